This design comes from an exercise in tuning for small area on the open sky130 flow, not from production work.
Where RTL was checked, it was by simulation tests only, not by an equivalence proof against the original.
Order is by start time. A run may have started before the one above it ended, and the first run may already hold edits.
Some runs may be left out. An edit can pass the tests and still lose a function that they never use.
No functional check of the RTL was part of run 9.

[flow/config.mk]
export PLATFORM = sky130hd
export DESIGN_NAME = Mitm
export DESIGN_NICKNAME = Mitm
export VERILOG_FILES = /design/flow/design.v
export SDC_FILE = /design/flow/constraint.sdc
export NUM_CORES = 4
export LEC_CHECK = 0
export CAP_MARGIN = 20
export CORE_MARGIN = 2
export CORE_UTILIZATION = 40
export SLEW_MARGIN = 20
[flow/constraint.sdc]
create_clock -name core_clock -period 10.0 [get_ports {CLK}]
set_input_delay 2.0000 -clock core_clock [delete_from_list [all_inputs] [get_ports {CLK}]]
set_output_delay 2.0000 -clock core_clock [all_outputs]
set_load 0.01 [all_outputs]
[flow/design.v]
`timescale 1ns / 1ps
module Receiver(
	input wire clk,
	input wire rst,
	input wire din,
	output reg [7:0] data,
	output wire valid
	);
localparam [8:0] C0 = 9'd440;
reg [3:0] ph;
reg [8:0] cnt;
wire idle  = (ph[3:1] == 3'b000);
wire start = (ph == 4'd2);
wire stop  = (ph == 4'd3);
wire e139  = ((cnt & 9'b001111101) == (9'd346 & 9'b001111101));
wire e278  = ((cnt & 9'b110111001) == (9'd70  & 9'b110111001));
wire e140  = ((cnt & 9'b101001010) == (9'd180 & 9'b101001010));
assign valid = (ph == 4'd1);
always @(posedge clk) begin
	cnt <= (idle | e278) ? C0 : {cnt[7:0], cnt[8] ^ cnt[1]};
	if (ph[3] && e139)
		data[ph[2:0]] <= din;
	if (rst)
		ph <= 4'd0;
	else if (idle)
		ph <= din ? 4'd0 : 4'd2;
	else if (start) begin
		if (e139 && din) ph <= 4'd0;
		else if (e278) ph <= 4'd8;
	end else if (stop) begin
		if (e139 && !din) ph <= 4'd0;
		else if (e140) ph <= 4'd1;
	end else if (e278)
		ph <= (ph == 4'd15) ? 4'd3 : ph + 4'd1;
end
endmodule
`timescale 1ns / 1ps
module Transmitter(
	input wire clk,
	input wire rst,
	input wire en,
	output wire [2:0] idx,
	input wire bit_in,
	output reg dout
	);
localparam [8:0] C0 = 9'd171;
reg [3:0] ph;
reg [8:0] cnt;
wire ready = (ph[3:1] == 3'b000);
wire start = (ph == 4'd2);
wire e0    = ((cnt & 9'b101110100) == (9'd171 & 9'b101110100));
wire e278  = ((cnt & 9'b110100111) == (9'd280 & 9'b110100111));
assign idx = ph[2:0];
always @(posedge clk) begin
	cnt <= (ready | e278) ? C0 : {cnt[7:0], cnt[8] ^ cnt[1]};
	if (rst | ~ph[3] & ~start)
		dout <= 1'b1;
	else if (start)
		dout <= 1'b0;
	else if (e0)
		dout <= bit_in;
	if (rst)
		ph <= 4'd0;
	else if (ready)
		ph <= en ? 4'd2 : 4'd0;
	else if (e278)
		ph <= start ? 4'd8 : (ph == 4'd15) ? 4'd3 : ph[3] ? ph + 4'd1 : 4'd0;
end
endmodule
`timescale 1ns / 1ps
module Mitm(
	input wire CLK,
	input wire rst,  
	input wire RX,
	output wire TX,
	output wire C4,  
	output wire C5,  
	input wire C6,  
	input wire C7,  
	output reg LED1
);
reg [1:0] state;
wire green  = ~state[1];
wire normal = ~state[0];
reg grn, fwd_bs, fwd_bg;
reg bs_en, bg_en;
wire [7:0] data, bs_data_rx, bg_data_rx;
wire usb_valid, bs_valid, bg_valid;
wire [2:0] usb_idx, bs_idx, bg_idx;
Receiver r_usb(.clk(CLK), .rst(rst), .din(RX), .data(data), .valid(usb_valid));
Receiver r_bs (.clk(CLK), .rst(rst), .din(C6), .data(bs_data_rx), .valid(bs_valid));
Receiver r_bg (.clk(CLK), .rst(rst), .din(C7), .data(bg_data_rx), .valid(bg_valid));
wire [7:0] G = 8'd71;
Transmitter t_usb(.clk(CLK), .rst(rst), .en(usb_valid), .idx(usb_idx),
	.bit_in(data[usb_idx]), .dout(TX));
Transmitter t_bs(.clk(CLK), .rst(rst), .en(bs_en), .idx(bs_idx),
	.bit_in(fwd_bs ? bg_data_rx[bs_idx] : grn & G[bs_idx]), .dout(C4));
Transmitter t_bg(.clk(CLK), .rst(rst), .en(bg_en), .idx(bg_idx),
	.bit_in(fwd_bg ? bs_data_rx[bg_idx] : grn & G[bg_idx]), .dout(C5));
wire cmd = usb_valid & (data[7:4] == 4'b0100) & data[2] & data[1] & (data[3] | data[0]);
always @(posedge CLK) begin
	if (rst) begin
		state <= 2'b11;
		LED1 <= 1'b0;
		grn <= 1'b0;
		fwd_bs <= 1'b0;
		fwd_bg <= 1'b0;
		bs_en <= 1'b0;
		bg_en <= 1'b0;
	end else begin
		if (cmd) begin
			LED1 <= ~LED1;
			state <= {data[3], data[0]};
		end
		if (normal) begin
			bg_en <= bs_valid;
			bs_en <= bg_valid & ~bs_valid;
			if (bs_valid) fwd_bg <= 1'b1;
			else if (bg_valid) fwd_bs <= 1'b1;
		end else begin
			bg_en <= green;
			bs_en <= green;
			grn <= green;
			fwd_bs <= 1'b0;
			fwd_bg <= 1'b0;
		end
	end
end
endmodule
[flow/run.sh]
#!/bin/bash
# synth_recipe.tcl (not shown) runs the flow's synth.tcl, then flattens the netlist and writes it again
# the make line also repeats each setting of config.mk as NAME=value (left out here)
make -C /OpenROAD-flow-scripts/flow DESIGN_CONFIG=/design/flow/config.mk WORK_HOME=/design/flow/orfs CLKGATE_MAP_FILE= SYNTH_SCRIPT=/design/flow/synth_recipe.tcl finish
==> flow_summary_export.csv, run 1 <==
group,metric,value,unit
outcome,run_status,"timing/DRC/antenna clean",
sta,worst_slack,6300,ps
global_route,grt_max_degree,33,
clock_tree,clock_latency,420,ps
detailed_routing,drtAntennaViolNets,0,
global_route,antenna_found_initial,0,
detailed_routing,routed_via_density,5.33,
logic_synthesis,syn_area_per_cell,9.71,um2
logic_synthesis,synth_top_area_share,32.4,%
floorplanning,initial_utilization,41.2,%
worst_setup_path,end_kind,"flop",
placement,post-place-ws,5890,ps
floorplanning,die_h,121,um
worst_setup_path,crit_fanout,10,
worst_setup_path,path_delay_family,"simple AND/OR/NAND/NOR gates",
logic_synthesis,synth_area_leader_cell,"dfxtp_1",
floorplanning,die_w,121,um
logic_synthesis,synth_fa_ha_area_share,4.78,%
floorplanning,ios,9,
clock_tree,post_cts_buffers,0,
global_route,grt_overflow,0,
clock_tree,cts-htree-levels,4,
detailed_routing,drt_pass1_iterations,4,
placement,dp_hpwl,7020,um
sta,setup_tns,0,ps
sta,finalCritPeriodShare,37.0,%
clock_tree,ctsResizeCount,0,
hold_path,hold_path_class,"reg -> reg",
floorplanning,rows,42,
placement,gp_congestion,0.829,
logic_synthesis,synthSimpleGateAreaFrac,25.2,%
detailed_routing,vias,4051,
detailed_routing,wl,10400,um
logic_synthesis,synth_top_family_by_area,"simple AND/OR/NAND/NOR gates",
cells_and_area,nets,598,
placement,numPlacedInstances,729,
clock_tree,cts.sinks,113,
logic_synthesis,synth-seq-area-share,45.5,%
cells_and_area,fill_cells,1274,
logic_synthesis,synthTopCellsByArea,"dfxtp_1 32%, edfxtp_1 13%, ha_1 4.8%, nand2_1 3.3%, o21ai_0 2.8%",
sta,tightest_slew,929,ps
logic_synthesis,syn-instance-count,566,
logic_synthesis,yosysWarnings,3,
global_route,grt_use_total,15.1,%
cells_and_area,fin_util,46.9,%
cells_and_area,antenna_cells,0,
clock_tree,clock-root-buffer,"clkbuf_16",
cells_and_area,final_cell_count_no_fill,760,
logic_synthesis,synth_compound_area_share,11.0,%
clock_tree,cts_buffers,17,
sta,setup_viol,0,
run,cap_violations,0,
clock_tree,clk_pin_slew,60,ps
detailed_routing,drc,0,
logic_synthesis,postSynthNetCount,592,
placement,io_buffers,8,
worst_setup_path,crit_arrival,4040,ps
detailed_routing,wl_per_cell,13.6,um
worst_setup_path,cp_slowest_cell,"clkdlybuf4s50_1",
clock_tree,cts.path.max_buffers,2,
sta,relSlewSlack,37.6,%
logic_synthesis,muxShareOfSynthArea,7.29,%
global_route,grt_pass1_wl,17600,um
worst_setup_path,crit_chain,"clkdlybuf4s50_1 > nand4bb_1 > nor4_1 > o32ai_2 > or4_1 > a21oi_1",
logic_synthesis,synth_ff_type,"dfxtp_1",
worst_setup_path,crit_type,"in -> reg",
worst_setup_path,cp.required,10340,ps
sta,hold_violations,0,
floorplanning,die_area,14700,um2
logic_synthesis,ys_seq_elements,113,
clock_tree,cts_tree,"done",
cells_and_area,area_growth,13.8,%
global_route,grt_pass1_vias,3830,
logic_synthesis,syn_area,5500,um2
sta,timing.fmax,270,MHz
sta,grt_setup_unrepaired,"no",
worst_setup_path,critical_path.max_stage_delay,670,ps
sta,maxSlewViolCount,0,
worst_setup_path,path_buf_inv,1,
cells_and_area,drive_above_1_share,14.2,%
floorplanning,core_area,13300,um2
logic_synthesis,synth_cell_types,59,
sta,min_period,3700,ps
worst_setup_path,start_kind,"input port",
logic_synthesis,synth-edff-count,24,
clock_tree,cts_hold_buf,0,
sta,fin_skew,8.30,ps
detailed_routing,drt_iter0_drc,284,
logic_synthesis,ys_async_sr_fraction,0,%
logic_synthesis,synth-xor-area-share,2.07,%
final cells by class:
cell class	count	area (um2)	area share, %
clock inverter	12	81.3	1.30
clock buffer	19	464	7.42
multi-input combinational	402	2780	44.5
sequential	113	2500	40.0
inverter	27	101	1.62
timing repair buffer	11	103	1.64
tap	176	220	3.52
path summary, 6_finish.rpt:
path,startpoint,to,slack [ps],depth (start not counted)
worst max-delay path,C6,r_bs.ph[2]$_SDFFE_PP0P_,6300,6
worst max register to register,r_bs.ph[0]$_SDFFE_PP0P_,r_bs.ph[1]$_SDFFE_PP0P_,7490,7
worst min-delay path,t_usb.cnt[3]$_SDFF_PP1_,t_usb.cnt[4]$_SDFF_PP0_,430,1
worst min register to register,t_usb.cnt[3]$_SDFF_PP1_,t_usb.cnt[4]$_SDFF_PP0_,430,1
through the flow:
stage          area [um2]  hold WS [ps]
2_1_floorplan        5500           406
3_5_place_dp         5690           414
6_report             6250           430
3_3_place_gp         5690           413
4_1_cts              6240           427
5_1_grt              6250           440
logic make-up after synthesis:
logic type      Yosys count
compound gates           94
mux                      31
buf+inv                  51
simple gates            243
xor+xnor                 13
flops                   113
fa+ha+maj                21
metal layers:
layer  up-vias  part of all wire (%)  GRT usage (%)
li1       2059                     -              -
met1      1910                    48           19.3
met2        66                    46           23.5
met3        16                   3.2           4.28
met4         0                   2.2           7.47
met5         -                     0              0
cells in the mapped netlist (all sizes together) (4+ instances only):
master / n
mux4: 6
ha: 21
nand4b: 7
inv: 27
nand2b: 14
a21oi: 29
nand3: 13
nand4: 4
a211oi: 7
or2: 16
nor4: 16
clkbuf: 20
nor3b: 7
mux2i: 13
a31oi: 5
nor3: 16
nor2b: 12
mux2: 12
or4: 8
a221oi: 4
nor2: 37
and2: 9
o21ai: 32
nor4b: 6
dfxtp: 89
edfxtp: 24
o31ai: 4
or3: 14
xnor2: 10
nand2: 48
nand3b: 7
cells in the final DEF, fill, tap and decap left out, drive strengths merged, types with 5 or more instances in the layout:
| cell type | count |
|---|---|
| nor2 | 37 |
| nor3b | 7 |
| or4 | 8 |
| inv | 31 |
| mux2 | 12 |
| clkinv | 6 |
| o21ai | 32 |
| mux4 | 6 |
| nand4b | 7 |
| edfxtp | 24 |
| nand3 | 13 |
| a31oi | 5 |
| or3 | 14 |
| nor2b | 12 |
| a21oi | 29 |
| nor3 | 16 |
| clkdlybuf4s50 | 8 |
| nand2 | 48 |
| nand3b | 7 |
| nor4b | 6 |
| mux2i | 13 |
| ha | 21 |
| a211oi | 7 |
| clkbuf | 19 |
| or2 | 16 |
| and2 | 9 |
| xnor2 | 10 |
| nor4 | 16 |
| dfxtp | 89 |
| nand2b | 14 |
sequential cells by signal, summed over array words and instances, names as in the netlist, 8 cells and up:
| name | cells |
|---|---|
| t_usb.cnt | 9 |
| r_bs.data | 8 |
| r_bg.data | 8 |
| r_bs.cnt | 9 |
| r_usb.data | 8 |
| r_bg.cnt | 9 |
| r_usb.cnt | 9 |
| t_bs.cnt | 9 |
| t_bg.cnt | 9 |
worst register-to-register path: cells and delay by family (launching register included):
family,cells,cell delay (ps)
AO/OA/AOI/OAI,2,570
adder cells (fa/ha/maj),1,300
buffers and inverters,1,180
flip-flops,1,600
AND/OR/NAND/NOR,3,760
Power of run 1 is not shown: the default activity estimate is doubtful for this run.
==> run 2: changes to the inputs <==
==> flow/design.v (replaced) <==
`timescale 1ns / 1ps
module Receiver(
	input wire clk,
	input wire rst,
	input wire din,
	output reg [7:0] data,
	output wire valid
	);
localparam [8:0] C0 = 9'd237;
reg d;           
reg [2:0] i;     
reg [8:0] cnt;
wire idle  = ~d & ~i[1];
wire start = ~d & i[1] & ~i[0];
wire stop  = ~d & i[1] & i[0];
wire e139  = ~cnt[6] & ~cnt[5] & ~cnt[4] & cnt[3] & cnt[2] & cnt[0];
wire e278  = cnt[8] & ~cnt[7] & ~cnt[5] & cnt[4] & ~cnt[3] & cnt[0];
wire e140  = cnt[8] & cnt[6] & ~cnt[3] & ~cnt[1];
assign valid = ~d & ~i[1] & i[0];
wire wr = d & e139;
always @(posedge clk) begin
	cnt <= (idle | e278) ? C0 : {~cnt[7:0], cnt[8] ^ cnt[1]};
	if (wr & ~i[2] & ~i[1] & ~i[0]) data[0] <= din;
	if (wr & ~i[2] & ~i[1] &  i[0]) data[1] <= din;
	if (wr & ~i[2] &  i[1] & ~i[0]) data[2] <= din;
	if (wr & ~i[2] &  i[1] &  i[0]) data[3] <= din;
	if (wr &  i[2] & ~i[1] & ~i[0]) data[4] <= din;
	if (wr &  i[2] & ~i[1] &  i[0]) data[5] <= din;
	if (wr &  i[2] &  i[1] & ~i[0]) data[6] <= din;
	if (wr &  i[2] &  i[1] &  i[0]) data[7] <= din;
	if (rst) begin
		d <= 1'b0; i <= 3'd0;
	end else if (idle) begin
		i <= din ? 3'd0 : 3'd2;
	end else if (start) begin
		if (e139 && din) i <= 3'd0;
		else if (e278) begin d <= 1'b1; i <= 3'd0; end
	end else if (stop) begin
		if (e139 && !din) i <= 3'd0;
		else if (e140) i <= 3'd1;
	end else if (e278) begin
		i[0] <= ~i[0];
		i[1] <= i[1] ^ i[0];
		i[2] <= i[2] ^ (i[1] & i[0]);
		if (i[2] & i[1] & i[0]) begin d <= 1'b0; i <= 3'd3; end
	end
end
endmodule
`timescale 1ns / 1ps
module Transmitter #(parameter EARLY = 0) (
	input wire clk,
	input wire rst,
	input wire en,
	output wire [2:0] idx,
	input wire bit_in,
	output reg dout
	);
localparam [8:0] C0 = 9'd0;
reg d;
reg [2:0] i;
reg [8:0] cnt;
wire ready = ~d & ~i[1];
wire start = ~d & i[1] & ~i[0];
wire stop  = ~d & i[1] & i[0];
wire e0    = ~cnt[7] & ~cnt[5] & ~cnt[4] & ~cnt[3] & ~cnt[1];
wire e278  = cnt[8] & cnt[7] & cnt[6] & cnt[4] & ~cnt[1] & cnt[0];
assign idx = i;
always @(posedge clk) begin
	cnt <= (ready | e278) ? C0 : {~cnt[7:0], cnt[8] ^ cnt[1]};
	if (rst | ~d & ~start)
		dout <= 1'b1;
	else if (start)
		dout <= 1'b0;
	else if (e0)
		dout <= bit_in;
	if (rst) begin
		d <= 1'b0; i <= 3'd0;
	end else if (ready) begin
		if (EARLY && i[0]) i <= 3'd2;
		else if (en) i <= EARLY ? 3'd1 : 3'd2;
	end else if (e278) begin
		if (start) begin
			d <= 1'b1; i <= 3'd0;
		end else if (stop) begin
			i <= {2'b00, EARLY != 0 && en};
		end else begin
			i[0] <= ~i[0];
			i[1] <= i[1] ^ i[0];
			i[2] <= i[2] ^ (i[1] & i[0]);
			if (i[2] & i[1] & i[0]) begin d <= 1'b0; i <= 3'd3; end
		end
	end
end
endmodule
`timescale 1ns / 1ps
module Mitm(
	input wire CLK,
	input wire rst,  
	input wire RX,
	output wire TX,
	output wire C4,  
	output wire C5,  
	input wire C6,  
	input wire C7,  
	output reg LED1
);
reg [1:0] state;
wire green  = ~state[1];
wire normal = ~state[0];
reg grn, fwd_bs, fwd_bg;
wire [7:0] data, bs_data_rx, bg_data_rx;
wire usb_valid, bs_valid, bg_valid;
wire [2:0] usb_idx, bs_idx, bg_idx;
Receiver r_usb(.clk(CLK), .rst(rst), .din(RX), .data(data), .valid(usb_valid));
Receiver r_bs (.clk(CLK), .rst(rst), .din(C6), .data(bs_data_rx), .valid(bs_valid));
Receiver r_bg (.clk(CLK), .rst(rst), .din(C7), .data(bg_data_rx), .valid(bg_valid));
wire [7:0] G = 8'd71;
wire bg_en = green | normal & bs_valid;
wire bs_en = green | normal & bg_valid & ~bs_valid;
Transmitter t_usb(.clk(CLK), .rst(rst), .en(usb_valid), .idx(usb_idx),
	.bit_in(data[usb_idx]), .dout(TX));
Transmitter #(1) t_bs(.clk(CLK), .rst(rst), .en(bs_en), .idx(bs_idx),
	.bit_in(fwd_bs ? bg_data_rx[bs_idx] : grn & G[bs_idx]), .dout(C4));
Transmitter #(1) t_bg(.clk(CLK), .rst(rst), .en(bg_en), .idx(bg_idx),
	.bit_in(fwd_bg ? bs_data_rx[bg_idx] : grn & G[bg_idx]), .dout(C5));
wire cmd = usb_valid & (data[7:4] == 4'b0100) & data[2] & data[1] & (data[3] | data[0]);
always @(posedge CLK) begin
	if (rst) begin
		state <= 2'b11;
		LED1 <= 1'b0;
		grn <= 1'b0;
		fwd_bs <= 1'b0;
		fwd_bg <= 1'b0;
	end else begin
		if (cmd) begin
			LED1 <= ~LED1;
			state <= {data[3], data[0]};
		end
		if (normal) begin
			if (bs_valid) fwd_bg <= 1'b1;
			else if (bg_valid) fwd_bs <= 1'b1;
		end else begin
			grn <= green;
			fwd_bs <= 1'b0;
			fwd_bg <= 1'b0;
		end
	end
end
endmodule
--- a/flow/config.mk
+++ b/flow/config.mk
@@ -7,5 +7,8 @@
 export LEC_CHECK = 0
 export CAP_MARGIN = 20
 export CORE_MARGIN = 2
-export CORE_UTILIZATION = 40
+export CORE_UTILIZATION = 60
+export CTS_BUF_LIST = sky130_fd_sc_hd__clkbuf_8
+export CTS_CLUSTER_DIAMETER = 100
+export CTS_CLUSTER_SIZE = 30
 export SLEW_MARGIN = 20
==> run 2 against run 1 <==
- global-route usage up 5.1 points
- largest cell class is now flip-flops and latches
- fmax up 13%
- via count down 18%
- worst hold slack worse by 40 ps
- flip-flop and latch count down 2
- final area down 20%
- register-to-register slack better by 580 ps
- critical path type is now reg -> out
- final cell count down 23%
- setup slack better by 440 ps
- count of clock-buffer cells in the layout down 10
- non-clock buffer count down 2
==> flow_summary_export.csv, run 2 <==
group,metric,value,unit
worst_setup_path,crit_type,"reg -> out",
global_route,grt_util_met3,4.15,%
sta,setup_viol,0,
logic_synthesis,synthTopCellsByArea,"dfxtp_1 37%, edfxtp_1 15%, nor2_1 6.9%, nand2_1 3.5%, mux4_2 2.4%",
global_route,grt_use_met1,26.4,%
worst_setup_path,end_kind,"output port",
sta,timing.fmax,307,MHz
worst_setup_path,critical_path.max_stage_delay,540,ps
floorplanning,ios,9,
cells_and_area,fill_cells,659,
logic_synthesis,synth_top_area_share,37.2,%
detailed_routing,vias,3339,
sta,fin_skew,9.09,ps
logic_synthesis,synth_ff_type,"dfxtp_1",
floorplanning,initial_utilization,61.2,%
global_route,grt_use_total,20.2,%
logic_synthesis,ys_seq_elements,111,
global_route,grt_max_degree,38,
cells_and_area,final_common_cell,"dfxtp_1",
worst_setup_path,cp_slowest_cell,"clkdlybuf4s50_1",
run,cap_violations,0,
logic_synthesis,postSynthNetCount,490,
clock_tree,clk_pin_slew,90,ps
worst_setup_path,crit_chain,"clkdlybuf4s50_1",
worst_setup_path,path_delay_family,"buffers and inverters",
detailed_routing,drt_pass1_iterations,4,
detailed_routing,drc,0,
logic_synthesis,synth-edff-count,24,
worst_setup_path,path_buf_inv,1,
worst_setup_path,crit_arrival,1260,ps
clock_tree,cts.path.max_buffers,2,
hold_path,hold_path_depth,1,
logic_synthesis,yosysMostFrequentCell,"dfxtp_1",
sta,grt_setup_unrepaired,"no",
global_route,antenna_found_initial,0,
cells_and_area,nets,489,
floorplanning,die_w,92.3,um
logic_synthesis,syn_area_per_cell,9.76,um2
clock_tree,cts_buffers,9,
detailed_routing,wl,7960,um
cells_and_area,seq_area,2460,um2
logic_synthesis,ys_async_sr_fraction,0,%
logic_synthesis,yosysWarnings,4,
clock_tree,cts.sinks,111,
sta,min_period,3260,ps
floorplanning,die_h,92.3,um
detailed_routing,routed_via_density,5.71,
hold_path,hold_path_class,"reg -> reg",
cells_and_area,final_cell_mix,"87 x dfxtp_1, 86 x nor2_1, 43 x nand2_1, 24 x edfxtp_1, 22 x a21oi_1",
placement,io_buffers,8,
sta,tightest_slew,754,ps
worst_setup_path,crit_fanout,2,
sta,finalCritPeriodShare,32.6,%
worst_setup_path,rr_worst_depth,3,
floorplanning,die_area,8520,um2
floorplanning,rows,32,
global_route,grt_pass1_wl,14000,um
logic_synthesis,synth_cell_types,61,
logic_synthesis,syn-instance-count,479,
sta,setup_tns,0,ps
placement,gp_congestion,0.777,
global_route,met2_usage,33.9,%
cells_and_area,multi_input_area,2070,um2
logic_synthesis,synth_area_leader_cell,"dfxtp_1",
cells_and_area,antenna_cells,0,
cells_and_area,drive_above_1_share,7.45,%
detailed_routing,wl_per_cell,13.6,um
logic_synthesis,syn_area,4680,um2
clock_tree,ctsResizeCount,0,
clock_tree,post_cts_buffers,0,
worst_setup_path,start_kind,"flop",
clock_tree,cts_tree,"done",
sta,maxSlewViolCount,0,
placement,dp_hpwl,5560,um
logic_synthesis,synth_common_cells,"87 x dfxtp_1, 86 x nor2_1, 43 x nand2_1",
clock_tree,clock_latency,370,ps
worst_setup_path,cp.depth,1,
logic_synthesis,synth-seq-area-share,52.6,%
clock_tree,clock-root-buffer,"clkbuf_8",
global_route,gr-max-usage-layer,"met2",
detailed_routing,drt_iter0_drc,123,
clock_tree,cts_hold_buf,0,
cells_and_area,area_growth,6.96,%
sta,hold_violations,0,
clock_tree,cts-htree-levels,3,
global_route,grt_pass1_vias,3143,
floorplanning,core_area,7650,um2
detailed_routing,drtAntennaViolNets,0,
worst_setup_path,cp.required,8000,ps
sta,relSlewSlack,49.4,%
global_route,grt_overflow,0,
outcome,run_status,"timing/DRC/antenna clean",
==> run 2: kinds of logic (layout without fill, tap and decap cells) <==
family          Yosys count  count (layout)  synth area share (%)
compound gates           95              95                  14.2
xor+xnor                  7               7                  1.31
fa+ha+maj                 6               6                  1.61
buf+inv                  35              39                  3.13
flops                   111             111                  52.6
mux                      15              15                  4.63
simple gates            210             210                  22.5
==> run 2: area by class of cell <==
class / instances / share of cell area [%]
Clock buffer: 9 / 2.48
Multi-Input combinational cell: 333 / 41.3
Inverter: 14 / 1.05
Sequential cell: 111 / 49.2
Tap cell: 102 / 2.55
Timing Repair Buffer: 9 / 1.75
Clock inverter: 7 / 1.60
==> run 2: metrics by stage <==
stage	instances	setup WS [ps]	cell area [um2]	hold WS (ps)	utilization, %
final	585	6740	5000	389	65.4
after global routing	585	6560	5000	405	65.4
after CTS	585	6720	5000	390	65.4
after detailed placement	569	6330	4800	369	62.7
after global placement	569	6440	4800	361	62.7
after floorplan	479	6980	4680	353	-
==> run 2: worst paths after layout <==
| kind | startpoint | to | slack [ps] |
|---|---|---|---|
| worst max-delay path | LED1$_SDFFE_PP0P_ | LED1 | 6740 |
| worst min-delay path | t_bg.cnt[2]$_SDFF_PP0_ | t_bg.cnt[3]$_SDFF_PP0_ | 390 |
| worst max register to register | r_bs.d$_SDFFE_PP0P_ | r_bs.data[0]$_DFFE_PP_ | 8070 |
| worst min register to register | t_bg.cnt[2]$_SDFF_PP0_ | t_bg.cnt[3]$_SDFF_PP0_ | 390 |
==> run 2: routing by layer <==
layer | share of wire, % | vias up
li1 | - | 1708
met1 | 49 | 1588
met2 | 47 | 34
met3 | 2.2 | 9
met4 | 1.4 | 0
met5 | 0 | -
==> run 2: worst register-to-register path: stages, from the launching register on <==
cell     delay (ps)
dfxtp_1         620
inv_1           160
or4_1           620
nor3_1          230
Power of run 2 is not shown: the default activity estimate is doubtful for this run.
==> run 3: changes to the inputs <==
==> flow/flow/run.sh (new file) <==
#!/bin/bash
# The standard layout, with two changes:
# - clock tree: small clock buffers and no dummy loads on the leaf nets
#   (the design is small and its clock tree needs no balancing loads);
# - port buffers: the smallest buffer (repair may still resize it).
set -euo pipefail
export CTS_ARGS="-sink_clustering_enable -repair_clock_nets -dont_use_dummy_load -root_buf sky130_fd_sc_hd__clkbuf_16 -buf_list sky130_fd_sc_hd__clkbuf_4 -sink_clustering_size 12 -sink_clustering_max_diameter 50"
export BUFFER_PORTS_ARGS="-buffer_cell sky130_fd_sc_hd__buf_1"
bash standard.sh finish > standard.log 2>&1
==> flow/standard.sh (new file) <==
#!/bin/bash
# synth_recipe.tcl (not shown) runs the flow's synth.tcl, then flattens the netlist and writes it again
# the make line also repeats each setting of config.mk as NAME=value (left out here)
make -C /OpenROAD-flow-scripts/flow DESIGN_CONFIG=/design/flow/config.mk WORK_HOME=/design/flow/orfs CLKGATE_MAP_FILE= SYNTH_SCRIPT=/design/flow/synth_recipe.tcl "${@:-finish}"
--- a/flow/config.mk
+++ b/flow/config.mk
@@ -8,7 +8,4 @@
 export CAP_MARGIN = 20
 export CORE_MARGIN = 2
 export CORE_UTILIZATION = 60
-export CTS_BUF_LIST = sky130_fd_sc_hd__clkbuf_8
-export CTS_CLUSTER_DIAMETER = 100
-export CTS_CLUSTER_SIZE = 30
 export SLEW_MARGIN = 20
removed: flow/run.sh
==> run 3 against run 2 <==
- still clean on timing, DRC and antenna
- count of clock-buffer cells in the layout unchanged
- synthesized cell count stayed put
- die area unchanged
- first-iteration DRC count down 19%
- global-route usage about the same
- routed wire length increased by 0.65%
- critical endpoint is now r_bg.i[1]$_SDFFE_PP0P_
==> flow_summary_export.csv, run 3 <==
group,metric,value,unit
cells_and_area,antenna_cells,0,
detailed_routing,drtAntennaViolNets,0,
global_route,grt_max_degree,38,
floorplanning,die_w,92.3,um
hold_path,hold_path_class,"reg -> reg",
detailed_routing,wl_per_cell,13.9,um
worst_setup_path,cp_slowest_cell,"buf_1",
cells_and_area,area_growth,6.34,%
detailed_routing,drt_pass1_iterations,6,
worst_setup_path,critical_path.max_stage_delay,310,ps
sta,maxSlewViolCount,0,
logic_synthesis,synth_ff_type,"dfxtp_1",
detailed_routing,routed_via_density,5.76,
clock_tree,clock_latency,330,ps
logic_synthesis,syn_area,4680,um2
floorplanning,core_area,7650,um2
run,cap_violations,0,
worst_setup_path,start_kind,"input port",
logic_synthesis,syn-instance-count,479,
sta,hold_violations,0,
sta,relSlewSlack,49.1,%
sta,setup_viol,0,
clock_tree,post_cts_buffers,0,
sta,grt_setup_unrepaired,"no",
clock_tree,clk_pin_slew,70,ps
clock_tree,cts.path.max_buffers,2,
clock_tree,cts.sinks,111,
detailed_routing,wl,8010,um
worst_setup_path,end_kind,"flop",
detailed_routing,drc,0,
logic_synthesis,synth-edff-count,24,
detailed_routing,vias,3329,
floorplanning,die_area,8520,um2
cells_and_area,final_cell_mix,"87 x dfxtp_1, 86 x nor2_1, 43 x nand2_1, 24 x edfxtp_1, 22 x a21oi_1",
logic_synthesis,syn_area_per_cell,9.76,um2
clock_tree,cts-htree-levels,3,
worst_setup_path,path_buf_inv,2,
logic_synthesis,ys_seq_elements,111,
clock_tree,ctsResizeCount,0,
floorplanning,ios,9,
worst_setup_path,crit_arrival,3190,ps
placement,dp_hpwl,5620,um
sta,setup_tns,0,ps
global_route,grt_overflow,0,
sta,timing.fmax,340,MHz
global_route,grt_pass1_wl,14000,um
worst_setup_path,cp.required,10240,ps
global_route,grt_pass1_vias,3180,
logic_synthesis,ys_async_sr_fraction,0,%
logic_synthesis,synthTopCellsByArea,"dfxtp_1 37%, edfxtp_1 15%, nor2_1 6.9%, nand2_1 3.5%, mux4_2 2.4%",
detailed_routing,drt_iter0_drc,100,
sta,tightest_slew,758,ps
logic_synthesis,synth-seq-area-share,52.6,%
logic_synthesis,yosysWarnings,4,
logic_synthesis,postSynthNetCount,490,
cells_and_area,seq_area,2460,um2
worst_setup_path,crit_type,"in -> reg",
logic_synthesis,yosysMostFrequentCell,"dfxtp_1",
worst_setup_path,crit_fanout,11,
sta,fin_skew,11.4,ps
global_route,antenna_found_initial,0,
global_route,grt_use_total,20.2,%
cells_and_area,fill_cells,616,
placement,io_buffers,8,
cells_and_area,multi_input_area,2070,um2
clock_tree,cts_buffers,9,
placement,gp_congestion,0.777,
worst_setup_path,path_delay_family,"compound AO/OA/AOI/OAI gates",
logic_synthesis,synth_common_cells,"87 x dfxtp_1, 86 x nor2_1, 43 x nand2_1",
logic_synthesis,synth_top_area_share,37.2,%
clock_tree,cts_hold_buf,0,
floorplanning,initial_utilization,61.2,%
logic_synthesis,synth_area_leader_cell,"dfxtp_1",
sta,min_period,2940,ps
worst_setup_path,crit_chain,"buf_1 > inv_1 > a311o_1 > a31oi_1 > nor2_1 > a221oi_1",
outcome,run_status,"timing/DRC/antenna clean",
cells_and_area,drive_above_1_share,6.09,%
clock_tree,cts_tree,"done",
clock_tree,clock-root-buffer,"clkbuf_16",
cells_and_area,final_common_cell,"dfxtp_1",
floorplanning,rows,32,
cells_and_area,nets,489,
sta,finalCritPeriodShare,29.4,%
logic_synthesis,synth_cell_types,61,
floorplanning,die_h,92.3,um
==> run 3: cell counts after synthesis <==
Identical to the previous run, type by type.
==> run 3: cells by family (layout without fill, tap and decap cells) <==
logic type	count (synthesis)	in the layout	share of synthesized area [%]
AO/OA/AOI/OAI	95	95	14.2
XOR/XNOR	7	7	1.31
adder cells (fa/ha/maj)	6	6	1.61
buffers and inverters	35	32	3.13
flip-flops	111	111	52.6
multiplexers	15	15	4.63
AND/OR/NAND/NOR	210	210	22.5
==> run 3: cell type report <==
| cell class | count | area share [%] |
|---|---|---|
| Tap cell | 102 | 2.57 |
| Sequential cell | 111 | 49.5 |
| Inverter | 14 | 1.06 |
| Timing Repair Buffer | 9 | 0.755 |
| Multi-Input combinational cell | 333 | 41.6 |
| Clock buffer | 9 | 4.53 |
==> run 3: layer usage <==
layer  share of wire [%]  vias to the layer above  GRT usage [%]
li1                    -                     1714              -
met3                 3.4                        7           5.21
met4                0.85                        0           4.60
met5                   0                        -              0
met1                  49                     1555           25.8
met2                  47                       53           34.9
==> run 3: metrics by stage <==
step / hold slack (ps) / setup slack, ps / cells / area, um2 / utilization [%]
6_report: 380 / 7060 / 578 / 4970 / 65.0
5_1_grt: 391 / 6920 / 578 / 4970 / 65.0
4_1_cts: 384 / 7070 / 578 / 4970 / 65.0
3_5_place_dp: 362 / 6720 / 569 / 4750 / 62.1
3_3_place_gp: 361 / 6790 / 569 / 4750 / 62.1
2_1_floorplan: 353 / 6980 / 479 / 4680 / -
==> run 3: worst paths after layout <==
kind	start	end	slack [ps]	cells after the start
setup / recovery	C7	r_bg.i[1]$_SDFFE_PP0P_	7060	6
hold / removal	r_usb.cnt[2]$_SDFF_PP1_	r_usb.cnt[3]$_SDFF_PP1_	380	1
setup reg to reg	r_bs.d$_SDFFE_PP0P_	r_bs.data[0]$_DFFE_PP_	8090	3
hold reg to reg	r_usb.cnt[2]$_SDFF_PP1_	r_usb.cnt[3]$_SDFF_PP1_	380	1
Power of run 3 is not shown: the default activity estimate is doubtful for this run.
==> run 4: changes to the inputs <==
==> flow/flow/run.sh (replaced) <==
#!/bin/bash
# The standard layout, with two changes:
# - clock tree: small clock buffers and no dummy loads on the leaf nets
#   (the design is small and its clock tree needs no balancing loads);
# - port buffers: the smallest buffer (repair may still resize it).
set -euo pipefail
export CTS_ARGS="-sink_clustering_enable -repair_clock_nets -dont_use_dummy_load -root_buf sky130_fd_sc_hd__clkbuf_8 -buf_list sky130_fd_sc_hd__clkbuf_8 -sink_clustering_size 20 -sink_clustering_max_diameter 80"
export BUFFER_PORTS_ARGS="-buffer_cell sky130_fd_sc_hd__buf_1"
bash standard.sh finish > standard.log 2>&1
==> run 4 against run 3 <==
- via count up 0.45%
- highest routed layer unchanged
- critical endpoint unchanged
- global-route usage up 0.12 points
- count of clock-buffer cells in the layout unchanged
- setup slack better by 31 ps
- clock skew up 7.1 ps
- synthesized cell count unchanged
- register-to-register slack about the same
- final area down 2.0%
==> flow_summary_export.csv, run 4 <==
group,metric,value,unit
sta,setup_viol,0,
clock_tree,clk_pin_slew,90,ps
global_route,antenna_found_initial,0,
sta,relSlewSlack,49.1,%
sta,min_period,2910,ps
placement,placed_area,4750,um2
sta,fin_skew,18.6,ps
clock_tree,cts_tree,"done",
logic_synthesis,synth_top_area_share,37.2,%
worst_setup_path,crit_chain,"buf_1 > inv_1 > a311o_1 > a31oi_1 > nor2_1 > a221oi_1",
cells_and_area,fin_util,63.7,%
floorplanning,initial_utilization,61.2,%
worst_setup_path,critical_path.max_stage_delay,310,ps
cells_and_area,nets,489,
detailed_routing,vias,3344,
logic_synthesis,ys_seq_elements,111,
worst_setup_path,crit_type,"in -> reg",
floorplanning,core_area,7650,um2
worst_setup_path,end_kind,"flop",
detailed_routing,drtAntennaViolNets,0,
detailed_routing,drc,0,
cells_and_area,stdcell_area,4870,um2
placement,numPlacedInstances,569,
sta,grt_setup_unrepaired,"no",
cells_and_area,final_cell_mix,"87 x dfxtp_1, 86 x nor2_1, 43 x nand2_1, 24 x edfxtp_1, 22 x a21oi_1",
placement,io_buffers,8,
clock_tree,cts-htree-levels,3,
logic_synthesis,muxShareOfSynthArea,4.63,%
logic_synthesis,yosysWarnings,4,
global_route,grt_max_degree,38,
worst_setup_path,cp.required,10270,ps
clock_tree,clock-root-buffer,"clkbuf_8",
logic_synthesis,yosysMostFrequentCell,"dfxtp_1",
worst_setup_path,path_delay_family,"compound AO/OA/AOI/OAI gates",
cells_and_area,area_growth,4.17,%
sta,tightest_slew,759,ps
logic_synthesis,synthTopCellsByArea,"dfxtp_1 37%, edfxtp_1 15%, nor2_1 6.9%, nand2_1 3.5%, mux4_2 2.4%",
cells_and_area,final_common_cell,"dfxtp_1",
logic_synthesis,syn_area,4680,um2
global_route,grt_pass1_wl,14000,um
logic_synthesis,synth_compound_area_share,14.2,%
worst_setup_path,crit_fanout,11,
floorplanning,die_w,92.3,um
worst_setup_path,start_kind,"input port",
logic_synthesis,synthSimpleGateAreaFrac,22.5,%
logic_synthesis,syn_area_per_cell,9.76,um2
sta,maxSlewViolCount,0,
clock_tree,cts_buffers,9,
logic_synthesis,synth_common_cells,"87 x dfxtp_1, 86 x nor2_1, 43 x nand2_1",
logic_synthesis,synth_fa_ha_area_share,1.61,%
logic_synthesis,synth_cell_types,61,
global_route,grt_overflow,0,
detailed_routing,drt_pass1_iterations,5,
hold_path,hold_path_class,"reg -> reg",
logic_synthesis,ys_async_sr_fraction,0,%
clock_tree,clock_latency,350,ps
detailed_routing,wl_per_cell,13.9,um
floorplanning,die_area,8520,um2
worst_setup_path,path_buf_inv,2,
detailed_routing,drt_iter0_drc,113,
logic_synthesis,synth-seq-area-share,52.6,%
detailed_routing,routed_via_density,5.79,
worst_setup_path,crit_arrival,3180,ps
logic_synthesis,syn-instance-count,479,
sta,hold_violations,0,
sta,setup_tns,0,ps
logic_synthesis,postSynthNetCount,490,
floorplanning,die_h,92.3,um
sta,timing.fmax,343,MHz
sta,finalCritPeriodShare,29.1,%
cells_and_area,antenna_cells,0,
cells_and_area,fill_cells,636,
logic_synthesis,synth_area_leader_cell,"dfxtp_1",
floorplanning,rows,32,
clock_tree,post_cts_buffers,0,
clock_tree,cts_hold_buf,0,
cells_and_area,final_cell_count_no_fill,578,
clock_tree,cts.sinks,111,
placement,gp_congestion,0.777,
logic_synthesis,synth_top_family_by_area,"simple AND/OR/NAND/NOR gates",
clock_tree,ctsResizeCount,0,
detailed_routing,wl,8040,um
clock_tree,cts.path.max_buffers,2,
global_route,grt_use_total,20.4,%
worst_setup_path,cp_slowest_cell,"buf_1",
global_route,grt_pass1_vias,3165,
logic_synthesis,synth-xor-area-share,1.31,%
logic_synthesis,synth_ff_type,"dfxtp_1",
logic_synthesis,synth-edff-count,24,
placement,dp_hpwl,5620,um
floorplanning,ios,9,
outcome,run_status,"timing/DRC/antenna clean",
cells_and_area,drive_above_1_share,6.09,%
run,cap_violations,0,
-- run 4: cell counts after synthesis --
Identical to the previous run, type by type.
-- run 4: path summary, 6_finish.rpt --
kind,cells after the start,slack (ps),startpoint,to
worst max-delay path,6,7090,C7,r_bg.i[1]$_SDFFE_PP0P_
worst min-delay path,1,390,r_usb.cnt[2]$_SDFF_PP1_,r_usb.cnt[3]$_SDFF_PP1_
worst max register to register,3,8090,r_bs.d$_SDFFE_PP0P_,r_bs.data[0]$_DFFE_PP_
worst min register to register,1,390,r_usb.cnt[2]$_SDFF_PP1_,r_usb.cnt[3]$_SDFF_PP1_
-- run 4: worst register-to-register path, cell delays in order (launching register included) --
cell and delay (ps):
dfxtp_1 620, inv_1 160, or4_1 620, nor3_1 210
-- run 4: metrics by stage --
step                      setup slack (ps)  hold slack (ps)
after detailed placement              6720              362
after global routing                  6960              400
after CTS                             7110              392
after floorplan                       6980              353
after global placement                6790              361
final                                 7090              387
-- run 4: layer usage --
metal	vias to the layer above	global-route usage, %	share of wire [%]
met3	8	5.70	3.3
li1	1716	-	-
met5	-	0	0
met4	0	4.98	1.1
met1	1567	25.8	49
met2	53	34.7	47
-- run 4: cells by family after synthesis --
group,after synthesis
buffers and inverters,35
multiplexers,15
XOR/XNOR,7
AO/OA/AOI/OAI,95
AND/OR/NAND/NOR,210
flip-flops,111
adder cells (fa/ha/maj),6
-- run 4: layout make-up --
| type | instances | area (um2) | share of cell area [%] |
|---|---|---|---|
| sequential | 111 | 2460 | 50.5 |
| inverter | 14 | 52.6 | 1.08 |
| multi-input combinational | 333 | 2070 | 42.4 |
| tap | 102 | 128 | 2.62 |
| clock buffer | 9 | 124 | 2.54 |
| timing repair buffer | 9 | 37.5 | 0.770 |
Power of run 4 is not shown: the default activity estimate is doubtful for this run.
==> run 5: changes to the inputs <==
==> flow/flow/run.sh (replaced) <==
#!/bin/bash
# The standard layout, with two changes:
# - clock tree: small clock buffers and no dummy loads on the leaf nets
#   (the design is small and its clock tree needs no balancing loads);
# - port buffers: the smallest buffer (repair may still resize it).
set -euo pipefail
export CTS_ARGS="-sink_clustering_enable -repair_clock_nets -dont_use_dummy_load -root_buf sky130_fd_sc_hd__clkbuf_8 -buf_list sky130_fd_sc_hd__clkbuf_4 -sink_clustering_size 14 -sink_clustering_max_diameter 60"
export BUFFER_PORTS_ARGS="-buffer_cell sky130_fd_sc_hd__buf_1"
bash standard.sh finish > standard.log 2>&1
==> run 5 against run 4 <==
- critical path depth did not move
- first-iteration DRC count unchanged
- global-route usage unchanged
- clock skew is the same
- routed wire length did not move
- utilization unchanged
- area after synthesis is the same
- non-clock buffer count unchanged
- sequential share of layout area unchanged
- setup slack did not move
- via count stayed put
- count of clock-buffer cells in the layout unchanged
==> flow_summary_export.csv, run 5 <==
group,metric,value,unit
outcome,run_status,"timing/DRC/antenna clean",
sta,timing.fmax,343,MHz
clock_tree,ctsResizeCount,0,
floorplanning,die_area,8520,um2
global_route,grt_max_degree,38,
clock_tree,cts_hold_buf,0,
logic_synthesis,synth_common_cells,"87 x dfxtp_1, 86 x nor2_1, 43 x nand2_1",
logic_synthesis,ys_async_sr_fraction,0,%
floorplanning,die_h,92.3,um
placement,dp_hpwl,5620,um
logic_synthesis,yosysWarnings,4,
worst_setup_path,start_kind,"input port",
logic_synthesis,syn_area_per_cell,9.76,um2
worst_setup_path,crit_chain,"buf_1 > inv_1 > a311o_1 > a31oi_1 > nor2_1 > a221oi_1",
cells_and_area,final_cell_mix,"87 x dfxtp_1, 86 x nor2_1, 43 x nand2_1, 24 x edfxtp_1, 22 x a21oi_1",
logic_synthesis,synth-seq-area-share,52.6,%
sta,hold_violations,0,
sta,setup_viol,0,
sta,setup_tns,0,ps
logic_synthesis,syn-instance-count,479,
placement,io_buffers,8,
logic_synthesis,synth_ff_type,"dfxtp_1",
cells_and_area,area_growth,4.17,%
cells_and_area,final_cell_count_no_fill,578,
sta,min_period,2910,ps
clock_tree,cts_buffers,9,
detailed_routing,drt_iter0_drc,113,
floorplanning,rows,32,
sta,relSlewSlack,49.1,%
run,cap_violations,0,
worst_setup_path,cp_slowest_cell,"buf_1",
worst_setup_path,crit_type,"in -> reg",
sta,fin_skew,18.6,ps
cells_and_area,antenna_cells,0,
global_route,grt_pass1_wl,14000,um
sta,grt_setup_unrepaired,"no",
worst_setup_path,crit_fanout,11,
sta,maxSlewViolCount,0,
clock_tree,cts_tree,"done",
placement,post-place-ws,6720,ps
global_route,grt_overflow,0,
sta,worst_slack,7090,ps
worst_setup_path,end_kind,"flop",
placement,gp_congestion,0.777,
floorplanning,die_w,92.3,um
worst_setup_path,cp.required,10270,ps
clock_tree,cts-htree-levels,3,
logic_synthesis,synth_cell_types,61,
clock_tree,clock_latency,350,ps
detailed_routing,drt_pass1_iterations,5,
logic_synthesis,synthTopCellsByArea,"dfxtp_1 37%, edfxtp_1 15%, nor2_1 6.9%, nand2_1 3.5%, mux4_2 2.4%",
logic_synthesis,ys_seq_elements,111,
sta,fin_hold_ws,387,ps
detailed_routing,wl,8040,um
cells_and_area,final_common_cell,"dfxtp_1",
logic_synthesis,postSynthNetCount,490,
cells_and_area,drive_above_1_share,6.09,%
sta,finalCritPeriodShare,29.1,%
global_route,antenna_found_initial,0,
clock_tree,post_cts_buffers,0,
clock_tree,cts.path.max_buffers,2,
clock_tree,clock-root-buffer,"clkbuf_8",
detailed_routing,vias,3344,
worst_setup_path,crit_arrival,3180,ps
global_route,grt_pass1_vias,3165,
worst_setup_path,critical_path.max_stage_delay,310,ps
logic_synthesis,syn_area,4680,um2
detailed_routing,drc,0,
sta,tightest_slew,759,ps
logic_synthesis,synth_area_leader_cell,"dfxtp_1",
detailed_routing,wl_per_cell,13.9,um
hold_path,hold_path_class,"reg -> reg",
detailed_routing,drtAntennaViolNets,0,
global_route,grt_use_total,20.4,%
logic_synthesis,synth_top_area_share,37.2,%
clock_tree,clk_pin_slew,90,ps
floorplanning,initial_utilization,61.2,%
placement,numPlacedInstances,569,
floorplanning,core_area,7650,um2
cells_and_area,nets,489,
clock_tree,cts.sinks,111,
logic_synthesis,synth-edff-count,24,
logic_synthesis,yosysMostFrequentCell,"dfxtp_1",
detailed_routing,routed_via_density,5.79,
floorplanning,ios,9,
-- run 5: cell counts in the layout (fill, tap and decap cells not counted) --
Identical to the previous run, type by type.
-- run 5: per-stage QoR --
step	utilization [%]	area (um2)
2_1_floorplan	-	4680
3_3_place_gp	62.1	4750
3_5_place_dp	62.1	4750
4_1_cts	63.7	4870
5_1_grt	63.7	4870
6_report	63.7	4870
-- run 5: metal layers --
metal | wire length (um) | track usage (%)
met4 | 85 | 4.98
met2 | 3780 | 34.7
met5 | 0 | 0
met1 | 3900 | 25.8
met3 | 267 | 5.70
-- run 5: final timing paths --
| check | start | end | slack (ps) | cells after the start |
|---|---|---|---|---|
| min reg2reg | r_usb.cnt[2]$_SDFF_PP1_ | r_usb.cnt[3]$_SDFF_PP1_ | 390 | 1 |
| min | r_usb.cnt[2]$_SDFF_PP1_ | r_usb.cnt[3]$_SDFF_PP1_ | 390 | 1 |
| max | C7 | r_bg.i[1]$_SDFFE_PP0P_ | 7090 | 6 |
| max reg2reg | r_bs.d$_SDFFE_PP0P_ | r_bs.data[0]$_DFFE_PP_ | 8090 | 3 |
-- run 5: worst max-delay path: cells and delay by family --
kind            cells  cell delay [ps]
simple gates        1               70
compound gates      3              720
buf+inv             2              390
-- run 5: cells by family after synthesis --
group           count (synthesis)  share of synthesized area, %
compound gates                 95                          14.2
flops                         111                          52.6
mux                            15                          4.63
simple gates                  210                          22.5
buf+inv                        35                          3.13
xor+xnor                        7                          1.31
fa+ha+maj                       6                          1.61
-- run 5: layout make-up --
cell class | count | area (um2)
repair buffers | 9 | 37.5
well taps | 102 | 128
inverters | 14 | 52.6
clock buffers | 9 | 124
multi-input cells | 333 | 2070
fillers | 636 | 2780
flip-flops and latches | 111 | 2460
Power of run 5 is not shown: the default activity estimate is doubtful for this run.
==> run 6: changes to the inputs <==
==> flow/flow/run.sh (replaced) <==
#!/bin/bash
# The standard layout, with three changes:
# - synthesis maps the logic with an area-oriented ABC script (flow/synth_area.tcl);
# - clock tree: small clock buffers and no dummy loads on the leaf nets;
# - port buffers: the smallest buffer (repair may still resize it).
set -euo pipefail
export AREA_ABC_SCRIPT="$PWD/flow/abc_area.script"
export CTS_ARGS="-sink_clustering_enable -repair_clock_nets -dont_use_dummy_load -root_buf sky130_fd_sc_hd__clkbuf_8 -buf_list sky130_fd_sc_hd__clkbuf_4 -sink_clustering_size 14 -sink_clustering_max_diameter 60"
export BUFFER_PORTS_ARGS="-buffer_cell sky130_fd_sc_hd__buf_1"
bash standard.sh SYNTH_SCRIPT="$PWD/flow/synth_area.tcl" synth > synth.log 2>&1
bash standard.sh finish > standard.log 2>&1
==> flow/flow/abc_area.script (new file) <==
strash
dch
map -a
topo
dnsize -c
==> flow/flow/synth_area.tcl (new file) <==
# synth_recipe.tcl (the standard synthesis) with one change: ABC maps the
# logic with an area-oriented script (abc_area.script beside this file)
# instead of ORFS's delay-oriented one. Registers are mapped before ABC runs,
# so they are the same as in the standard synthesis.
proc synth {args} { yosys synth -nofsm -noshare {*}$args }
proc abc {args} {
  set i [lsearch $args -script]
  if { $i >= 0 } { lset args [expr {$i + 1}] $::env(AREA_ABC_SCRIPT) }
  yosys abc {*}$args
}
source $::env(SCRIPTS_DIR)/synth.tcl
# left out here: clear keep_hierarchy, flatten, clean up, hide names made inside functions, write 1_2_yosys.v
==> run 6 against run 5 <==
- still clean
- count of clock-buffer cells in the layout unchanged
- via count increased by 6.1%
- sequential share of layout area rose by 1.6 points
- largest cell class unchanged
- highest routed layer unchanged
==> flow_summary_export.csv, run 6 <==
group,metric,value,unit
detailed_routing,drc,0,
logic_synthesis,synthSimpleGateAreaFrac,21.6,%
logic_synthesis,yosysWarnings,4,
placement,io_buffers,8,
detailed_routing,vias,3547,
logic_synthesis,synth-seq-area-share,55.5,%
sta,timing.fmax,315,MHz
cells_and_area,area_growth,6.43,%
logic_synthesis,ys_async_sr_fraction,0,%
detailed_routing,wl,7950,um
logic_synthesis,synthTopCellsByArea,"dfxtp_1 39%, edfxtp_1 16%, nor2_1 8.3%, clkinv_1 5.4%, nand2_1 5.1%",
logic_synthesis,synth_common_cells,"98 x nor2_1, 87 x dfxtp_1, 64 x clkinv_1",
clock_tree,clk_pin_slew,80,ps
global_route,antenna_found_initial,0,
logic_synthesis,syn-instance-count,521,
clock_tree,clock_latency,360,ps
worst_setup_path,rr_startpoint,"r_bs.i[0]$_SDFFE_PP0P_",
floorplanning,rows,31,
placement,placed_area,4600,um2
logic_synthesis,syn_area,4440,um2
hold_path,hold_path_class,"reg -> reg",
global_route,grt_overflow,0,
cells_and_area,antenna_cells,0,
sta,maxSlewViolCount,0,
worst_setup_path,rr_worst_depth,7,
sta,min_period,3170,ps
sta,finalCritPeriodShare,31.7,%
cells_and_area,drive_above_1_share,2.04,%
clock_tree,cts_hold_buf,0,
worst_setup_path,r2r_setup_slack,7810,ps
cells_and_area,nets,552,
logic_synthesis,synth-xor-area-share,1.38,%
logic_synthesis,yosysMostFrequentCell,"nor2_1",
worst_setup_path,start_kind,"input port",
sta,setup_viol,0,
sta,tightest_slew,538,ps
clock_tree,cts_tree,"done",
cells_and_area,final_cell_count_no_fill,638,
detailed_routing,drt_iter0_drc,196,
floorplanning,initial_utilization,61.5,%
placement,gp_congestion,0.894,
floorplanning,die_h,90.0,um
floorplanning,die_area,8100,um2
clock_tree,cts.path.max_buffers,2,
worst_setup_path,cp.required,10230,ps
clock_tree,cts.sinks,111,
global_route,grt_pass1_wl,14200,um
logic_synthesis,synth_top_family_by_area,"simple AND/OR/NAND/NOR gates",
worst_setup_path,crit_arrival,3400,ps
detailed_routing,drtAntennaViolNets,0,
cells_and_area,stdcell_area,4720,um2
logic_synthesis,ys_seq_elements,111,
detailed_routing,wl_per_cell,12.5,um
floorplanning,ios,9,
cells_and_area,fill_cells,651,
floorplanning,core_area,7210,um2
clock_tree,cts-htree-levels,3,
worst_setup_path,end_kind,"flop",
logic_synthesis,synth_top_area_share,39.2,%
logic_synthesis,synth_compound_area_share,14.4,%
detailed_routing,routed_via_density,5.56,
logic_synthesis,syn_area_per_cell,8.52,um2
sta,grt_setup_unrepaired,"no",
sta,fin_skew,18.0,ps
clock_tree,ctsResizeCount,0,
hold_path,hold_end,"t_bs.cnt[3]$_SDFF_PP0_",
logic_synthesis,postSynthNetCount,532,
worst_setup_path,crit_fanout,10,
logic_synthesis,synth_cell_types,27,
clock_tree,post_cts_buffers,0,
clock_tree,cts_buffers,9,
logic_synthesis,synth_fa_ha_area_share,1.69,%
sta,setup_tns,0,ps
logic_synthesis,synth_ff_type,"dfxtp_1",
detailed_routing,drt_pass1_iterations,5,
global_route,grt_use_total,20.9,%
cells_and_area,final_common_cell,"nor2_1",
sta,hold_violations,0,
placement,numPlacedInstances,629,
logic_synthesis,synth-edff-count,24,
logic_synthesis,synth_area_leader_cell,"dfxtp_1",
placement,dp_hpwl,5760,um
outcome,run_status,"timing/DRC/antenna clean",
global_route,grt_pass1_vias,3288,
hold_path,hold_path_depth,1,
floorplanning,die_w,90.0,um
hold_path,worstHoldStart,"t_bs.cnt[2]$_SDFF_PP0_",
worst_setup_path,r2r-end,"r_bs.d$_SDFFE_PP0P_",
global_route,grt_max_degree,21,
run,cap_violations,0,
logic_synthesis,muxShareOfSynthArea,0,%
worst_setup_path,crit_type,"in -> reg",
clock_tree,clock-root-buffer,"clkbuf_8",
cells_and_area,final_cell_mix,"98 x nor2_1, 87 x dfxtp_1, 64 x clkinv_1, 60 x nand2_1, 42 x o21ai_0",
sta,relSlewSlack,63.8,%
[run 6: worst max path at each step]
stage	end	slack (ps)	start
after global routing	r_bs.i[1]$_SDFFE_PP0P_	6590	C6
final	r_bs.i[1]$_SDFFE_PP0P_	6830	C6
after CTS	r_bs.i[1]$_SDFFE_PP0P_	6840	C6
after detailed placement	r_bs.i[1]$_SDFFE_PP0P_	6490	C6
after global placement	r_bs.i[1]$_SDFFE_PP0P_	6590	C6
after floorplan	r_bs.i[1]$_SDFFE_PP0P_	7060	C6
[run 6: cells by family (layout without fill, tap and decap cells)]
family,Yosys count,in the layout
XOR/XNOR,7,7
flip-flops,111,111
AO/OA/AOI/OAI,111,111
AND/OR/NAND/NOR,222,222
adder cells (fa/ha/maj),6,6
buffers and inverters,64,82
[run 6: final cells by class]
cell class	count	area (um2)	area share, %
inverter	64	240	5.09
tap	99	124	2.62
clock buffer	9	124	2.62
timing repair buffer	9	37.5	0.795
sequential	111	2460	52.1
multi-input combinational	346	1740	36.7
[run 6: through the flow]
stage,hold WS [ps],util [%],setup WS (ps)
2_1_floorplan,366,-,7060
3_3_place_gp,369,63.8,6590
3_5_place_dp,377,63.8,6490
4_1_cts,387,65.5,6840
5_1_grt,404,65.5,6590
6_report,391,65.5,6830
[run 6: metal layers]
metal	vias to the layer above	wire length, um	global-route usage (%)
li1	1841	-	-
met1	1637	3760	26.2
met2	56	3800	35.8
met3	13	281	5.62
met4	0	114	5.77
met5	-	0	0
[run 6: worst max-delay path, stage by stage]
cell      delay [ps]
buf_1            280
clkinv_1         150
o21ai_0          230
a21oi_1          110
a31oi_1          200
clkinv_1         150
o21ai_0          220
a21oi_1           60
Power of run 6 is not shown: the default activity estimate is doubtful for this run.
==> run 7: changes to the inputs <==
--- a/flow/config.mk
+++ b/flow/config.mk
@@ -7,5 +7,5 @@
 export LEC_CHECK = 0
 export CAP_MARGIN = 20
 export CORE_MARGIN = 2
-export CORE_UTILIZATION = 60
+export CORE_UTILIZATION = 80
 export SLEW_MARGIN = 20
==> run 7 against run 6 <==
- worst hold slack worse by 4.6 ps
- setup slack better by 43 ps
- utilization is 21 points higher
- fmax is 1.4% higher
- flip-flop and latch count stayed put
- critical path depth stayed put
- synthesized cell count stayed put
- non-clock buffer count stayed put
- clock skew is 7.4 ps higher
- count of clock-buffer cells in the layout stayed put
- die area is 24% lower
- critical path type unchanged
- largest cell class unchanged
==> flow_summary_export.csv, run 7 <==
group,metric,value,unit
outcome,run_status,"timing/DRC/antenna clean",
worst_setup_path,rr_startpoint,"r_bs.i[0]$_SDFFE_PP0P_",
clock_tree,cts.path.max_buffers,2,
floorplanning,core_area,5440,um2
worst_setup_path,critical_path.max_stage_delay,290,ps
detailed_routing,wl_per_cell,14.5,um
sta,hold_violations,0,
clock_tree,cts_hold_buf,0,
sta,timing.fmax,320,MHz
worst_setup_path,r2r-end,"r_bs.d$_SDFFE_PP0P_",
worst_setup_path,crit_type,"in -> reg",
logic_synthesis,synthTopCellsByArea,"dfxtp_1 39%, edfxtp_1 16%, nor2_1 8.3%, clkinv_1 5.4%, nand2_1 5.1%",
global_route,grt_overflow,0,
worst_setup_path,cp.required,10240,ps
floorplanning,rows,27,
clock_tree,cts_tree,"done",
detailed_routing,drc,0,
global_route,grt_pass1_wl,15100,um
hold_path,hold_path_class,"reg -> reg",
worst_setup_path,crit_chain,"buf_1 > clkinv_1 > o21ai_0 > a21oi_1 > a31oi_1 > clkinv_1 > o21ai_0 > a21oi_1",
worst_setup_path,start_kind,"input port",
cells_and_area,nets,552,
logic_synthesis,ys_seq_elements,111,
logic_synthesis,synth_common_cells,"98 x nor2_1, 87 x dfxtp_1, 64 x clkinv_1",
detailed_routing,top_layer,"met4",
hold_path,hold_path_depth,1,
sta,setup_tns,0,ps
sta,tightest_slew,637,ps
sta,fin_skew,25.4,ps
sta,min_period,3130,ps
global_route,grt_pass1_vias,3521,
logic_synthesis,syn-instance-count,521,
logic_synthesis,synth_area_leader_cell,"dfxtp_1",
placement,dp_hpwl,6170,um
detailed_routing,drt_iter0_drc,262,
logic_synthesis,yosysMostFrequentCell,"nor2_1",
clock_tree,cts.sinks,111,
logic_synthesis,synth_cell_types,27,
sta,maxSlewViolCount,0,
placement,io_buffers,8,
placement,gp_congestion,0.862,
cells_and_area,area_growth,5.67,%
logic_synthesis,synth_ff_type,"dfxtp_1",
clock_tree,cts_buffers,9,
detailed_routing,drt_pass1_iterations,6,
logic_synthesis,syn_area,4440,um2
worst_setup_path,crit_arrival,3370,ps
worst_setup_path,end_kind,"flop",
floorplanning,die_h,78.5,um
worst_setup_path,path_delay_family,"compound AO/OA/AOI/OAI gates",
detailed_routing,wl_met1,3760,um
clock_tree,clk_pin_slew,80,ps
logic_synthesis,syn_area_per_cell,8.52,um2
global_route,antenna_found_initial,0,
logic_synthesis,ys_async_sr_fraction,0,%
worst_setup_path,r2r_setup_slack,7620,ps
cells_and_area,drive_above_1_share,2.04,%
logic_synthesis,synth-edff-count,24,
floorplanning,die_w,78.5,um
detailed_routing,routed_via_density,6.15,
global_route,grt_use_total,31.2,%
sta,setup_viol,0,
detailed_routing,vias,3758,
detailed_routing,drtAntennaViolNets,0,
cells_and_area,antenna_cells,0,
cells_and_area,final_cell_mix,"98 x nor2_1, 87 x dfxtp_1, 64 x clkinv_1, 60 x nand2_1, 42 x o21ai_0",
sta,grt_setup_unrepaired,"no",
global_route,grt_max_degree,21,
clock_tree,clock_latency,370,ps
detailed_routing,wl_met3,504,um
run,cap_violations,0,
clock_tree,clock-root-buffer,"clkbuf_8",
sta,relSlewSlack,56.4,%
clock_tree,post_cts_buffers,0,
worst_setup_path,crit_fanout,10,
worst_setup_path,path_buf_inv,3,
logic_synthesis,postSynthNetCount,532,
worst_setup_path,cp_slowest_cell,"buf_1",
logic_synthesis,yosysWarnings,4,
floorplanning,ios,9,
worst_setup_path,critPathLaunch,"C6",
worst_setup_path,rr_worst_depth,7,
cells_and_area,final_common_cell,"nor2_1",
logic_synthesis,synth-seq-area-share,55.5,%
logic_synthesis,synth_top_area_share,39.2,%
sta,finalCritPeriodShare,31.3,%
clock_tree,cts-htree-levels,3,
detailed_routing,wl_met2,4310,um
worst_setup_path,cp-endpoint,"r_bs.i[1]$_SDFFE_PP0P_",
clock_tree,ctsResizeCount,0,
floorplanning,initial_utilization,81.6,%
floorplanning,die_area,6160,um2
detailed_routing,wl,8880,um
worst_setup_path,cp.depth,8,
## run 7: metrics by stage
stage	cells	cell area (um2)	hold slack [ps]	utilization [%]	setup slack, ps
after global routing	611	4690	410	86.2	6560
final	611	4690	386	86.2	6870
after detailed placement	602	4570	374	83.9	6520
after floorplan	521	4440	366	-	7060
after CTS	611	4690	387	86.2	6890
after global placement	602	4570	368	83.9	6600
## run 7: area by class of cell
class / instances / area [um2]
multi-input combinational: 346 / 1740
inverter: 64 / 240
clock buffer: 9 / 124
tap: 72 / 90.1
sequential: 111 / 2460
timing repair buffer: 9 / 37.5
fill: 314 / 749
## run 7: kinds of logic after synthesis
family / share of synthesized area [%]
DFF: 55.5
adders and majority gates: 1.69
AOI/OAI and AO/OA: 14.4
buffers and inverters: 5.41
xor gates and xnor gates: 1.38
and+or+nand+nor: 21.6
## run 7: how the worst min path moves through the flow
| stage | start | endpoint | slack, ps |
|---|---|---|---|
| finish | t_bs.cnt[2]$_SDFF_PP0_ | t_bs.cnt[3]$_SDFF_PP0_ | 390 |
| global route | r_bg.cnt[2]$_SDFF_PP1_ | r_bg.cnt[3]$_SDFF_PP1_ | 410 |
| CTS | t_bs.cnt[2]$_SDFF_PP0_ | t_bs.cnt[3]$_SDFF_PP0_ | 390 |
| detailed placement | t_bs.cnt[2]$_SDFF_PP0_ | t_bs.cnt[3]$_SDFF_PP0_ | 370 |
| global placement | t_usb.cnt[2]$_SDFF_PP0_ | t_usb.cnt[3]$_SDFF_PP0_ | 370 |
| floorplan | r_bg.cnt[2]$_SDFF_PP1_ | r_bg.cnt[3]$_SDFF_PP1_ | 370 |
## run 7: routing by layer
layer	GRT usage (%)	vias up
li1	-	1844
met1	38.5	1732
met2	51.8	143
met3	8.97	39
met4	12.5	0
met5	0	-
Power of run 7 is not shown: the default activity estimate is doubtful for this run.
==> run 8: changes to the inputs <==
==> flow/flow/run.sh (replaced) <==
#!/bin/bash
# The standard layout, with three changes:
# - synthesis maps the logic with an area-oriented ABC script (flow/synth_area.tcl);
# - clock tree: small clock buffers and no dummy loads on the leaf nets;
# - port buffers: the smallest buffer (repair may still resize it).
set -euo pipefail
export AREA_ABC_SCRIPT="$PWD/flow/abc_area.script"
export CTS_ARGS="-sink_clustering_enable -repair_clock_nets -dont_use_dummy_load -root_buf sky130_fd_sc_hd__clkbuf_8 -tree_buf sky130_fd_sc_hd__clkbuf_4 -buf_list sky130_fd_sc_hd__clkbuf_4 -sink_clustering_size 10 -sink_clustering_max_diameter 40"
export BUFFER_PORTS_ARGS="-buffer_cell sky130_fd_sc_hd__buf_1"
bash standard.sh SYNTH_SCRIPT="$PWD/flow/synth_area.tcl" synth > synth.log 2>&1
bash standard.sh finish > standard.log 2>&1
--- a/flow/config.mk
+++ b/flow/config.mk
@@ -7,5 +7,5 @@
 export LEC_CHECK = 0
 export CAP_MARGIN = 20
 export CORE_MARGIN = 2
-export CORE_UTILIZATION = 80
+export CORE_UTILIZATION = 60
 export SLEW_MARGIN = 20
==> run 8 against run 7 <==
- fmax decreased by 1.4%
- critical path depth is the same
- clock skew shrank 7.4 ps
- routed wire length shrank 10%
- sequential share of layout area down 0.38 points
- final cell count up 4.4%
- flip-flop and latch count unchanged
- critical path type unchanged
- critical endpoint unchanged
- largest cell class unchanged
==> flow_summary_export.csv, run 8 <==
group,metric,value,unit
global_route,antenna_found_initial,0,
floorplanning,rows,31,
placement,io_buffers,8,
logic_synthesis,yosysMostFrequentCell,"nor2_1",
floorplanning,core_area,7210,um2
worst_setup_path,end_kind,"flop",
sta,setup_tns,0,ps
logic_synthesis,synth_common_cells,"98 x nor2_1, 87 x dfxtp_1, 64 x clkinv_1",
cells_and_area,drive_above_1_share,2.04,%
logic_synthesis,synth_top_area_share,39.2,%
sta,finalCritPeriodShare,31.7,%
worst_setup_path,start_kind,"input port",
sta,hold_violations,0,
logic_synthesis,synth_area_leader_cell,"dfxtp_1",
cells_and_area,area_growth,6.43,%
cells_and_area,antenna_cells,0,
clock_tree,cts.path.max_buffers,2,
global_route,grt_max_degree,21,
logic_synthesis,syn_area_per_cell,8.52,um2
worst_setup_path,crit_chain,"buf_1 > clkinv_1 > o21ai_0 > a21oi_1 > a31oi_1 > clkinv_1 > o21ai_0 > a21oi_1",
cells_and_area,final_cell_mix,"98 x nor2_1, 87 x dfxtp_1, 64 x clkinv_1, 60 x nand2_1, 42 x o21ai_0",
detailed_routing,wl,7950,um
clock_tree,cts.sinks,111,
sta,fin_skew,18.0,ps
global_route,grt_pass1_wl,14200,um
sta,timing.fmax,315,MHz
clock_tree,clock-root-buffer,"clkbuf_8",
worst_setup_path,crit_arrival,3400,ps
worst_setup_path,cp.required,10230,ps
logic_synthesis,postSynthNetCount,532,
cells_and_area,nets,552,
clock_tree,clk_pin_slew,80,ps
detailed_routing,drtAntennaViolNets,0,
sta,grt_setup_unrepaired,"no",
sta,tightest_slew,538,ps
sta,min_period,3170,ps
detailed_routing,drt_iter0_drc,196,
logic_synthesis,yosysWarnings,4,
logic_synthesis,synth-seq-area-share,55.5,%
logic_synthesis,ys_seq_elements,111,
worst_setup_path,critPathLaunch,"C6",
hold_path,worstHoldStart,"t_bs.cnt[2]$_SDFF_PP0_",
global_route,grt_use_total,20.9,%
global_route,grt_pass1_vias,3288,
placement,gp_congestion,0.894,
placement,placed_area,4600,um2
detailed_routing,routed_via_density,5.56,
logic_synthesis,synth-edff-count,24,
clock_tree,cts_hold_buf,0,
clock_tree,post_cts_buffers,0,
clock_tree,clock_latency,360,ps
run,cap_violations,0,
detailed_routing,wl_per_cell,12.5,um
clock_tree,ctsResizeCount,0,
floorplanning,initial_utilization,61.5,%
floorplanning,ios,9,
floorplanning,die_w,90.0,um
placement,dp_hpwl,5760,um
logic_synthesis,synth_ff_type,"dfxtp_1",
floorplanning,die_h,90.0,um
worst_setup_path,critical_path.max_stage_delay,280,ps
global_route,grt_overflow,0,
sta,relSlewSlack,63.8,%
logic_synthesis,syn_area,4440,um2
clock_tree,cts_buffers,9,
worst_setup_path,crit_fanout,10,
clock_tree,cts_tree,"done",
sta,setup_viol,0,
detailed_routing,drc,0,
logic_synthesis,synth_cell_types,27,
logic_synthesis,ys_async_sr_fraction,0,%
cells_and_area,final_common_cell,"nor2_1",
worst_setup_path,rr_startpoint,"r_bs.i[0]$_SDFFE_PP0P_",
cells_and_area,stdcell_area,4720,um2
clock_tree,cts-htree-levels,3,
worst_setup_path,crit_type,"in -> reg",
worst_setup_path,cp_slowest_cell,"buf_1",
detailed_routing,vias,3547,
outcome,run_status,"timing/DRC/antenna clean",
sta,maxSlewViolCount,0,
logic_synthesis,synthTopCellsByArea,"dfxtp_1 39%, edfxtp_1 16%, nor2_1 8.3%, clkinv_1 5.4%, nand2_1 5.1%",
hold_path,hold_path_class,"reg -> reg",
floorplanning,die_area,8100,um2
detailed_routing,drt_pass1_iterations,5,
logic_synthesis,syn-instance-count,521,
run 8: area by class of cell:
| class | instances | area [um2] |
|---|---|---|
| inverter | 64 | 240 |
| fill | 651 | 2490 |
| multi-input combinational | 346 | 1740 |
| clock buffer | 9 | 124 |
| sequential | 111 | 2460 |
| timing repair buffer | 9 | 37.5 |
| tap | 99 | 124 |
run 8: critical path, delay by kind of cell:
kind	cells	cell delay, ps
AO/OA/AOI/OAI	5	820
buffers and inverters	3	580
run 8: final timing paths:
check                           slack, ps                endpoint  cells after the start
worst max register to register       7810     r_bs.d$_SDFFE_PP0P_                      7
worst min register to register        390  t_bs.cnt[3]$_SDFF_PP0_                      1
worst max-delay path                 6830  r_bs.i[1]$_SDFFE_PP0P_                      8
worst min-delay path                  390  t_bs.cnt[3]$_SDFF_PP0_                      1
run 8: kinds of logic after synthesis:
family / after synthesis / synth area share (%)
AO/OA/AOI/OAI: 111 / 14.4
XOR/XNOR: 7 / 1.38
adder cells (fa/ha/maj): 6 / 1.69
buffers and inverters: 64 / 5.41
flip-flops: 111 / 55.5
AND/OR/NAND/NOR: 222 / 21.6
run 8: metal layers:
layer | vias to the layer above | GRT usage (%) | part of all wire [%]
met5 | - | 0 | 0
met4 | 0 | 5.77 | 1.4
met3 | 13 | 5.62 | 3.5
met2 | 56 | 35.8 | 48
met1 | 1637 | 26.2 | 47
li1 | 1841 | - | -
run 8: metrics by stage:
stage	setup slack, ps	hold WS (ps)	cells	util (%)
floorplan	7060	366	521	-
global placement	6590	369	629	63.8
detailed placement	6490	377	629	63.8
CTS	6840	387	638	65.5
global route	6590	404	638	65.5
finish	6830	391	638	65.5
Power of run 8 is not shown: the default activity estimate is doubtful for this run.
==> run 9: changes to the inputs <==
--- a/flow/design.v
+++ b/flow/design.v
@@ -29,7 +29,7 @@
 	if (wr &  i[2] &  i[1] & ~i[0]) data[6] <= din;
 	if (wr &  i[2] &  i[1] &  i[0]) data[7] <= din;
 	if (rst) begin
-		d <= 1'b0; i <= 3'd0;
+		d <= 1'b0; i[1:0] <= 2'd0;	 
 	end else if (idle) begin
 		i <= din ? 3'd0 : 3'd2;
 	end else if (start) begin
@@ -74,7 +74,7 @@
 	else if (e0)
 		dout <= bit_in;
 	if (rst) begin
-		d <= 1'b0; i <= 3'd0;
+		d <= 1'b0; i[1:0] <= 2'd0;	 
 	end else if (ready) begin
 		if (EARLY && i[0]) i <= 3'd2;
 		else if (en) i <= EARLY ? 3'd1 : 3'd2;
@@ -128,22 +128,19 @@
 	if (rst) begin
 		state <= 2'b11;
 		LED1 <= 1'b0;
-		grn <= 1'b0;
+	end else if (cmd) begin
+		LED1 <= ~LED1;
+		state <= {data[3], data[0]};
+	end
+end
+always @(posedge CLK) begin
+	if (normal) begin
+		if (bs_valid) fwd_bg <= 1'b1;
+		else if (bg_valid) fwd_bs <= 1'b1;
+	end else begin
+		grn <= green;
 		fwd_bs <= 1'b0;
 		fwd_bg <= 1'b0;
-	end else begin
-		if (cmd) begin
-			LED1 <= ~LED1;
-			state <= {data[3], data[0]};
-		end
-		if (normal) begin
-			if (bs_valid) fwd_bg <= 1'b1;
-			else if (bg_valid) fwd_bs <= 1'b1;
-		end else begin
-			grn <= green;
-			fwd_bs <= 1'b0;
-			fwd_bg <= 1'b0;
-		end
 	end
 end
 endmodule
==> flow/flow/run.sh (replaced) <==
#!/bin/bash
# The standard layout, with three changes:
# - synthesis maps the logic with an area-oriented ABC script (flow/synth_area.tcl);
# - clock tree: small clock buffers and no dummy loads on the leaf nets;
# - port buffers: the smallest buffer (repair may still resize it).
set -euo pipefail
export AREA_ABC_SCRIPT="$PWD/flow/abc_area.script"
export CTS_ARGS="-sink_clustering_enable -repair_clock_nets -dont_use_dummy_load -root_buf sky130_fd_sc_hd__clkbuf_8 -buf_list sky130_fd_sc_hd__clkbuf_4 -sink_clustering_size 14 -sink_clustering_max_diameter 60"
export BUFFER_PORTS_ARGS="-buffer_cell sky130_fd_sc_hd__buf_1"
bash standard.sh SYNTH_SCRIPT="$PWD/flow/synth_area.tcl" synth > synth.log 2>&1
bash standard.sh finish > standard.log 2>&1
==> flow/flow/abc_area.script (replaced) <==
&get -n
&st
&syn3
&dch -f
&nf -R 1000 -p -F 8 -A 4
&put
topo
==> run 9 against run 8 <==
- global-route usage decreased by 0.93 points
- setup slack worse by 190 ps
- die area decreased by 0.79%
- non-clock buffer count unchanged
- utilization down 0.15 points
- via count down 11%
- worst hold slack got worse by 27 ps
- final cell count is 12% lower
- area after synthesis is 0.82% lower
- flip-flop and latch count stayed put
- routed wire length down 5.6%
- critical path type unchanged
==> flow_summary_export.csv, run 9 <==
group,metric,value,unit
outcome,run_status,"timing/DRC/antenna clean",
sta,min_period,3360,ps
logic_synthesis,synth_top_area_share,36.4,%
clock_tree,cts_buffers,9,
global_route,grt_max_degree,27,
worst_setup_path,r2r_setup_slack,7850,ps
cells_and_area,drive_above_1_share,3.48,%
floorplanning,die_w,89.7,um
clock_tree,cts_tree,"done",
worst_setup_path,crit_fanout,11,
worst_setup_path,cp.required,10060,ps
logic_synthesis,yosysWarnings,4,
cells_and_area,antenna_cells,0,
placement,gp_congestion,0.827,
clock_tree,cts.sinks,111,
logic_synthesis,ys_async_sr_fraction,0,%
clock_tree,clock-root-buffer,"clkbuf_8",
logic_synthesis,synth-seq-area-share,57.5,%
clock_tree,cts.path.max_buffers,2,
sta,setup_viol,0,
sta,grt_setup_unrepaired,"no",
logic_synthesis,ys_seq_elements,111,
hold_path,hold_path_class,"reg -> reg",
placement,dp_hpwl,5160,um
cells_and_area,final_cell_mix,"80 x dfxtp_1, 77 x nor2_1, 54 x nand2_1, 31 x edfxtp_1, 26 x o21ai_0",
logic_synthesis,postSynthNetCount,453,
clock_tree,cts-htree-levels,3,
global_route,grt_pass1_vias,2792,
clock_tree,clk_pin_slew,100,ps
placement,post-place-ws,6290,ps
logic_synthesis,syn-instance-count,442,
detailed_routing,wl,7510,um
hold_path,hold_path_depth,1,
sta,maxSlewViolCount,0,
logic_synthesis,synth_area_leader_cell,"dfxtp_1",
cells_and_area,nets,473,
sta,worst_slack,6640,ps
sta,tightest_slew,961,ps
cells_and_area,area_growth,6.48,%
global_route,grt_pass1_wl,12500,um
detailed_routing,drt_pass1_iterations,4,
hold_path,hold_end,"t_usb.cnt[3]$_SDFF_PP0_",
detailed_routing,vias,3173,
worst_setup_path,crit_arrival,3420,ps
logic_synthesis,syn_area,4400,um2
worst_setup_path,cp_slowest_cell,"a21oi_1",
detailed_routing,wl_per_cell,13.4,um
cells_and_area,fill_cells,597,
logic_synthesis,synth_ff_type,"dfxtp_1",
sta,setup_tns,0,ps
logic_synthesis,syn_area_per_cell,9.96,um2
hold_path,worstHoldStart,"t_usb.cnt[2]$_SDFF_PP0_",
worst_setup_path,rr_worst_depth,7,
logic_synthesis,synth_common_cells,"80 x dfxtp_1, 77 x nor2_1, 54 x nand2_1",
floorplanning,ios,9,
clock_tree,clock_latency,360,ps
worst_setup_path,start_kind,"input port",
worst_setup_path,path_buf_inv,2,
sta,relSlewSlack,35.0,%
sta,fin_skew,18.7,ps
run,cap_violations,0,
clock_tree,post_cts_buffers,0,
worst_setup_path,path_delay_family,"compound AO/OA/AOI/OAI gates",
floorplanning,rows,31,
floorplanning,die_h,89.7,um
clock_tree,ctsResizeCount,0,
floorplanning,die_area,8040,um2
worst_setup_path,cp.depth,6,
logic_synthesis,synth-edff-count,31,
floorplanning,core_area,7180,um2
worst_setup_path,critical_path.max_stage_delay,350,ps
detailed_routing,drtAntennaViolNets,0,
worst_setup_path,end_kind,"flop",
worst_setup_path,crit_type,"in -> reg",
logic_synthesis,synth_cell_types,40,
worst_setup_path,crit_chain,"buf_1 > clkinv_1 > o21ai_0 > o21bai_1 > a21oi_1 > and2_0",
sta,hold_violations,0,
detailed_routing,routed_via_density,5.68,
floorplanning,initial_utilization,61.3,%
cells_and_area,final_common_cell,"dfxtp_1",
worst_setup_path,rr_startpoint,"r_usb.cnt[0]$_SDFF_PP1_",
global_route,antenna_found_initial,0,
logic_synthesis,synthTopCellsByArea,"dfxtp_1 36%, edfxtp_1 21%, nor2_1 6.6%, nand2_1 4.6%, o21ai_0 3.2%",
worst_setup_path,critPathLaunch,"C6",
global_route,grt_use_total,20.0,%
detailed_routing,drc,0,
detailed_routing,drt_iter0_drc,85,
sta,timing.fmax,298,MHz
placement,io_buffers,8,
sta,finalCritPeriodShare,33.6,%
worst_setup_path,r2r-end,"r_usb.i[0]$_SDFFE_PP0P_",
clock_tree,cts_hold_buf,0,
logic_synthesis,yosysMostFrequentCell,"dfxtp_1",
global_route,grt_overflow,0,
run 9: cell types whose count changed after synthesis, sizes merged, moves of 5 or more:
cell and change:
a211oi +6, a21oi -13, clkinv -53, dfxtp -7
edfxtp +7, mux4 +6, nand2 -6, nand2b +15
nor2 -21, nor2b +5, nor3 -6, nor3b +6
nor4 -19, o21ai -14
run 9: cell families after synthesis:
logic type	Yosys count	synth area share, %
AO/OA/AOI/OAI	90	12.3
buffers and inverters	11	0.938
AND/OR/NAND/NOR	207	22.1
adder cells (fa/ha/maj)	6	1.71
XOR/XNOR	7	1.39
multiplexers	10	3.98
flip-flops	111	57.5
run 9: layout make-up:
type                            instances  area (um2)  area share (%)
Sequential cell                       111        2530            54.0
Multi-Input combinational cell        320        1830            39.0
Clock buffer                            9         124            2.64
Tap cell                               99         124            2.64
Inverter                               11        41.3           0.881
Timing Repair Buffer                    9        37.5           0.801
run 9: worst max-delay path by stage:
stage                               to  slack, ps
2_1_floorplan  r_bs.i[2]$_SDFFCE_PP0P_       6940
3_3_place_gp   r_bs.i[2]$_SDFFCE_PP0P_       6470
3_5_place_dp   r_bs.i[2]$_SDFFCE_PP0P_       6290
4_1_cts        r_bs.i[2]$_SDFFCE_PP0P_       6660
5_1_grt        r_bs.i[2]$_SDFFCE_PP0P_       6460
6_report       r_bs.i[2]$_SDFFCE_PP0P_       6640
run 9: stage by stage:
| stage | util, % | instance area, um2 | hold WS [ps] | instances |
|---|---|---|---|---|
| 4_1_cts | 65.3 | 4690 | 366 | 559 |
| 5_1_grt | 65.3 | 4690 | 363 | 559 |
| 3_3_place_gp | 63.6 | 4560 | 358 | 550 |
| 2_1_floorplan | - | 4400 | 353 | 442 |
| 3_5_place_dp | 63.6 | 4560 | 359 | 550 |
| 6_report | 65.3 | 4690 | 363 | 559 |
run 9: metal layers:
| metal | routed length, um | track usage (%) | vias up |
|---|---|---|---|
| met1 | 3700 | 27.6 | 1495 |
| met3 | 252 | 5.76 | 8 |
| li1 | - | - | 1631 |
| met4 | 78 | 5.56 | 0 |
| met2 | 3480 | 30.9 | 39 |
| met5 | 0 | 0 | - |
Power of run 9 is not shown: the default activity estimate is doubtful for this run.
==> run 10: changes to the inputs <==
--- a/flow/design.v
+++ b/flow/design.v
@@ -29,7 +29,7 @@
 	if (wr &  i[2] &  i[1] & ~i[0]) data[6] <= din;
 	if (wr &  i[2] &  i[1] &  i[0]) data[7] <= din;
 	if (rst) begin
-		d <= 1'b0; i[1:0] <= 2'd0;	 
+		d <= 1'b0; i <= 3'd0;
 	end else if (idle) begin
 		i <= din ? 3'd0 : 3'd2;
 	end else if (start) begin
@@ -74,7 +74,7 @@
 	else if (e0)
 		dout <= bit_in;
 	if (rst) begin
-		d <= 1'b0; i[1:0] <= 2'd0;	 
+		d <= 1'b0; i <= 3'd0;
 	end else if (ready) begin
 		if (EARLY && i[0]) i <= 3'd2;
 		else if (en) i <= EARLY ? 3'd1 : 3'd2;
@@ -128,19 +128,22 @@
 	if (rst) begin
 		state <= 2'b11;
 		LED1 <= 1'b0;
-	end else if (cmd) begin
-		LED1 <= ~LED1;
-		state <= {data[3], data[0]};
-	end
-end
-always @(posedge CLK) begin
-	if (normal) begin
-		if (bs_valid) fwd_bg <= 1'b1;
-		else if (bg_valid) fwd_bs <= 1'b1;
-	end else begin
-		grn <= green;
+		grn <= 1'b0;
 		fwd_bs <= 1'b0;
 		fwd_bg <= 1'b0;
+	end else begin
+		if (cmd) begin
+			LED1 <= ~LED1;
+			state <= {data[3], data[0]};
+		end
+		if (normal) begin
+			if (bs_valid) fwd_bg <= 1'b1;
+			else if (bg_valid) fwd_bs <= 1'b1;
+		end else begin
+			grn <= green;
+			fwd_bs <= 1'b0;
+			fwd_bg <= 1'b0;
+		end
 	end
 end
 endmodule
==> run 10 against run 9 <==
- still clean on timing, DRC and antenna
- die area is 0.70% lower
- non-clock buffer count stayed put
- fmax is 4.8% higher
- via count is 0.19% higher
- area after synthesis is 0.74% lower
- clock skew is 10 ps higher
- first-iteration DRC count is 38% higher
- final cell count is 0.72% higher
- critical path depth is 1 higher
- flip-flop and latch count stayed put
- critical endpoint is now r_bs.i[2]$_SDFFE_PP0P_
- largest cell class unchanged
==> flow_summary_export.csv, run 10 <==
group,metric,value,unit
clock_tree,ctsResizeCount,0,
hold_path,hold_path_class,"reg -> reg",
worst_setup_path,start_kind,"input port",
logic_synthesis,synth-seq-area-share,56.4,%
cells_and_area,area_growth,6.53,%
detailed_routing,drt_pass1_iterations,6,
detailed_routing,routed_via_density,5.65,
cells_and_area,final_cell_mix,"87 x dfxtp_1, 78 x nor2_1, 48 x nand2_1, 28 x a21oi_1, 25 x o21ai_0",
cells_and_area,antenna_cells,0,
floorplanning,ios,9,
global_route,grt_pass1_wl,12400,um
global_route,grt_pass1_vias,2847,
cells_and_area,final_common_cell,"dfxtp_1",
logic_synthesis,yosysMostFrequentCell,"dfxtp_1",
logic_synthesis,syn_area,4370,um2
worst_setup_path,crit_arrival,3410,ps
clock_tree,cts.sinks,111,
global_route,grt_overflow,0,
sta,maxSlewViolCount,0,
sta,relSlewSlack,39.7,%
logic_synthesis,synthTopCellsByArea,"dfxtp_1 40%, edfxtp_1 16%, nor2_1 6.7%, nand2_1 4.1%, a21oi_1 3.2%",
global_route,grt_use_total,19.6,%
logic_synthesis,postSynthNetCount,457,
clock_tree,cts.path.max_buffers,2,
sta,setup_viol,0,
worst_setup_path,crit_fanout,11,
global_route,grt_max_degree,34,
logic_synthesis,ys_async_sr_fraction,0,%
cells_and_area,nets,477,
detailed_routing,wl_per_cell,13.0,um
logic_synthesis,synth_ff_type,"dfxtp_1",
worst_setup_path,end_kind,"flop",
worst_setup_path,crit_type,"in -> reg",
detailed_routing,drt_iter0_drc,117,
clock_tree,clk_pin_slew,80,ps
cells_and_area,drive_above_1_share,3.45,%
logic_synthesis,synth-edff-count,24,
sta,grt_setup_unrepaired,"no",
logic_synthesis,yosysWarnings,4,
detailed_routing,wl,7310,um
detailed_routing,drc,0,
worst_setup_path,cp.required,10200,ps
clock_tree,cts_buffers,9,
floorplanning,core_area,7140,um2
detailed_routing,drtAntennaViolNets,0,
floorplanning,rows,31,
sta,finalCritPeriodShare,32.1,%
clock_tree,post_cts_buffers,0,
detailed_routing,vias,3179,
clock_tree,clock_latency,350,ps
sta,hold_violations,0,
sta,timing.fmax,312,MHz
clock_tree,cts_hold_buf,0,
floorplanning,die_w,89.3,um
logic_synthesis,synth_area_leader_cell,"dfxtp_1",
clock_tree,cts_tree,"done",
floorplanning,initial_utilization,61.2,%
placement,io_buffers,8,
outcome,run_status,"timing/DRC/antenna clean",
sta,tightest_slew,891,ps
clock_tree,clock-root-buffer,"clkbuf_8",
logic_synthesis,synth_cell_types,40,
logic_synthesis,synth_common_cells,"87 x dfxtp_1, 78 x nor2_1, 48 x nand2_1",
logic_synthesis,syn-instance-count,446,
floorplanning,die_h,89.3,um
cells_and_area,fill_cells,623,
global_route,antenna_found_initial,0,
placement,gp_congestion,0.799,
sta,setup_tns,0,ps
run,cap_violations,0,
clock_tree,cts-htree-levels,3,
sta,min_period,3210,ps
sta,fin_skew,28.8,ps
logic_synthesis,ys_seq_elements,111,
placement,dp_hpwl,5170,um
logic_synthesis,synth_top_area_share,39.9,%
logic_synthesis,syn_area_per_cell,9.80,um2
floorplanning,die_area,7980,um2
==> run 10: cell count changes after synthesis, sizes merged, moves of 6 or more <==
cell    previous run  this run
nand2             54        48
edfxtp            31        24
dfxtp             80        87
nor3              14        21
==> run 10: per-layer routing <==
| layer | share of wire [%] | track usage, % | up-vias | wire (um) |
|---|---|---|---|---|
| li1 | - | - | 1649 | - |
| met1 | 49 | 24.9 | 1498 | 3550 |
| met2 | 48 | 33.3 | 28 | 3490 |
| met3 | 3.0 | 5.63 | 4 | 217 |
| met4 | 0.70 | 4.75 | 0 | 51 |
| met5 | 0 | 0 | - | 0 |
==> run 10: logic make-up (layout without fill, tap and decap cells) <==
kind of cell | Yosys count | after routing | share of synthesized area (%)
simple gates | 216 | 216 | 23.8
flops | 111 | 111 | 56.4
compound gates | 86 | 86 | 11.5
mux | 12 | 12 | 4.47
buf+inv | 8 | 26 | 0.687
xor+xnor | 7 | 7 | 1.40
fa+ha+maj | 6 | 6 | 1.72
==> run 10: layout make-up <==
cell class | instances | area, um2 | area share (%)
inverter | 8 | 30.0 | 0.645
tap | 99 | 124 | 2.66
timing repair buffer | 9 | 37.5 | 0.806
sequential | 111 | 2460 | 52.9
multi-input combinational | 327 | 1880 | 40.3
clock buffer | 9 | 124 | 2.66
==> run 10: stage by stage <==
stage | util [%] | cells | worst slack (ps) | hold slack (ps) | instance area (um2)
floorplan | - | 446 | 7010 | 354 | 4370
global placement | 63.5 | 554 | 6530 | 363 | 4530
detailed placement | 63.5 | 554 | 6440 | 368 | 4530
CTS | 65.2 | 563 | 6810 | 368 | 4650
global route | 65.2 | 563 | 6570 | 383 | 4650
finish | 65.2 | 563 | 6790 | 364 | 4650
==> run 10: path summary, 6_finish.rpt <==
path / start / slack (ps) / to / cells past startpoint
max reg2reg: r_bg.cnt[0]$_SDFF_PP1_ / 7700 / r_bg.i[2]$_SDFFE_PP0P_ / 9
max: C6 / 6790 / r_bs.i[2]$_SDFFE_PP0P_ / 7
min reg2reg: t_bs.cnt[2]$_SDFF_PP0_ / 360 / t_bs.cnt[3]$_SDFF_PP0_ / 1
min: t_bs.cnt[2]$_SDFF_PP0_ / 360 / t_bs.cnt[3]$_SDFF_PP0_ / 1
==> run 10: worst max-delay path, cell delays in order <==
cell,delay [ps]
buf_1,300
clkinv_1,120
a211o_1,290
o22ai_1,330
nor3b_1,90
o21ai_0,180
a21oi_1,90
Power of run 10 is not shown: the default activity estimate is doubtful for this run.
==> run 11: changes to the inputs <==
==> flow/flow/run.sh (replaced) <==
#!/bin/bash
# The standard layout, with three changes:
# - synthesis maps the logic with area-oriented ABC scripts (flow/synth_area.tcl):
#   each flow/abc_*.script is tried in a synthesis of its own and the one
#   giving the smallest cell area is used for the layout;
# - clock tree: no dummy loads on the leaf nets;
# - port buffers: the smallest buffer (repair may still resize it).
# Each tool's output goes to a log file in this folder.
set -euo pipefail
W=$PWD
export CTS_ARGS="-sink_clustering_enable -repair_clock_nets -dont_use_dummy_load -root_buf sky130_fd_sc_hd__clkbuf_8 -buf_list sky130_fd_sc_hd__clkbuf_4 -sink_clustering_size 14 -sink_clustering_max_diameter 60"
export BUFFER_PORTS_ARGS="-buffer_cell sky130_fd_sc_hd__buf_1"

trial() {
  local s=$1 n
  n=$(basename "$s" .script)
  AREA_ABC_SCRIPT="$s" make -C "$FLOW_HOME" DESIGN_CONFIG="$W/config.mk" WORK_HOME="$W/trial_$n" \
    CLKGATE_MAP_FILE= SYNTH_SCRIPT="$W/flow/synth_area.tcl" synth > "$W/trial_$n.log" 2>&1 || return 0
  awk '/Chip area for module/ {print $NF}' "$W/trial_$n/reports/$FLOW_PLATFORM/Mitm/base/synth_stat.txt" \
    > "$W/trial_$n.area"
}
pids=()
for s in "$W"/flow/abc_*.script; do
  trial "$s" &
  pids+=($!)
  if (( ${#pids[@]} >= ${NUM_CORES:-4} )); then wait "${pids[0]}"; pids=("${pids[@]:1}"); fi
done
wait
best=$(for f in "$W"/trial_*.area; do [[ -s $f ]] && echo "$(cat "$f") $(basename "$f" .area)"; done | sort -g | head -1 | awk '{print $2}')
best=${best#trial_}
echo "areas:"; for f in "$W"/trial_*.area; do echo "  $(basename "$f" .area) $(cat "$f")"; done
echo "using $best"
rm -rf "$W"/trial_*/
export AREA_ABC_SCRIPT="$W/flow/$best.script"
bash standard.sh SYNTH_SCRIPT="$W/flow/synth_area.tcl" synth > synth.log 2>&1
bash standard.sh finish > standard.log 2>&1
==> flow/flow/abc_s1.script (new file) <==
strash
dch
map -a
topo
dnsize -c
==> flow/flow/abc_s12.script (new file) <==
strash
dch -f
map -a
strash
dch -f
map -a
strash
dch -f
map -a
topo
==> flow/flow/abc_t10.script (new file) <==
&get -n
&st
&syn3
&syn3
&dch -f
&nf -R 1000 -p -F 8 -A 4
&put
topo
==> flow/flow/abc_t11.script (new file) <==
&get -n
&st
&syn3
&dch -f
&nf -R 1000 -p -C 32 -F 16 -A 8
&put
topo
==> flow/flow/abc_t2.script (new file) <==
&get -n
&st
&syn2
&dch -f
&nf -R 1000 -p -F 8 -A 4
&put
topo
==> flow/flow/abc_t5.script (new file) <==
&get -n
&st
&syn2
&dch -f
&nf -R 1000 -p -C 32 -F 8 -A 4
&put
topo
==> flow/flow/abc_t6.script (new file) <==
&get -n
&st
&syn2
&dch -f
&nf -R 1000 -p -F 8 -A 4
&st
&syn2
&dch -f
&nf -R 1000 -p -F 8 -A 4
&put
topo
==> flow/flow/abc_t8.script (new file) <==
&get -n
&st
&syn3
&dch -f
&nf -R 1000 -p -F 8 -A 4
&put
topo
removed: flow/flow/abc_area.script
==> run 11 against run 10 <==
- non-clock buffer count unchanged
- clock skew shrank 3.8 ps
- final area is the same
- register-to-register slack worse by 90 ps
- largest cell class unchanged
==> flow_summary_export.csv, run 11 <==
group,metric,value,unit
outcome,run_status,"timing/DRC/antenna clean",
sta,timing.fmax,311,MHz
sta,setup_tns,0,ps
logic_synthesis,synth-seq-area-share,56.4,%
floorplanning,core_area,7140,um2
logic_synthesis,synth_common_cells,"87 x dfxtp_1, 78 x nor2_1, 45 x nand2_1",
placement,gp_congestion,0.826,
cells_and_area,nets,480,
floorplanning,ios,9,
global_route,grt_overflow,0,
logic_synthesis,ys_seq_elements,111,
cells_and_area,drive_above_1_share,3.43,%
clock_tree,cts_tree,"done",
placement,io_buffers,8,
sta,tightest_slew,1030,ps
worst_setup_path,crit_fanout,11,
logic_synthesis,yosysMostFrequentCell,"dfxtp_1",
sta,relSlewSlack,30.2,%
logic_synthesis,synth_cell_types,38,
sta,setup_viol,0,
sta,grt_setup_unrepaired,"no",
worst_setup_path,crit_type,"in -> reg",
worst_setup_path,end_kind,"flop",
cells_and_area,final_cell_mix,"87 x dfxtp_1, 78 x nor2_1, 45 x nand2_1, 31 x o21ai_0, 29 x a21oi_1",
sta,finalCritPeriodShare,32.1,%
detailed_routing,vias,3235,
worst_setup_path,cp_slowest_cell,"o41ai_1",
logic_synthesis,syn-instance-count,449,
clock_tree,cts-htree-levels,3,
detailed_routing,routed_via_density,5.72,
sta,worst_slack,6790,ps
global_route,grt_max_degree,34,
logic_synthesis,synth_top_family_by_area,"simple AND/OR/NAND/NOR gates",
detailed_routing,wl_per_cell,13.7,um
worst_setup_path,critical_path.max_stage_delay,610,ps
cells_and_area,antenna_cells,0,
logic_synthesis,synth_top_area_share,39.9,%
logic_synthesis,ys_async_sr_fraction,0,%
worst_setup_path,path_delay_family,"compound AO/OA/AOI/OAI gates",
global_route,antenna_found_initial,0,
worst_setup_path,path_buf_inv,1,
detailed_routing,wl,7760,um
sta,fin_skew,25.0,ps
logic_synthesis,syn_area,4370,um2
clock_tree,post_cts_buffers,0,
floorplanning,rows,31,
floorplanning,die_w,89.3,um
clock_tree,clock-root-buffer,"clkbuf_8",
placement,post-place-ws,6450,ps
cells_and_area,final_common_cell,"dfxtp_1",
global_route,grt_pass1_wl,13200,um
worst_setup_path,start_kind,"input port",
logic_synthesis,synth-xor-area-share,1.40,%
logic_synthesis,synthSimpleGateAreaFrac,23.3,%
global_route,grt_pass1_vias,3040,
logic_synthesis,syn_area_per_cell,9.73,um2
clock_tree,cts_hold_buf,0,
detailed_routing,drtAntennaViolNets,0,
logic_synthesis,postSynthNetCount,460,
run,cap_violations,0,
logic_synthesis,synthTopCellsByArea,"dfxtp_1 40%, edfxtp_1 16%, nor2_1 6.7%, nand2_1 3.9%, o21ai_0 3.6%",
logic_synthesis,synth_ff_type,"dfxtp_1",
worst_setup_path,crit_chain,"buf_1 > nor2b_1 > o41ai_1 > nor3b_1 > o21ai_0 > a21oi_1",
detailed_routing,drt_iter0_drc,126,
hold_path,hold_path_class,"reg -> reg",
sta,maxSlewViolCount,0,
logic_synthesis,synth_fa_ha_area_share,1.72,%
logic_synthesis,synth-edff-count,24,
worst_setup_path,crit_arrival,3430,ps
detailed_routing,drt_pass1_iterations,4,
sta,min_period,3210,ps
clock_tree,clk_pin_slew,90,ps
global_route,grt_use_total,21.0,%
floorplanning,initial_utilization,61.2,%
worst_setup_path,cp.required,10220,ps
detailed_routing,drc,0,
logic_synthesis,yosysWarnings,4,
logic_synthesis,synth_area_leader_cell,"dfxtp_1",
clock_tree,cts.path.max_buffers,2,
logic_synthesis,synth_compound_area_share,12.0,%
clock_tree,clock_latency,370,ps
clock_tree,ctsResizeCount,0,
floorplanning,die_area,7980,um2
clock_tree,cts.sinks,111,
cells_and_area,area_growth,6.53,%
floorplanning,die_h,89.3,um
placement,dp_hpwl,5520,um
clock_tree,cts_buffers,9,
logic_synthesis,muxShareOfSynthArea,4.24,%
sta,hold_violations,0,
[run 11: changes by cell type in the layout (fill, tap and decap cells not counted), sizes merged, moves of 2 or more]
cell    before  now
o21ai       25   31
clkinv       8   12
a211o        3    0
nand2       48   45
and3         8    6
nand2b      10    8
nand3       12   14
[run 11: cell families (layout without fill, tap and decap cells)]
group,Yosys count,count (layout)
xor gates and xnor gates,7,7
muxes,11,11
AOI/OAI and AO/OA,91,91
buffers and inverters,12,30
adders and majority gates,6,6
DFF,111,111
and+or+nand+nor,211,211
[run 11: through the flow]
step                      utilization [%]  cells  hold WS [ps]  cell area, um2
after floorplan                         -    449           354            4370
after global placement               63.5    557           361            4530
after global routing                 65.2    566           386            4650
after CTS                            65.2    566           372            4650
after detailed placement             63.5    557           367            4530
final                                65.2    566           368            4650
[run 11: metal layers]
metal	global-route usage (%)	vias to the layer above	share of wire, %
met5	0	-	0
met4	5.70	0	1.0
li1	-	1656	-
met1	26.4	1533	47
met2	35.8	38	49
met3	5.91	8	2.6
[run 11: final cells by class]
class                      instances  area [um2]
timing repair buffer               9        37.5
clock buffer                       9         124
sequential                       111        2460
fill                             647        2480
multi-input combinational        326        1860
tap                               99         124
inverter                          12        45.0
[run 11: final timing paths]
kind / from / to / slack [ps] / depth (start not counted)
min reg2reg: r_bg.cnt[5]$_SDFF_PP1_ / r_bg.cnt[6]$_SDFF_PP1_ / 370 / 1
max: C7 / r_bg.i[2]$_SDFFE_PP0P_ / 6790 / 6
min: r_bg.cnt[5]$_SDFF_PP1_ / r_bg.cnt[6]$_SDFF_PP1_ / 370 / 1
max reg2reg: r_bs.cnt[0]$_SDFF_PP1_ / r_bs.i[2]$_SDFFE_PP0P_ / 7610 / 7
Power of run 11 is not shown: the default activity estimate is doubtful for this run.
==> run 12: changes to the inputs <==
==> flow/flow/abc_t14.script (new file) <==
&get -n
&st
&syn3
&dch -f
&nf -R 1000 -p -F 8 -A 4
&put
mfs3 -ae
topo
==> flow/flow/abc_u1.script (new file) <==
&get -n
&st
&syn3
&dch -f
&nf -R 1000 -p -F 8 -A 4
&put
mfs3 -aer
mfs3 -ae
topo
==> flow/flow/abc_u10.script (new file) <==
&get -n
&st
&syn3
&put
strash
&get -n
&dch -f
&nf -R 1000 -p -F 8 -A 4
&put
mfs3 -ae
strash
&get -n
&dch -f
&nf -R 1000 -p -F 8 -A 4
&put
mfs3 -ae
strash
&get -n
&dch -f
&nf -R 1000 -p -F 8 -A 4
&put
mfs3 -ae
strash
&get -n
&dch -f
&nf -R 1000 -p -F 8 -A 4
&put
mfs3 -ae
topo
==> flow/flow/abc_u4.script (new file) <==
&get -n
&st
&syn3
&dch -f
&nf -R 1000 -p -F 8 -A 4
&put
mfs3 -ae
strash
&get -n
&dch -f
&nf -R 1000 -p -F 8 -A 4
&put
mfs3 -ae
topo
==> flow/flow/abc_u5.script (new file) <==
&get -n
&st
&put
strash
&get -n
&syn3
&dch -f
&nf -R 1000 -p -F 8 -A 4
&put
mfs3 -ae
strash
&get -n
&dch -f
&nf -R 1000 -p -F 8 -A 4
&put
mfs3 -ae
strash
&get -n
&dch -f
&nf -R 1000 -p -F 8 -A 4
&put
mfs3 -ae
topo
==> flow/flow/abc_u7.script (new file) <==
&get -n
&st
&put
strash
&get -n
&dch -f
&nf -R 1000 -p -F 8 -A 4
&put
mfs3 -ae
strash
&get -n
&dch -f
&nf -R 1000 -p -F 8 -A 4
&put
mfs3 -ae
strash
&get -n
&dch -f
&nf -R 1000 -p -F 8 -A 4
&put
mfs3 -ae
strash
&get -n
&dch -f
&nf -R 1000 -p -F 8 -A 4
&put
mfs3 -ae
topo
==> flow/flow/abc_u9.script (new file) <==
&get -n
&st
&put
strash
&get -n
&dch -f
&nf -R 1000 -p -F 8 -A 4
&put
mfs3 -ae
strash
&get -n
&dch -f
&nf -R 1000 -p -F 8 -A 4
&put
mfs3 -ae
strash
&get -n
&dch -f
&nf -R 1000 -p -F 8 -A 4
&put
mfs3 -ae
strash
&get -n
&dch -f
&nf -R 1000 -p -F 8 -A 4
&put
mfs3 -ae
strash
&get -n
&dch -f
&nf -R 1000 -p -F 8 -A 4
&put
mfs3 -ae
strash
&get -n
&dch -f
&nf -R 1000 -p -F 8 -A 4
&put
mfs3 -ae
topo
removed: flow/flow/abc_s1.script
removed: flow/flow/abc_s12.script
removed: flow/flow/abc_t10.script
removed: flow/flow/abc_t11.script
removed: flow/flow/abc_t2.script
removed: flow/flow/abc_t5.script
removed: flow/flow/abc_t6.script
==> run 12 against run 11 <==
- global-route usage up 0.21 points
- routed wire length down 3.8%
- sequential share of layout area up 0.81 points
- final area down 1.5%
- critical path type unchanged
==> flow_summary_export.csv, run 12 <==
group,metric,value,unit
outcome,run_status,"timing/DRC/antenna clean",
logic_synthesis,syn-instance-count,445,
logic_synthesis,synth_ff_type,"dfxtp_1",
sta,min_period,3040,ps
worst_setup_path,path_buf_inv,1,
cells_and_area,seq_area,2460,um2
logic_synthesis,synth-seq-area-share,57.2,%
cells_and_area,fill_cells,585,
detailed_routing,wl_per_cell,13.4,um
placement,numPlacedInstances,550,
detailed_routing,wl,7460,um
detailed_routing,drt_pass1_iterations,4,
global_route,grt_overflow,0,
detailed_routing,drc,0,
clock_tree,cts.sinks,111,
sta,setup_viol,0,
cells_and_area,nets,476,
placement,gp_congestion,0.810,
sta,hold_violations,0,
worst_setup_path,cp.required,10210,ps
cells_and_area,drive_above_1_share,3.46,%
global_route,grt_max_degree,34,
placement,dp_hpwl,5240,um
clock_tree,ctsResizeCount,0,
sta,tightest_slew,873,ps
worst_setup_path,path_delay_family,"compound AO/OA/AOI/OAI gates",
floorplanning,die_h,88.7,um
worst_setup_path,crit_arrival,3250,ps
logic_synthesis,ys_async_sr_fraction,0,%
floorplanning,die_w,88.7,um
logic_synthesis,yosysMostFrequentCell,"dfxtp_1",
logic_synthesis,synth_cell_types,31,
detailed_routing,routed_via_density,5.73,
logic_synthesis,synth_common_cells,"87 x dfxtp_1, 82 x nor2_1, 49 x nand2_1",
logic_synthesis,postSynthNetCount,456,
cells_and_area,area_growth,6.54,%
logic_synthesis,ys_seq_elements,111,
logic_synthesis,yosysWarnings,4,
detailed_routing,wl_met1,3600,um
cells_and_area,final_cell_mix,"87 x dfxtp_1, 82 x nor2_1, 49 x nand2_1, 32 x a21oi_1, 28 x nor3_1",
floorplanning,core_area,6870,um2
logic_synthesis,synth-edff-count,24,
clock_tree,cts.path.max_buffers,2,
sta,fin_skew,24.4,ps
detailed_routing,wl_met3,230,um
detailed_routing,drtAntennaViolNets,0,
cells_and_area,final_cell_count_no_fill,559,
cells_and_area,multi_input_area,1810,um2
sta,maxSlewViolCount,0,
clock_tree,post_cts_buffers,0,
placement,io_buffers,8,
clock_tree,clock-root-buffer,"clkbuf_8",
clock_tree,cts_hold_buf,0,
global_route,antenna_found_initial,0,
floorplanning,ios,9,
global_route,grt_pass1_vias,2976,
logic_synthesis,synthTopCellsByArea,"dfxtp_1 40%, edfxtp_1 17%, nor2_1 7.2%, nand2_1 4.3%, a21oi_1 3.7%",
cells_and_area,final_common_cell,"dfxtp_1",
worst_setup_path,crit_chain,"buf_1 > o21ai_0 > o22ai_1 > xnor2_1 > o21ai_0 > a21oi_1",
detailed_routing,top_layer,"met4",
worst_setup_path,start_kind,"input port",
global_route,grt_pass1_wl,13200,um
logic_synthesis,syn_area,4300,um2
worst_setup_path,end_kind,"flop",
worst_setup_path,cp_slowest_cell,"o22ai_1",
run,cap_violations,0,
cells_and_area,antenna_cells,0,
floorplanning,initial_utilization,62.6,%
hold_path,hold_path_class,"reg -> reg",
sta,finalCritPeriodShare,30.4,%
floorplanning,rows,30,
sta,grt_setup_unrepaired,"no",
detailed_routing,wl_met2,3580,um
floorplanning,die_area,7870,um2
clock_tree,clk_pin_slew,80,ps
clock_tree,clock_latency,360,ps
detailed_routing,drt_iter0_drc,188,
worst_setup_path,path_common_cell,"o21ai_0",
sta,timing.fmax,329,MHz
detailed_routing,vias,3202,
logic_synthesis,synth_area_leader_cell,"dfxtp_1",
worst_setup_path,crit_type,"in -> reg",
global_route,grt_use_total,21.3,%
clock_tree,cts_tree,"done",
clock_tree,cts-htree-levels,3,
worst_setup_path,crit_fanout,11,
worst_setup_path,critical_path.max_stage_delay,340,ps
sta,relSlewSlack,41.2,%
sta,setup_tns,0,ps
clock_tree,cts_buffers,9,
logic_synthesis,syn_area_per_cell,9.67,um2
logic_synthesis,synth_top_area_share,40.5,%
[run 12: layout make-up]
| cell class | instances | area share [%] |
|---|---|---|
| clock buffers | 9 | 2.70 |
| repair buffers | 9 | 0.819 |
| well taps | 96 | 2.62 |
| multi-input cells | 326 | 39.5 |
| flip-flops and latches | 111 | 53.7 |
| inverters | 8 | 0.655 |
[run 12: through the flow]
step	hold slack (ps)	cell area, um2	utilization [%]	setup WS, ps
2_1_floorplan	358	4300	-	7160
3_3_place_gp	365	4460	64.9	6790
3_5_place_dp	372	4460	64.9	6640
4_1_cts	392	4580	66.7	7010
5_1_grt	409	4580	66.7	6850
6_report	388	4580	66.7	6960
[run 12: kinds of logic (layout without fill, tap and decap cells)]
kind of cell	after synthesis	count (layout)	share of synthesized area, %
buffers and inverters	8	26	0.698
adder cells (fa/ha/maj)	6	6	1.74
AND/OR/NAND/NOR	214	214	22.5
multiplexers	13	13	4.77
XOR/XNOR	9	9	1.83
AO/OA/AOI/OAI	84	84	11.2
flip-flops	111	111	57.2
[run 12: path summary, 6_finish.rpt]
| check | slack [ps] | endpoint | cells after the start | from |
|---|---|---|---|---|
| max | 6960 | r_bs.i[0]$_SDFFE_PP0P_ | 6 | C6 |
| min | 390 | t_bg.cnt[3]$_SDFF_PP0_ | 1 | t_bg.cnt[2]$_SDFF_PP0_ |
| max reg2reg | 7930 | r_usb.i[0]$_SDFFE_PP0P_ | 9 | r_usb.cnt[0]$_SDFF_PP1_ |
| min reg2reg | 390 | t_bg.cnt[3]$_SDFF_PP0_ | 1 | t_bg.cnt[2]$_SDFF_PP0_ |
[run 12: per-layer routing]
| metal | vias up | track usage, % |
|---|---|---|
| met5 | - | 0 |
| met4 | 0 | 5.23 |
| li1 | 1643 | - |
| met1 | 1509 | 27.0 |
| met2 | 46 | 35.8 |
| met3 | 4 | 6.25 |
Power of run 12 is not shown: the default activity estimate is doubtful for this run.
==> run 13: changes to the inputs <==
--- a/flow/design.v
+++ b/flow/design.v
@@ -6,20 +6,18 @@
 	output reg [7:0] data,
 	output wire valid
 	);
-localparam [8:0] C0 = 9'd237;
-reg d;           
-reg [2:0] i;     
+reg d;
+reg [2:0] i;
 reg [8:0] cnt;
-wire idle  = ~d & ~i[1];
-wire start = ~d & i[1] & ~i[0];
-wire stop  = ~d & i[1] & i[0];
-wire e139  = ~cnt[6] & ~cnt[5] & ~cnt[4] & cnt[3] & cnt[2] & cnt[0];
-wire e278  = cnt[8] & ~cnt[7] & ~cnt[5] & cnt[4] & ~cnt[3] & cnt[0];
-wire e140  = cnt[8] & cnt[6] & ~cnt[3] & ~cnt[1];
-assign valid = ~d & ~i[1] & i[0];
-wire wr = d & e139;
+wire idle  = ~d & ~i[2] & ~i[1];
+wire start = ~d & ~i[2] & i[1] & ~i[0];
+wire stop  = ~d & ~i[2] & i[1] & i[0];
+wire last  = ~d & i[2];
+wire chk   = ~cnt[6] & cnt[5] & ~cnt[3] & cnt[2] & ~cnt[1] & ~cnt[0];
+wire wr    = d & chk;
+assign valid = ~d & ~i[2] & ~i[1] & i[0];
 always @(posedge clk) begin
-	cnt <= (idle | e278) ? C0 : {~cnt[7:0], cnt[8] ^ cnt[1]};
+	cnt <= idle ? 9'd0 : {~cnt[7:0], cnt[8] ^ (cnt[3] | cnt[4] & cnt[0])};
 	if (wr & ~i[2] & ~i[1] & ~i[0]) data[0] <= din;
 	if (wr & ~i[2] & ~i[1] &  i[0]) data[1] <= din;
 	if (wr & ~i[2] &  i[1] & ~i[0]) data[2] <= din;
@@ -32,17 +30,19 @@
 		d <= 1'b0; i <= 3'd0;
 	end else if (idle) begin
 		i <= din ? 3'd0 : 3'd2;
-	end else if (start) begin
-		if (e139 && din) i <= 3'd0;
-		else if (e278) begin d <= 1'b1; i <= 3'd0; end
-	end else if (stop) begin
-		if (e139 && !din) i <= 3'd0;
-		else if (e140) i <= 3'd1;
-	end else if (e278) begin
-		i[0] <= ~i[0];
-		i[1] <= i[1] ^ i[0];
-		i[2] <= i[2] ^ (i[1] & i[0]);
-		if (i[2] & i[1] & i[0]) begin d <= 1'b0; i <= 3'd3; end
+	end else if (last) begin
+		i <= 3'd1;
+	end else if (chk) begin
+		if (start) begin
+			d <= ~din; i <= 3'd0;
+		end else if (stop) begin
+			i <= din ? 3'd4 : 3'd0;
+		end else begin
+			i[0] <= ~i[0];
+			i[1] <= i[1] ^ i[0];
+			i[2] <= i[2] ^ (i[1] & i[0]);
+			if (i[2] & i[1] & i[0]) begin d <= 1'b0; i <= 3'd3; end
+		end
 	end
 end
 endmodule
==> run 13 against run 12 <==
- register-to-register slack lost 380 ps
- worst hold slack lost 2.7 ps
- routed wire length shrank 5.4%
- final cell count shrank 2.1%
- first-iteration DRC count shrank 22%
- synthesized cell count shrank 3.4%
- die area shrank 2.0%
- critical path type is now reg -> out
- largest cell class unchanged
==> flow_summary_export.csv, run 13 <==
group,metric,value,unit
outcome,run_status,"timing/DRC/antenna clean",
logic_synthesis,syn_area_per_cell,9.80,um2
worst_setup_path,cp.required,8000,ps
sta,hold_violations,0,
clock_tree,clock-root-buffer,"clkbuf_8",
logic_synthesis,synth_ff_type,"dfxtp_1",
placement,gp_congestion,0.817,
sta,setup_viol,0,
sta,fin_skew,25.4,ps
logic_synthesis,synth_cell_types,40,
worst_setup_path,cp_slowest_cell,"dfxtp_1",
worst_setup_path,start_kind,"flop",
logic_synthesis,synth_top_area_share,41.3,%
floorplanning,die_area,7710,um2
detailed_routing,wl_per_cell,12.9,um
sta,finalCritPeriodShare,28.9,%
sta,maxSlewViolCount,0,
logic_synthesis,yosysMostFrequentCell,"nor2_1",
sta,tightest_slew,715,ps
logic_synthesis,synth-seq-area-share,58.4,%
floorplanning,ios,9,
placement,numPlacedInstances,538,
global_route,antenna_found_initial,0,
detailed_routing,routed_via_density,5.60,
logic_synthesis,ys_seq_elements,111,
logic_synthesis,postSynthNetCount,441,
hold_path,hold_path_class,"reg -> reg",
worst_setup_path,rr_worst_depth,8,
logic_synthesis,ys_async_sr_fraction,0,%
cells_and_area,final_cell_count_no_fill,547,
detailed_routing,vias,3064,
worst_setup_path,rr_startpoint,"r_bs.i[2]$_SDFFE_PP0P_",
logic_synthesis,synth_top_family_by_area,"simple AND/OR/NAND/NOR gates",
clock_tree,post_cts_buffers,0,
cells_and_area,fill_cells,578,
hold_path,worstHoldStart,"t_bg.cnt[2]$_SDFF_PP0_",
hold_path,hold_end,"t_bg.cnt[3]$_SDFF_PP0_",
global_route,grt_overflow,0,
cells_and_area,drive_above_1_share,4.21,%
logic_synthesis,muxShareOfSynthArea,3.45,%
placement,dp_hpwl,4950,um
detailed_routing,drt_iter0_drc,147,
logic_synthesis,synth_area_leader_cell,"dfxtp_1",
clock_tree,clock_latency,350,ps
placement,io_buffers,8,
logic_synthesis,syn_area,4210,um2
worst_setup_path,crit_fanout,2,
clock_tree,cts_buffers,9,
cells_and_area,final_common_cell,"nor2_1",
floorplanning,initial_utilization,62.0,%
sta,min_period,2890,ps
sta,timing.fmax,346,MHz
worst_setup_path,path_buf_inv,1,
global_route,grt_use_total,20.5,%
global_route,grt_pass1_vias,2816,
worst_setup_path,critical_path.max_stage_delay,380,ps
logic_synthesis,synth_fa_ha_area_share,1.78,%
logic_synthesis,synth_compound_area_share,13.4,%
detailed_routing,wl,7060,um
floorplanning,core_area,6790,um2
clock_tree,cts.sinks,111,
logic_synthesis,synthTopCellsByArea,"dfxtp_1 41%, edfxtp_1 17%, nor2_1 8.9%, a21oi_1 3.4%, mux4_2 3.2%",
worst_setup_path,crit_type,"reg -> out",
sta,setup_tns,0,ps
logic_synthesis,syn-instance-count,430,
sta,grt_setup_unrepaired,"no",
cells_and_area,fin_util,66.5,%
clock_tree,cts_tree,"done",
logic_synthesis,synthSimpleGateAreaFrac,19.7,%
hold_path,hold_path_depth,1,
detailed_routing,drc,0,
clock_tree,cts_hold_buf,0,
worst_setup_path,crit_arrival,890,ps
cells_and_area,antenna_cells,0,
clock_tree,cts-htree-levels,3,
floorplanning,die_w,87.8,um
worst_setup_path,r2r_setup_slack,7550,ps
global_route,grt_pass1_wl,12400,um
detailed_routing,drt_pass1_iterations,4,
clock_tree,clk_pin_slew,100,ps
logic_synthesis,synth_common_cells,"100 x nor2_1, 87 x dfxtp_1, 29 x a21oi_1",
run,cap_violations,0,
global_route,grt_max_degree,34,
worst_setup_path,path_delay_family,"flip-flops",
floorplanning,die_h,87.8,um
cells_and_area,area_growth,7.22,%
clock_tree,cts.path.max_buffers,2,
sta,relSlewSlack,51.8,%
detailed_routing,drtAntennaViolNets,0,
logic_synthesis,synth-edff-count,24,
floorplanning,rows,30,
logic_synthesis,yosysWarnings,4,
cells_and_area,nets,464,
cells_and_area,multi_input_area,1690,um2
cells_and_area,final_cell_mix,"100 x nor2_1, 87 x dfxtp_1, 29 x a21oi_1, 28 x nand2_1, 25 x o21ai_0",
clock_tree,ctsResizeCount,0,
cells_and_area,seq_area,2460,um2
worst_setup_path,end_kind,"output port",
worst_setup_path,crit_chain,"buf_1",
worst_setup_path,r2r-end,"t_bs.i[2]$_SDFFE_PP0P_",
logic_synthesis,synth-xor-area-share,1.87,%
[run 13: changes by cell type in the layout (fill, tap and decap cells not counted), moves of 4 or more]
cell      previous run  this run
a221oi_1             0         5
clkinv_1             8        16
mux2i_1              7         1
nand2_1             49        28
nand3_1             18        13
nor2_1              82       100
nor3_1              28        21
xnor2_1              9         5
xor2_1               0         4
[run 13: layout make-up]
type	instances	share of cell area, %
multi-input combinational	303	37.4
sequential	111	54.5
tap	96	2.66
inverter	16	1.33
clock buffer	9	2.74
timing repair buffer	12	1.33
[run 13: cell families (layout without fill, tap and decap cells)]
group | Yosys count | after routing
and+or+nand+nor | 189 | 189
DFF | 111 | 111
AOI/OAI and AO/OA | 92 | 92
buffers and inverters | 16 | 37
xor gates and xnor gates | 9 | 9
muxes | 7 | 7
adders and majority gates | 6 | 6
[run 13: per-layer routing]
layer	track usage, %	wire length, um
met5	0	0
met4	6.99	33
met3	4.24	223
met2	33.0	3360
met1	27.7	3440
[run 13: how the worst max path moves through the flow]
| stage | start | endpoint | slack [ps] | depth (start not counted) |
|---|---|---|---|---|
| after floorplan | C7 | r_bg.i[1]$_SDFFE_PP0P_ | 7490 | 3 |
| after global placement | C7 | r_bg.i[1]$_SDFFE_PP0P_ | 7080 | 4 |
| after detailed placement | C7 | r_bg.i[1]$_SDFFE_PP0P_ | 6980 | 4 |
| after CTS | LED1$_SDFFE_PP0P_ | LED1 | 7080 | 1 |
| after global routing | LED1$_SDFFE_PP0P_ | LED1 | 7070 | 1 |
| final | LED1$_SDFFE_PP0P_ | LED1 | 7110 | 1 |
[run 13: worst reg2reg max path: stages (launching register included)]
cell and delay (ps):
dfxtp_1 430, nor3_1 500, nand2_1 200, nand3_1 120, o21ai_0 110, o41ai_1 500
clkinv_1 210, a21oi_1 180, nor3_1 60
[run 13: stage by stage]
stage	area [um2]	worst slack (ps)	hold slack (ps)
after global routing	4520	7070	395
after CTS	4520	7080	385
after floorplan	4210	7490	368
final	4520	7110	385
after global placement	4390	7080	370
after detailed placement	4390	6980	378
Power of run 13 is not shown: the default activity estimate is doubtful for this run.
==> run 14: changes to the inputs <==
--- a/flow/config.mk
+++ b/flow/config.mk
@@ -8,4 +8,5 @@
 export CAP_MARGIN = 20
 export CORE_MARGIN = 2
 export CORE_UTILIZATION = 60
+export GPL_TIMING_DRIVEN = 0
 export SLEW_MARGIN = 20
==> run 14 against run 13 <==
- final cell count decreased by 0.73%
- final area decreased by 0.30%
- synthesized cell count unchanged
- fmax increased by 1.0%
- highest routed layer unchanged
- utilization decreased by 0.20 points
- first-iteration DRC count decreased by 18%
==> flow_summary_export.csv, run 14 <==
group,metric,value,unit
cells_and_area,final_common_cell,"nor2_1",
clock_tree,ctsResizeCount,0,
logic_synthesis,synth_common_cells,"100 x nor2_1, 87 x dfxtp_1, 29 x a21oi_1",
sta,finalCritPeriodShare,28.6,%
clock_tree,cts_buffers,9,
sta,setup_viol,0,
detailed_routing,wl_per_cell,12.7,um
sta,setup_tns,0,ps
floorplanning,initial_utilization,62.0,%
clock_tree,cts_tree,"done",
logic_synthesis,synth_top_area_share,41.3,%
floorplanning,die_area,7710,um2
cells_and_area,final_cell_count_no_fill,543,
logic_synthesis,syn-instance-count,430,
logic_synthesis,postSynthNetCount,441,
clock_tree,cts.path.max_buffers,2,
cells_and_area,drive_above_1_share,4.25,%
detailed_routing,drc,0,
placement,numPlacedInstances,534,
floorplanning,ios,9,
detailed_routing,vias,3058,
global_route,grt_overflow,0,
sta,timing.fmax,349,MHz
placement,dp_hpwl,4780,um
logic_synthesis,synth_ff_type,"dfxtp_1",
logic_synthesis,yosysMostFrequentCell,"nor2_1",
floorplanning,die_w,87.8,um
hold_path,hold_path_class,"reg -> reg",
cells_and_area,fill_cells,566,
floorplanning,rows,30,
cells_and_area,area_growth,6.89,%
sta,min_period,2860,ps
placement,io_buffers,8,
logic_synthesis,synth_cell_types,40,
worst_setup_path,start_kind,"flop",
worst_setup_path,critical_path.max_stage_delay,350,ps
worst_setup_path,cp_slowest_cell,"dfxtp_1",
worst_setup_path,crit_type,"reg -> out",
logic_synthesis,ys_async_sr_fraction,0,%
placement,gp_congestion,0.820,
cells_and_area,final_cell_mix,"100 x nor2_1, 87 x dfxtp_1, 29 x a21oi_1, 28 x nand2_1, 25 x o21ai_0",
clock_tree,cts.sinks,111,
run,cap_violations,0,
sta,fin_skew,26.7,ps
global_route,antenna_found_initial,0,
global_route,grt_max_degree,34,
floorplanning,core_area,6790,um2
detailed_routing,wl,6910,um
sta,hold_violations,0,
sta,grt_setup_unrepaired,"no",
cells_and_area,antenna_cells,0,
clock_tree,post_cts_buffers,0,
clock_tree,cts_hold_buf,0,
sta,maxSlewViolCount,0,
worst_setup_path,cp.required,8000,ps
clock_tree,clock-root-buffer,"clkbuf_8",
worst_setup_path,path_delay_family,"flip-flops",
worst_setup_path,crit_fanout,2,
global_route,grt_pass1_wl,12200,um
clock_tree,clk_pin_slew,70,ps
logic_synthesis,ys_seq_elements,111,
worst_setup_path,end_kind,"output port",
logic_synthesis,synth-seq-area-share,58.4,%
global_route,grt_use_total,20.1,%
logic_synthesis,yosysWarnings,4,
logic_synthesis,syn_area,4210,um2
logic_synthesis,synth-edff-count,24,
detailed_routing,routed_via_density,5.63,
worst_setup_path,path_buf_inv,1,
sta,tightest_slew,706,ps
global_route,grt_pass1_vias,2748,
logic_synthesis,synthTopCellsByArea,"dfxtp_1 41%, edfxtp_1 17%, nor2_1 8.9%, a21oi_1 3.4%, mux4_2 3.2%",
logic_synthesis,syn_area_per_cell,9.80,um2
sta,relSlewSlack,52.5,%
cells_and_area,nets,460,
clock_tree,cts-htree-levels,3,
logic_synthesis,synth_area_leader_cell,"dfxtp_1",
detailed_routing,drtAntennaViolNets,0,
worst_setup_path,crit_arrival,860,ps
outcome,run_status,"timing/DRC/antenna clean",
floorplanning,die_h,87.8,um
detailed_routing,drt_iter0_drc,121,
worst_setup_path,crit_chain,"buf_1",
clock_tree,clock_latency,360,ps
detailed_routing,drt_pass1_iterations,4,
==> run 14: stage by stage <==
step	setup slack [ps]	utilization, %	area, um2	hold WS (ps)
3_3_place_gp	6470	64.2	4360	372
4_1_cts	7110	66.1	4490	388
6_report	7140	66.3	4500	385
5_1_grt	6940	66.3	4500	392
3_5_place_dp	6970	64.3	4370	373
2_1_floorplan	7490	-	4210	368
==> run 14: worst reg2reg max path, delay by kind of cell (launching register included) <==
kind	cells	cell delay, ps
AO/OA/AOI/OAI	3	860
flip-flops	1	430
AND/OR/NAND/NOR	4	1050
buffers and inverters	1	250
==> run 14: logic make-up after synthesis <==
family	count (synthesis)	share of synthesized area (%)
compound gates	92	13.4
xor+xnor	9	1.87
fa+ha+maj	6	1.78
buf+inv	16	1.43
flops	111	58.4
mux	7	3.45
simple gates	189	19.7
==> run 14: final timing paths <==
kind,end,cells after the start,from,slack (ps)
hold / removal,t_bg.cnt[3]$_SDFF_PP0_,1,t_bg.cnt[2]$_SDFF_PP0_,380
setup reg to reg,t_bs.i[2]$_SDFFE_PP0P_,8,r_bs.i[1]$_SDFFE_PP0P_,7280
setup / recovery,LED1,1,LED1$_SDFFE_PP0P_,7140
hold reg to reg,t_bg.cnt[3]$_SDFF_PP0_,1,t_bg.cnt[2]$_SDFF_PP0_,380
==> run 14: per-layer routing <==
metal / track usage (%) / routed length, um / part of all wire (%) / vias to the layer above
li1: - / - / - / 1582
met1: 27.5 / 3430 / 50 / 1433
met2: 31.7 / 3220 / 47 / 37
met3: 5.00 / 190 / 2.8 / 6
met4: 6.29 / 70 / 1.0 / 0
met5: 0 / 0 / 0 / -
==> run 14: area by class of cell <==
cell class              instances  area [um2]  area share [%]
inverters                      16        60.1            1.33
well taps                      96         120            2.67
multi-input cells             303        1710            37.9
clock buffers                   9         124            2.75
repair buffers                  8        31.3           0.695
flip-flops and latches        111        2460            54.7
Power of run 14 is not shown: the default activity estimate is doubtful for this run.
==> run 15: changes to the inputs <==
--- a/flow/flow/run.sh
+++ b/flow/flow/run.sh
@@ -8,7 +8,7 @@
 # Each tool's output goes to a log file in this folder.
 set -euo pipefail
 W=$PWD
-export CTS_ARGS="-sink_clustering_enable -repair_clock_nets -dont_use_dummy_load -root_buf sky130_fd_sc_hd__clkbuf_8 -buf_list sky130_fd_sc_hd__clkbuf_4 -sink_clustering_size 14 -sink_clustering_max_diameter 60"
+export CTS_ARGS="-sink_clustering_enable -repair_clock_nets -dont_use_dummy_load -root_buf sky130_fd_sc_hd__clkbuf_8 -buf_list {sky130_fd_sc_hd__clkbuf_4 sky130_fd_sc_hd__clkbuf_8} -sink_clustering_size 14 -sink_clustering_max_diameter 60"
 export BUFFER_PORTS_ARGS="-buffer_cell sky130_fd_sc_hd__buf_1"
 
 trial() {
==> run 15 against run 14 <==
- die area stayed put
- area after synthesis stayed put
- global-route usage did not move
- worst hold slack unchanged
- largest cell class unchanged
- critical path depth stayed put
- synthesized cell count stayed put
==> flow_summary_export.csv, run 15 <==
group,metric,value,unit
outcome,run_status,"timing/DRC/antenna clean",
detailed_routing,drt_iter0_drc,121,
clock_tree,cts_buffers,9,
global_route,antenna_found_initial,0,
clock_tree,clk_pin_slew,70,ps
sta,maxSlewViolCount,0,
floorplanning,die_w,87.8,um
clock_tree,ctsResizeCount,0,
worst_setup_path,cp.required,8000,ps
floorplanning,initial_utilization,62.0,%
cells_and_area,nets,460,
cells_and_area,fill_cells,566,
worst_setup_path,path_delay_family,"flip-flops",
floorplanning,ios,9,
logic_synthesis,ys_seq_elements,111,
placement,post-place-ws,6970,ps
worst_setup_path,crit_fanout,2,
sta,fin_hold_ws,385,ps
detailed_routing,drtAntennaViolNets,0,
detailed_routing,wl_per_cell,12.7,um
worst_setup_path,critical_path.max_stage_delay,350,ps
placement,dp_hpwl,4780,um
logic_synthesis,synthTopCellsByArea,"dfxtp_1 41%, edfxtp_1 17%, nor2_1 8.9%, a21oi_1 3.4%, mux4_2 3.2%",
logic_synthesis,yosysWarnings,4,
hold_path,worstHoldStart,"t_bg.cnt[2]$_SDFF_PP0_",
clock_tree,cts.path.max_buffers,2,
worst_setup_path,path_buf_inv,1,
logic_synthesis,synth_common_cells,"100 x nor2_1, 87 x dfxtp_1, 29 x a21oi_1",
cells_and_area,area_growth,6.89,%
logic_synthesis,synth_cell_types,40,
cells_and_area,multi_input_area,1710,um2
sta,hold_violations,0,
logic_synthesis,syn-instance-count,430,
hold_path,hold_path_class,"reg -> reg",
placement,io_buffers,8,
floorplanning,core_area,6790,um2
worst_setup_path,cp_slowest_cell,"dfxtp_1",
sta,min_period,2860,ps
logic_synthesis,syn_area,4210,um2
sta,setup_viol,0,
logic_synthesis,synth_area_leader_cell,"dfxtp_1",
worst_setup_path,crit_chain,"buf_1",
detailed_routing,routed_via_density,5.63,
sta,grt_setup_unrepaired,"no",
sta,fin_skew,26.7,ps
sta,finalCritPeriodShare,28.6,%
worst_setup_path,crit_arrival,860,ps
cells_and_area,final_common_cell,"nor2_1",
worst_setup_path,crit_type,"reg -> out",
clock_tree,cts_tree,"done",
clock_tree,cts-htree-levels,3,
logic_synthesis,synth_ff_type,"dfxtp_1",
logic_synthesis,yosysMostFrequentCell,"nor2_1",
sta,relSlewSlack,52.5,%
worst_setup_path,end_kind,"output port",
logic_synthesis,ys_async_sr_fraction,0,%
hold_path,hold_end,"t_bg.cnt[3]$_SDFF_PP0_",
worst_setup_path,r2r-end,"t_bs.i[2]$_SDFFE_PP0P_",
worst_setup_path,r2r_setup_slack,7280,ps
detailed_routing,wl,6910,um
logic_synthesis,synth-edff-count,24,
placement,gp_congestion,0.820,
sta,worst_slack,7140,ps
clock_tree,cts.sinks,111,
clock_tree,clock-root-buffer,"clkbuf_8",
logic_synthesis,syn_area_per_cell,9.80,um2
logic_synthesis,synth_top_area_share,41.3,%
sta,tightest_slew,706,ps
worst_setup_path,start_kind,"flop",
cells_and_area,seq_area,2460,um2
run,cap_violations,0,
detailed_routing,drc,0,
global_route,grt_overflow,0,
logic_synthesis,postSynthNetCount,441,
global_route,grt_use_total,20.1,%
floorplanning,rows,30,
detailed_routing,vias,3058,
global_route,grt_pass1_wl,12200,um
clock_tree,post_cts_buffers,0,
cells_and_area,drive_above_1_share,4.25,%
clock_tree,cts_hold_buf,0,
hold_path,hold_path_depth,1,
clock_tree,clock_latency,360,ps
floorplanning,die_h,87.8,um
cells_and_area,antenna_cells,0,
sta,setup_tns,0,ps
detailed_routing,drt_pass1_iterations,4,
cells_and_area,final_cell_mix,"100 x nor2_1, 87 x dfxtp_1, 29 x a21oi_1, 28 x nand2_1, 25 x o21ai_0",
global_route,grt_max_degree,34,
logic_synthesis,synth-seq-area-share,58.4,%
worst_setup_path,rr_startpoint,"r_bs.i[1]$_SDFFE_PP0P_",
sta,timing.fmax,349,MHz
global_route,grt_pass1_vias,2748,
floorplanning,die_area,7710,um2
worst_setup_path,rr_worst_depth,8,
-- run 15: cell counts after synthesis --
No cell type changed its count.
-- run 15: metrics by stage --
stage | utilization [%] | instance area (um2) | instances
after floorplan | - | 4210 | 430
after global placement | 64.2 | 4360 | 534
after global routing | 66.3 | 4500 | 543
final | 66.3 | 4500 | 543
after detailed placement | 64.3 | 4370 | 534
after CTS | 66.1 | 4490 | 543
-- run 15: metal layers --
| layer | part of all wire (%) | vias up | global-route usage [%] |
|---|---|---|---|
| li1 | - | 1582 | - |
| met1 | 50 | 1433 | 27.5 |
| met2 | 47 | 37 | 31.7 |
| met3 | 2.8 | 6 | 5.00 |
| met4 | 1.0 | 0 | 6.29 |
| met5 | 0 | - | 0 |
-- run 15: worst reg2reg max path: stages (launching register included) --
cell and delay (ps):
dfxtp_1 430, nor3_2 630, nand2_1 220, nand3_1 130, o21ai_0 120, o41ai_1 540
clkinv_1 250, a21oi_1 200, nor3_1 70
-- run 15: worst max-delay path by stage --
| stage | cells past startpoint | to | start |
|---|---|---|---|
| detailed placement | 4 | r_bg.i[1]$_SDFFE_PP0P_ | C7 |
| floorplan | 3 | r_bg.i[1]$_SDFFE_PP0P_ | C7 |
| global placement | 4 | r_bs.i[2]$_SDFFE_PP0P_ | rst |
| CTS | 1 | LED1 | LED1$_SDFFE_PP0P_ |
| finish | 1 | LED1 | LED1$_SDFFE_PP0P_ |
| global route | 8 | t_bs.i[2]$_SDFFE_PP0P_ | r_bs.i[1]$_SDFFE_PP0P_ |
-- run 15: final cells by class --
| cell class | count | area share [%] |
|---|---|---|
| repair buffers | 8 | 0.695 |
| well taps | 96 | 2.67 |
| multi-input cells | 303 | 37.9 |
| flip-flops and latches | 111 | 54.7 |
| inverters | 16 | 1.33 |
| clock buffers | 9 | 2.75 |
-- run 15: cells by family after synthesis --
group           share of synthesized area, %
simple gates                            19.7
flops                                   58.4
compound gates                          13.4
buf+inv                                 1.43
xor+xnor                                1.87
mux                                     3.45
fa+ha+maj                               1.78
Power of run 15 is not shown: the default activity estimate is doubtful for this run.
==> run 16: changes to the inputs <==
--- a/flow/flow/run.sh
+++ b/flow/flow/run.sh
@@ -8,7 +8,7 @@
 # Each tool's output goes to a log file in this folder.
 set -euo pipefail
 W=$PWD
-export CTS_ARGS="-sink_clustering_enable -repair_clock_nets -dont_use_dummy_load -root_buf sky130_fd_sc_hd__clkbuf_8 -buf_list {sky130_fd_sc_hd__clkbuf_4 sky130_fd_sc_hd__clkbuf_8} -sink_clustering_size 14 -sink_clustering_max_diameter 60"
+export CTS_ARGS="-sink_clustering_enable -repair_clock_nets -dont_use_dummy_load -root_buf sky130_fd_sc_hd__clkbuf_8 -buf_list sky130_fd_sc_hd__clkbuf_4 -sink_clustering_size 14 -sink_clustering_max_diameter 60"
 export BUFFER_PORTS_ARGS="-buffer_cell sky130_fd_sc_hd__buf_1"
 
 trial() {
--- a/flow/config.mk
+++ b/flow/config.mk
@@ -5,8 +5,8 @@
 export SDC_FILE = /design/flow/constraint.sdc
 export NUM_CORES = 4
 export LEC_CHECK = 0
-export CAP_MARGIN = 20
+export CAP_MARGIN = 5
 export CORE_MARGIN = 2
 export CORE_UTILIZATION = 60
 export GPL_TIMING_DRIVEN = 0
-export SLEW_MARGIN = 20
+export SLEW_MARGIN = 5
==> run 16 against run 15 <==
- non-clock buffer count stayed put
- via count is 0.52% lower
- area after synthesis stayed put
- setup slack got worse by 220 ps
- final cell count unchanged
- register-to-register slack worse by 360 ps
- routed wire length grew 0.23%
- synthesized cell count unchanged
- final area down 0.33%
- critical path depth increased by 7
==> flow_summary_export.csv, run 16 <==
group,metric,value,unit
sta,relSlewSlack,23.4,%
sta,tightest_slew,1140,ps
cells_and_area,final_common_cell,"nor2_1",
worst_setup_path,crit_chain,"nor3_1 > nand2_1 > nand3_1 > o21ai_0 > o41ai_1 > clkinv_1 > a21oi_1 > nor3_1",
worst_setup_path,path_delay_family,"simple AND/OR/NAND/NOR gates",
detailed_routing,drt_iter0_drc,127,
floorplanning,rows,30,
global_route,grt_use_total,20.3,%
worst_setup_path,crit_fanout,12,
detailed_routing,drtAntennaViolNets,0,
cells_and_area,fin_util,66.1,%
hold_path,hold_path_class,"reg -> reg",
clock_tree,post_cts_buffers,0,
worst_setup_path,crit_type,"reg -> reg",
floorplanning,die_w,87.8,um
floorplanning,initial_utilization,62.0,%
worst_setup_path,end_kind,"flop",
worst_setup_path,path_common_cell,"nor3_1",
logic_synthesis,synth_ff_type,"dfxtp_1",
sta,grt_setup_unrepaired,"no",
placement,dp_hpwl,4770,um
clock_tree,cts-htree-levels,3,
cells_and_area,final_cell_mix,"100 x nor2_1, 87 x dfxtp_1, 29 x a21oi_1, 28 x nand2_1, 25 x o21ai_0",
sta,fin_skew,28.5,ps
clock_tree,cts.sinks,111,
sta,min_period,3080,ps
placement,io_buffers,8,
sta,timing.fmax,325,MHz
global_route,grt_max_degree,34,
cells_and_area,drive_above_1_share,3.58,%
floorplanning,ios,9,
logic_synthesis,syn_area_per_cell,9.80,um2
clock_tree,cts_hold_buf,0,
logic_synthesis,synth_cell_types,40,
clock_tree,clock_latency,360,ps
sta,hold_violations,0,
global_route,antenna_found_initial,0,
global_route,grt_overflow,0,
detailed_routing,drc,0,
detailed_routing,wl,6920,um
worst_setup_path,cp_slowest_cell,"nor3_1",
clock_tree,clock-root-buffer,"clkbuf_8",
logic_synthesis,synth_compound_area_share,13.4,%
logic_synthesis,synth_top_area_share,41.3,%
logic_synthesis,yosysMostFrequentCell,"nor2_1",
logic_synthesis,syn-instance-count,430,
cells_and_area,stdcell_area,4490,um2
sta,finalCritPeriodShare,30.8,%
floorplanning,core_area,6790,um2
sta,maxSlewViolCount,0,
logic_synthesis,synth_common_cells,"100 x nor2_1, 87 x dfxtp_1, 29 x a21oi_1",
logic_synthesis,synth_top_family_by_area,"simple AND/OR/NAND/NOR gates",
logic_synthesis,synth_area_leader_cell,"dfxtp_1",
placement,gp_congestion,0.820,
logic_synthesis,synth-edff-count,24,
cells_and_area,final_cell_count_no_fill,543,
clock_tree,cts_tree,"done",
logic_synthesis,synth-xor-area-share,1.87,%
logic_synthesis,synth_fa_ha_area_share,1.78,%
worst_setup_path,path_buf_inv,1,
clock_tree,ctsResizeCount,0,
outcome,run_status,"timing/DRC/antenna clean",
cells_and_area,fill_cells,565,
detailed_routing,vias,3042,
cells_and_area,nets,460,
detailed_routing,drt_pass1_iterations,4,
logic_synthesis,ys_seq_elements,111,
detailed_routing,wl_per_cell,12.8,um
worst_setup_path,crit_arrival,3300,ps
sta,setup_viol,0,
placement,numPlacedInstances,534,
global_route,grt_pass1_vias,2778,
placement,placed_area,4360,um2
sta,setup_tns,0,ps
run,cap_violations,0,
logic_synthesis,syn_area,4210,um2
clock_tree,clk_pin_slew,90,ps
global_route,grt_pass1_wl,12200,um
logic_synthesis,ys_async_sr_fraction,0,%
clock_tree,cts.path.max_buffers,2,
cells_and_area,area_growth,6.53,%
logic_synthesis,synth-seq-area-share,58.4,%
worst_setup_path,critical_path.max_stage_delay,960,ps
worst_setup_path,start_kind,"flop",
worst_setup_path,cp.required,10220,ps
logic_synthesis,yosysWarnings,4,
clock_tree,cts_buffers,9,
logic_synthesis,synthSimpleGateAreaFrac,19.7,%
floorplanning,die_area,7710,um2
floorplanning,die_h,87.8,um
cells_and_area,antenna_cells,0,
logic_synthesis,postSynthNetCount,441,
logic_synthesis,muxShareOfSynthArea,3.45,%
detailed_routing,routed_via_density,5.60,
logic_synthesis,synthTopCellsByArea,"dfxtp_1 41%, edfxtp_1 17%, nor2_1 8.9%, a21oi_1 3.4%, mux4_2 3.2%",
-- run 16: cell count changes in the layout (fill, tap and decap cells not counted) --
cell / change
nor3_2: -3
nor3_1: +3
-- run 16: final timing paths --
kind,cells past startpoint,slack (ps),start,end
setup / recovery,8,6920,r_bs.i[1]$_SDFFE_PP0P_,t_bs.i[2]$_SDFFE_PP0P_
hold reg to reg,1,380,t_bg.cnt[2]$_SDFF_PP0_,t_bg.cnt[3]$_SDFF_PP0_
setup reg to reg,8,6920,r_bs.i[1]$_SDFFE_PP0P_,t_bs.i[2]$_SDFFE_PP0P_
hold / removal,1,380,t_bg.cnt[2]$_SDFF_PP0_,t_bg.cnt[3]$_SDFF_PP0_
-- run 16: metal layers --
metal | GRT usage (%) | vias up | share of wire [%]
met5 | 0 | - | 0
met4 | 8.25 | 0 | 1.4
met3 | 4.81 | 11 | 2.7
met2 | 32.2 | 39 | 46
met1 | 27.2 | 1403 | 50
li1 | - | 1589 | -
-- run 16: per-stage QoR --
stage                     hold slack, ps  setup WS, ps
after floorplan                      368          7490
after CTS                            387          6890
after global placement               372          6470
after detailed placement             373          6910
after global routing                 392          6600
final                                384          6920
-- run 16: final cells by class --
type	count	area, um2	share of cell area, %
Multi-Input combinational cell	303	1690	37.7
Clock buffer	9	124	2.76
Inverter	16	60.1	1.34
Timing Repair Buffer	8	31.3	0.697
Tap cell	96	120	2.68
Sequential cell	111	2460	54.9
-- run 16: cell families (layout without fill, tap and decap cells) --
family | Yosys count | count (layout)
muxes | 7 | 7
buffers and inverters | 16 | 33
AOI/OAI and AO/OA | 92 | 92
xor gates and xnor gates | 9 | 9
and+or+nand+nor | 189 | 189
DFF | 111 | 111
adders and majority gates | 6 | 6
Power of run 16 is not shown: the default activity estimate is doubtful for this run.
==> run 17: changes to the inputs <==
--- a/flow/config.mk
+++ b/flow/config.mk
@@ -5,8 +5,8 @@
 export SDC_FILE = /design/flow/constraint.sdc
 export NUM_CORES = 4
 export LEC_CHECK = 0
-export CAP_MARGIN = 5
+export CAP_MARGIN = 0
 export CORE_MARGIN = 2
 export CORE_UTILIZATION = 60
 export GPL_TIMING_DRIVEN = 0
-export SLEW_MARGIN = 5
+export SLEW_MARGIN = 0
==> run 17 against run 16 <==
- clock skew did not move
- via count did not move
- first-iteration DRC count did not move
- highest routed layer unchanged
- sequential share of layout area did not move
- fmax did not move
==> flow_summary_export.csv, run 17 <==
group,metric,value,unit
logic_synthesis,yosysMostFrequentCell,"nor2_1",
floorplanning,die_w,87.8,um
logic_synthesis,synth-edff-count,24,
clock_tree,clock-root-buffer,"clkbuf_8",
global_route,grt_max_degree,34,
logic_synthesis,synth_common_cells,"100 x nor2_1, 87 x dfxtp_1, 29 x a21oi_1",
cells_and_area,final_cell_mix,"100 x nor2_1, 87 x dfxtp_1, 29 x a21oi_1, 28 x nand2_1, 25 x o21ai_0",
logic_synthesis,ys_async_sr_fraction,0,%
clock_tree,cts_tree,"done",
clock_tree,cts_hold_buf,0,
global_route,grt_pass1_wl,12200,um
logic_synthesis,yosysWarnings,4,
logic_synthesis,synth_area_leader_cell,"dfxtp_1",
worst_setup_path,cp.required,10220,ps
outcome,run_status,"timing/DRC/antenna clean",
worst_setup_path,crit_arrival,3300,ps
logic_synthesis,syn_area,4210,um2
cells_and_area,nets,460,
logic_synthesis,ys_seq_elements,111,
hold_path,hold_path_class,"reg -> reg",
worst_setup_path,path_common_cell,"nor3_1",
global_route,antenna_found_initial,0,
placement,gp_congestion,0.820,
placement,io_buffers,8,
sta,tightest_slew,1140,ps
logic_synthesis,synth-seq-area-share,58.4,%
run,cap_violations,0,
sta,setup_tns,0,ps
clock_tree,cts.path.max_buffers,2,
worst_setup_path,crit_chain,"nor3_1 > nand2_1 > nand3_1 > o21ai_0 > o41ai_1 > clkinv_1 > a21oi_1 > nor3_1",
worst_setup_path,crit_fanout,12,
detailed_routing,wl,6920,um
clock_tree,clock_latency,360,ps
floorplanning,die_h,87.8,um
logic_synthesis,synth_cell_types,40,
sta,min_period,3080,ps
logic_synthesis,postSynthNetCount,441,
sta,relSlewSlack,23.4,%
detailed_routing,drt_pass1_iterations,4,
detailed_routing,drtAntennaViolNets,0,
sta,grt_setup_unrepaired,"no",
worst_setup_path,critical_path.max_stage_delay,960,ps
sta,maxSlewViolCount,0,
global_route,grt_overflow,0,
logic_synthesis,syn_area_per_cell,9.80,um2
sta,hold_violations,0,
detailed_routing,drc,0,
floorplanning,rows,30,
clock_tree,cts_buffers,9,
sta,fin_skew,28.5,ps
detailed_routing,drt_iter0_drc,127,
logic_synthesis,synth_ff_type,"dfxtp_1",
sta,finalCritPeriodShare,30.8,%
clock_tree,clk_pin_slew,90,ps
detailed_routing,wl_per_cell,12.8,um
floorplanning,initial_utilization,62.0,%
global_route,grt_use_total,20.3,%
clock_tree,cts.sinks,111,
cells_and_area,final_common_cell,"nor2_1",
floorplanning,die_area,7710,um2
sta,setup_viol,0,
logic_synthesis,synth_top_area_share,41.3,%
floorplanning,ios,9,
clock_tree,post_cts_buffers,0,
worst_setup_path,cp_slowest_cell,"nor3_1",
logic_synthesis,synthTopCellsByArea,"dfxtp_1 41%, edfxtp_1 17%, nor2_1 8.9%, a21oi_1 3.4%, mux4_2 3.2%",
floorplanning,core_area,6790,um2
placement,dp_hpwl,4770,um
logic_synthesis,syn-instance-count,430,
cells_and_area,drive_above_1_share,3.58,%
worst_setup_path,crit_type,"reg -> reg",
clock_tree,cts-htree-levels,3,
worst_setup_path,start_kind,"flop",
detailed_routing,vias,3042,
worst_setup_path,end_kind,"flop",
cells_and_area,area_growth,6.53,%
clock_tree,ctsResizeCount,0,
sta,timing.fmax,325,MHz
detailed_routing,routed_via_density,5.60,
global_route,grt_pass1_vias,2778,
cells_and_area,antenna_cells,0,
==> run 17: cell counts after synthesis <==
No cell type changed its count.
==> run 17: final timing paths <==
| path | from | to | slack [ps] | cells past startpoint |
|---|---|---|---|---|
| worst max-delay path | r_bs.i[1]$_SDFFE_PP0P_ | t_bs.i[2]$_SDFFE_PP0P_ | 6920 | 8 |
| worst min register to register | t_bg.cnt[2]$_SDFF_PP0_ | t_bg.cnt[3]$_SDFF_PP0_ | 380 | 1 |
| worst max register to register | r_bs.i[1]$_SDFFE_PP0P_ | t_bs.i[2]$_SDFFE_PP0P_ | 6920 | 8 |
| worst min-delay path | t_bg.cnt[2]$_SDFF_PP0_ | t_bg.cnt[3]$_SDFF_PP0_ | 380 | 1 |
==> run 17: logic make-up after synthesis <==
family	synth area share (%)
multiplexers	3.45
flip-flops	58.4
AND/OR/NAND/NOR	19.7
XOR/XNOR	1.87
AO/OA/AOI/OAI	13.4
buffers and inverters	1.43
adder cells (fa/ha/maj)	1.78
==> run 17: cell type report <==
type                    count  area [um2]
fillers                   565        2310
well taps                  96         120
inverters                  16        60.1
repair buffers              8        31.3
multi-input cells         303        1690
flip-flops and latches    111        2460
clock buffers               9         124
==> run 17: worst max-delay path: cells and delay by family (launching register included) <==
family | cells | cell delay, ps
buffers and inverters | 1 | 250
flip-flops | 1 | 430
AO/OA/AOI/OAI | 3 | 840
AND/OR/NAND/NOR | 4 | 1410
==> run 17: layer usage <==
metal	global-route usage [%]	routed length, um	vias up
met5	0	0	-
met2	32.2	3180	39
li1	-	-	1589
met1	27.2	3460	1403
met4	8.25	95	0
met3	4.81	190	11
==> run 17: per-stage QoR <==
step | area [um2] | setup slack, ps | util (%) | std cells | hold slack, ps
floorplan | 4210 | 7490 | - | 430 | 368
global placement | 4360 | 6470 | 64.2 | 534 | 372
detailed placement | 4360 | 6910 | 64.2 | 534 | 373
CTS | 4490 | 6890 | 66.1 | 543 | 387
global route | 4490 | 6600 | 66.1 | 543 | 392
finish | 4490 | 6920 | 66.1 | 543 | 384
Power of run 17 is not shown: the default activity estimate is doubtful for this run.
==> run 18: changes to the inputs <==
--- a/flow/flow/run.sh
+++ b/flow/flow/run.sh
@@ -1,6 +1,7 @@
 #!/bin/bash
 # The standard layout, with three changes:
-# - synthesis maps the logic with area-oriented ABC scripts (flow/synth_area.tcl):
+# - synthesis maps the logic with area-oriented ABC scripts and no adder
+#   extraction (flow/synth_area.tcl):
 #   each flow/abc_*.script is tried in a synthesis of its own and the one
 #   giving the smallest cell area is used for the layout;
 # - clock tree: no dummy loads on the leaf nets;
==> flow/flow/synth_area.tcl (replaced) <==
# synth_recipe.tcl (the standard synthesis) with two changes to the mapping of
# the logic between the registers:
# - ABC maps it with an area-oriented script ($AREA_ABC_SCRIPT) instead of
#   ORFS's delay-oriented one;
# - half/full adders are not extracted into adder cells before ABC (ORFS's
#   ADDER_MAP_FILE step), so ABC sees and optimises all of the logic.
# Registers are mapped before ABC runs, so they are the same as in the
# standard synthesis.
proc synth {args} { yosys synth -nofsm -noshare {*}$args }
proc abc {args} {
  set i [lsearch $args -script]
  if { $i >= 0 } { lset args [expr {$i + 1}] $::env(AREA_ABC_SCRIPT) }
  yosys abc {*}$args
}
set ::env(ADDER_MAP_FILE) ""
source $::env(SCRIPTS_DIR)/synth.tcl
# left out here: clear keep_hierarchy, flatten, clean up, hide names made inside functions, write 1_2_yosys.v
--- a/flow/config.mk
+++ b/flow/config.mk
@@ -5,8 +5,8 @@
 export SDC_FILE = /design/flow/constraint.sdc
 export NUM_CORES = 4
 export LEC_CHECK = 0
-export CAP_MARGIN = 0
+export CAP_MARGIN = 5
 export CORE_MARGIN = 2
 export CORE_UTILIZATION = 60
 export GPL_TIMING_DRIVEN = 0
-export SLEW_MARGIN = 0
+export SLEW_MARGIN = 5
==> run 18 against run 17 <==
- setup slack better by 230 ps
- routed wire length shrank 6.8%
- fmax is 8.1% higher
- worst hold slack improved by 1.2 ps
- sequential share of layout area up 1.8 points
- final area decreased by 3.2%
- synthesized cell count fell by 3.5%
- via count decreased by 3.7%
- clock skew is 1.3 ps lower
- count of clock-buffer cells in the layout unchanged
- highest routed layer unchanged
==> flow_summary_export.csv, run 18 <==
group,metric,value,unit
outcome,run_status,"timing/DRC/antenna clean",
detailed_routing,drtAntennaViolNets,0,
clock_tree,ctsResizeCount,0,
sta,min_period,2850,ps
placement,gp_congestion,0.787,
logic_synthesis,ys_seq_elements,111,
worst_setup_path,cp_slowest_cell,"dfxtp_1",
clock_tree,cts_buffers,9,
worst_setup_path,crit_fanout,2,
logic_synthesis,synth-edff-count,24,
clock_tree,cts.path.max_buffers,2,
logic_synthesis,synth-seq-area-share,60.3,%
cells_and_area,fill_cells,557,
run,cap_violations,0,
logic_synthesis,synth_ff_type,"dfxtp_1",
cells_and_area,multi_input_area,1590,um2
sta,hold_violations,0,
detailed_routing,routed_via_density,5.72,
detailed_routing,drt_iter0_drc,90,
sta,grt_setup_unrepaired,"no",
floorplanning,rows,30,
sta,fin_skew,27.1,ps
clock_tree,cts_tree,"done",
worst_setup_path,crit_arrival,850,ps
worst_setup_path,cp.required,8000,ps
placement,dp_hpwl,4410,um
cells_and_area,area_growth,6.37,%
global_route,grt_max_degree,34,
logic_synthesis,syn_area,4090,um2
detailed_routing,drc,0,
logic_synthesis,synthTopCellsByArea,"dfxtp_1 43%, edfxtp_1 18%, nor2_1 9.5%, a21oi_1 4.0%, mux4_2 3.3%",
worst_setup_path,critPathLaunch,"LED1$_SDFFE_PP0P_",
clock_tree,clk_pin_slew,80,ps
clock_tree,clock-root-buffer,"clkbuf_8",
logic_synthesis,yosysWarnings,4,
worst_setup_path,rr_startpoint,"r_bs.i[2]$_SDFFE_PP0P_",
global_route,grt_pass1_wl,11800,um
floorplanning,die_area,7480,um2
sta,finalCritPeriodShare,28.5,%
worst_setup_path,path_buf_inv,1,
floorplanning,die_h,86.5,um
clock_tree,cts.sinks,111,
hold_path,hold_path_class,"reg -> reg",
floorplanning,ios,9,
clock_tree,post_cts_buffers,0,
sta,setup_viol,0,
cells_and_area,antenna_cells,0,
detailed_routing,drt_pass1_iterations,5,
floorplanning,initial_utilization,61.1,%
logic_synthesis,ys_async_sr_fraction,0,%
global_route,antenna_found_initial,0,
worst_setup_path,r2r-end,"t_bs.i[1]$_SDFFE_PP0P_",
detailed_routing,vias,2929,
global_route,grt_use_total,19.9,%
worst_setup_path,path_delay_family,"flip-flops",
worst_setup_path,rr_worst_depth,7,
detailed_routing,wl_per_cell,12.6,um
worst_setup_path,cp-endpoint,"LED1",
detailed_routing,wl,6460,um
worst_setup_path,r2r_setup_slack,7450,ps
logic_synthesis,syn-instance-count,415,
logic_synthesis,synth_top_area_share,42.6,%
sta,maxSlewViolCount,0,
worst_setup_path,start_kind,"flop",
cells_and_area,nets,439,
cells_and_area,seq_area,2460,um2
logic_synthesis,synth_area_leader_cell,"dfxtp_1",
logic_synthesis,syn_area_per_cell,9.84,um2
cells_and_area,final_common_cell,"nor2_1",
floorplanning,core_area,6680,um2
sta,timing.fmax,351,MHz
logic_synthesis,postSynthNetCount,420,
worst_setup_path,end_kind,"output port",
sta,setup_tns,0,ps
global_route,grt_overflow,0,
clock_tree,clock_latency,370,ps
cells_and_area,final_cell_mix,"103 x nor2_1, 87 x dfxtp_1, 33 x a21oi_1, 27 x nand2_1, 24 x edfxtp_1",
sta,tightest_slew,1200,ps
worst_setup_path,cp.depth,1,
worst_setup_path,critical_path.max_stage_delay,350,ps
clock_tree,cts_hold_buf,0,
logic_synthesis,yosysMostFrequentCell,"nor2_1",
global_route,grt_pass1_vias,2712,
clock_tree,cts-htree-levels,3,
placement,io_buffers,8,
worst_setup_path,crit_chain,"buf_1",
sta,relSlewSlack,19.2,%
logic_synthesis,synth_common_cells,"103 x nor2_1, 87 x dfxtp_1, 33 x a21oi_1",
cells_and_area,drive_above_1_share,3.94,%
logic_synthesis,synth_cell_types,37,
floorplanning,die_w,86.5,um
worst_setup_path,crit_type,"reg -> out",
==> run 18: how the worst min path moves through the flow <==
stage / from / endpoint / slack [ps] / depth (start not counted)
3_3_place_gp: t_bg.cnt[2]$_SDFF_PP0_ / t_bg.cnt[3]$_SDFF_PP0_ / 370 / 1
5_1_grt: r_usb.cnt[7]$_SDFF_PP0_ / r_usb.cnt[8]$_SDFF_PP0_ / 410 / 1
2_1_floorplan: r_bg.cnt[7]$_SDFF_PN0_ / r_bg.cnt[8]$_SDFF_PN0_ / 370 / 1
3_5_place_dp: r_usb.cnt[7]$_SDFF_PP0_ / r_usb.cnt[8]$_SDFF_PP0_ / 370 / 1
4_1_cts: t_bg.cnt[2]$_SDFF_PP0_ / t_bg.cnt[3]$_SDFF_PP0_ / 390 / 1
6_report: t_bg.cnt[2]$_SDFF_PP0_ / t_bg.cnt[3]$_SDFF_PP0_ / 390 / 1
==> run 18: routing by layer <==
layer  part of all wire (%)  up-vias  track usage [%]
li1                       -     1506                -
met1                     49     1391             26.2
met2                     47       23             31.7
met3                    2.9        9             5.05
met4                    1.7        0             7.67
met5                      0        -                0
==> run 18: final cells by class <==
| type | instances | area share (%) |
|---|---|---|
| repair buffers | 8 | 0.720 |
| clock buffers | 9 | 2.85 |
| inverters | 9 | 0.777 |
| flip-flops and latches | 111 | 56.7 |
| well taps | 80 | 2.30 |
| multi-input cells | 295 | 36.7 |
==> run 18: logic make-up after synthesis <==
logic type,after synthesis,share of synthesized area (%)
mux,8,3.80
compound gates,84,12.4
simple gates,194,20.7
xor+xnor,9,1.93
buf+inv,9,0.827
flops,111,60.3
==> run 18: stage by stage <==
| stage | utilization (%) | cell area (um2) | worst slack [ps] | cells | hold slack, ps |
|---|---|---|---|---|---|
| 2_1_floorplan | - | 4090 | 7410 | 415 | 368 |
| 3_3_place_gp | 63.1 | 4220 | 6380 | 503 | 370 |
| 3_5_place_dp | 63.1 | 4220 | 7030 | 503 | 375 |
| 4_1_cts | 65.0 | 4340 | 7130 | 512 | 388 |
| 5_1_grt | 65.0 | 4350 | 7020 | 512 | 413 |
| 6_report | 65.0 | 4350 | 7150 | 512 | 386 |
Power of run 18 is not shown: the default activity estimate is doubtful for this run.
==> run 19: changes to the inputs <==
==> flow/flow/abc_u12.script (new file) <==
&get -n
&st
&put
strash
&get -n
&dch -f
&nf -R 1000 -p -F 8 -A 4
&put
mfs3 -ae
strash
&get -n
&dch -f
&nf -R 1000 -p -F 8 -A 4
&put
mfs3 -ae
strash
&get -n
&dch -f
&nf -R 1000 -p -F 8 -A 4
&put
mfs3 -ae
strash
&get -n
&dch -f
&nf -R 1000 -p -F 8 -A 4
&put
mfs3 -ae
strash
&get -n
&dch -f
&nf -R 1000 -p -F 8 -A 4
&put
mfs3 -ae
strash
&get -n
&dch -f
&nf -R 1000 -p -F 8 -A 4
&put
mfs3 -ae
strash
&get -n
&dch -f
&nf -R 1000 -p -F 8 -A 4
&put
mfs3 -ae
strash
&get -n
&dch -f
&nf -R 1000 -p -F 8 -A 4
&put
mfs3 -ae
topo
==> flow/flow/abc_u13.script (new file) <==
&get -n
&st
&syn3
&put
strash
&get -n
&dch -f
&nf -R 1000 -p -F 8 -A 4
&put
mfs3 -ae
strash
&get -n
&dch -f
&nf -R 1000 -p -F 8 -A 4
&put
mfs3 -ae
strash
&get -n
&dch -f
&nf -R 1000 -p -F 8 -A 4
&put
mfs3 -ae
strash
&get -n
&dch -f
&nf -R 1000 -p -F 8 -A 4
&put
mfs3 -ae
strash
&get -n
&dch -f
&nf -R 1000 -p -F 8 -A 4
&put
mfs3 -ae
strash
&get -n
&dch -f
&nf -R 1000 -p -F 8 -A 4
&put
mfs3 -ae
topo
==> flow/flow/abc_u14.script (new file) <==
&get -n
&st
&put
strash
&get -n
&dch -f
&nf -R 1000 -p -F 8 -A 4
&put
mfs3 -aer
strash
&get -n
&dch -f
&nf -R 1000 -p -F 8 -A 4
&put
mfs3 -aer
strash
&get -n
&dch -f
&nf -R 1000 -p -F 8 -A 4
&put
mfs3 -aer
strash
&get -n
&dch -f
&nf -R 1000 -p -F 8 -A 4
&put
mfs3 -aer
strash
&get -n
&dch -f
&nf -R 1000 -p -F 8 -A 4
&put
mfs3 -aer
strash
&get -n
&dch -f
&nf -R 1000 -p -F 8 -A 4
&put
mfs3 -aer
topo
==> flow/flow/abc_u15.script (new file) <==
&get -n
&st
&put
strash
&get -n
&dch
&nf -R 1000 -p -F 8 -A 4
&put
mfs3 -ae
strash
&get -n
&dch -f
&nf -R 1000 -p -F 8 -A 4
&put
mfs3 -ae
strash
&get -n
&dch
&nf -R 1000 -p -F 8 -A 4
&put
mfs3 -ae
strash
&get -n
&dch -f
&nf -R 1000 -p -F 8 -A 4
&put
mfs3 -ae
strash
&get -n
&dch
&nf -R 1000 -p -F 8 -A 4
&put
mfs3 -ae
strash
&get -n
&dch -f
&nf -R 1000 -p -F 8 -A 4
&put
mfs3 -ae
topo
==> flow/flow/abc_v3.script (new file) <==
&get -n
&st
&syn2
&put
strash
&get -n
&dch -f
&nf -R 1000 -p -F 8 -A 4
&put
mfs3 -ae
strash
&get -n
&dch -f
&nf -R 1000 -p -F 8 -A 4
&put
mfs3 -ae
strash
&get -n
&dch -f
&nf -R 1000 -p -F 8 -A 4
&put
mfs3 -ae
strash
&get -n
&dch -f
&nf -R 1000 -p -F 8 -A 4
&put
mfs3 -ae
topo
==> run 19 against run 18 <==
- utilization shrank 0.13 points
- count of clock-buffer cells in the layout is the same
- via count shrank 2.4%
- final cell count shrank 2.5%
- critical path type unchanged
==> flow_summary_export.csv, run 19 <==
group,metric,value,unit
outcome,run_status,"timing/DRC/antenna clean",
logic_synthesis,synth_cell_types,38,
sta,fin_skew,16.7,ps
clock_tree,clk_pin_slew,80,ps
sta,setup_viol,0,
logic_synthesis,ys_seq_elements,111,
logic_synthesis,synth_top_family_by_area,"simple AND/OR/NAND/NOR gates",
clock_tree,cts.path.max_buffers,2,
worst_setup_path,rr_worst_depth,8,
worst_setup_path,cp_slowest_cell,"dfxtp_1",
logic_synthesis,muxShareOfSynthArea,4.30,%
worst_setup_path,end_kind,"output port",
placement,placed_area,4210,um2
detailed_routing,wl_met2,3270,um
sta,grt_setup_unrepaired,"no",
detailed_routing,wl_met1,3210,um
floorplanning,core_area,6680,um2
clock_tree,cts_tree,"done",
placement,numPlacedInstances,490,
logic_synthesis,synthSimpleGateAreaFrac,20.2,%
sta,timing.fmax,349,MHz
sta,relSlewSlack,18.9,%
logic_synthesis,synth_top_area_share,42.7,%
detailed_routing,wl_per_cell,13.7,um
global_route,grt_max_degree,34,
worst_setup_path,path_buf_inv,1,
worst_setup_path,crit_arrival,870,ps
worst_setup_path,start_kind,"flop",
sta,setup_tns,0,ps
detailed_routing,drtAntennaViolNets,0,
cells_and_area,stdcell_area,4340,um2
worst_setup_path,cp.required,8000,ps
global_route,antenna_found_initial,0,
cells_and_area,final_cell_mix,"97 x nor2_1, 87 x dfxtp_1, 28 x a21oi_1, 24 x nor3_1, 24 x edfxtp_1",
cells_and_area,nets,426,
logic_synthesis,synth-seq-area-share,60.4,%
detailed_routing,wl,6830,um
detailed_routing,drt_pass1_iterations,5,
cells_and_area,antenna_cells,0,
floorplanning,rows,30,
logic_synthesis,synth-edff-count,24,
detailed_routing,wl_met3,252,um
logic_synthesis,ys_async_sr_fraction,0,%
run,cap_violations,0,
logic_synthesis,synth_compound_area_share,12.2,%
floorplanning,die_w,86.4,um
worst_setup_path,path_delay_family,"flip-flops",
placement,gp_congestion,0.817,
floorplanning,die_area,7470,um2
hold_path,hold_path_class,"reg -> reg",
sta,hold_violations,0,
sta,finalCritPeriodShare,28.7,%
logic_synthesis,synthTopCellsByArea,"dfxtp_1 43%, edfxtp_1 18%, nor2_1 8.9%, a21oi_1 3.4%, mux4_2 3.3%",
logic_synthesis,synth_ff_type,"dfxtp_1",
worst_setup_path,critical_path.max_stage_delay,360,ps
clock_tree,cts.sinks,111,
hold_path,hold_end,"t_bs.cnt[3]$_SDFF_PP0_",
floorplanning,die_h,86.4,um
cells_and_area,fin_util,64.9,%
detailed_routing,vias,2859,
logic_synthesis,syn-instance-count,402,
sta,maxSlewViolCount,0,
logic_synthesis,yosysWarnings,4,
global_route,grt_use_total,20.0,%
clock_tree,clock-root-buffer,"clkbuf_8",
clock_tree,cts_buffers,9,
floorplanning,initial_utilization,61.0,%
detailed_routing,top_layer,"met4",
placement,dp_hpwl,4660,um
clock_tree,ctsResizeCount,0,
logic_synthesis,syn_area,4080,um2
worst_setup_path,crit_chain,"buf_1",
cells_and_area,final_common_cell,"nor2_1",
clock_tree,cts_hold_buf,0,
worst_setup_path,crit_type,"reg -> out",
logic_synthesis,yosysMostFrequentCell,"nor2_1",
floorplanning,ios,9,
global_route,grt_overflow,0,
worst_setup_path,r2r-end,"t_bs.i[2]$_SDFFE_PP0P_",
worst_setup_path,rr_startpoint,"r_bs.i[2]$_SDFFE_PP0P_",
clock_tree,cts-htree-levels,3,
detailed_routing,drc,0,
worst_setup_path,r2r_setup_slack,7210,ps
cells_and_area,area_growth,6.38,%
detailed_routing,routed_via_density,5.73,
clock_tree,clock_latency,360,ps
logic_synthesis,postSynthNetCount,407,
logic_synthesis,syn_area_per_cell,10.1,um2
logic_synthesis,synth_fa_ha_area_share,0,%
cells_and_area,drive_above_1_share,4.06,%
clock_tree,post_cts_buffers,0,
detailed_routing,drt_iter0_drc,208,
global_route,grt_pass1_wl,11800,um
hold_path,worstHoldStart,"t_bs.cnt[2]$_SDFF_PP0_",
sta,tightest_slew,1200,ps
hold_path,hold_path_depth,1,
cells_and_area,final_cell_count_no_fill,499,
worst_setup_path,crit_fanout,3,
logic_synthesis,synth_area_leader_cell,"dfxtp_1",
logic_synthesis,synth-xor-area-share,2.15,%
sta,min_period,2870,ps
global_route,grt_pass1_vias,2636,
logic_synthesis,synth_common_cells,"97 x nor2_1, 87 x dfxtp_1, 28 x a21oi_1",
placement,io_buffers,8,
[run 19: cell count changes after synthesis, moves of 3 or more]
cell | before | now
a21oi_1 | 33 | 28
a31oi_1 | 8 | 5
nand2_1 | 27 | 15
nand2b_1 | 10 | 7
nand3_1 | 17 | 11
nor2_1 | 103 | 97
nor2b_1 | 2 | 7
nor3_1 | 21 | 25
[run 19: kinds of logic after synthesis]
group | count (synthesis)
XOR/XNOR | 10
multiplexers | 10
buffers and inverters | 9
AO/OA/AOI/OAI | 80
AND/OR/NAND/NOR | 182
flip-flops | 111
[run 19: final cells by class]
class | count | area (um2)
well taps | 80 | 100
flip-flops and latches | 111 | 2460
multi-input cells | 282 | 1590
clock buffers | 9 | 124
repair buffers | 8 | 31.3
inverters | 9 | 33.8
fillers | 557 | 2340
[run 19: metal layers]
metal	up-vias	global-route usage, %
li1	1487	-
met1	1325	25.9
met2	38	32.6
met3	9	5.81
met4	0	6.53
met5	-	0
[run 19: worst max-delay path by stage]
| stage | from | end | slack (ps) | cells past startpoint |
|---|---|---|---|---|
| 4_1_cts | LED1$_SDFFE_PP0P_ | LED1 | 7110 | 1 |
| 6_report | LED1$_SDFFE_PP0P_ | LED1 | 7130 | 1 |
| 3_5_place_dp | RX | r_usb.i[1]$_SDFFE_PP0P_ | 7090 | 3 |
| 2_1_floorplan | RX | r_usb.i[1]$_SDFFE_PP0P_ | 7390 | 2 |
| 3_3_place_gp | rst | r_bs.i[2]$_SDFFE_PP0P_ | 6570 | 2 |
| 5_1_grt | r_bs.i[2]$_SDFFE_PP0P_ | t_bs.i[2]$_SDFFE_PP0P_ | 6770 | 8 |
[run 19: stage by stage]
step | worst slack [ps] | hold slack [ps]
after floorplan | 7390 | 368
after global placement | 6570 | 369
after detailed placement | 7090 | 375
after CTS | 7110 | 381
after global routing | 6770 | 398
final | 7130 | 381
Power of run 19 is not shown: the default activity estimate is doubtful for this run.
==> run 20: changes to the inputs <==
--- a/flow/design.v
+++ b/flow/design.v
@@ -55,41 +55,31 @@
 	input wire bit_in,
 	output reg dout
 	);
-localparam [8:0] C0 = 9'd0;
-reg d;
-reg [2:0] i;
+reg [3:0] ph;
 reg [8:0] cnt;
-wire ready = ~d & ~i[1];
-wire start = ~d & i[1] & ~i[0];
-wire stop  = ~d & i[1] & i[0];
+wire ready = ~ph[3] & ph[2] & ~ph[1];
+wire pre   = ready & ph[0];
+wire start = ~ph[3] & ph[2] & ph[1] & ph[0];
+wire stop  = ph == 4'd0;
 wire e0    = ~cnt[7] & ~cnt[5] & ~cnt[4] & ~cnt[3] & ~cnt[1];
 wire e278  = cnt[8] & cnt[7] & cnt[6] & cnt[4] & ~cnt[1] & cnt[0];
-assign idx = i;
+assign idx = ph[2:0];
 always @(posedge clk) begin
-	cnt <= (ready | e278) ? C0 : {~cnt[7:0], cnt[8] ^ cnt[1]};
-	if (rst | ~d & ~start)
+	cnt <= (ready | e278) ? 9'd0 : {~cnt[7:0], cnt[8] ^ cnt[1]};
+	if (rst | ~ph[3] & ~start)
 		dout <= 1'b1;
 	else if (start)
 		dout <= 1'b0;
 	else if (e0)
 		dout <= bit_in;
-	if (rst) begin
-		d <= 1'b0; i <= 3'd0;
-	end else if (ready) begin
-		if (EARLY && i[0]) i <= 3'd2;
-		else if (en) i <= EARLY ? 3'd1 : 3'd2;
-	end else if (e278) begin
-		if (start) begin
-			d <= 1'b1; i <= 3'd0;
-		end else if (stop) begin
-			i <= {2'b00, EARLY != 0 && en};
-		end else begin
-			i[0] <= ~i[0];
-			i[1] <= i[1] ^ i[0];
-			i[2] <= i[2] ^ (i[1] & i[0]);
-			if (i[2] & i[1] & i[0]) begin d <= 1'b0; i <= 3'd3; end
-		end
-	end
+	if (rst)
+		ph <= 4'd4;
+	else if (EARLY && pre)
+		ph <= 4'd7;
+	else if (ready)
+		ph <= en ? (EARLY ? 4'd5 : 4'd7) : 4'd4;
+	else if (e278)
+		ph <= stop ? ((EARLY != 0 && en) ? 4'd5 : 4'd4) : ph + 4'd1;
 end
 endmodule
 `timescale 1ns / 1ps
==> run 20 against run 19 <==
- register-to-register slack better by 190 ps
- clock skew is 11 ps higher
- global-route usage is 0.95 points lower
- routed wire length is 7.4% lower
- flip-flop and latch count stayed put
- setup slack better by 4.8 ps
- highest routed layer unchanged
==> flow_summary_export.csv, run 20 <==
group,metric,value,unit
outcome,run_status,"timing/DRC/antenna clean",
sta,setup_tns,0,ps
logic_synthesis,postSynthNetCount,407,
floorplanning,ios,9,
worst_setup_path,rr_worst_depth,5,
worst_setup_path,crit_chain,"buf_1",
floorplanning,core_area,6420,um2
cells_and_area,nets,426,
global_route,grt_pass1_vias,2504,
placement,numPlacedInstances,487,
logic_synthesis,yosysMostFrequentCell,"nor2_1",
worst_setup_path,crit_type,"reg -> out",
worst_setup_path,cp_slowest_cell,"dfxtp_1",
global_route,antenna_found_initial,0,
cells_and_area,fin_util,66.5,%
worst_setup_path,cp.required,8000,ps
detailed_routing,top_layer,"met4",
logic_synthesis,ys_seq_elements,111,
placement,io_buffers,8,
sta,setup_viol,0,
clock_tree,cts.path.max_buffers,2,
placement,dp_hpwl,4290,um
sta,hold_violations,0,
detailed_routing,vias,2836,
worst_setup_path,critical_path.max_stage_delay,360,ps
worst_setup_path,r2r_setup_slack,7400,ps
worst_setup_path,end_kind,"output port",
sta,tightest_slew,1150,ps
worst_setup_path,path_buf_inv,1,
logic_synthesis,syn_area,4020,um2
clock_tree,ctsResizeCount,0,
logic_synthesis,synth_top_area_share,43.4,%
worst_setup_path,start_kind,"flop",
cells_and_area,drive_above_1_share,3.82,%
logic_synthesis,synth_cell_types,35,
sta,min_period,2860,ps
worst_setup_path,crit_fanout,2,
clock_tree,clock_latency,370,ps
sta,fin_skew,27.6,ps
floorplanning,initial_utilization,62.5,%
logic_synthesis,synthTopCellsByArea,"dfxtp_1 43%, edfxtp_1 18%, nor2_1 9.7%, a21oi_1 4.2%, mux4_2 3.4%",
cells_and_area,final_cell_count_no_fill,496,
cells_and_area,area_growth,6.26,%
cells_and_area,antenna_cells,0,
run,cap_violations,0,
sta,maxSlewViolCount,0,
global_route,grt_pass1_wl,11100,um
logic_synthesis,syn_area_per_cell,9.99,um2
cells_and_area,final_common_cell,"nor2_1",
floorplanning,rows,29,
global_route,grt_overflow,0,
clock_tree,cts_tree,"done",
logic_synthesis,syn-instance-count,402,
logic_synthesis,synth_common_cells,"104 x nor2_1, 87 x dfxtp_1, 34 x a21oi_1",
sta,timing.fmax,349,MHz
logic_synthesis,synth-edff-count,24,
floorplanning,die_area,7360,um2
logic_synthesis,synth_ff_type,"dfxtp_1",
clock_tree,cts_buffers,9,
worst_setup_path,path_delay_family,"flip-flops",
global_route,grt_use_total,19.1,%
logic_synthesis,ys_async_sr_fraction,0,%
logic_synthesis,synth_area_leader_cell,"dfxtp_1",
clock_tree,cts.sinks,111,
placement,gp_congestion,0.815,
detailed_routing,drt_iter0_drc,95,
sta,relSlewSlack,22.7,%
worst_setup_path,crit_arrival,860,ps
clock_tree,clock-root-buffer,"clkbuf_8",
detailed_routing,wl_met2,2890,um
logic_synthesis,synth-seq-area-share,61.3,%
logic_synthesis,yosysWarnings,4,
sta,fin_hold_ws,377,ps
hold_path,hold_path_depth,1,
sta,grt_setup_unrepaired,"no",
detailed_routing,routed_via_density,5.72,
detailed_routing,wl,6320,um
floorplanning,die_h,85.8,um
floorplanning,die_w,85.8,um
hold_path,hold_path_class,"reg -> reg",
clock_tree,post_cts_buffers,0,
detailed_routing,wl_met3,189,um
sta,finalCritPeriodShare,28.6,%
clock_tree,clk_pin_slew,80,ps
detailed_routing,drt_pass1_iterations,7,
cells_and_area,final_cell_mix,"104 x nor2_1, 87 x dfxtp_1, 34 x a21oi_1",
clock_tree,cts-htree-levels,3,
global_route,grt_max_degree,33,
worst_setup_path,cp.depth,1,
detailed_routing,drc,0,
detailed_routing,drtAntennaViolNets,0,
detailed_routing,wl_per_cell,12.8,um
clock_tree,cts_hold_buf,0,
detailed_routing,wl_met1,3140,um
-- run 20: cell count changes in the layout (fill, tap and decap cells not counted), sizes merged, moves of 3 or more --
cell    change
a21oi       +6
or3         -3
nor2b       -6
a31oi       -3
nand3       +4
a21boi      -3
nand2       +9
nand2b      +3
nor2        +7
a211o       -3
clkinv      -4
o211ai      +3
-- run 20: worst register-to-register path, delay by kind of cell (launching register included) --
kind / cells / cell delay (ps)
XOR/XNOR: 1 / 190
flip-flops: 1 / 420
AND/OR/NAND/NOR: 4 / 1860
-- run 20: final cells by class --
| class | instances | area [um2] |
|---|---|---|
| sequential | 111 | 2460 |
| fill | 557 | 2150 |
| multi-input combinational | 286 | 1540 |
| clock buffer | 9 | 124 |
| tap | 77 | 96.3 |
| timing repair buffer | 8 | 31.3 |
| inverter | 5 | 18.8 |
-- run 20: stage by stage --
step,area (um2),worst slack [ps]
2_1_floorplan,4020,7380
3_3_place_gp,4140,6520
3_5_place_dp,4140,6980
4_1_cts,4270,7120
5_1_grt,4270,7030
6_report,4270,7140
-- run 20: final timing paths --
| check | start | to |
|---|---|---|
| worst max-delay path | LED1$_SDFFE_PP0P_ | LED1 |
| worst min-delay path | t_usb.cnt[2]$_SDFF_PP0_ | t_usb.cnt[3]$_SDFF_PP0_ |
| worst max register to register | r_usb.i[1]$_SDFFE_PP0P_ | LED1$_SDFFE_PP0P_ |
| worst min register to register | t_usb.cnt[2]$_SDFF_PP0_ | t_usb.cnt[3]$_SDFF_PP0_ |
-- run 20: cells by family after synthesis --
logic type / after synthesis / share of synthesized area [%]
compound gates: 74 / 10.9
buf+inv: 5 / 0.467
mux: 10 / 4.36
simple gates: 192 / 20.8
xor+xnor: 10 / 2.18
flops: 111 / 61.3
-- run 20: per-layer routing --
metal / up-vias / global-route usage [%]
met4: 0 / 6.06
met2: 32 / 29.2
met3: 11 / 6.35
met5: - / 0
met1: 1329 / 25.9
li1: 1464 / -
Power of run 20 is not shown: the default activity estimate is doubtful for this run.
==> run 21: changes to the inputs <==
--- a/flow/flow/run.sh
+++ b/flow/flow/run.sh
@@ -9,7 +9,7 @@
 # Each tool's output goes to a log file in this folder.
 set -euo pipefail
 W=$PWD
-export CTS_ARGS="-sink_clustering_enable -repair_clock_nets -dont_use_dummy_load -root_buf sky130_fd_sc_hd__clkbuf_8 -buf_list sky130_fd_sc_hd__clkbuf_4 -sink_clustering_size 14 -sink_clustering_max_diameter 60"
+export CTS_ARGS="-sink_clustering_enable -repair_clock_nets -dont_use_dummy_load -root_buf sky130_fd_sc_hd__clkbuf_8 -buf_list sky130_fd_sc_hd__clkbuf_16 -sink_clustering_levels 1 -sink_clustering_size 28 -sink_clustering_max_diameter 80"
 export BUFFER_PORTS_ARGS="-buffer_cell sky130_fd_sc_hd__buf_1"
 
 trial() {
==> run 21 against run 20 <==
- still clean on timing, DRC and antenna
- first-iteration DRC count unchanged
- utilization unchanged
- setup slack unchanged
- count of clock-buffer cells in the layout unchanged
- routed wire length unchanged
- critical endpoint unchanged
==> flow_summary_export.csv, run 21 <==
group,metric,value,unit
clock_tree,cts_buffers,9,
clock_tree,cts_hold_buf,0,
cells_and_area,stdcell_area,4270,um2
placement,dp_hpwl,4290,um
floorplanning,core_area,6420,um2
detailed_routing,vias,2836,
floorplanning,initial_utilization,62.5,%
global_route,grt_pass1_vias,2504,
sta,finalCritPeriodShare,28.6,%
run,cap_violations,0,
clock_tree,ctsResizeCount,0,
cells_and_area,area_growth,6.26,%
worst_setup_path,crit_type,"reg -> out",
detailed_routing,wl,6320,um
logic_synthesis,syn_area_per_cell,9.99,um2
logic_synthesis,syn_area,4020,um2
floorplanning,die_w,85.8,um
global_route,grt_overflow,0,
sta,timing.fmax,349,MHz
clock_tree,clock_latency,370,ps
logic_synthesis,synthTopCellsByArea,"dfxtp_1 43%, edfxtp_1 18%, nor2_1 9.7%, a21oi_1 4.2%, mux4_2 3.4%",
detailed_routing,drt_iter0_drc,95,
logic_synthesis,postSynthNetCount,407,
detailed_routing,wl_per_cell,12.8,um
logic_synthesis,yosysMostFrequentCell,"nor2_1",
sta,setup_viol,0,
cells_and_area,final_cell_mix,"104 x nor2_1, 87 x dfxtp_1, 34 x a21oi_1",
clock_tree,cts.sinks,111,
worst_setup_path,crit_fanout,2,
sta,hold_violations,0,
worst_setup_path,critical_path.max_stage_delay,360,ps
clock_tree,cts.path.max_buffers,2,
sta,min_period,2860,ps
sta,setup_tns,0,ps
worst_setup_path,crit_chain,"buf_1",
worst_setup_path,rr_startpoint,"r_usb.i[1]$_SDFFE_PP0P_",
floorplanning,die_h,85.8,um
logic_synthesis,synth_top_area_share,43.4,%
placement,gp_congestion,0.815,
worst_setup_path,critPathLaunch,"LED1$_SDFFE_PP0P_",
worst_setup_path,start_kind,"flop",
clock_tree,cts_tree,"done",
detailed_routing,routed_via_density,5.72,
detailed_routing,drc,0,
logic_synthesis,syn-instance-count,402,
worst_setup_path,end_kind,"output port",
hold_path,worstHoldStart,"t_usb.cnt[2]$_SDFF_PP0_",
global_route,grt_use_total,19.1,%
clock_tree,clock-root-buffer,"clkbuf_8",
worst_setup_path,cp.required,8000,ps
placement,placed_area,4140,um2
global_route,grt_max_degree,33,
cells_and_area,drive_above_1_share,3.82,%
floorplanning,rows,29,
logic_synthesis,ys_seq_elements,111,
placement,post-place-ws,6980,ps
logic_synthesis,synth_area_leader_cell,"dfxtp_1",
sta,grt_setup_unrepaired,"no",
logic_synthesis,synth_common_cells,"104 x nor2_1, 87 x dfxtp_1, 34 x a21oi_1",
sta,tightest_slew,1150,ps
worst_setup_path,crit_arrival,860,ps
logic_synthesis,ys_async_sr_fraction,0,%
placement,io_buffers,8,
logic_synthesis,synth_cell_types,35,
logic_synthesis,synth-edff-count,24,
logic_synthesis,yosysWarnings,4,
cells_and_area,fin_util,66.5,%
cells_and_area,antenna_cells,0,
hold_path,hold_path_class,"reg -> reg",
detailed_routing,drt_pass1_iterations,7,
sta,fin_skew,27.6,ps
outcome,run_status,"timing/DRC/antenna clean",
clock_tree,cts-htree-levels,3,
cells_and_area,final_common_cell,"nor2_1",
worst_setup_path,path_buf_inv,1,
global_route,grt_pass1_wl,11100,um
clock_tree,post_cts_buffers,0,
logic_synthesis,synth_ff_type,"dfxtp_1",
floorplanning,die_area,7360,um2
clock_tree,clk_pin_slew,80,ps
cells_and_area,nets,426,
sta,relSlewSlack,22.7,%
sta,worst_slack,7140,ps
detailed_routing,drtAntennaViolNets,0,
worst_setup_path,cp_slowest_cell,"dfxtp_1",
global_route,antenna_found_initial,0,
logic_synthesis,synth-seq-area-share,61.3,%
floorplanning,ios,9,
sta,maxSlewViolCount,0,
worst_setup_path,path_delay_family,"flip-flops",
[run 21: cell counts in the layout (fill, tap and decap cells not counted)]
Identical to the previous run, type by type.
[run 21: kinds of logic after synthesis]
kind of cell | synth area share, %
DFF | 61.3
and+or+nand+nor | 20.8
xor gates and xnor gates | 2.18
muxes | 4.36
AOI/OAI and AO/OA | 10.9
buffers and inverters | 0.467
[run 21: worst paths after layout]
kind                                   to  slack, ps  depth (start not counted)
setup reg to reg        LED1$_SDFFE_PP0P_       7400                          5
setup / recovery                     LED1       7140                          1
hold reg to reg   t_usb.cnt[3]$_SDFF_PP0_        380                          1
hold / removal    t_usb.cnt[3]$_SDFF_PP0_        380                          1
[run 21: layout make-up]
class,count,area [um2]
inverter,5,18.8
sequential,111,2460
tap,77,96.3
fill,557,2150
timing repair buffer,8,31.3
multi-input combinational,286,1540
clock buffer,9,124
[run 21: routing by layer]
metal	share of wire (%)	vias up	routed length (um)	global-route usage (%)
met1	50	1329	3140	25.9
li1	-	1464	-	-
met4	1.7	0	105	6.06
met2	46	32	2890	29.2
met5	0	-	0	0
met3	3.0	11	189	6.35
[run 21: per-stage QoR]
stage | std cells | hold slack, ps
final | 496 | 377
after detailed placement | 487 | 373
after floorplan | 402 | 368
after global placement | 487 | 373
after CTS | 496 | 378
after global routing | 496 | 394
Power of run 21 is not shown: the default activity estimate is doubtful for this run.

## separate check: timing with driven ports
Ports are ideal in the flow. The routed layouts listed here were re-timed in OpenROAD. Step 1 sets driving cells, clkbuf_16 on the clock port and buf_2 on the other inputs (assumed; they add their load-dependent delay and slew). Step 2 times the ports against the registers' clock, not the clock port: input delays grow and output delays shrink by t, the midpoint of the rising clock arrivals with the driver on. Three values: ideal, step 1, step 2; two values: the first two.
run	t, ns	setup WS [ns]	latest minus earliest clock arrival (ns)
run 1	0.450	6.301 / 6.313 / 5.863	0.008 / 0.009
run 2	0.397	6.740 / 6.711 / 6.370	0.011 / 0.012
run 3	0.361	7.055 / 7.070 / 6.709	0.013 / 0.012
run 4	0.377	7.087 / 7.097 / 6.720	0.021 / 0.020
run 5	0.377	7.087 / 7.097 / 6.720	0.021 / 0.020
run 6	0.380	6.828 / 6.837 / 6.457	0.018 / 0.018
run 7	0.385	6.871 / 6.882 / 6.497	0.026 / 0.026
run 8	0.380	6.828 / 6.837 / 6.457	0.018 / 0.018
run 9	0.384	6.641 / 6.652 / 6.268	0.026 / 0.026
run 10	0.370	6.794 / 6.802 / 6.432	0.038 / 0.038
run 11	0.384	6.787 / 6.795 / 6.412	0.025 / 0.025
run 12	0.375	6.958 / 6.965 / 6.590	0.026 / 0.026
run 13	0.371	7.109 / 7.077 / 6.965	0.026 / 0.026
run 14	0.374	7.139 / 7.109 / 6.944	0.027 / 0.027
run 15	0.374	7.139 / 7.109 / 6.944	0.027 / 0.027
run 16	0.379	6.922 / 6.922 / 6.922	0.029 / 0.028
run 17	0.379	6.922 / 6.922 / 6.922	0.029 / 0.028
run 18	0.386	7.153 / 7.119 / 7.021	0.028 / 0.029
run 19	0.383	7.133 / 7.101 / 7.078	0.018 / 0.017
run 20	0.389	7.138 / 7.106 / 6.966	0.029 / 0.028
run 21	0.389	7.138 / 7.106 / 6.966	0.029 / 0.028
After both steps every run listed still meets setup and hold. For run 1, which loses most, drivers alone change the setup slack by +0.012 ns; drivers and shift together by -0.438 ns.
